This is an optimization exercise on Yosys and OpenROAD, whose aim is small area, not a production implementation. At most, simulation tests tie the RTL to the original design; equivalence was not proved. Order is by start time. A run may have started before the one above it ended, and the first run may already hold edits. Some runs may be left out. An edit can pass the tests and still lose a function that they never use. Function not checked in runs 1 and 2: the RTL went through the layout flow alone. The clock input has no modelled driver; a real chip could not lean on it and would need a root buffer or a full tree. No activity file was given, so power comes from the tool's default toggle rates.

$ cat config.mk
export PLATFORM = sky130hd
export DESIGN_NAME = top
export DESIGN_NICKNAME = top
export VERILOG_FILES = /design/flow/design.v
export SDC_FILE = /design/flow/constraint.sdc
export NUM_CORES = 4
export LEC_CHECK = 0
export CAP_MARGIN = 20
export CORE_MARGIN = 2
export CORE_UTILIZATION = 40
export SLEW_MARGIN = 20
$ cat constraint.sdc
create_clock -name core_clock -period 10.0 [get_ports {clk}]
set_input_delay 2.0000 -clock core_clock [delete_from_list [all_inputs] [get_ports {clk}]]
set_output_delay 2.0000 -clock core_clock [all_outputs]
set_load 0.01 [all_outputs]
$ cat design.v
module clk_divider #(
	parameter   input_clk_freq  = 100_000_000,       
    parameter   output_clk_freq = 10                 
)(
    input       clk,
    input       rst_n,                               
    output      clk_100Hz,                           
    output      tick_100Hz                           
);
    reg         clk_100Hz_temp;
    integer     count;
    localparam integer half_cycle = input_clk_freq / output_clk_freq / 2 - 1;
    always @(posedge clk) begin
        if (~rst_n) begin
            clk_100Hz_temp <= 0;
            count <= 0;
        end else if (count == half_cycle) begin
            clk_100Hz_temp <= ~clk_100Hz_temp;
            count <= 0;
        end else
            count <= count + 1;
    end
    assign clk_100Hz = clk_100Hz_temp;
    assign tick_100Hz = rst_n && (count == half_cycle) && ~clk_100Hz_temp;
endmodule
module gen_eninput_pulse #(
	parameter   input_clk_freq  = 100_000_000,       
    parameter   output_clk_freq = 100                
)(
    input       clk,
    input       rst_n,                               
    input       clk_100Hz,                           
    output      en_input                             
);
    reg         en_input_r;
    integer     count;
    always @(posedge clk)
        if (~rst_n) begin
            count <= 0;
            en_input_r <= 0;
        end else if (clk_100Hz) begin
            count <= count + 1;
            if (count == 1000)           
                en_input_r <= 1;
            else if (count == 500)       
                en_input_r <= 0;
        end else begin
            count <= 0;
            en_input_r <= 0;
        end
    assign en_input = en_input_r;
endmodule
module gen_pulse #(
    parameter   setup_time      = 100,       
    parameter   pulse_duration  = 100        
)(
    input wire  clk,                         
    input wire  rst_n,                       
    input wire  toggle,
    output wire pulse
);
    localparam  [1:0]   IDLE    = 2'b00,
                        LOW     = 2'b01,
                        HIGH    = 2'b10,
                        WAIT    = 2'b11;
    reg [1:0]   state;    
    integer     count;
    reg         pulse_r;
    assign pulse = pulse_r;
    always @(posedge clk) begin
        if (~rst_n) begin
            state       <= IDLE;
            pulse_r     <= 0;
            count       <= 0;
        end else
        case (state)
            IDLE: begin                              
                if (toggle) begin
                    state       <= LOW;
                    pulse_r     <= 0;
                    count       <= 0;
                end
            end
            LOW: begin                               
                if (count == setup_time - 3) begin   
                    state       <= HIGH;
                    pulse_r     <= 1;
                    count       <= 0;
                end else begin
                    count       <= count + 1;
                end
            end
            HIGH: begin                              
                if (count == pulse_duration - 1) begin
                    state       <= WAIT;
                    pulse_r     <= 0;
                    count       <= 0;
                end else begin
                    count       <= count + 1;
                end
            end
            WAIT: begin                              
                if (~toggle) begin
                    state   <= IDLE;
                end
            end    
        endcase
    end
endmodule
module ledmatrix_convert(
    input   [31:0] data_in,
    output  [63:0] line1, line2, line3, line4, line5, line6, line7, line8
);
    reg [63:0] matrix1, matrix2, matrix3, matrix4;
    always @(*) begin
        case (data_in[31:24])
            8'h30: matrix1 = 64'h3c66666e76663c00;            
            8'h31: matrix1 = 64'h7e1818181c181800;            
            8'h32: matrix1 = 64'h7e060c3060663c00;            
            8'h33: matrix1 = 64'h3c66603860663c00;            
            8'h34: matrix1 = 64'h30307e3234383000;            
            8'h35: matrix1 = 64'h3c6660603e067e00;            
            8'h36: matrix1 = 64'h3c66663e06663c00;            
            8'h37: matrix1 = 64'h1818183030667e00;            
            8'h38: matrix1 = 64'h3c66663c66663c00;            
            8'h39: matrix1 = 64'h3c66607c66663c00;            
            8'h41: matrix1 = 64'h6666667e66663c00;            
            8'h42: matrix1 = 64'h3e66663e66663e00;            
            8'h43: matrix1 = 64'h3c66060606663c00;            
            8'h44: matrix1 = 64'h3e66666666663e00;            
            8'h45: matrix1 = 64'h7e06063e06067e00;            
            8'h46: matrix1 = 64'h0606063e06067e00;            
            8'h47: matrix1 = 64'h3c66760606663c00;            
            8'h48: matrix1 = 64'h6666667e66666600;            
            8'h49: matrix1 = 64'h3c18181818183c00;            
            8'h4a: matrix1 = 64'h1c36363030307800;            
            8'h4b: matrix1 = 64'h66361e0e1e366600;            
            8'h4c: matrix1 = 64'h7e06060606060600;            
            8'h4d: matrix1 = 64'hc6c6c6d6feeec600;            
            8'h4e: matrix1 = 64'hc6e6f6decec6c600;            
            8'h4f: matrix1 = 64'h3c66666666663c00;            
            8'h50: matrix1 = 64'h06063e6666663e00;            
            8'h51: matrix1 = 64'h603c766666663c00;            
            8'h52: matrix1 = 64'h66361e3e66663e00;            
            8'h53: matrix1 = 64'h3c66603c06663c00;            
            8'h54: matrix1 = 64'h18181818185a7e00;            
            8'h55: matrix1 = 64'h7c66666666666600;            
            8'h56: matrix1 = 64'h183c666666666600;            
            8'h57: matrix1 = 64'hc6eefed6c6c6c600;            
            8'h58: matrix1 = 64'hc6c66c386cc6c600;            
            8'h59: matrix1 = 64'h1818183c66666600;            
            8'h5a: matrix1 = 64'h7e060c1830607e00;            
            8'h80: matrix1 = 64'h183c66c3dbff6600;            
            default: matrix1 = 64'h0000000000000000;
        endcase
    end
    always @(*) begin
        case (data_in[23:16])
            8'h30: matrix2 = 64'h3c66666e76663c00;            
            8'h31: matrix2 = 64'h7e1818181c181800;            
            8'h32: matrix2 = 64'h7e060c3060663c00;            
            8'h33: matrix2 = 64'h3c66603860663c00;            
            8'h34: matrix2 = 64'h30307e3234383000;            
            8'h35: matrix2 = 64'h3c6660603e067e00;            
            8'h36: matrix2 = 64'h3c66663e06663c00;            
            8'h37: matrix2 = 64'h1818183030667e00;            
            8'h38: matrix2 = 64'h3c66663c66663c00;            
            8'h39: matrix2 = 64'h3c66607c66663c00;            
            8'h41: matrix2 = 64'h6666667e66663c00;            
            8'h42: matrix2 = 64'h3e66663e66663e00;            
            8'h43: matrix2 = 64'h3c66060606663c00;            
            8'h44: matrix2 = 64'h3e66666666663e00;            
            8'h45: matrix2 = 64'h7e06063e06067e00;            
            8'h46: matrix2 = 64'h0606063e06067e00;            
            8'h47: matrix2 = 64'h3c66760606663c00;            
            8'h48: matrix2 = 64'h6666667e66666600;            
            8'h49: matrix2 = 64'h3c18181818183c00;            
            8'h4a: matrix2 = 64'h1c36363030307800;            
            8'h4b: matrix2 = 64'h66361e0e1e366600;            
            8'h4c: matrix2 = 64'h7e06060606060600;            
            8'h4d: matrix2 = 64'hc6c6c6d6feeec600;            
            8'h4e: matrix2 = 64'hc6e6f6decec6c600;            
            8'h4f: matrix2 = 64'h3c66666666663c00;            
            8'h50: matrix2 = 64'h06063e6666663e00;            
            8'h51: matrix2 = 64'h603c766666663c00;            
            8'h52: matrix2 = 64'h66361e3e66663e00;            
            8'h53: matrix2 = 64'h3c66603c06663c00;            
            8'h54: matrix2 = 64'h18181818185a7e00;            
            8'h55: matrix2 = 64'h7c66666666666600;            
            8'h56: matrix2 = 64'h183c666666666600;            
            8'h57: matrix2 = 64'hc6eefed6c6c6c600;            
            8'h58: matrix2 = 64'hc6c66c386cc6c600;            
            8'h59: matrix2 = 64'h1818183c66666600;            
            8'h5a: matrix2 = 64'h7e060c1830607e00;            
            8'h80: matrix2 = 64'h183c66c3dbff6600;            
            default: matrix2 = 64'h0000000000000000;
        endcase
    end
    always @(*) begin
        case (data_in[15:8])
            8'h30: matrix3 = 64'h3c66666e76663c00;            
            8'h31: matrix3 = 64'h7e1818181c181800;            
            8'h32: matrix3 = 64'h7e060c3060663c00;            
            8'h33: matrix3 = 64'h3c66603860663c00;            
            8'h34: matrix3 = 64'h30307e3234383000;            
            8'h35: matrix3 = 64'h3c6660603e067e00;            
            8'h36: matrix3 = 64'h3c66663e06663c00;            
            8'h37: matrix3 = 64'h1818183030667e00;            
            8'h38: matrix3 = 64'h3c66663c66663c00;            
            8'h39: matrix3 = 64'h3c66607c66663c00;            
            8'h41: matrix3 = 64'h6666667e66663c00;            
            8'h42: matrix3 = 64'h3e66663e66663e00;            
            8'h43: matrix3 = 64'h3c66060606663c00;            
            8'h44: matrix3 = 64'h3e66666666663e00;            
            8'h45: matrix3 = 64'h7e06063e06067e00;            
            8'h46: matrix3 = 64'h0606063e06067e00;            
            8'h47: matrix3 = 64'h3c66760606663c00;            
            8'h48: matrix3 = 64'h6666667e66666600;            
            8'h49: matrix3 = 64'h3c18181818183c00;            
            8'h4a: matrix3 = 64'h1c36363030307800;            
            8'h4b: matrix3 = 64'h66361e0e1e366600;            
            8'h4c: matrix3 = 64'h7e06060606060600;            
            8'h4d: matrix3 = 64'hc6c6c6d6feeec600;            
            8'h4e: matrix3 = 64'hc6e6f6decec6c600;            
            8'h4f: matrix3 = 64'h3c66666666663c00;            
            8'h50: matrix3 = 64'h06063e6666663e00;            
            8'h51: matrix3 = 64'h603c766666663c00;            
            8'h52: matrix3 = 64'h66361e3e66663e00;            
            8'h53: matrix3 = 64'h3c66603c06663c00;            
            8'h54: matrix3 = 64'h18181818185a7e00;            
            8'h55: matrix3 = 64'h7c66666666666600;            
            8'h56: matrix3 = 64'h183c666666666600;            
            8'h57: matrix3 = 64'hc6eefed6c6c6c600;            
            8'h58: matrix3 = 64'hc6c66c386cc6c600;            
            8'h59: matrix3 = 64'h1818183c66666600;            
            8'h5a: matrix3 = 64'h7e060c1830607e00;            
            8'h80: matrix3 = 64'h183c66c3dbff6600;            
            default: matrix3 = 64'h0000000000000000;
        endcase
    end
    always @(*) begin
        case (data_in[7:0])
            8'h30: matrix4 = 64'h3c66666e76663c00;            
            8'h31: matrix4 = 64'h7e1818181c181800;            
            8'h32: matrix4 = 64'h7e060c3060663c00;            
            8'h33: matrix4 = 64'h3c66603860663c00;            
            8'h34: matrix4 = 64'h30307e3234383000;            
            8'h35: matrix4 = 64'h3c6660603e067e00;            
            8'h36: matrix4 = 64'h3c66663e06663c00;            
            8'h37: matrix4 = 64'h1818183030667e00;            
            8'h38: matrix4 = 64'h3c66663c66663c00;            
            8'h39: matrix4 = 64'h3c66607c66663c00;            
            8'h41: matrix4 = 64'h6666667e66663c00;            
            8'h42: matrix4 = 64'h3e66663e66663e00;            
            8'h43: matrix4 = 64'h3c66060606663c00;            
            8'h44: matrix4 = 64'h3e66666666663e00;            
            8'h45: matrix4 = 64'h7e06063e06067e00;            
            8'h46: matrix4 = 64'h0606063e06067e00;            
            8'h47: matrix4 = 64'h3c66760606663c00;            
            8'h48: matrix4 = 64'h6666667e66666600;            
            8'h49: matrix4 = 64'h3c18181818183c00;            
            8'h4a: matrix4 = 64'h1c36363030307800;            
            8'h4b: matrix4 = 64'h66361e0e1e366600;            
            8'h4c: matrix4 = 64'h7e06060606060600;            
            8'h4d: matrix4 = 64'hc6c6c6d6feeec600;            
            8'h4e: matrix4 = 64'hc6e6f6decec6c600;            
            8'h4f: matrix4 = 64'h3c66666666663c00;            
            8'h50: matrix4 = 64'h06063e6666663e00;            
            8'h51: matrix4 = 64'h603c766666663c00;            
            8'h52: matrix4 = 64'h66361e3e66663e00;            
            8'h53: matrix4 = 64'h3c66603c06663c00;            
            8'h54: matrix4 = 64'h18181818185a7e00;            
            8'h55: matrix4 = 64'h7c66666666666600;            
            8'h56: matrix4 = 64'h183c666666666600;            
            8'h57: matrix4 = 64'hc6eefed6c6c6c600;            
            8'h58: matrix4 = 64'hc6c66c386cc6c600;            
            8'h59: matrix4 = 64'h1818183c66666600;            
            8'h5a: matrix4 = 64'h7e060c1830607e00;            
            8'h80: matrix4 = 64'h183c66c3dbff6600;            
            default: matrix4 = 64'h0000000000000000;
        endcase
    end
    assign line1 = {8'h08, matrix4[7:0],   8'h08, matrix3[7:0],   8'h08, matrix2[7:0],   8'h08, matrix1[7:0]};
    assign line2 = {8'h07, matrix4[15:8],  8'h07, matrix3[15:8],  8'h07, matrix2[15:8],  8'h07, matrix1[15:8]};
    assign line3 = {8'h06, matrix4[23:16], 8'h06, matrix3[23:16], 8'h06, matrix2[23:16], 8'h06, matrix1[23:16]};
    assign line4 = {8'h05, matrix4[31:24], 8'h05, matrix3[31:24], 8'h05, matrix2[31:24], 8'h05, matrix1[31:24]};
    assign line5 = {8'h04, matrix4[39:32], 8'h04, matrix3[39:32], 8'h04, matrix2[39:32], 8'h04, matrix1[39:32]};
    assign line6 = {8'h03, matrix4[47:40], 8'h03, matrix3[47:40], 8'h03, matrix2[47:40], 8'h03, matrix1[47:40]};
    assign line7 = {8'h02, matrix4[55:48], 8'h02, matrix3[55:48], 8'h02, matrix2[55:48], 8'h02, matrix1[55:48]};
    assign line8 = {8'h01, matrix4[63:56], 8'h01, matrix3[63:56], 8'h01, matrix2[63:56], 8'h01, matrix1[63:56]};   
endmodule
module ledmatrix_gendata(
    input               clk,
    input               tick_100Hz,                  
    input               rst_n,                       
    output reg [63:0]   data
);
    reg     [31:0]      data_in;
    wire    [63:0]      line1, line2, line3, line4, line5, line6, line7, line8;
    ledmatrix_convert matrix_convert(
        .data_in    (data_in),
        .line1      (line1),
        .line2      (line2),
        .line3      (line3),
        .line4      (line4),
        .line5      (line5),
        .line6      (line6),
        .line7      (line7),
        .line8      (line8)
    );
    integer count;
    always @(posedge clk) begin
        if (~rst_n) begin
            count <= 0;
            data_in <= 0;
            data <= 0;
        end else if (tick_100Hz) begin
            case (count)
                10:     data <= 64'h0900090009000900;         
                11:     data <= 64'h0A0F0A0F0A0F0A0F;
                12:     data <= 64'h0B070B070B070B07;
                13:     data <= 64'h0C010C010C010C01;
                14:     data <= 64'h0F000F000F000F00;
                100:    begin
                            data_in <= 32'h00313000;         
                            data <= line1;
                        end
                101:    data <= line2;
                102:    data <= line3;
                103:    data <= line4;
                104:    data <= line5;
                105:    data <= line6;
                106:    data <= line7;
                107:    data <= line8;
                200:    begin
                            data_in <= 32'h00003900;         
                            data <= line1;
                        end
                201:    data <= line2;
                202:    data <= line3;
                203:    data <= line4;
                204:    data <= line5;
                205:    data <= line6;
                206:    data <= line7;
                207:    data <= line8;
                300:    begin
                            data_in <= 32'h00003800;         
                            data <= line1;
                        end
                301:    data <= line2;
                302:    data <= line3;
                303:    data <= line4;
                304:    data <= line5;
                305:    data <= line6;
                306:    data <= line7;
                307:    data <= line8;
                400:    begin
                            data_in <= 32'h00003700;         
                            data <= line1;
                        end
                401:    data <= line2;
                402:    data <= line3;
                403:    data <= line4;
                404:    data <= line5;
                405:    data <= line6;
                406:    data <= line7;
                407:    data <= line8;
                500:    begin
                            data_in <= 32'h00003600;         
                            data <= line1;
                        end
                501:    data <= line2;
                502:    data <= line3;
                503:    data <= line4;
                504:    data <= line5;
                505:    data <= line6;
                506:    data <= line7;
                507:    data <= line8;
                600:    begin
                            data_in <= 32'h00003500;         
                            data <= line1;
                        end
                601:    data <= line2;
                602:    data <= line3;
                603:    data <= line4;
                604:    data <= line5;
                605:    data <= line6;
                606:    data <= line7;
                607:    data <= line8;
                700:    begin
                            data_in <= 32'h00003400;         
                            data <= line1;
                        end
                701:    data <= line2;
                702:    data <= line3;
                703:    data <= line4;
                704:    data <= line5;
                705:    data <= line6;
                706:    data <= line7;
                707:    data <= line8;
                800:    begin
                            data_in <= 32'h00003300;         
                            data <= line1;
                        end
                801:    data <= line2;
                802:    data <= line3;
                803:    data <= line4;
                804:    data <= line5;
                805:    data <= line6;
                806:    data <= line7;
                807:    data <= line8;
                900:    begin
                            data_in <= 32'h00003200;         
                            data <= line1;
                        end
                901:    data <= line2;
                902:    data <= line3;
                903:    data <= line4;
                904:    data <= line5;
                905:    data <= line6;
                906:    data <= line7;
                907:    data <= line8;
                1000:   begin
                            data_in <= 32'h00003100;         
                            data <= line1;
                        end
                1001:   data <= line2;
                1002:   data <= line3;
                1003:   data <= line4;
                1004:   data <= line5;
                1005:   data <= line6;
                1006:   data <= line7;
                1007:   data <= line8;
                1100:   begin
                            data_in <= 32'h00000000;         
                            data <= line1;
                        end
                1101:   data <= line2;
                1102:   data <= line3;
                1103:   data <= line4;
                1104:   data <= line5;
                1105:   data <= line6;
                1106:   data <= line7;
                1107:   data <= line8;
                1200:   begin
                            data_in <= 32'h00000049;         
                            data <= line1;
                        end
                1201:   data <= line2;
                1202:   data <= line3;
                1203:   data <= line4;
                1204:   data <= line5;
                1205:   data <= line6;
                1206:   data <= line7;
                1207:   data <= line8;
                1250:   begin
                            data_in <= 32'h00004980;         
                            data <= line1;
                        end
                1251:   data <= line2;
                1252:   data <= line3;
                1253:   data <= line4;
                1254:   data <= line5;
                1255:   data <= line6;
                1256:   data <= line7;
                1257:   data <= line8;
                1300:   begin
                            data_in <= 32'h00498055;         
                            data <= line1;
                        end
                1301:   data <= line2;
                1302:   data <= line3;
                1303:   data <= line4;
                1304:   data <= line5;
                1305:   data <= line6;
                1306:   data <= line7;
                1307:   data <= line8;
                1350:   begin
                            data_in <= 32'h49805500;         
                            data <= line1;
                        end
                1351:   data <= line2;
                1352:   data <= line3;
                1353:   data <= line4;
                1354:   data <= line5;
                1355:   data <= line6;
                1356:   data <= line7;
                1357:   data <= line8;
                1400:   begin
                            data_in <= 32'h80550000;         
                            data <= line1;
                        end
                1401:   data <= line2;
                1402:   data <= line3;
                1403:   data <= line4;
                1404:   data <= line5;
                1405:   data <= line6;
                1406:   data <= line7;
                1407:   data <= line8;
                1450:   begin
                            data_in <= 32'h55000000;         
                            data <= line1;
                        end
                1451:   data <= line2;
                1452:   data <= line3;
                1453:   data <= line4;
                1454:   data <= line5;
                1455:   data <= line6;
                1456:   data <= line7;
                1457:   data <= line8;
                1500:   begin
                            data_in <= 32'h00000000;         
                            data <= line1;
                        end
                1501:   data <= line2;
                1502:   data <= line3;
                1503:   data <= line4;
                1504:   data <= line5;
                1505:   data <= line6;
                1506:   data <= line7;
                1507:   data <= line8;
                default:;
            endcase
            if (count == 1700)
                count <= 0;
            else
                count <= count + 1;
        end
    end
endmodule
module max7219_driver #(
    parameter   N = 8,                       
    parameter   setup_time      = 100,       
    parameter   pulse_duration  = 100        
)(
    input wire  clk,                         
    input wire  rst_n,                       
    input wire  en_input,                    
    input wire  [N-1:0] data_in,             
    output wire RDY,                         
    output wire SRCLK,                       
    output wire RCLK,                        
    output wire SER                          
);
    localparam  [1:0]   IDLE    = 2'b00,     
                        SHIFT   = 2'b01,
                        LATCH   = 2'b10;
    localparam  [1:0]   PUSH    = 2'b00,     
                        TGL_ON  = 2'b01,
                        TGL_OFF = 2'b10,
                        CHECK   = 2'b11;
    reg [1:0]   state;
    reg [1:0]   sub_state;
    reg [5:0]   count;
    reg [N:0]   shift;
    reg         SRCLK_toggle_r;
    reg         RCLK_toggle_r;
    reg         RDY_r;
    wire        SRCLK_toggle;
    wire        RCLK_toggle;
    assign SRCLK_toggle = SRCLK_toggle_r;
    assign RCLK_toggle  = RCLK_toggle_r;
    assign RDY          = RDY_r;
    assign SER          = shift[N];
    gen_pulse #(.setup_time(setup_time), .pulse_duration(pulse_duration)) SRCLK_gen (
        .clk            (clk),
        .rst_n          (rst_n),
        .toggle         (SRCLK_toggle),
        .pulse          (SRCLK)
    );
    gen_pulse #(.setup_time(setup_time), .pulse_duration(pulse_duration)) RCLK_gen (
        .clk            (clk),
        .rst_n          (rst_n),
        .toggle         (RCLK_toggle),
        .pulse          (RCLK)
    );
    always @(posedge clk) begin
        if (~rst_n) begin
            state           <= IDLE;
            sub_state       <= PUSH;
            count           <= 0;
            shift           <= 0;
            RDY_r           <= 1;
            SRCLK_toggle_r  <= 0;
            RCLK_toggle_r   <= 0;
        end else
        case (state)
            IDLE: begin                                  
                if (en_input) begin
                    state           <= SHIFT;
                    sub_state       <= PUSH;
                    shift[N-1:0]    <= data_in;
                    count           <= 0;
                    RDY_r           <= 0;
                    SRCLK_toggle_r  <= 0;
                    RCLK_toggle_r   <= 0;
                end else begin
                    state           <= IDLE;
                    sub_state       <= PUSH;
                    count           <= 0;
                    RDY_r           <= 1;
                    SRCLK_toggle_r  <= 0;
                    RCLK_toggle_r   <= 0;
                end
            end
            SHIFT: begin                                 
                case (sub_state)
                    PUSH: begin                          
                        sub_state           <= TGL_ON;
                        shift               <= {shift[N-1:0], 1'b0};
                    end
                    TGL_ON: begin                        
                        sub_state           <= TGL_OFF;
                        SRCLK_toggle_r      <= 1;
                    end
                    TGL_OFF: begin                       
                        if (SRCLK == 1) begin
                            sub_state       <= CHECK;
                            SRCLK_toggle_r  <= 0;
                        end
                    end
                    CHECK: begin                         
                        if (SRCLK == 0) begin
                            if (count == N-1) begin
                                state       <= LATCH;
                                sub_state   <= TGL_ON;
                                count       <= 0;
                            end else begin
                                sub_state   <= PUSH;
                                count       <= count + 1;
                            end
                        end
                    end
                endcase
            end
            LATCH: begin                                 
                case (sub_state)
                    TGL_ON: begin                        
                        sub_state           <= TGL_OFF;
                        RCLK_toggle_r       <= 1;
                    end
                    TGL_OFF: begin                       
                        if (RCLK == 1) begin
                            sub_state       <= CHECK;
                            RCLK_toggle_r   <= 0;
                        end
                    end
                    CHECK: begin                         
                        if (RCLK == 0) begin
                            state           <= IDLE;
                            sub_state       <= PUSH;
                            RDY_r           <= 1;
                        end
                    end
                endcase
            end
            default: begin
                state           <= IDLE;
                sub_state       <= PUSH;
                RDY_r           <= 1;
            end
        endcase
    end
endmodule
module top #(
    parameter   input_clk_freq  = 100_000_000,       
    parameter   output_clk_freq = 40_000,            
    parameter   setup_time      = 10,                
    parameter   pulse_duration  = 10                 
)(
    input   clk,
    input   rst_n,                                   
    output  SRCLK,
    output  RCLK,
    output  SER
);
    wire        clk_100Hz;
    wire        tick_100Hz;
    wire        en_input;
    wire [63:0] data;
    clk_divider #(
        .input_clk_freq (input_clk_freq),
        .output_clk_freq(output_clk_freq)
    ) clk_100Hz_gen(
        .clk        (clk),
        .rst_n      (rst_n),
        .clk_100Hz  (clk_100Hz),
        .tick_100Hz (tick_100Hz)
    );
    gen_eninput_pulse #(
        .input_clk_freq (input_clk_freq),
        .output_clk_freq(output_clk_freq)
    ) eninput_pulse_gen(
        .clk        (clk),
        .rst_n      (rst_n),
        .clk_100Hz  (clk_100Hz),
        .en_input   (en_input)
    );
    ledmatrix_gendata ledmatrix(
        .clk        (clk),
        .tick_100Hz (tick_100Hz),
        .rst_n      (rst_n),
        .data       (data)
    );
    max7219_driver #(
        .N              (64),
        .setup_time     (setup_time),
        .pulse_duration (pulse_duration)
    ) max7219_controller(
        .clk        (clk),
        .rst_n      (rst_n),
        .en_input   (en_input),
        .data_in    (data),
        .RDY        (),
        .SRCLK      (SRCLK),
        .RCLK       (RCLK),
        .SER        (SER)      
    );
endmodule
$ cat run.sh
#!/bin/bash
# synth_recipe.tcl (not shown) runs the flow's synth.tcl, then flattens the netlist and writes it again
# the make line also repeats each setting of config.mk as NAME=value (left out here)
make -C /OpenROAD-flow-scripts/flow DESIGN_CONFIG=/design/flow/config.mk WORK_HOME=/design/flow/orfs CLKGATE_MAP_FILE= SYNTH_SCRIPT=/design/flow/synth_recipe.tcl finish
==> results.json, run 1 <==
{
  "slew_violations": 0,
  "use_met2": 0.373,
  "die_w_um": 225,
  "hold_viol": 0,
  "fmax_mhz": 218,
  "post-dp-hpwl_mm": 41.5,
  "io_buffers": 4,
  "hp-class": "reg2reg",
  "wl_mm": 61.3,
  "core_area_sq_mm": 0.0479,
  "comb_power_share": 0.038,
  "p_seq_frac": 0.458,
  "grt_max_degree": 88,
  "cp-start-kind": "flop",
  "fin_crit_ps": 4580,
  "via_count": 19900,
  "synth_edf_count": 0,
  "cts_resized": 0,
  "critical_path.endpoint_type": "flop",
  "met3_usage": 0.0430,
  "root_buffer": "clkbuf_16",
  "yosysMostFrequentCell": "nor2_1",
  "worst_slew_pin_slew_ps": 1130,
  "ant_nets": 0,
  "slew-limit-headroom": 0.243,
  "avgSynthCellArea_sq_um": 7.41,
  "synth-seq-cells": 300,
  "tritoncts": "built",
  "initial_core_util": 0.408,
  "ctsHoldBuffers": 0,
  "yosysWarnings": 6,
  "finalSetupViolations": 0,
  "drcViolationCount": 0,
  "async_reset_ff_frac": 0,
  "die_h_um": 225,
  "gp_congestion": 0.961,
  "num_io_pins": 5,
  "cts_made_buffers": 35,
  "antenna_cells": 0,
  "worstSetupPathType": "reg2reg",
  "fin_crit_sh": 0.458,
  "clockPowerShare": 0.505,
  "synthTopCellsByArea": "dfxtp_1 31%, nor2_1 7.4%, nand2_1 4.6%",
  "grt_pass1_wl_mm": 99.0,
  "power_density_mw_per_mm2": 125,
  "busiest_layer": "met2",
  "grt_overflow": 0,
  "p_sw_uw": 576,
  "vdd_drop_max_uv": 107,
  "drive_gt1_frac": 0.0642,
  "clock_latency_ps": 520,
  "swShare": 0.219,
  "ys.flop_type": "dfxtp_1",
  "grt_pass1_vias": 18400,
  "drt_iter0_markers": 2566,
  "htree_levels": 2,
  "use_met1": 0.319,
  "power_leakage_uw": 0.00701,
  "rsz0062_at_grt": "false",
  "ys_seq_area_frac": 0.307,
  "postCtsSetupBuffers": 0,
  "cp.required_ps": 10390,
  "syn_inst": 2638,
  "synth_common_cells": "386 x nor2_1, 300 x dfxtp_1, 241 x nand2_1",
  "clock-sinks": 300,
  "area_delta_synth_final_pct": 8.19,
  "antenna_found_initial": 1,
  "vias_per_cell": 6.27,
  "cts-root-to-sink-buffers": 3,
  "maxCapViolations": 0,
  "crit_fanout": 34,
  "placed_area_sq_mm": 0.0199,
  "p_int_uw": 2060,
  "clock_skew_ps": 11.2,
  "netlist_area_sq_mm": 0.0195,
  "yosysTopAreaCellShare": 0.307,
  "placementRows": 80,
  "final_cell_area_sq_mm": 0.0211,
  "clk_pin_slew_worst_paths_ps": 60,
  "final_net_count": 2562,
  "track_usage": 0.236,
  "wl_per_cell_um": 19.4,
  "yosysUniqueCellTypes": 93,
  "dr.pass1.iters": 7,
  "yosysTopAreaCell": "dfxtp_1",
  "synth_nets": 2669,
  "worstPathArrival_ps": 4960,
  "die-area_sq_mm": 0.0506,
  "outcome": "timing/DRC/antenna clean",
  "fin_setup_tns_ps": 0
}
==> worst paths after layout <==
| kind | startpoint | to | slack (ps) | cells after the start |
|---|---|---|---|---|
| worst max register to register | ledmatrix.count[6]$_SDFFE_PN0P_ | ledmatrix.data[18]$_SDFFE_PN0P_ | 5420 | 10 |
| worst min register to register | ledmatrix.data[20]$_SDFFE_PN0P_ | ledmatrix.data[20]$_SDFFE_PN0P_ | 460 | 2 |
| worst max-delay path | ledmatrix.count[6]$_SDFFE_PN0P_ | ledmatrix.data[18]$_SDFFE_PN0P_ | 5420 | 10 |
| worst min-delay path | ledmatrix.data[20]$_SDFFE_PN0P_ | ledmatrix.data[20]$_SDFFE_PN0P_ | 460 | 2 |
==> power by group through the flow <==
stage / clock, uW / combinational, uW / sequential (uW)
2_1_floorplan: 0 / 76.0 / 1230
3_5_place_dp: 0 / 97.2 / 1230
5_1_grt: 1410 / 111 / 1210
3_3_place_gp: 0 / 95.5 / 1230
4_1_cts: 1370 / 97.8 / 1210
6_report: 1330 / 99.3 / 1210
==> flip-flops by register name, summed over array words and instances (netlist names), 6 cells and up <==
signal,cells
max7219_controller.shift,65
ledmatrix.data,36
max7219_controller.count,6
eninput_pulse_gen.count,32
ledmatrix.count,32
max7219_controller.SRCLK_gen.count,32
ledmatrix.data_in,19
max7219_controller.RCLK_gen.count,32
clk_100Hz_gen.count,32
==> metrics by stage <==
stage / total power (uW) / worst slack [ps] / utilization / cells / hold slack, ps
finish: 2630 / 5420 / 0.441 / 3168 / 457
global route: 2730 / 5350 / 0.441 / 3168 / 476
CTS: 2670 / 5610 / 0.441 / 3167 / 458
detailed placement: 1330 / 5270 / 0.416 / 3108 / 445
global placement: 1330 / 5340 / 0.416 / 3108 / 444
floorplan: 1310 / 5850 / - / 2638 / 428
==> layout make-up <==
type / instances / area [sq um]
multi-input cells: 2089 / 12600
clock buffers: 46 / 988
fillers: 4838 / 26800
clock inverters: 13 / 209
repair buffers: 47 / 362
well taps: 615 / 769
flip-flops and latches: 300 / 6010
inverters: 58 / 220
==> cells by family after synthesis <==
family / Yosys count / share of synthesized area
multiplexers: 56 / 0.0291
flip-flops: 300 / 0.307
XOR/XNOR: 121 / 0.0542
buffers and inverters: 249 / 0.0516
AND/OR/NAND/NOR: 1178 / 0.304
AO/OA/AOI/OAI: 705 / 0.235
adder cells (fa/ha/maj): 29 / 0.0186
==> critical path: stages (launching register included) <==
cell and delay [ps]:
dfxtp_1 1070, and4b_1 430, a22oi_1 230, a21oi_1 110, a2111oi_0 950, a21o_1 660, a2bb2oi_1 260, nand4_1 100
a2111oi_0 360, buf_4 190, o21ai_0 60
==> cells in the final DEF, fill, tap and decap left out, types with 32 or more instances in the layout <==
cell type / synthesis / final
a211oi_1: 69 / 69
o22ai_1: 35 / 35
nor2_1: 386 / 385
dfxtp_1: 300 / 299
and3_1: 52 / 52
buf_4: 7 / 42
o211ai_1: 37 / 37
inv_1: 58 / 57
clkbuf_16: 0 / 36
or3_1: 33 / 33
a21oi_1: 173 / 170
nor4_1: 54 / 54
o21ai_0: 150 / 149
nor3_1: 74 / 74
nand2_1: 241 / 241
xor2_1: 71 / 71
mux2i_1: 50 / 50
nand4_1: 37 / 37
nor2b_1: 32 / 32
a22oi_1: 60 / 60
xnor2_1: 50 / 50
nand3_1: 85 / 85
==> layer usage <==
| layer | wire length [um] | up-vias | share of wire |
|---|---|---|---|
| li1 | - | 9402 | - |
| met1 | 26900 | 9338 | 0.44 |
| met2 | 27300 | 936 | 0.44 |
| met3 | 5010 | 193 | 0.082 |
| met4 | 2160 | 0 | 0.035 |
| met5 | 0 | - | 0 |
==> run 2: changes to the inputs <==
==> design.v (replaced) <==
module top #(
    parameter   input_clk_freq  = 100_000_000,
    parameter   output_clk_freq = 40_000,
    parameter   setup_time      = 10,
    parameter   pulse_duration  = 10
)(
    input   clk,
    input   rst_n,
    output  SRCLK,
    output  RCLK,
    output  SER
);
    reg [4:0] P;
    reg [5:0] Q;
    reg [5:0] R;
    reg [6:0] U;
    wire n8;
    wire n10;
    wire n11;
    wire n14;
    wire n16;
    wire n18;
    wire n19;
    wire n21;
    wire n22;
    wire n23;
    wire n24;
    wire n25;
    wire n27;
    wire n28;
    wire n31;
    wire n32;
    wire n33;
    wire n35;
    wire n37;
    wire n38;
    wire n39;
    wire n40;
    wire n41;
    wire n42;
    wire n43;
    wire n45;
    wire n47;
    wire n48;
    wire n49;
    wire n50;
    wire n51;
    wire n52;
    wire n53;
    wire n54;
    wire n55;
    wire n56;
    wire n57;
    wire n58;
    wire n59;
    wire n60;
    wire n61;
    wire n62;
    wire n63;
    wire n64;
    wire n65;
    wire n66;
    wire n67;
    wire n68;
    wire n69;
    wire n70;
    wire n71;
    wire n72;
    wire n73;
    wire n74;
    wire n75;
    wire n76;
    wire n77;
    wire n78;
    wire n79;
    wire n80;
    wire n81;
    wire n82;
    wire n83;
    wire n84;
    wire n85;
    wire n86;
    wire n87;
    wire n88;
    wire n89;
    wire n90;
    wire n91;
    wire n92;
    wire n93;
    wire n94;
    wire n95;
    wire n96;
    wire n97;
    wire n98;
    wire n99;
    wire n100;
    wire n101;
    wire n102;
    wire n103;
    wire n104;
    wire n105;
    wire n107;
    wire n108;
    wire n109;
    wire n110;
    wire n111;
    wire n112;
    wire n113;
    wire n114;
    wire n115;
    wire n116;
    wire n117;
    wire n118;
    wire n119;
    wire n120;
    wire n121;
    wire n122;
    wire n123;
    wire n124;
    wire n125;
    wire n126;
    wire n127;
    wire n128;
    wire n129;
    wire n130;
    wire n131;
    wire n132;
    wire n133;
    wire n134;
    wire n135;
    wire n136;
    wire n137;
    wire n138;
    wire n139;
    wire n141;
    wire n143;
    wire n144;
    wire n145;
    wire n146;
    wire n147;
    wire n148;
    wire n149;
    wire n150;
    wire n151;
    wire n152;
    wire n153;
    wire n154;
    wire n155;
    wire n156;
    wire n157;
    wire n158;
    wire n159;
    wire n160;
    wire n161;
    wire n162;
    wire n163;
    wire n164;
    wire n165;
    wire n166;
    wire n167;
    wire n168;
    wire n169;
    wire n170;
    wire n171;
    wire n172;
    wire n173;
    wire n174;
    wire n175;
    wire n176;
    wire n177;
    wire n178;
    wire n179;
    wire n180;
    wire n181;
    wire n182;
    wire n183;
    wire n184;
    wire n185;
    wire n186;
    wire n187;
    wire n188;
    wire n189;
    wire n190;
    wire n191;
    wire n192;
    wire n193;
    wire n194;
    wire n195;
    wire n196;
    wire n197;
    wire n198;
    wire n199;
    wire n201;
    wire n202;
    wire n203;
    wire n204;
    wire n205;
    wire n206;
    wire n207;
    wire n208;
    wire n209;
    wire n210;
    wire n211;
    wire n212;
    wire n213;
    wire n214;
    wire n215;
    wire n216;
    wire n217;
    wire n218;
    wire n219;
    wire n220;
    wire n221;
    wire n222;
    wire n223;
    wire n224;
    wire n225;
    wire n227;
    wire n228;
    wire n229;
    wire n233;
    wire n235;
    wire n237;
    wire n238;
    wire n239;
    wire n240;
    wire n241;
    wire n242;
    wire n243;
    wire n244;
    wire n245;
    wire n246;
    wire n247;
    wire n248;
    wire n249;
    wire n250;
    wire n251;
    wire n252;
    wire n253;
    wire n254;
    wire n255;
    wire n256;
    wire n257;
    wire n258;
    wire n259;
    wire n260;
    wire n261;
    wire n262;
    wire n263;
    wire n264;
    wire n265;
    wire n266;
    wire n267;
    wire n268;
    wire n269;
    wire n270;
    wire n271;
    wire n272;
    wire n273;
    wire n274;
    wire n275;
    wire n276;
    wire n277;
    wire n278;
    wire n279;
    wire n280;
    wire n281;
    wire n282;
    wire n283;
    wire n284;
    wire n285;
    wire n286;
    wire n287;
    wire n288;
    wire n289;
    wire n290;
    wire n291;
    wire n292;
    wire n293;
    wire n294;
    wire n295;
    wire n296;
    wire n297;
    wire n298;
    wire n299;
    wire n300;
    wire n301;
    wire n302;
    wire n303;
    wire n304;
    wire n305;
    wire n306;
    wire n307;
    wire n308;
    wire n309;
    wire n310;
    wire n311;
    wire n312;
    wire n313;
    wire n314;
    wire n315;
    wire n316;
    wire n317;
    wire n318;
    wire n319;
    wire n320;
    wire n321;
    wire n322;
    wire n323;
    wire n324;
    wire n325;
    wire n326;
    wire n327;
    wire n328;
    wire n329;
    wire n330;
    wire n331;
    wire n332;
    wire n333;
    wire n334;
    wire n335;
    wire n336;
    wire n337;
    wire n338;
    wire n339;
    wire n340;
    wire n341;
    wire n342;
    wire n343;
    always @(posedge clk) begin
        P[0] <= n340;
        P[1] <= n338;
        P[2] <= n339;
        P[3] <= n343;
        P[4] <= n333;
        Q[0] <= n325;
        Q[1] <= n323;
        Q[2] <= n321;
        Q[3] <= n319;
        Q[4] <= n328;
        Q[5] <= n336;
        R[0] <= n310;
        R[1] <= n307;
        R[2] <= n305;
        R[3] <= n303;
        R[4] <= n300;
        R[5] <= n287;
        U[0] <= n298;
        U[1] <= n296;
        U[2] <= n293;
        U[3] <= n271;
        U[4] <= n269;
        U[5] <= n266;
        U[6] <= n290;
    end
    lm_clkinv g0 (.A(R[0]), .Y(n8));
    lm_nor2 g1 (.A(R[1]), .B(n8), .Y(n10));
    lm_clkinv g2 (.A(n10), .Y(n11));
    lm_nor2 g3 (.A(Q[2]), .B(Q[3]), .Y(n14));
    lm_clkinv g4 (.A(Q[4]), .Y(n16));
    lm_clkinv g5 (.A(Q[1]), .Y(n18));
    lm_nand3 g6 (.A(n14), .B(n16), .C(n18), .Y(n19));
    lm_clkinv g7 (.A(Q[0]), .Y(n21));
    lm_clkinv g8 (.A(Q[2]), .Y(n22));
    lm_nor3 g9 (.A(n21), .B(n18), .C(n22), .Y(n23));
    lm_clkinv g10 (.A(Q[3]), .Y(n24));
    lm_nor2 g11 (.A(n16), .B(n24), .Y(n25));
    lm_nand3 g12 (.A(n23), .B(Q[5]), .C(n25), .Y(n27));
    lm_o21ai g13 (.A1(Q[5]), .A2(n19), .B1(n27), .Y(n28));
    lm_nor2 g14 (.A(R[4]), .B(R[5]), .Y(n31));
    lm_o21ai g15 (.A1(Q[1]), .A2(n21), .B1(n31), .Y(n32));
    lm_clkinv g16 (.A(n32), .Y(n33));
    lm_clkinv g17 (.A(R[3]), .Y(n35));
    lm_nor2 g18 (.A(R[1]), .B(R[2]), .Y(n37));
    lm_o21ai g19 (.A1(n35), .A2(n37), .B1(n33), .Y(n38));
    lm_nand3 g20 (.A(n28), .B(n33), .C(n38), .Y(n39));
    lm_nor2 g21 (.A(n11), .B(n39), .Y(n40));
    lm_clkinv g22 (.A(Q[5]), .Y(n41));
    lm_nand2 g23 (.A(n19), .B(n41), .Y(n42));
    lm_clkinv g24 (.A(n25), .Y(n43));
    lm_clkinv g25 (.A(U[5]), .Y(n45));
    lm_nand3 g26 (.A(n43), .B(U[4]), .C(n45), .Y(n47));
    lm_nor2 g27 (.A(Q[2]), .B(n47), .Y(n48));
    lm_clkinv g28 (.A(n48), .Y(n49));
    lm_nor2 g29 (.A(n42), .B(n49), .Y(n50));
    lm_nor2 g30 (.A(U[4]), .B(n21), .Y(n51));
    lm_clkinv g31 (.A(U[4]), .Y(n52));
    lm_nor2 g32 (.A(Q[0]), .B(n52), .Y(n53));
    lm_nor2 g33 (.A(n51), .B(n53), .Y(n54));
    lm_clkinv g34 (.A(n54), .Y(n55));
    lm_nor3 g35 (.A(Q[1]), .B(Q[2]), .C(n45), .Y(n56));
    lm_nor2 g36 (.A(Q[1]), .B(n45), .Y(n57));
    lm_nor2 g37 (.A(n22), .B(n57), .Y(n58));
    lm_nor4 g38 (.A(Q[5]), .B(n56), .C(n58), .D(n43), .Y(n59));
    lm_clkinv g39 (.A(n59), .Y(n60));
    lm_nand2 g40 (.A(n14), .B(n16), .Y(n61));
    lm_o32ai g41 (.A1(U[4]), .A2(n45), .A3(n61), .B1(Q[1]), .B2(n47), .Y(n62));
    lm_nand3 g42 (.A(n62), .B(n41), .C(n19), .Y(n63));
    lm_o21ai g43 (.A1(n55), .A2(n60), .B1(n63), .Y(n64));
    lm_clkinv g44 (.A(n64), .Y(n65));
    lm_nor2 g45 (.A(n50), .B(n65), .Y(n66));
    lm_clkinv g46 (.A(n66), .Y(n67));
    lm_nor2 g47 (.A(U[5]), .B(n18), .Y(n68));
    lm_nor2 g48 (.A(n57), .B(n68), .Y(n69));
    lm_clkinv g49 (.A(n69), .Y(n70));
    lm_nand2 g50 (.A(n70), .B(n51), .Y(n71));
    lm_nand2 g51 (.A(n69), .B(n53), .Y(n72));
    lm_nor3 g52 (.A(Q[4]), .B(U[5]), .C(n52), .Y(n73));
    lm_clkinv g53 (.A(n73), .Y(n74));
    lm_nor2 g54 (.A(n42), .B(n74), .Y(n75));
    lm_a31oi g55 (.A1(n59), .A2(n71), .A3(n72), .B1(n75), .Y(n76));
    lm_nor2 g56 (.A(n76), .B(n64), .Y(n77));
    lm_clkinv g57 (.A(n77), .Y(n78));
    lm_nand2 g58 (.A(n67), .B(n78), .Y(n79));
    lm_clkinv g59 (.A(R[1]), .Y(n80));
    lm_nor4 g60 (.A(R[3]), .B(R[4]), .C(R[5]), .D(n23), .Y(n81));
    lm_o21ai g61 (.A1(n21), .A2(n25), .B1(n81), .Y(n82));
    lm_nor2 g62 (.A(n42), .B(n82), .Y(n83));
    lm_clkinv g63 (.A(n83), .Y(n84));
    lm_nor2 g64 (.A(R[2]), .B(n84), .Y(n85));
    lm_clkinv g65 (.A(n85), .Y(n86));
    lm_nor2 g66 (.A(n80), .B(n86), .Y(n87));
    lm_clkinv g67 (.A(n75), .Y(n88));
    lm_nor2 g68 (.A(n24), .B(n88), .Y(n89));
    lm_nor2 g69 (.A(n89), .B(n76), .Y(n90));
    lm_nor2 g70 (.A(n64), .B(n90), .Y(n91));
    lm_o21ai g71 (.A1(n76), .A2(n91), .B1(n49), .Y(n92));
    lm_nor2 g72 (.A(n70), .B(n55), .Y(n93));
    lm_clkinv g73 (.A(n93), .Y(n94));
    lm_nand2 g74 (.A(n92), .B(n94), .Y(n95));
    lm_clkinv g75 (.A(n95), .Y(n96));
    lm_o211ai g76 (.A1(n8), .A2(n79), .B1(n87), .C1(n96), .Y(n97));
    lm_nand2 g77 (.A(n90), .B(n94), .Y(n98));
    lm_nor2 g78 (.A(n24), .B(n98), .Y(n99));
    lm_clkinv g79 (.A(n99), .Y(n100));
    lm_clkinv g80 (.A(n89), .Y(n101));
    lm_a21oi g81 (.A1(n100), .A2(n101), .B1(n91), .Y(n102));
    lm_nand3 g82 (.A(n102), .B(n10), .C(n85), .Y(n103));
    lm_nor2 g83 (.A(R[0]), .B(R[1]), .Y(n104));
    lm_clkinv g84 (.A(n104), .Y(n105));
    lm_clkinv g85 (.A(U[3]), .Y(n107));
    lm_nor3 g86 (.A(n8), .B(R[2]), .C(n39), .Y(n108));
    lm_nor2 g87 (.A(n107), .B(n108), .Y(n109));
    lm_o21ai g88 (.A1(n105), .A2(n39), .B1(n109), .Y(n110));
    lm_nor2 g89 (.A(n40), .B(n110), .Y(n111));
    lm_nand3 g90 (.A(n97), .B(n103), .C(n111), .Y(n112));
    lm_nor2 g91 (.A(R[1]), .B(n84), .Y(n113));
    lm_clkinv g92 (.A(n113), .Y(n114));
    lm_clkinv g93 (.A(n50), .Y(n115));
    lm_a31oi g94 (.A1(n8), .A2(n115), .A3(n101), .B1(n78), .Y(n116));
    lm_nor3 g95 (.A(n114), .B(n99), .C(n116), .Y(n117));
    lm_nor2 g96 (.A(R[0]), .B(n84), .Y(n118));
    lm_a21oi g97 (.A1(n90), .A2(n94), .B1(n50), .Y(n119));
    lm_a21oi g98 (.A1(n102), .A2(n55), .B1(n119), .Y(n120));
    lm_clkinv g99 (.A(n120), .Y(n121));
    lm_nand3 g100 (.A(n121), .B(n88), .C(n65), .Y(n122));
    lm_nor2 g101 (.A(n115), .B(n65), .Y(n123));
    lm_nand2 g102 (.A(n123), .B(n73), .Y(n124));
    lm_nand2 g103 (.A(n122), .B(n124), .Y(n125));
    lm_nor2 g104 (.A(n118), .B(n125), .Y(n126));
    lm_clkinv g105 (.A(n123), .Y(n127));
    lm_nand4 g106 (.A(n122), .B(n118), .C(n124), .D(n96), .Y(n128));
    lm_nand2 g107 (.A(n128), .B(n114), .Y(n129));
    lm_a31oi g108 (.A1(n126), .A2(n76), .A3(n127), .B1(n129), .Y(n130));
    lm_nor3 g109 (.A(n85), .B(n117), .C(n130), .Y(n131));
    lm_nand2 g110 (.A(n8), .B(R[1]), .Y(n132));
    lm_nand2 g111 (.A(n11), .B(n132), .Y(n133));
    lm_nand2 g112 (.A(n83), .B(n133), .Y(n134));
    lm_nand3 g113 (.A(n105), .B(R[2]), .C(R[3]), .Y(n135));
    lm_nand2 g114 (.A(n33), .B(n135), .Y(n136));
    lm_a21oi g115 (.A1(n28), .A2(n136), .B1(U[3]), .Y(n137));
    lm_nand4 g116 (.A(n28), .B(n132), .C(n33), .D(n38), .Y(n138));
    lm_nand3 g117 (.A(n134), .B(n137), .C(n138), .Y(n139));
    lm_clkinv g118 (.A(U[1]), .Y(n141));
    lm_nor2 g119 (.A(U[0]), .B(n141), .Y(n143));
    lm_o211ai g120 (.A1(n112), .A2(n131), .B1(n139), .C1(n143), .Y(n144));
    lm_clkinv g121 (.A(n91), .Y(n145));
    lm_nor2 g122 (.A(n50), .B(n145), .Y(n146));
    lm_nor2 g123 (.A(n87), .B(n146), .Y(n147));
    lm_nor2 g124 (.A(n66), .B(n100), .Y(n148));
    lm_nand2 g125 (.A(n127), .B(n74), .Y(n149));
    lm_a21oi g126 (.A1(n149), .A2(n124), .B1(n99), .Y(n150));
    lm_nor2 g127 (.A(R[0]), .B(n150), .Y(n151));
    lm_a211oi g128 (.A1(n98), .A2(n66), .B1(n148), .C1(n151), .Y(n152));
    lm_nor2 g129 (.A(n86), .B(n152), .Y(n153));
    lm_nor3 g130 (.A(n8), .B(R[2]), .C(n99), .Y(n154));
    lm_clkinv g131 (.A(n129), .Y(n155));
    lm_o22ai g132 (.A1(n147), .A2(n153), .B1(n154), .B2(n155), .Y(n156));
    lm_clkinv g133 (.A(n146), .Y(n157));
    lm_nand2 g134 (.A(n67), .B(n8), .Y(n158));
    lm_nor3 g135 (.A(R[0]), .B(n102), .C(n150), .Y(n159));
    lm_a21oi g136 (.A1(n150), .A2(n158), .B1(n159), .Y(n160));
    lm_clkinv g137 (.A(R[2]), .Y(n161));
    lm_nor2 g138 (.A(n161), .B(n114), .Y(n162));
    lm_o21ai g139 (.A1(n74), .A2(n157), .B1(n160), .Y(n163));
    lm_o211ai g140 (.A1(n157), .A2(n160), .B1(n162), .C1(n163), .Y(n164));
    lm_nand3 g141 (.A(n156), .B(n109), .C(n164), .Y(n165));
    lm_nor2 g142 (.A(U[0]), .B(U[1]), .Y(n166));
    lm_a21oi g143 (.A1(n28), .A2(n38), .B1(U[3]), .Y(n167));
    lm_o21ai g144 (.A1(n105), .A2(n86), .B1(n167), .Y(n168));
    lm_nand3 g145 (.A(n165), .B(n166), .C(n168), .Y(n169));
    lm_nor2 g146 (.A(n27), .B(n38), .Y(n170));
    lm_nor4 g147 (.A(n40), .B(n170), .C(n108), .D(n118), .Y(n171));
    lm_clkinv g148 (.A(n111), .Y(n172));
    lm_a21oi g149 (.A1(n162), .A2(n8), .B1(n87), .Y(n173));
    lm_nor3 g150 (.A(n100), .B(n66), .C(n173), .Y(n174));
    lm_clkinv g151 (.A(U[0]), .Y(n175));
    lm_nor2 g152 (.A(n175), .B(n141), .Y(n176));
    lm_o221ai g153 (.A1(U[3]), .A2(n171), .B1(n172), .B2(n174), .C1(n176), .Y(n177));
    lm_o211ai g154 (.A1(n40), .A2(n144), .B1(n169), .C1(n177), .Y(n178));
    lm_o21ai g155 (.A1(n11), .A2(n86), .B1(n173), .Y(n179));
    lm_clkinv g156 (.A(n179), .Y(n180));
    lm_nand3 g157 (.A(n126), .B(n114), .C(n86), .Y(n181));
    lm_clkinv g158 (.A(n150), .Y(n182));
    lm_o211ai g159 (.A1(n113), .A2(n118), .B1(R[2]), .C1(n182), .Y(n183));
    lm_nand2 g160 (.A(n181), .B(n183), .Y(n184));
    lm_clkinv g161 (.A(n184), .Y(n185));
    lm_a21oi g162 (.A1(n185), .A2(n145), .B1(n146), .Y(n186));
    lm_nand2 g163 (.A(n79), .B(R[1]), .Y(n187));
    lm_o21ai g164 (.A1(n59), .A2(n187), .B1(n100), .Y(n188));
    lm_nand2 g165 (.A(n126), .B(n188), .Y(n189));
    lm_o211ai g166 (.A1(n80), .A2(n94), .B1(n133), .C1(n92), .Y(n190));
    lm_nand2 g167 (.A(n24), .B(Q[4]), .Y(n191));
    lm_a21oi g168 (.A1(n65), .A2(n50), .B1(n161), .Y(n192));
    lm_a22oi g169 (.A1(n8), .A2(n162), .B1(n117), .B2(n192), .Y(n193));
    lm_a31oi g170 (.A1(n120), .A2(n118), .A3(n191), .B1(n193), .Y(n194));
    lm_a31oi g171 (.A1(n189), .A2(n85), .A3(n190), .B1(n194), .Y(n195));
    lm_o31ai g172 (.A1(n113), .A2(n85), .A3(n186), .B1(n195), .Y(n196));
    lm_clkinv g173 (.A(n110), .Y(n197));
    lm_nand2 g174 (.A(n141), .B(U[0]), .Y(n198));
    lm_a221oi g175 (.A1(n137), .A2(n180), .B1(n196), .B2(n197), .C1(n198), .Y(n199));
    lm_o21ai g176 (.A1(n178), .A2(n199), .B1(U[2]), .Y(n201));
    lm_o21ai g177 (.A1(n8), .A2(n101), .B1(n87), .Y(n202));
    lm_nand2 g178 (.A(n75), .B(n14), .Y(n203));
    lm_o2111ai g179 (.A1(R[0]), .A2(n162), .B1(n100), .C1(n203), .D1(n122), .Y(n204));
    lm_o21ai g180 (.A1(n65), .A2(n100), .B1(n130), .Y(n205));
    lm_o211ai g181 (.A1(n158), .A2(n204), .B1(n184), .C1(n205), .Y(n206));
    lm_o2111ai g182 (.A1(n119), .A2(n202), .B1(n141), .C1(n103), .D1(n206), .Y(n207));
    lm_clkinv g183 (.A(n190), .Y(n208));
    lm_nor3 g184 (.A(n101), .B(n208), .C(n121), .Y(n209));
    lm_nor2 g185 (.A(n101), .B(n208), .Y(n210));
    lm_o21ai g186 (.A1(n101), .A2(n187), .B1(n208), .Y(n211));
    lm_nand2 g187 (.A(n121), .B(n211), .Y(n212));
    lm_o21ai g188 (.A1(n210), .A2(n212), .B1(n179), .Y(n213));
    lm_o221ai g189 (.A1(n209), .A2(n213), .B1(n174), .B2(n185), .C1(n143), .Y(n214));
    lm_o21ai g190 (.A1(n22), .A2(n101), .B1(n203), .Y(n215));
    lm_o22ai g191 (.A1(n101), .A2(n67), .B1(n8), .B2(n121), .Y(n216));
    lm_o21ai g192 (.A1(n216), .A2(n204), .B1(n176), .Y(n217));
    lm_a21oi g193 (.A1(n155), .A2(n215), .B1(n217), .Y(n218));
    lm_clkinv g194 (.A(U[2]), .Y(n219));
    lm_o311ai g195 (.A1(U[0]), .A2(U[1]), .A3(n174), .B1(n219), .C1(U[3]), .Y(n220));
    lm_a21oi g196 (.A1(n218), .A2(n156), .B1(n220), .Y(n221));
    lm_nand3 g197 (.A(n207), .B(n214), .C(n221), .Y(n222));
    lm_clkinv g198 (.A(R[4]), .Y(n223));
    lm_clkinv g199 (.A(R[5]), .Y(n224));
    lm_nor4 g200 (.A(n223), .B(n224), .C(n135), .D(n133), .Y(n225));
    lm_a21oi g201 (.A1(n201), .A2(n222), .B1(n225), .Y(SER));
    lm_clkinv g202 (.A(U[6]), .Y(n227));
    lm_nor3 g203 (.A(U[2]), .B(U[3]), .C(n227), .Y(n228));
    lm_nand4 g204 (.A(n228), .B(n52), .C(n45), .D(n166), .Y(n229));
    lm_o21ai g205 (.A1(P[1]), .A2(P[0]), .B1(P[2]), .Y(n233));
    lm_clkinv g206 (.A(P[4]), .Y(n235));
    lm_nor2 g207 (.A(P[3]), .B(n235), .Y(n237));
    lm_clkinv g208 (.A(P[3]), .Y(n238));
    lm_nor2 g209 (.A(P[4]), .B(n238), .Y(n239));
    lm_clkinv g210 (.A(n239), .Y(n240));
    lm_clkinv g211 (.A(P[1]), .Y(n241));
    lm_clkinv g212 (.A(P[0]), .Y(n242));
    lm_nor2 g213 (.A(n241), .B(n242), .Y(n243));
    lm_nor2 g214 (.A(P[2]), .B(n243), .Y(n244));
    lm_nor2 g215 (.A(n240), .B(n244), .Y(n245));
    lm_a21oi g216 (.A1(n233), .A2(n237), .B1(n245), .Y(n246));
    lm_nor3 g217 (.A(n229), .B(n246), .C(n225), .Y(RCLK));
    lm_a21oi g218 (.A1(P[2]), .A2(P[3]), .B1(P[4]), .Y(n247));
    lm_nor3 g219 (.A(U[6]), .B(n247), .C(n225), .Y(SRCLK));
    lm_nor3 g220 (.A(n52), .B(n45), .C(n198), .Y(n248));
    lm_nand2 g221 (.A(n248), .B(n228), .Y(n249));
    lm_clkinv g222 (.A(n249), .Y(n250));
    lm_clkinv g223 (.A(P[2]), .Y(n251));
    lm_nor3 g224 (.A(P[1]), .B(n242), .C(n251), .Y(n252));
    lm_clkinv g225 (.A(n252), .Y(n253));
    lm_nor2 g226 (.A(n240), .B(n253), .Y(n254));
    lm_nand2 g227 (.A(n250), .B(n254), .Y(n255));
    lm_nand2 g228 (.A(n255), .B(rst_n), .Y(n256));
    lm_clkinv g229 (.A(n255), .Y(n257));
    lm_a31oi g230 (.A1(n237), .A2(n249), .A3(n252), .B1(n257), .Y(n258));
    lm_clkinv g231 (.A(n258), .Y(n259));
    lm_nand2 g232 (.A(n259), .B(n176), .Y(n260));
    lm_nor2 g233 (.A(n219), .B(n260), .Y(n261));
    lm_nand2 g234 (.A(n261), .B(U[3]), .Y(n262));
    lm_nor3 g235 (.A(n52), .B(n45), .C(n262), .Y(n263));
    lm_nor2 g236 (.A(n52), .B(n262), .Y(n264));
    lm_nor2 g237 (.A(U[5]), .B(n264), .Y(n265));
    lm_nor3 g238 (.A(n256), .B(n263), .C(n265), .Y(n266));
    lm_clkinv g239 (.A(n262), .Y(n267));
    lm_nor2 g240 (.A(U[4]), .B(n267), .Y(n268));
    lm_nor3 g241 (.A(n264), .B(n256), .C(n268), .Y(n269));
    lm_nor2 g242 (.A(U[3]), .B(n261), .Y(n270));
    lm_o21ai g243 (.A1(n270), .A2(n267), .B1(rst_n), .Y(n271));
    lm_nor2 g244 (.A(n8), .B(n255), .Y(n272));
    lm_clkinv g245 (.A(n272), .Y(n273));
    lm_nor2 g246 (.A(n80), .B(n273), .Y(n274));
    lm_clkinv g247 (.A(n274), .Y(n275));
    lm_nor2 g248 (.A(n161), .B(n275), .Y(n276));
    lm_clkinv g249 (.A(n276), .Y(n277));
    lm_nor2 g250 (.A(n35), .B(n277), .Y(n278));
    lm_clkinv g251 (.A(n278), .Y(n279));
    lm_nor3 g252 (.A(n223), .B(n224), .C(n279), .Y(n280));
    lm_nand4 g253 (.A(n37), .B(n35), .C(R[4]), .D(R[5]), .Y(n281));
    lm_nor4 g254 (.A(n41), .B(Q[0]), .C(n18), .D(n61), .Y(n282));
    lm_nand2 g255 (.A(n257), .B(n282), .Y(n283));
    lm_o21ai g256 (.A1(n281), .A2(n273), .B1(n283), .Y(n284));
    lm_nor2 g257 (.A(n223), .B(n279), .Y(n285));
    lm_nor2 g258 (.A(R[5]), .B(n285), .Y(n286));
    lm_o31ai g259 (.A1(n280), .A2(n284), .A3(n286), .B1(rst_n), .Y(n287));
    lm_nor4 g260 (.A(n227), .B(n52), .C(n45), .D(n262), .Y(n288));
    lm_nor2 g261 (.A(U[6]), .B(n263), .Y(n289));
    lm_nor3 g262 (.A(n256), .B(n288), .C(n289), .Y(n290));
    lm_clkinv g263 (.A(n260), .Y(n291));
    lm_o21ai g264 (.A1(U[2]), .A2(n291), .B1(rst_n), .Y(n292));
    lm_nor2 g265 (.A(n261), .B(n292), .Y(n293));
    lm_nor2 g266 (.A(n175), .B(n258), .Y(n294));
    lm_o21ai g267 (.A1(U[1]), .A2(n294), .B1(n249), .Y(n295));
    lm_o21ai g268 (.A1(n295), .A2(n291), .B1(rst_n), .Y(n296));
    lm_nor2 g269 (.A(U[0]), .B(n259), .Y(n297));
    lm_o21ai g270 (.A1(n294), .A2(n297), .B1(rst_n), .Y(n298));
    lm_nor2 g271 (.A(R[4]), .B(n278), .Y(n299));
    lm_o31ai g272 (.A1(n284), .A2(n299), .A3(n285), .B1(rst_n), .Y(n300));
    lm_clkinv g273 (.A(n283), .Y(n301));
    lm_nor2 g274 (.A(R[3]), .B(n276), .Y(n302));
    lm_o31ai g275 (.A1(n301), .A2(n302), .A3(n278), .B1(rst_n), .Y(n303));
    lm_nor2 g276 (.A(R[2]), .B(n274), .Y(n304));
    lm_o31ai g277 (.A1(n304), .A2(n284), .A3(n276), .B1(rst_n), .Y(n305));
    lm_nor2 g278 (.A(R[1]), .B(n272), .Y(n306));
    lm_o31ai g279 (.A1(n306), .A2(n274), .A3(n284), .B1(rst_n), .Y(n307));
    lm_nor3 g280 (.A(n240), .B(n253), .C(n249), .Y(n308));
    lm_o211ai g281 (.A1(R[0]), .A2(n308), .B1(n283), .C1(n273), .Y(n309));
    lm_nand2 g282 (.A(n309), .B(rst_n), .Y(n310));
    lm_nand2 g283 (.A(n308), .B(R[0]), .Y(n311));
    lm_nor2 g284 (.A(n281), .B(n311), .Y(n312));
    lm_nand2 g285 (.A(n312), .B(n23), .Y(n313));
    lm_clkinv g286 (.A(n313), .Y(n314));
    lm_nor2 g287 (.A(Q[3]), .B(n314), .Y(n315));
    lm_nor2 g288 (.A(n281), .B(n273), .Y(n316));
    lm_nand2 g289 (.A(n316), .B(Q[0]), .Y(n317));
    lm_nor4 g290 (.A(n18), .B(n22), .C(n24), .D(n317), .Y(n318));
    lm_o21ai g291 (.A1(n315), .A2(n318), .B1(rst_n), .Y(n319));
    lm_a31oi g292 (.A1(n312), .A2(Q[0]), .A3(Q[1]), .B1(Q[2]), .Y(n320));
    lm_o21ai g293 (.A1(n320), .A2(n314), .B1(rst_n), .Y(n321));
    lm_nand3 g294 (.A(n317), .B(Q[1]), .C(n283), .Y(n322));
    lm_o211ai g295 (.A1(Q[1]), .A2(n317), .B1(rst_n), .C1(n322), .Y(n323));
    lm_o211ai g296 (.A1(Q[0]), .A2(n312), .B1(n283), .C1(n317), .Y(n324));
    lm_nand3 g297 (.A(n324), .B(rst_n), .C(n27), .Y(n325));
    lm_nor2 g298 (.A(n43), .B(n313), .Y(n326));
    lm_nor2 g299 (.A(Q[4]), .B(n318), .Y(n327));
    lm_o21ai g300 (.A1(n326), .A2(n327), .B1(rst_n), .Y(n328));
    lm_nand2 g301 (.A(n243), .B(P[2]), .Y(n329));
    lm_nand3 g302 (.A(n258), .B(P[4]), .C(n329), .Y(n330));
    lm_clkinv g303 (.A(n329), .Y(n331));
    lm_o21ai g304 (.A1(n239), .A2(n237), .B1(n331), .Y(n332));
    lm_a21boi g305 (.A1(n330), .A2(n332), .B1_N(rst_n), .Y(n333));
    lm_o21ai g306 (.A1(n41), .A2(n301), .B1(n326), .Y(n334));
    lm_o211ai g307 (.A1(n43), .A2(n313), .B1(Q[5]), .C1(n283), .Y(n335));
    lm_nand3 g308 (.A(n334), .B(rst_n), .C(n335), .Y(n336));
    lm_nor2 g309 (.A(P[1]), .B(P[0]), .Y(n337));
    lm_o31ai g310 (.A1(n243), .A2(n337), .A3(n259), .B1(rst_n), .Y(n338));
    lm_o31ai g311 (.A1(n244), .A2(n331), .A3(n259), .B1(rst_n), .Y(n339));
    lm_nand2 g312 (.A(P[0]), .B(rst_n), .Y(n340));
    lm_nor2 g313 (.A(P[3]), .B(n331), .Y(n341));
    lm_nor2 g314 (.A(n238), .B(n329), .Y(n342));
    lm_nor3 g315 (.A(n341), .B(n342), .C(n256), .Y(n343));
endmodule
module lm_a211oi(input A1, A2, B1, C1, output Y);
    assign Y = (~A1&~B1&~C1) | (~A2&~B1&~C1);
endmodule
module lm_a21boi(input A1, A2, B1_N, output Y);
    assign Y = (~A1&B1_N) | (~A2&B1_N);
endmodule
module lm_a21oi(input A1, A2, B1, output Y);
    assign Y = (~A1&~B1) | (~A2&~B1);
endmodule
module lm_a221oi(input A1, A2, B1, B2, C1, output Y);
    assign Y = (~A1&~B1&~C1) | (~A1&~B2&~C1) | (~A2&~B1&~C1) | (~A2&~B2&~C1);
endmodule
module lm_a22oi(input A1, A2, B1, B2, output Y);
    assign Y = (~A1&~B1) | (~A1&~B2) | (~A2&~B1) | (~A2&~B2);
endmodule
module lm_a31oi(input A1, A2, A3, B1, output Y);
    assign Y = (~A1&~B1) | (~A2&~B1) | (~A3&~B1);
endmodule
module lm_clkinv(input A, output Y);
    assign Y = (~A);
endmodule
module lm_nand2(input A, B, output Y);
    assign Y = (~A) | (~B);
endmodule
module lm_nand3(input A, B, C, output Y);
    assign Y = (~A) | (~B) | (~C);
endmodule
module lm_nand4(input A, B, C, D, output Y);
    assign Y = (~A) | (~B) | (~C) | (~D);
endmodule
module lm_nor2(input A, B, output Y);
    assign Y = (~A&~B);
endmodule
module lm_nor3(input A, B, C, output Y);
    assign Y = (~A&~B&~C);
endmodule
module lm_nor4(input A, B, C, D, output Y);
    assign Y = (~A&~B&~C&~D);
endmodule
module lm_o2111ai(input A1, A2, B1, C1, D1, output Y);
    assign Y = (~A1&~A2) | (~B1) | (~C1) | (~D1);
endmodule
module lm_o211ai(input A1, A2, B1, C1, output Y);
    assign Y = (~A1&~A2) | (~B1) | (~C1);
endmodule
module lm_o21ai(input A1, A2, B1, output Y);
    assign Y = (~A1&~A2) | (~B1);
endmodule
module lm_o221ai(input A1, A2, B1, B2, C1, output Y);
    assign Y = (~B1&~B2) | (~A1&~A2) | (~C1);
endmodule
module lm_o22ai(input A1, A2, B1, B2, output Y);
    assign Y = (~B1&~B2) | (~A1&~A2);
endmodule
module lm_o311ai(input A1, A2, A3, B1, C1, output Y);
    assign Y = (~A1&~A2&~A3) | (~B1) | (~C1);
endmodule
module lm_o31ai(input A1, A2, A3, B1, output Y);
    assign Y = (~A1&~A2&~A3) | (~B1);
endmodule
module lm_o32ai(input A1, A2, A3, B1, B2, output Y);
    assign Y = (~A1&~A2&~A3) | (~B1&~B2);
endmodule
==> flow/run.sh (new file) <==
#!/bin/bash
# Standard synthesis, then every combinational cell at its smallest drive
# strength, then the standard layout from floorplan to finish.
set -euo pipefail
R=orfs/results/$FLOW_PLATFORM/top/base
LIB=$FLOW_HOME/platforms/$FLOW_PLATFORM/lib/sky130_fd_sc_hd__tt_025C_1v80.lib
bash standard.sh synth > synth.log 2>&1
python3 flow/downsize.py $R/1_2_yosys.v $LIB > downsize.log 2>&1
rm -f $R/1_synth.odb $R/1_synth.sdc
bash standard.sh > layout.log 2>&1
==> flow/downsize.py (new file) <==
#!/usr/bin/env python3
"""Give every combinational cell in the synthesized netlist the smallest drive
strength of its function (the flow's repair steps upsize again where needed).
Registers, tie cells and buffers keep the cell the standard synthesis chose."""
import re, sys

net, lib = sys.argv[1], sys.argv[2]
dont = set(sys.argv[3].split()) if len(sys.argv) > 3 else set()
text = open(lib).read()
area = {}
for m in re.finditer(r'cell \("(sky130_fd_sc_hd__\w+)"\)\s*\{(.*?)\barea\s*:\s*([\d.]+)', text, re.S):
    area[m.group(1)] = float(m.group(3))
best = {}
for c, a in area.items():
    if c in dont:
        continue
    base = c.rsplit('_', 1)[0]
    if base not in best or a < area[best[base]] or (a == area[best[base]] and c < best[base]):
        best[base] = c
keep = ('dfxtp', 'dfrtp', 'dfstp', 'conb', 'buf', 'clkbuf', 'dlygate', 'dlymetal')
src = open(net).read()
count = {}
def sub(m):
    c = m.group(1)
    base = c.rsplit('_', 1)[0]
    short = base[len('sky130_fd_sc_hd__'):]
    if short.startswith(keep) or base not in best or best[base] == c:
        return m.group(0)
    count[c + ' -> ' + best[base]] = count.get(c + ' -> ' + best[base], 0) + 1
    return best[base] + m.group(2)
src = re.sub(r'\b(sky130_fd_sc_hd__\w+?)(\s+[\\\w])', sub, src)
open(net, 'w').write(src)
for k, v in sorted(count.items()):
    print(v, k)
==> standard.sh (new file) <==
#!/bin/bash
# synth_recipe.tcl (not shown) runs the flow's synth.tcl, then flattens the netlist and writes it again
# the make line also repeats each setting of config.mk as NAME=value (left out here)
make -C /OpenROAD-flow-scripts/flow DESIGN_CONFIG=/design/flow/config.mk WORK_HOME=/design/flow/orfs CLKGATE_MAP_FILE= SYNTH_SCRIPT=/design/flow/synth_recipe.tcl "${@:-finish}"
removed: run.sh
==> run 2 against run 1 <==
  * Still clean
  * Clock skew shrank 3.2 ps
  * Via count shrank 88%
  * First-iteration DRC count shrank 88%
  * Final cell count down 87%
==> results.json, run 2 <==
{
  "outcome": "timing/DRC/antenna clean",
  "worstSetupPathType": "reg2out",
  "cts_made_buffers": 3,
  "rsz0062_at_grt": "false",
  "yosysWarnings": 1,
  "vias_per_cell": 6.17,
  "finalSetupViolations": 0,
  "worstPathArrival_ps": 4210,
  "initial_core_util": 0.408,
  "drcViolationCount": 0,
  "reg.largest.list": "U x7, Q x6, R x6",
  "vdd_drop_max_uv": 73.5,
  "fin_crit_ps": 6210,
  "core_area_sq_mm": 0.00582,
  "p_int_uw": 161,
  "via_count": 2476,
  "clockPowerShare": 0.415,
  "fmax_mhz": 161,
  "final_cell_area_sq_mm": 0.00252,
  "tritoncts": "built",
  "netlist_area_sq_mm": 0.00237,
  "p_sw_uw": 45.7,
  "antenna_cells": 0,
  "worst_slew_pin_slew_ps": 917,
  "power_leakage_uw": 0.000957,
  "post-dp-hpwl_mm": 5.12,
  "hold_viol": 0,
  "io_buffers": 4,
  "hp-class": "reg2reg",
  "crit_fanout": 11,
  "avgSynthCellArea_sq_um": 7.20,
  "clk_pin_slew_worst_paths_ps": 90,
  "drt_iter0_markers": 301,
  "drive_gt1_frac": 0.0153,
  "root_buffer": "clkbuf_8",
  "ctsHoldBuffers": 0,
  "gp_congestion": 0.962,
  "maxCapViolations": 0,
  "final_net_count": 346,
  "placementRows": 28,
  "placed_area_sq_mm": 0.00245,
  "critical_path.endpoint_type": "primary output",
  "clock_latency_ps": 270,
  "htree_levels": 1,
  "antenna_found_initial": 0,
  "area_delta_synth_final_pct": 6.06,
  "swShare": 0.222,
  "grt_max_degree": 22,
  "p_seq_frac": 0.496,
  "final_common_cell": "nand2_1",
  "layout_common_cells": "38 x nand2_1, 26 x o21ai_0, 25 x nor2_1",
  "largest_reg_flops": 7,
  "comb_power_share": 0.089,
  "cp-start-kind": "flop",
  "wl_mm": 6.56,
  "grt_pass1_wl_mm": 10.9,
  "clock_skew_ps": 8.01,
  "die-area_sq_mm": 0.00657,
  "die_w_um": 81.1,
  "ant_nets": 0,
  "grt_pass1_vias": 2242,
  "fin_crit_sh": 0.621,
  "cts_resized": 0,
  "fin_setup_tns_ps": 0,
  "grt_overflow": 0,
  "synth_nets": 349,
  "dr.pass1.iters": 5,
  "postCtsSetupBuffers": 0,
  "cp.required_ps": 8000,
  "power_density_mw_per_mm2": 81.9,
  "die_h_um": 81.1,
  "track_usage": 0.209,
  "wl_per_cell_um": 16.4,
  "num_io_pins": 5,
  "clock-sinks": 24,
  "slew-limit-headroom": 0.384,
  "slew_violations": 0,
  "regMostFlops": "U",
  "cts-root-to-sink-buffers": 2,
  "syn_inst": 330
}
run 2: cell count changes in the layout (fill, tap and decap cells not counted), moves of 47 or more:
cell,before,now
a21oi_1,170,16
nand2_1,241,38
a211oi_1,69,5
a22oi_1,60,0
xor2_1,71,8
and3_1,52,5
nand3_1,85,14
nor3_1,74,12
mux2i_1,50,3
dfxtp_1,299,24
nor4_1,54,6
o21ai_0,149,26
nor2_1,385,25
run 2: layout make-up:
| class | count | area [sq um] |
|---|---|---|
| inverter | 19 | 71.3 |
| tap | 75 | 93.8 |
| clock inverter | 1 | 30.0 |
| timing repair buffer | 5 | 47.5 |
| fill | 619 | 3300 |
| clock buffer | 3 | 41.3 |
| sequential | 24 | 480 |
| multi-input combinational | 274 | 1750 |
run 2: stage by stage:
| stage | util | worst slack, ps | std cells | total power [uW] | hold slack, ps |
|---|---|---|---|---|---|
| 3_3_place_gp | 0.421 | 4130 | 397 | 123 | 413 |
| 5_1_grt | 0.433 | 3360 | 401 | 216 | 465 |
| 6_report | 0.433 | 3790 | 401 | 206 | 446 |
| 2_1_floorplan | - | 5080 | 330 | 119 | 400 |
| 3_5_place_dp | 0.421 | 4140 | 397 | 123 | 423 |
| 4_1_cts | 0.433 | 3830 | 401 | 208 | 446 |
run 2: power groups by stage:
stage	sequential [uW]	combinational (uW)	clock (uW)
global route	103	22.0	90.9
detailed placement	104	18.8	0
finish	102	18.4	85.5
global placement	104	18.3	0
CTS	102	18.8	87.3
floorplan	104	15.1	0
run 2: per-layer routing:
| layer | part of all wire | routed length (um) | vias to the layer above | GRT usage |
|---|---|---|---|---|
| met2 | 0.42 | 2780 | 114 | 0.312 |
| met1 | 0.48 | 3120 | 1123 | 0.297 |
| met3 | 0.060 | 392 | 28 | 0.0244 |
| met5 | 0 | 0 | - | 0 |
| met4 | 0.040 | 261 | 0 | 0.102 |
| li1 | - | - | 1211 | - |
run 2: path summary, 6_finish.rpt:
path | startpoint | endpoint | slack [ps] | depth (start not counted)
setup / recovery | Q[1]$_DFF_P_ | SER | 3790 | 12
hold / removal | P[0]$_DFF_P_ | P[0]$_DFF_P_ | 450 | 1
hold reg to reg | P[0]$_DFF_P_ | P[0]$_DFF_P_ | 450 | 1
setup reg to reg | U[4]$_DFF_P_ | R[4]$_DFF_P_ | 7030 | 6
run 2: worst max-delay path: stages (launching register included):
cell and delay (ps):
dfxtp_1 530, inv_1 170, ha_1 360, mux2i_1 230, nand4_1 270, and3_1 300, nor4b_1 490, nand3_1 180
o211ai_1 170, o21ai_0 140, a2111oi_0 440, o211ai_1 140, clkdlybuf4s50_1 500
==> run 3: changes to the inputs <==
==> design.v (replaced) <==
module top #(
    parameter   input_clk_freq  = 100_000_000,
    parameter   output_clk_freq = 40_000,
    parameter   setup_time      = 10,
    parameter   pulse_duration  = 10
)(
    input   clk,
    input   rst_n,
    output  SRCLK,
    output  RCLK,
    output  SER
);
    reg [4:0] P;
    reg [5:0] Q;
    reg [5:0] R;
    reg [6:0] U;
    wire n8;
    wire n11;
    wire n13;
    wire n14;
    wire n15;
    wire n17;
    wire n18;
    wire n20;
    wire n21;
    wire n22;
    wire n23;
    wire n24;
    wire n25;
    wire n26;
    wire n28;
    wire n31;
    wire n32;
    wire n34;
    wire n35;
    wire n37;
    wire n38;
    wire n39;
    wire n40;
    wire n42;
    wire n43;
    wire n44;
    wire n45;
    wire n46;
    wire n47;
    wire n49;
    wire n50;
    wire n51;
    wire n52;
    wire n53;
    wire n54;
    wire n55;
    wire n56;
    wire n57;
    wire n58;
    wire n59;
    wire n60;
    wire n61;
    wire n62;
    wire n63;
    wire n64;
    wire n65;
    wire n66;
    wire n67;
    wire n68;
    wire n69;
    wire n70;
    wire n71;
    wire n72;
    wire n73;
    wire n74;
    wire n75;
    wire n77;
    wire n78;
    wire n79;
    wire n80;
    wire n81;
    wire n82;
    wire n83;
    wire n84;
    wire n85;
    wire n86;
    wire n87;
    wire n88;
    wire n89;
    wire n90;
    wire n91;
    wire n92;
    wire n93;
    wire n94;
    wire n95;
    wire n96;
    wire n97;
    wire n98;
    wire n99;
    wire n100;
    wire n101;
    wire n102;
    wire n103;
    wire n104;
    wire n105;
    wire n106;
    wire n107;
    wire n108;
    wire n109;
    wire n110;
    wire n111;
    wire n112;
    wire n113;
    wire n114;
    wire n115;
    wire n116;
    wire n117;
    wire n118;
    wire n119;
    wire n120;
    wire n121;
    wire n123;
    wire n125;
    wire n126;
    wire n127;
    wire n128;
    wire n129;
    wire n130;
    wire n131;
    wire n132;
    wire n133;
    wire n134;
    wire n135;
    wire n136;
    wire n137;
    wire n138;
    wire n139;
    wire n140;
    wire n141;
    wire n142;
    wire n143;
    wire n144;
    wire n145;
    wire n146;
    wire n147;
    wire n148;
    wire n149;
    wire n150;
    wire n151;
    wire n152;
    wire n153;
    wire n154;
    wire n155;
    wire n156;
    wire n157;
    wire n158;
    wire n159;
    wire n160;
    wire n161;
    wire n162;
    wire n163;
    wire n164;
    wire n165;
    wire n166;
    wire n167;
    wire n168;
    wire n169;
    wire n170;
    wire n172;
    wire n174;
    wire n175;
    wire n176;
    wire n177;
    wire n178;
    wire n179;
    wire n180;
    wire n181;
    wire n182;
    wire n183;
    wire n184;
    wire n185;
    wire n186;
    wire n187;
    wire n188;
    wire n189;
    wire n190;
    wire n191;
    wire n192;
    wire n193;
    wire n194;
    wire n195;
    wire n196;
    wire n197;
    wire n198;
    wire n199;
    wire n200;
    wire n201;
    wire n202;
    wire n203;
    wire n204;
    wire n205;
    wire n206;
    wire n207;
    wire n208;
    wire n209;
    wire n210;
    wire n211;
    wire n212;
    wire n213;
    wire n214;
    wire n215;
    wire n216;
    wire n217;
    wire n218;
    wire n219;
    wire n220;
    wire n221;
    wire n222;
    wire n223;
    wire n224;
    wire n225;
    wire n226;
    wire n227;
    wire n228;
    wire n231;
    wire n234;
    wire n236;
    wire n237;
    wire n238;
    wire n239;
    wire n240;
    wire n241;
    wire n243;
    wire n244;
    wire n245;
    wire n246;
    wire n247;
    wire n248;
    wire n249;
    wire n250;
    wire n251;
    wire n252;
    wire n253;
    wire n254;
    wire n255;
    wire n256;
    wire n257;
    wire n258;
    wire n259;
    wire n260;
    wire n261;
    wire n262;
    wire n263;
    wire n264;
    wire n265;
    wire n266;
    wire n267;
    wire n268;
    wire n269;
    wire n270;
    wire n271;
    wire n272;
    wire n273;
    wire n274;
    wire n275;
    wire n276;
    wire n277;
    wire n278;
    wire n279;
    wire n280;
    wire n281;
    wire n282;
    wire n283;
    wire n284;
    wire n285;
    wire n286;
    wire n287;
    wire n288;
    wire n289;
    wire n290;
    wire n291;
    wire n292;
    wire n293;
    wire n294;
    wire n295;
    wire n296;
    wire n297;
    wire n298;
    wire n299;
    wire n300;
    wire n301;
    wire n302;
    wire n303;
    wire n304;
    wire n305;
    wire n306;
    wire n307;
    wire n308;
    wire n309;
    wire n310;
    wire n311;
    wire n312;
    wire n313;
    wire n314;
    wire n315;
    wire n316;
    wire n317;
    wire n318;
    wire n319;
    wire n320;
    wire n321;
    wire n322;
    wire n323;
    wire n324;
    wire n325;
    wire n326;
    wire n327;
    wire n328;
    wire n329;
    wire n330;
    wire n331;
    wire n332;
    wire n333;
    wire n334;
    wire n335;
    always @(posedge clk) begin
        P[0] <= n310;
        P[1] <= n309;
        P[2] <= n285;
        P[3] <= n306;
        P[4] <= n327;
        Q[0] <= n303;
        Q[1] <= n300;
        Q[2] <= n289;
        Q[3] <= n287;
        Q[4] <= n279;
        Q[5] <= n292;
        R[0] <= n269;
        R[1] <= n265;
        R[2] <= n335;
        R[3] <= n333;
        R[4] <= n330;
        R[5] <= n298;
        U[0] <= n326;
        U[1] <= n324;
        U[2] <= n321;
        U[3] <= n318;
        U[4] <= n315;
        U[5] <= n313;
        U[6] <= n282;
    end
    lm_clkinv g0 (.A(R[0]), .Y(n8));
    lm_nor2 g1 (.A(Q[3]), .B(Q[4]), .Y(n11));
    lm_clkinv g2 (.A(Q[2]), .Y(n13));
    lm_nand2 g3 (.A(n11), .B(n13), .Y(n14));
    lm_clkinv g4 (.A(n14), .Y(n15));
    lm_clkinv g5 (.A(Q[1]), .Y(n17));
    lm_nand2 g6 (.A(n15), .B(n17), .Y(n18));
    lm_clkinv g7 (.A(Q[5]), .Y(n20));
    lm_nand2 g8 (.A(n18), .B(n20), .Y(n21));
    lm_clkinv g9 (.A(n21), .Y(n22));
    lm_clkinv g10 (.A(Q[3]), .Y(n23));
    lm_clkinv g11 (.A(Q[4]), .Y(n24));
    lm_nor2 g12 (.A(n23), .B(n24), .Y(n25));
    lm_o21ai g13 (.A1(n17), .A2(n13), .B1(n25), .Y(n26));
    lm_nand2 g14 (.A(n26), .B(Q[0]), .Y(n28));
    lm_nor2 g15 (.A(R[4]), .B(R[5]), .Y(n31));
    lm_clkinv g16 (.A(n31), .Y(n32));
    lm_nor2 g17 (.A(R[3]), .B(n32), .Y(n34));
    lm_nand3 g18 (.A(n22), .B(n28), .C(n34), .Y(n35));
    lm_nor2 g19 (.A(R[1]), .B(n35), .Y(n37));
    lm_clkinv g20 (.A(n37), .Y(n38));
    lm_nor2 g21 (.A(n8), .B(n38), .Y(n39));
    lm_clkinv g22 (.A(n39), .Y(n40));
    lm_clkinv g23 (.A(U[5]), .Y(n42));
    lm_a21oi g24 (.A1(n42), .A2(Q[1]), .B1(Q[2]), .Y(n43));
    lm_o21ai g25 (.A1(n42), .A2(Q[1]), .B1(n43), .Y(n44));
    lm_clkinv g26 (.A(n25), .Y(n45));
    lm_nor2 g27 (.A(Q[5]), .B(n45), .Y(n46));
    lm_clkinv g28 (.A(Q[0]), .Y(n47));
    lm_nor2 g29 (.A(U[4]), .B(n47), .Y(n49));
    lm_clkinv g30 (.A(n49), .Y(n50));
    lm_nand2 g31 (.A(n47), .B(U[4]), .Y(n51));
    lm_nand3 g32 (.A(n46), .B(n50), .C(n51), .Y(n52));
    lm_nor2 g33 (.A(n44), .B(n52), .Y(n53));
    lm_clkinv g34 (.A(n53), .Y(n54));
    lm_clkinv g35 (.A(U[4]), .Y(n55));
    lm_nor2 g36 (.A(U[5]), .B(n55), .Y(n56));
    lm_clkinv g37 (.A(n56), .Y(n57));
    lm_nor3 g38 (.A(Q[1]), .B(n25), .C(n57), .Y(n58));
    lm_nor3 g39 (.A(U[4]), .B(n42), .C(n14), .Y(n59));
    lm_o21ai g40 (.A1(n58), .A2(n59), .B1(n22), .Y(n60));
    lm_nand2 g41 (.A(n54), .B(n60), .Y(n61));
    lm_clkinv g42 (.A(n61), .Y(n62));
    lm_a21oi g43 (.A1(n17), .A2(U[5]), .B1(n13), .Y(n63));
    lm_nor2 g44 (.A(n43), .B(n63), .Y(n64));
    lm_nand4 g45 (.A(n46), .B(n64), .C(n50), .D(n51), .Y(n65));
    lm_nand2 g46 (.A(n62), .B(n65), .Y(n66));
    lm_nor3 g47 (.A(Q[4]), .B(n57), .C(n21), .Y(n67));
    lm_clkinv g48 (.A(n67), .Y(n68));
    lm_nor2 g49 (.A(n23), .B(n68), .Y(n69));
    lm_clkinv g50 (.A(n64), .Y(n70));
    lm_nand2 g51 (.A(n70), .B(n50), .Y(n71));
    lm_nand2 g52 (.A(n44), .B(n49), .Y(n72));
    lm_nand3 g53 (.A(n71), .B(n72), .C(n46), .Y(n73));
    lm_clkinv g54 (.A(n73), .Y(n74));
    lm_a21oi g55 (.A1(n66), .A2(n69), .B1(n74), .Y(n75));
    lm_nor3 g56 (.A(R[2]), .B(n40), .C(n75), .Y(n77));
    lm_nor2 g57 (.A(R[0]), .B(n35), .Y(n78));
    lm_clkinv g58 (.A(n78), .Y(n79));
    lm_nor2 g59 (.A(Q[5]), .B(Q[2]), .Y(n80));
    lm_nand2 g60 (.A(n56), .B(n80), .Y(n81));
    lm_nor3 g61 (.A(n25), .B(n11), .C(n81), .Y(n82));
    lm_a21oi g62 (.A1(n67), .A2(n23), .B1(n82), .Y(n83));
    lm_clkinv g63 (.A(n83), .Y(n84));
    lm_nor2 g64 (.A(n74), .B(n84), .Y(n85));
    lm_clkinv g65 (.A(R[1]), .Y(n86));
    lm_nor2 g66 (.A(R[2]), .B(n35), .Y(n87));
    lm_clkinv g67 (.A(n87), .Y(n88));
    lm_nor2 g68 (.A(n86), .B(n88), .Y(n89));
    lm_clkinv g69 (.A(n89), .Y(n90));
    lm_a211oi g70 (.A1(n69), .A2(n79), .B1(n85), .C1(n90), .Y(n91));
    lm_clkinv g71 (.A(n85), .Y(n92));
    lm_nor2 g72 (.A(n67), .B(n92), .Y(n93));
    lm_clkinv g73 (.A(n93), .Y(n94));
    lm_nor2 g74 (.A(n67), .B(n66), .Y(n95));
    lm_clkinv g75 (.A(n95), .Y(n96));
    lm_a21oi g76 (.A1(n66), .A2(n54), .B1(n82), .Y(n97));
    lm_nor2 g77 (.A(n87), .B(n37), .Y(n98));
    lm_clkinv g78 (.A(n98), .Y(n99));
    lm_a2111oi g79 (.A1(n94), .A2(n96), .B1(n97), .C1(n78), .D1(n99), .Y(n100));
    lm_nor3 g80 (.A(n77), .B(n91), .C(n100), .Y(n101));
    lm_nor2 g81 (.A(n84), .B(n66), .Y(n102));
    lm_a211oi g82 (.A1(n73), .A2(n79), .B1(n99), .C1(n102), .Y(n103));
    lm_clkinv g83 (.A(R[2]), .Y(n104));
    lm_nor2 g84 (.A(n104), .B(n38), .Y(n105));
    lm_clkinv g85 (.A(n105), .Y(n106));
    lm_a21oi g86 (.A1(n75), .A2(n70), .B1(n82), .Y(n107));
    lm_a211oi g87 (.A1(n24), .A2(n66), .B1(R[0]), .C1(n107), .Y(n108));
    lm_nor2 g88 (.A(n106), .B(n108), .Y(n109));
    lm_nand2 g89 (.A(n66), .B(n69), .Y(n110));
    lm_nor2 g90 (.A(n85), .B(n110), .Y(n111));
    lm_nor2 g91 (.A(n93), .B(n111), .Y(n112));
    lm_clkinv g92 (.A(n112), .Y(n113));
    lm_a21oi g93 (.A1(n23), .A2(n95), .B1(n113), .Y(n114));
    lm_o21ai g94 (.A1(n103), .A2(n109), .B1(n114), .Y(n115));
    lm_clkinv g95 (.A(n66), .Y(n116));
    lm_o21ai g96 (.A1(n23), .A2(n116), .B1(n92), .Y(n117));
    lm_nor2 g97 (.A(R[0]), .B(n106), .Y(n118));
    lm_a21oi g98 (.A1(n117), .A2(R[0]), .B1(n118), .Y(n119));
    lm_nand2 g99 (.A(n95), .B(n74), .Y(n120));
    lm_a21oi g100 (.A1(n119), .A2(n90), .B1(n120), .Y(n121));
    lm_clkinv g101 (.A(U[1]), .Y(n123));
    lm_o21ai g102 (.A1(U[0]), .A2(n121), .B1(n123), .Y(n125));
    lm_a21oi g103 (.A1(n101), .A2(n115), .B1(n125), .Y(n126));
    lm_clkinv g104 (.A(U[0]), .Y(n127));
    lm_nor2 g105 (.A(n82), .B(n96), .Y(n128));
    lm_nor3 g106 (.A(n107), .B(n128), .C(n119), .Y(n129));
    lm_clkinv g107 (.A(n102), .Y(n130));
    lm_clkinv g108 (.A(R[3]), .Y(n131));
    lm_nor2 g109 (.A(n17), .B(n20), .Y(n132));
    lm_nor2 g110 (.A(Q[5]), .B(n18), .Y(n133));
    lm_a31oi g111 (.A1(Q[0]), .A2(n15), .A3(n132), .B1(n133), .Y(n134));
    lm_nor2 g112 (.A(n131), .B(n134), .Y(n135));
    lm_clkinv g113 (.A(n135), .Y(n136));
    lm_nor2 g114 (.A(n104), .B(n136), .Y(n137));
    lm_nor2 g115 (.A(R[0]), .B(R[1]), .Y(n138));
    lm_clkinv g116 (.A(n138), .Y(n139));
    lm_o21ai g117 (.A1(n87), .A2(n137), .B1(n139), .Y(n140));
    lm_a21oi g118 (.A1(n73), .A2(n37), .B1(n140), .Y(n141));
    lm_a21oi g119 (.A1(n37), .A2(n140), .B1(n141), .Y(n142));
    lm_o21ai g120 (.A1(n74), .A2(n130), .B1(n142), .Y(n143));
    lm_o21ai g121 (.A1(n15), .A2(n85), .B1(n96), .Y(n144));
    lm_nand2 g122 (.A(n144), .B(n120), .Y(n145));
    lm_nand2 g123 (.A(n145), .B(n38), .Y(n146));
    lm_nor3 g124 (.A(n79), .B(n102), .C(n113), .Y(n147));
    lm_a21oi g125 (.A1(n143), .A2(n146), .B1(n147), .Y(n148));
    lm_nor3 g126 (.A(n127), .B(n129), .C(n148), .Y(n149));
    lm_clkinv g127 (.A(n114), .Y(n150));
    lm_nor2 g128 (.A(n111), .B(n128), .Y(n151));
    lm_clkinv g129 (.A(n35), .Y(n152));
    lm_nor2 g130 (.A(n8), .B(n86), .Y(n153));
    lm_clkinv g131 (.A(n153), .Y(n154));
    lm_nand2 g132 (.A(n152), .B(n154), .Y(n155));
    lm_nand2 g133 (.A(n151), .B(n155), .Y(n156));
    lm_o21ai g134 (.A1(n79), .A2(n150), .B1(n156), .Y(n157));
    lm_o22ai g135 (.A1(n8), .A2(n87), .B1(n53), .B2(n92), .Y(n158));
    lm_a31oi g136 (.A1(n120), .A2(n54), .A3(n105), .B1(n39), .Y(n159));
    lm_a21oi g137 (.A1(n150), .A2(n158), .B1(n159), .Y(n160));
    lm_a21oi g138 (.A1(n24), .A2(Q[2]), .B1(n23), .Y(n161));
    lm_nor3 g139 (.A(n8), .B(n68), .C(n66), .Y(n162));
    lm_nor2 g140 (.A(n8), .B(n102), .Y(n163));
    lm_nor2 g141 (.A(R[0]), .B(n130), .Y(n164));
    lm_nor2 g142 (.A(n163), .B(n164), .Y(n165));
    lm_nor2 g143 (.A(n165), .B(n150), .Y(n166));
    lm_nor3 g144 (.A(n92), .B(n162), .C(n166), .Y(n167));
    lm_a311oi g145 (.A1(R[0]), .A2(n116), .A3(n161), .B1(n90), .C1(n167), .Y(n168));
    lm_a2111oi g146 (.A1(n98), .A2(n157), .B1(U[0]), .C1(n160), .D1(n168), .Y(n169));
    lm_nor3 g147 (.A(n123), .B(n149), .C(n169), .Y(n170));
    lm_clkinv g148 (.A(U[2]), .Y(n172));
    lm_o211ai g149 (.A1(n126), .A2(n170), .B1(n172), .C1(U[3]), .Y(n174));
    lm_a21oi g150 (.A1(Q[0]), .A2(n20), .B1(n32), .Y(n175));
    lm_nor2 g151 (.A(n175), .B(n134), .Y(n176));
    lm_clkinv g152 (.A(n176), .Y(n177));
    lm_o21ai g153 (.A1(R[2]), .A2(R[1]), .B1(n135), .Y(n178));
    lm_nand2 g154 (.A(n177), .B(n178), .Y(n179));
    lm_clkinv g155 (.A(U[3]), .Y(n180));
    lm_o21ai g156 (.A1(n139), .A2(n88), .B1(n180), .Y(n181));
    lm_nor2 g157 (.A(n154), .B(n136), .Y(n182));
    lm_a21oi g158 (.A1(n137), .A2(n8), .B1(n182), .Y(n183));
    lm_a31oi g159 (.A1(n152), .A2(n139), .A3(n154), .B1(n176), .Y(n184));
    lm_nand2 g160 (.A(n137), .B(n86), .Y(n185));
    lm_nand2 g161 (.A(n182), .B(n104), .Y(n186));
    lm_a21boi g162 (.A1(n185), .A2(n186), .B1_N(n175), .Y(n187));
    lm_nor2 g163 (.A(n180), .B(n187), .Y(n188));
    lm_a21oi g164 (.A1(n183), .A2(n184), .B1(n188), .Y(n189));
    lm_a211oi g165 (.A1(n144), .A2(n120), .B1(n90), .C1(n162), .Y(n190));
    lm_o21ai g166 (.A1(n189), .A2(n190), .B1(n104), .Y(n191));
    lm_a21oi g167 (.A1(n191), .A2(n143), .B1(n147), .Y(n192));
    lm_a21oi g168 (.A1(n96), .A2(n75), .B1(n163), .Y(n193));
    lm_o31ai g169 (.A1(n106), .A2(n193), .A3(n166), .B1(U[3]), .Y(n194));
    lm_o221ai g170 (.A1(n179), .A2(n181), .B1(n192), .B2(n194), .C1(n127), .Y(n195));
    lm_nor2 g171 (.A(n23), .B(n116), .Y(n196));
    lm_o21ai g172 (.A1(n67), .A2(n196), .B1(n110), .Y(n197));
    lm_nand2 g173 (.A(n154), .B(n139), .Y(n198));
    lm_a22oi g174 (.A1(R[1]), .A2(n53), .B1(n197), .B2(n198), .Y(n199));
    lm_nor2 g175 (.A(n92), .B(n196), .Y(n200));
    lm_o22ai g176 (.A1(n61), .A2(n40), .B1(n79), .B2(n200), .Y(n201));
    lm_nand3 g177 (.A(n199), .B(n94), .C(n201), .Y(n202));
    lm_nand2 g178 (.A(n140), .B(n177), .Y(n203));
    lm_nor2 g179 (.A(n203), .B(n118), .Y(n204));
    lm_nand2 g180 (.A(n102), .B(n183), .Y(n205));
    lm_nand3 g181 (.A(n204), .B(n155), .C(n205), .Y(n206));
    lm_a211oi g182 (.A1(n202), .A2(n206), .B1(n87), .C1(n111), .Y(n207));
    lm_a21oi g183 (.A1(n54), .A2(n85), .B1(n199), .Y(n208));
    lm_o21ai g184 (.A1(n138), .A2(n200), .B1(n156), .Y(n209));
    lm_nand2 g185 (.A(n209), .B(n87), .Y(n210));
    lm_o21ai g186 (.A1(n208), .A2(n210), .B1(U[3]), .Y(n211));
    lm_a21oi g187 (.A1(n204), .A2(n180), .B1(n127), .Y(n212));
    lm_o21ai g188 (.A1(n207), .A2(n211), .B1(n212), .Y(n213));
    lm_nand3 g189 (.A(n195), .B(n123), .C(n213), .Y(n214));
    lm_nor3 g190 (.A(n180), .B(n187), .C(n121), .Y(n215));
    lm_nor3 g191 (.A(Q[5]), .B(n18), .C(n179), .Y(n216));
    lm_nor2 g192 (.A(n20), .B(n24), .Y(n217));
    lm_a2111oi g193 (.A1(n187), .A2(R[0]), .B1(n78), .C1(n216), .D1(n217), .Y(n218));
    lm_o21ai g194 (.A1(U[3]), .A2(n218), .B1(U[0]), .Y(n219));
    lm_nor2 g195 (.A(n89), .B(n77), .Y(n220));
    lm_nor2 g196 (.A(n107), .B(n199), .Y(n221));
    lm_a21oi g197 (.A1(n17), .A2(n45), .B1(n106), .Y(n222));
    lm_o311ai g198 (.A1(Q[3]), .A2(R[0]), .A3(n107), .B1(n222), .C1(n114), .Y(n223));
    lm_a21oi g199 (.A1(n147), .A2(R[1]), .B1(n100), .Y(n224));
    lm_o311ai g200 (.A1(n200), .A2(n220), .A3(n221), .B1(n223), .C1(n224), .Y(n225));
    lm_a21oi g201 (.A1(n225), .A2(U[3]), .B1(n189), .Y(n226));
    lm_o221ai g202 (.A1(n215), .A2(n219), .B1(U[0]), .B2(n226), .C1(U[1]), .Y(n227));
    lm_nand3 g203 (.A(n214), .B(U[2]), .C(n227), .Y(n228));
    lm_nand2 g204 (.A(n174), .B(n228), .Y(SER));
    lm_or2 g205 (.A(P[0]), .B(P[1]), .X(n231));
    lm_a21oi g206 (.A1(n231), .A2(P[2]), .B1(P[3]), .Y(n234));
    lm_clkinv g207 (.A(P[4]), .Y(n236));
    lm_nor2 g208 (.A(n236), .B(n217), .Y(n237));
    lm_clkinv g209 (.A(P[3]), .Y(n238));
    lm_nand3 g210 (.A(P[2]), .B(P[0]), .C(P[1]), .Y(n239));
    lm_nor2 g211 (.A(n238), .B(n239), .Y(n240));
    lm_clkinv g212 (.A(n240), .Y(n241));
    lm_nor4 g213 (.A(U[0]), .B(U[4]), .C(U[5]), .D(U[6]), .Y(n243));
    lm_nand3 g214 (.A(n237), .B(n241), .C(n243), .Y(n244));
    lm_nor2 g215 (.A(n234), .B(n244), .Y(RCLK));
    lm_a21oi g216 (.A1(P[2]), .A2(P[1]), .B1(P[3]), .Y(n245));
    lm_nand2 g217 (.A(n237), .B(U[6]), .Y(n246));
    lm_nor2 g218 (.A(n245), .B(n246), .Y(SRCLK));
    lm_nor2 g219 (.A(n236), .B(n241), .Y(n247));
    lm_clkinv g220 (.A(n247), .Y(n248));
    lm_nor2 g221 (.A(n127), .B(n248), .Y(n249));
    lm_nand2 g222 (.A(n249), .B(U[1]), .Y(n250));
    lm_nor2 g223 (.A(n172), .B(n250), .Y(n251));
    lm_clkinv g224 (.A(n251), .Y(n252));
    lm_nor2 g225 (.A(n180), .B(n252), .Y(n253));
    lm_nand2 g226 (.A(n253), .B(U[4]), .Y(n254));
    lm_nor2 g227 (.A(n42), .B(n254), .Y(n255));
    lm_clkinv g228 (.A(n255), .Y(n256));
    lm_nor2 g229 (.A(U[6]), .B(n256), .Y(n257));
    lm_clkinv g230 (.A(n257), .Y(n258));
    lm_nor2 g231 (.A(n8), .B(n258), .Y(n259));
    lm_nor2 g232 (.A(R[1]), .B(n259), .Y(n260));
    lm_nor2 g233 (.A(n154), .B(n258), .Y(n261));
    lm_nand3 g234 (.A(n259), .B(R[4]), .C(R[5]), .Y(n262));
    lm_nand3 g235 (.A(n257), .B(n47), .C(n132), .Y(n263));
    lm_nand3 g236 (.A(n262), .B(rst_n), .C(n263), .Y(n264));
    lm_nor3 g237 (.A(n260), .B(n261), .C(n264), .Y(n265));
    lm_nor2 g238 (.A(R[0]), .B(n257), .Y(n266));
    lm_nor2 g239 (.A(n266), .B(n259), .Y(n267));
    lm_nand2 g240 (.A(n267), .B(n263), .Y(n268));
    lm_nand2 g241 (.A(n268), .B(rst_n), .Y(n269));
    lm_nor2 g242 (.A(n47), .B(n262), .Y(n270));
    lm_clkinv g243 (.A(n270), .Y(n271));
    lm_nor2 g244 (.A(n17), .B(n271), .Y(n272));
    lm_clkinv g245 (.A(n272), .Y(n273));
    lm_nor2 g246 (.A(n80), .B(n273), .Y(n274));
    lm_clkinv g247 (.A(n274), .Y(n275));
    lm_a21oi g248 (.A1(Q[2]), .A2(n45), .B1(n275), .Y(n276));
    lm_nor2 g249 (.A(n23), .B(n275), .Y(n277));
    lm_nor2 g250 (.A(Q[4]), .B(n277), .Y(n278));
    lm_o21ai g251 (.A1(n276), .A2(n278), .B1(rst_n), .Y(n279));
    lm_clkinv g252 (.A(rst_n), .Y(n280));
    lm_a21oi g253 (.A1(n256), .A2(U[6]), .B1(n280), .Y(n281));
    lm_nand2 g254 (.A(n258), .B(n281), .Y(n282));
    lm_a21oi g255 (.A1(P[0]), .A2(P[1]), .B1(P[2]), .Y(n283));
    lm_nand2 g256 (.A(n239), .B(rst_n), .Y(n284));
    lm_nor2 g257 (.A(n283), .B(n284), .Y(n285));
    lm_a21oi g258 (.A1(n272), .A2(Q[2]), .B1(Q[3]), .Y(n286));
    lm_o21ai g259 (.A1(n286), .A2(n277), .B1(rst_n), .Y(n287));
    lm_nor2 g260 (.A(Q[2]), .B(n272), .Y(n288));
    lm_o21ai g261 (.A1(n288), .A2(n274), .B1(rst_n), .Y(n289));
    lm_nor2 g262 (.A(n20), .B(n25), .Y(n290));
    lm_o211ai g263 (.A1(n46), .A2(n290), .B1(Q[2]), .C1(n272), .Y(n291));
    lm_o211ai g264 (.A1(n20), .A2(n272), .B1(rst_n), .C1(n291), .Y(n292));
    lm_nand3 g265 (.A(n259), .B(R[4]), .C(R[5]), .Y(n293));
    lm_nand2 g266 (.A(n293), .B(n263), .Y(n294));
    lm_nand2 g267 (.A(n261), .B(R[2]), .Y(n295));
    lm_nor3b g268 (.A(n131), .B(n295), .C_N(R[4]), .Y(n296));
    lm_nor2 g269 (.A(R[5]), .B(n296), .Y(n297));
    lm_o21ai g270 (.A1(n294), .A2(n297), .B1(rst_n), .Y(n298));
    lm_nor2 g271 (.A(Q[1]), .B(n270), .Y(n299));
    lm_o21ai g272 (.A1(n299), .A2(n272), .B1(rst_n), .Y(n300));
    lm_o21ai g273 (.A1(Q[0]), .A2(n294), .B1(n271), .Y(n301));
    lm_nand3 g274 (.A(n257), .B(n13), .C(n132), .Y(n302));
    lm_nand3 g275 (.A(n301), .B(rst_n), .C(n302), .Y(n303));
    lm_o21ai g276 (.A1(n236), .A2(n243), .B1(n240), .Y(n304));
    lm_nand2 g277 (.A(n304), .B(rst_n), .Y(n305));
    lm_a21oi g278 (.A1(n238), .A2(n239), .B1(n305), .Y(n306));
    lm_nand2 g279 (.A(P[0]), .B(P[1]), .Y(n307));
    lm_a21oi g280 (.A1(n231), .A2(n307), .B1(n247), .Y(n308));
    lm_nor2 g281 (.A(n280), .B(n308), .Y(n309));
    lm_nand2 g282 (.A(P[0]), .B(rst_n), .Y(n310));
    lm_clkinv g283 (.A(n254), .Y(n311));
    lm_o21ai g284 (.A1(U[5]), .A2(n311), .B1(rst_n), .Y(n312));
    lm_nor2 g285 (.A(n255), .B(n312), .Y(n313));
    lm_o21ai g286 (.A1(U[4]), .A2(n253), .B1(rst_n), .Y(n314));
    lm_nor2 g287 (.A(n314), .B(n311), .Y(n315));
    lm_nor2 g288 (.A(U[3]), .B(n251), .Y(n316));
    lm_nand2 g289 (.A(n255), .B(U[6]), .Y(n317));
    lm_o211ai g290 (.A1(n253), .A2(n316), .B1(rst_n), .C1(n317), .Y(n318));
    lm_nand2 g291 (.A(n250), .B(n172), .Y(n319));
    lm_nand2 g292 (.A(n252), .B(n319), .Y(n320));
    lm_a21oi g293 (.A1(n317), .A2(n320), .B1(n280), .Y(n321));
    lm_o21ai g294 (.A1(n127), .A2(n248), .B1(n123), .Y(n322));
    lm_nand2 g295 (.A(n250), .B(n322), .Y(n323));
    lm_nand3 g296 (.A(n317), .B(rst_n), .C(n323), .Y(n324));
    lm_nor2 g297 (.A(U[0]), .B(n247), .Y(n325));
    lm_o21ai g298 (.A1(n325), .A2(n249), .B1(rst_n), .Y(n326));
    lm_o211ai g299 (.A1(n236), .A2(n240), .B1(rst_n), .C1(n304), .Y(n327));
    lm_nor2 g300 (.A(n131), .B(n295), .Y(n328));
    lm_nor2 g301 (.A(R[4]), .B(n328), .Y(n329));
    lm_o31ai g302 (.A1(n294), .A2(n296), .A3(n329), .B1(rst_n), .Y(n330));
    lm_clkinv g303 (.A(n295), .Y(n331));
    lm_nor2 g304 (.A(R[3]), .B(n331), .Y(n332));
    lm_nor3 g305 (.A(n264), .B(n328), .C(n332), .Y(n333));
    lm_nor2 g306 (.A(R[2]), .B(n261), .Y(n334));
    lm_nor3 g307 (.A(n334), .B(n331), .C(n264), .Y(n335));
endmodule
module lm_a2111oi(input A1, A2, B1, C1, D1, output Y);
    assign Y = (~A1&~B1&~C1&~D1) | (~A2&~B1&~C1&~D1);
endmodule
module lm_a211oi(input A1, A2, B1, C1, output Y);
    assign Y = (~A1&~B1&~C1) | (~A2&~B1&~C1);
endmodule
module lm_a21boi(input A1, A2, B1_N, output Y);
    assign Y = (~A1&B1_N) | (~A2&B1_N);
endmodule
module lm_a21oi(input A1, A2, B1, output Y);
    assign Y = (~A1&~B1) | (~A2&~B1);
endmodule
module lm_a22oi(input A1, A2, B1, B2, output Y);
    assign Y = (~A1&~B1) | (~A1&~B2) | (~A2&~B1) | (~A2&~B2);
endmodule
module lm_a311oi(input A1, A2, A3, B1, C1, output Y);
    assign Y = (~A1&~B1&~C1) | (~A2&~B1&~C1) | (~A3&~B1&~C1);
endmodule
module lm_a31oi(input A1, A2, A3, B1, output Y);
    assign Y = (~A1&~B1) | (~A2&~B1) | (~A3&~B1);
endmodule
module lm_clkinv(input A, output Y);
    assign Y = (~A);
endmodule
module lm_nand2(input A, B, output Y);
    assign Y = (~A) | (~B);
endmodule
module lm_nand3(input A, B, C, output Y);
    assign Y = (~A) | (~B) | (~C);
endmodule
module lm_nand4(input A, B, C, D, output Y);
    assign Y = (~A) | (~B) | (~C) | (~D);
endmodule
module lm_nor2(input A, B, output Y);
    assign Y = (~A&~B);
endmodule
module lm_nor3(input A, B, C, output Y);
    assign Y = (~A&~B&~C);
endmodule
module lm_nor3b(input A, B, C_N, output Y);
    assign Y = (~A&~B&C_N);
endmodule
module lm_nor4(input A, B, C, D, output Y);
    assign Y = (~A&~B&~C&~D);
endmodule
module lm_o211ai(input A1, A2, B1, C1, output Y);
    assign Y = (~A1&~A2) | (~B1) | (~C1);
endmodule
module lm_o21ai(input A1, A2, B1, output Y);
    assign Y = (~A1&~A2) | (~B1);
endmodule
module lm_o221ai(input A1, A2, B1, B2, C1, output Y);
    assign Y = (~B1&~B2) | (~A1&~A2) | (~C1);
endmodule
module lm_o22ai(input A1, A2, B1, B2, output Y);
    assign Y = (~B1&~B2) | (~A1&~A2);
endmodule
module lm_o311ai(input A1, A2, A3, B1, C1, output Y);
    assign Y = (~A1&~A2&~A3) | (~B1) | (~C1);
endmodule
module lm_o31ai(input A1, A2, A3, B1, output Y);
    assign Y = (~A1&~A2&~A3) | (~B1);
endmodule
module lm_or2(input A, B, output X);
    assign X = (A) | (B);
endmodule
--- a/config.mk
+++ b/config.mk
@@ -11 +11,2 @@
 export SLEW_MARGIN = 20
+export SYNTH_HIERARCHICAL = 1
==> run 3 against run 2 <==
  * Critical endpoint unchanged
  * Via count shrank 8.4%
  * Wire length down 5.8%
  * Register-to-register slack worse by 1500 ps
  * Sequential share of layout area grew 4.4 points
  * Highest routed layer unchanged
  * Hold slack improved by 10 ps
  * Global-route usage grew 4.3 points
  * Final cell count decreased by 2.2%
==> results.json, run 3 <==
{
  "grt_pass1_wl_mm": 10.2,
  "final_net_count": 343,
  "slowest_delay_ps": 480,
  "finalSetupViolations": 0,
  "ant_nets": 0,
  "placed_area_sq_mm": 0.00198,
  "slew_violations": 0,
  "hold_viol": 0,
  "fmax_mhz": 154,
  "clock-sinks": 24,
  "io_buffers": 4,
  "syn_inst": 332,
  "antenna_cells": 0,
  "grt_pass1_vias": 2089,
  "die-area_sq_mm": 0.00525,
  "crit_chain": "inv_1 -> nor2_1 -> inv_1 -> nor2_1 -> nand3_1 -> nor2_1 -> inv_1 -> nand2_1 -> inv_1 -> nand2_1 -> nand2_1 -> nor2_1 -> nor2_1 -> inv_1 -> a21oi_1 -> inv_1 -> nor2_1 -> nor3_1 -> a311oi_1 -> a2111oi_0 -> nor3_1 -> o211ai_1 -> nand2_1 -> clkdlybuf4s50_1",
  "track_usage": 0.252,
  "num_io_pins": 5,
  "fin_crit_ps": 6490,
  "dr.pass1.iters": 6,
  "placementRows": 24,
  "vias_per_cell": 5.79,
  "grt_max_degree": 21,
  "die_w_um": 72.4,
  "final_common_cell": "nor2_1",
  "worstPathArrival_ps": 4490,
  "clk_pin_slew_worst_paths_ps": 90,
  "grt_overflow": 0,
  "critical_path.endpoint_type": "primary output",
  "crit_path_start": "Q[3]$_DFF_P_",
  "clock_latency_ps": 270,
  "postCtsSetupBuffers": 0,
  "avgSynthCellArea_sq_um": 5.64,
  "worstHoldEndpoint": "P[0]$_DFF_P_",
  "crit_fanout": 8,
  "reg2reg_depth": 26,
  "netlist_area_sq_mm": 0.00187,
  "clock_skew_ps": 2.45,
  "fin_setup_tns_ps": 0,
  "whs_path_depth": 1,
  "initial_core_util": 0.421,
  "tritoncts": "built",
  "drive_gt1_frac": 0.0118,
  "rsz0062_at_grt": "false",
  "slew-limit-headroom": 0.519,
  "worst_slew_pin_slew_ps": 715,
  "final_cell_area_sq_mm": 0.00205,
  "wl_mm": 6.18,
  "reg.largest.list": "U x7, Q x6, R x6",
  "maxCapViolations": 0,
  "root_buffer": "clkbuf_8",
  "cts-root-to-sink-buffers": 2,
  "gp_congestion": 1.01,
  "critPathSlowestCell": "a2111oi_0",
  "fin_crit_sh": 0.649,
  "cp-start-kind": "flop",
  "layout_common_cells": "81 x nor2_1, 60 x inv_1, 40 x nand2_1",
  "worstSetupPathType": "reg2out",
  "cts_made_buffers": 3,
  "regMostFlops": "U",
  "outcome": "timing/DRC/antenna clean",
  "setup_ws_ps": 3510,
  "reg2reg_from": "P[1]$_DFF_P_",
  "rr_endpoint": "Q[4]$_DFF_P_",
  "r2r_slack_ps": 5510,
  "core_area_sq_mm": 0.00444,
  "largest_reg_flops": 7,
  "hp-class": "reg2reg",
  "via_count": 2269,
  "drt_iter0_markers": 353,
  "antenna_found_initial": 0,
  "ctsHoldBuffers": 0,
  "cts_resized": 0,
  "drcViolationCount": 0,
  "die_h_um": 72.4,
  "dp_slack_ps": 3930,
  "synth_nets": 334,
  "hp-start": "P[0]$_DFF_P_",
  "cp.required_ps": 8000,
  "area_delta_synth_final_pct": 9.42,
  "wl_per_cell_um": 15.8,
  "utilization": 0.461,
  "yosysWarnings": 7,
  "htree_levels": 1,
  "post-dp-hpwl_mm": 4.88
}
## run 3: changes by cell type in the layout (fill, tap and decap cells not counted), moves of 6 or more
cell and change:
xor2_1 -8, and2_0 -7, nand4_1 -7, inv_1 +42
nor2_1 +56, nand2b_1 -7, xnor2_1 -7, ha_1 -17
a21oi_1 +18, or3_1 -6
## run 3: cell type report
class                           count  area (sq um)
Tap cell                           52          65.1
Clock inverter                      1          30.0
Clock buffer                        3          41.3
Fill cell                         513          2390
Multi-Input combinational cell    248          1170
Inverter                           60           225
Timing Repair Buffer                4          40.0
Sequential cell                    24           480
## run 3: metrics by stage
step,instances,hold slack [ps]
2_1_floorplan,332,399
3_3_place_gp,388,430
3_5_place_dp,388,431
4_1_cts,392,454
5_1_grt,392,490
6_report,392,456
## run 3: worst max path at each step
stage | end | slack (ps)
2_1_floorplan | SER | 5040
3_3_place_gp | SER | 3850
3_5_place_dp | SER | 3930
4_1_cts | SER | 3610
5_1_grt | SER | 3140
6_report | SER | 3510
## run 3: per-layer routing
metal,up-vias,part of all wire,global-route usage
met5,-,0,0
met4,0,0.051,0.119
met3,28,0.056,0.0361
met2,96,0.42,0.380
met1,1024,0.47,0.353
li1,1121,-,-
## run 3: worst max-delay path: cells and delay by family, from the launching register on
kind                   cells  cell delay (ps)
DFF                        1              380
buffers and inverters      7             1110
and+or+nand+nor           13             1930
AOI/OAI and AO/OA          4              810
Power of run 3 is not shown: the default activity estimate is doubtful for this run.
==> run 4: changes to the inputs <==
--- a/flow/run.sh
+++ b/flow/run.sh
@@ -2,3 +2,4 @@
 # Standard synthesis, then every combinational cell at its smallest drive
-# strength, then the standard layout from floorplan to finish.
+# strength, then the standard layout from floorplan to finish, with the ports
+# buffered by buf_1 and a clock tree without dummy loads.
 set -euo pipefail
@@ -9,2 +10,4 @@
 rm -f $R/1_synth.odb $R/1_synth.sdc
+export BUFFER_PORTS_ARGS="-buffer_cell sky130_fd_sc_hd__buf_1"
+export CTS_ARGS="-sink_clustering_enable -repair_clock_nets -dont_use_dummy_load"
 bash standard.sh > layout.log 2>&1
==> run 4 against run 3 <==
  * Hold slack worse by 5.6 ps
  * First-iteration DRC count fell by 7.6%
  * Design area is 2.7% lower
  * Register-to-register slack better by 90 ps
  * Sequential cell count did not move
  * Count of clock-buffer cells in the layout is the same
  * Sequential share of layout area increased by 0.65 points
  * Maximum frequency grew 4.3%
==> results.json, run 4 <==
{
  "tritoncts": "built",
  "core_area_sq_mm": 0.00444,
  "die_w_um": 72.4,
  "busiest_layer": "met2",
  "track_usage": 0.251,
  "antenna_found_initial": 0,
  "fill_cells": 502,
  "ant_nets": 0,
  "yosysWarnings": 7,
  "cp-start-kind": "flop",
  "reg2reg_from": "P[1]$_DFF_P_",
  "outcome": "timing/DRC/antenna clean",
  "synth_nets": 334,
  "crit_fanout": 8,
  "dp_slack_ps": 4210,
  "setup_ws_ps": 3780,
  "placementRows": 24,
  "slew-limit-headroom": 0.482,
  "vias_per_cell": 5.81,
  "avgSynthCellArea_sq_um": 5.64,
  "cts_resized": 0,
  "dr.pass1.iters": 5,
  "hp-class": "reg2reg",
  "dp.cells": 388,
  "via_count": 2271,
  "hp-start": "P[0]$_DFF_P_",
  "worstSetupPathType": "reg2out",
  "worst_slew_pin_slew_ps": 777,
  "slew_violations": 0,
  "grt_overflow": 0,
  "postCtsSetupBuffers": 0,
  "htree_levels": 1,
  "utilization": 0.449,
  "clk_pin_slew_worst_paths_ps": 90,
  "clock_skew_ps": 9.37,
  "drcViolationCount": 0,
  "ctsHoldBuffers": 0,
  "io_buffers": 4,
  "gp_congestion": 0.975,
  "largest_reg_flops": 7,
  "wl_per_cell_um": 15.8,
  "cts_made_buffers": 3,
  "initial_core_util": 0.421,
  "clock-sinks": 24,
  "netlist_area_sq_mm": 0.00187,
  "drt_iter0_markers": 326,
  "worstPathArrival_ps": 4220,
  "met3_usage": 0.0444,
  "wl_mm": 6.17,
  "grt_max_degree": 21,
  "regMostFlops": "U",
  "stdcell_count": 391,
  "finalSetupViolations": 0,
  "antenna_cells": 0,
  "clock_latency_ps": 270,
  "use_met1": 0.340,
  "critical_path.endpoint_type": "primary output",
  "area_delta_synth_final_pct": 6.48,
  "final_common_cell": "nor2_1",
  "rsz0062_at_grt": "false",
  "layout_common_cells": "81 x nor2_1, 60 x inv_1, 40 x nand2_1",
  "fin_crit_sh": 0.622,
  "final_net_count": 343,
  "drive_gt1_frac": 0.00885,
  "grt_pass1_vias": 2124,
  "syn_inst": 332,
  "die-area_sq_mm": 0.00525,
  "grt_pass1_wl_mm": 10.3,
  "cts-root-to-sink-buffers": 2,
  "die_h_um": 72.4,
  "hold_viol": 0,
  "cp.required_ps": 8000,
  "crit_path_start": "Q[3]$_DFF_P_",
  "fin_setup_tns_ps": 0,
  "post-dp-hpwl_mm": 4.91,
  "r2r_slack_ps": 5600,
  "reg.largest.list": "U x7, Q x6, R x6",
  "num_io_pins": 5,
  "maxCapViolations": 0,
  "fmax_mhz": 161,
  "root_buffer": "clkbuf_8",
  "use_met2": 0.379,
  "fin_crit_ps": 6220
}
run 4: area by class of cell:
class                   instances  area (sq um)  area share
multi-input cells             248          1170       0.585
flip-flops and latches         24           480       0.241
inverters                      60           225       0.113
well taps                      52          65.1      0.0326
clock buffers                   3          41.3      0.0207
repair buffers                  4          15.0     0.00753
run 4: path summary, 6_finish.rpt:
kind	endpoint	depth (start not counted)
max	SER	24
min	P[0]$_DFF_P_	1
max reg2reg	Q[4]$_DFF_P_	26
min reg2reg	P[0]$_DFF_P_	1
run 4: metrics by stage:
step	hold slack (ps)	area, sq um
global placement	429	1950
floorplan	399	1870
finish	451	1990
global route	502	1990
detailed placement	429	1950
CTS	451	1990
run 4: routing by layer:
| layer | up-vias | share of wire | wire, um |
|---|---|---|---|
| li1 | 1124 | - | - |
| met4 | 0 | 0.042 | 257 |
| met2 | 99 | 0.43 | 2670 |
| met5 | - | 0 | 0 |
| met3 | 24 | 0.060 | 368 |
| met1 | 1024 | 0.47 | 2870 |
run 4: worst max-delay path, cell delays in order, from the launching register on:
cell       delay (ps)
dfxtp_1           390
inv_1             160
nor2_1            260
inv_1             130
nor2_1            220
nand3_1           120
nor2_1            220
inv_1             140
nand2_1           110
inv_1              40
nand2_1           210
nand2_1           140
nor2_1            220
nor2_1             70
inv_1             100
a21oi_1            80
inv_1             120
nor2_1             70
nor3_1            200
a311oi_1           70
a2111oi_0         430
nor3_1             90
o211ai_1          180
nand2_1            70
buf_1             120
Power of run 4 is not shown: the default activity estimate is doubtful for this run.
==> run 5: changes to the inputs <==
--- a/flow/run.sh
+++ b/flow/run.sh
@@ -3,3 +3,4 @@
 # strength, then the standard layout from floorplan to finish, with the ports
-# buffered by buf_1 and a clock tree without dummy loads.
+# buffered by buf_1, a clock tree without dummy loads and its root buffer
+# (which drives only the buffers below it) at clkbuf_2.
 set -euo pipefail
@@ -12,2 +13,4 @@
 export CTS_ARGS="-sink_clustering_enable -repair_clock_nets -dont_use_dummy_load"
+bash standard.sh cts > layout_cts.log 2>&1
+CTS_ODB=$R/4_cts.odb openroad -no_init -exit flow/rootbuf.tcl > rootbuf.log 2>&1
 bash standard.sh > layout.log 2>&1
==> flow/rootbuf.tcl (new file) <==
# The clock tree's root buffer only drives the few buffers below it: give it
# the smallest clock buffer that does, and legalize the placement again.
read_db $::env(CTS_ODB)
set block [ord::get_db_block]
set small [[ord::get_db] findMaster sky130_fd_sc_hd__clkbuf_2]
set clk [$block findNet clk]
foreach it [$clk getITerms] {
  set inst [$it getInst]
  set m [[$inst getMaster] getName]
  if {[regexp {clkbuf} $m] && [$it isInputSignal]} {
    set out [[$inst findITerm X] getNet]
    set fanout [llength [$out getITerms]]
    set leafs 1
    foreach o [$out getITerms] {
      if {[$o isInputSignal] && ![regexp {clkbuf} [[[$o getInst] getMaster] getName]]} { set leafs 0 }
    }
    puts "root [$inst getName] $m fanout [expr $fanout - 1] only_buffers $leafs"
    if {$leafs && $fanout <= 5} {
      $inst swapMaster $small
      puts "swapped to sky130_fd_sc_hd__clkbuf_2"
    }
  }
}
detailed_placement
check_placement -verbose
write_db $::env(CTS_ODB)
==> run 5 against run 4 <==
  * Still clean on timing, DRC and antenna
  * Via count about the same
  * Synthesized area unchanged
  * Maximum frequency decreased by 0.35%
  * Die area unchanged
  * Register-to-register slack got worse by 70 ps
  * Critical path type unchanged
  * Critical endpoint unchanged
  * Largest cell class unchanged
==> results.json, run 5 <==
{
  "clock_skew_ps": 11.6,
  "rsz0062_at_grt": "false",
  "grt_overflow": 0,
  "postCtsSetupBuffers": 0,
  "via_count": 2270,
  "drt_iter0_markers": 288,
  "die_w_um": 72.4,
  "fin_crit_ps": 6240,
  "wl_per_cell_um": 15.8,
  "clock_latency_ps": 280,
  "avgSynthCellArea_sq_um": 5.64,
  "ant_nets": 0,
  "antenna_found_initial": 0,
  "track_usage": 0.250,
  "final_common_cell": "nor2_1",
  "critPathTopFamily": "simple AND/OR/NAND/NOR gates",
  "gp_congestion": 0.975,
  "drive_gt1_frac": 0.00885,
  "hold_viol": 0,
  "slew-limit-headroom": 0.495,
  "worstSetupPathType": "reg2out",
  "crit_chain": "inv_1 -> nor2_1 -> inv_1 -> nor2_1 -> nand3_1 -> nor2_1 -> inv_1 -> nand2_1 -> inv_1 -> nand2_1 -> nand2_1 -> nor2_1 -> nor2_1 -> inv_1 -> a21oi_1 -> inv_1 -> nor2_1 -> nor3_1 -> a311oi_1 -> a2111oi_0 -> nor3_1 -> o211ai_1 -> nand2_1 -> buf_1",
  "slowest_delay_ps": 430,
  "largest_reg_flops": 7,
  "drcViolationCount": 0,
  "grt_pass1_wl_mm": 10.2,
  "maxCapViolations": 0,
  "reg2reg_from": "P[1]$_DFF_P_",
  "clock-sinks": 24,
  "rr_endpoint": "Q[4]$_DFF_P_",
  "critical_path_buf_inv_count": 7,
  "die_h_um": 72.4,
  "crit_fanout": 8,
  "synth_nets": 334,
  "area_delta_synth_final_pct": 6.01,
  "hp-class": "reg2reg",
  "whs_path_depth": 1,
  "outcome": "timing/DRC/antenna clean",
  "root_buffer": "clkbuf_8",
  "vias_per_cell": 5.81,
  "netlist_area_sq_mm": 0.00187,
  "wl_mm": 6.17,
  "htree_levels": 1,
  "reg2reg_depth": 26,
  "critPathSlowestCell": "a2111oi_0",
  "initial_core_util": 0.421,
  "yosysWarnings": 7,
  "grt_max_degree": 21,
  "r2r_slack_ps": 5530,
  "regMostFlops": "U",
  "critical_path.endpoint_type": "primary output",
  "antenna_cells": 0,
  "grt_pass1_vias": 2121,
  "worstPathArrival_ps": 4240,
  "fmax_mhz": 160,
  "cp-start-kind": "flop",
  "tritoncts": "built",
  "num_io_pins": 5,
  "reg.largest.list": "U x7, Q x6, R x6",
  "cts_resized": 0,
  "layout_common_cells": "81 x nor2_1, 60 x inv_1, 40 x nand2_1",
  "clk_pin_slew_worst_paths_ps": 90,
  "final_net_count": 343,
  "ctsHoldBuffers": 0,
  "fin_setup_tns_ps": 0,
  "placementRows": 24,
  "finalSetupViolations": 0,
  "die-area_sq_mm": 0.00525,
  "hp-start": "P[0]$_DFF_P_",
  "syn_inst": 332,
  "core_area_sq_mm": 0.00444,
  "dr.pass1.iters": 7,
  "fill_cells": 502,
  "io_buffers": 4,
  "worst_slew_pin_slew_ps": 757,
  "cp.required_ps": 8000,
  "cts_made_buffers": 3,
  "post-dp-hpwl_mm": 4.91,
  "fin_crit_sh": 0.624,
  "slew_violations": 0,
  "worstHoldEndpoint": "P[0]$_DFF_P_",
  "cts-root-to-sink-buffers": 2
}
run 5: cell type report:
type                    count  area [sq um]  share of cell area
well taps                  52          65.1              0.0328
multi-input cells         248          1170               0.588
flip-flops and latches     24           480               0.242
inverters                  60           225               0.113
clock buffers               3          32.5              0.0164
repair buffers              4          15.0             0.00756
run 5: worst register-to-register path: cells and delay by family (launching register included):
family	cells	cell delay [ps]
AND/OR/NAND/NOR	17	3130
buffers and inverters	8	730
flip-flops	1	410
AO/OA/AOI/OAI	1	150
run 5: stage by stage:
step                setup WS [ps]  instances  utilization  cell area, sq um  hold WS, ps
floorplan                    5040        332            -              1870          399
global placement             4150        388        0.439              1950          429
detailed placement           4210        388        0.439              1950          429
CTS                          3920        391        0.449              1990          451
global route                 3340        391        0.447              1990          502
finish                       3760        391        0.447              1990          451
run 5: layer usage:
layer / track usage / vias up / routed length [um]
met4: 0.136 / 0 / 235
met2: 0.379 / 104 / 2680
met5: 0 / - / 0
met3: 0.0403 / 18 / 387
li1: - / 1125 / -
met1: 0.340 / 1023 / 2870
run 5: how the worst max path moves through the flow:
| stage | start | end | slack (ps) | cells after the start |
|---|---|---|---|---|
| 2_1_floorplan | Q[3]$_DFF_P_ | SER | 5040 | 23 |
| 3_3_place_gp | Q[2]$_DFF_P_ | SER | 4150 | 22 |
| 3_5_place_dp | Q[3]$_DFF_P_ | SER | 4210 | 24 |
| 4_1_cts | Q[3]$_DFF_P_ | SER | 3920 | 24 |
| 5_1_grt | Q[3]$_DFF_P_ | SER | 3340 | 24 |
| 6_report | Q[3]$_DFF_P_ | SER | 3760 | 24 |
Power of run 5 is not shown: the default activity estimate is doubtful for this run.
==> run 6: changes to the inputs <==
==> design.v (replaced) <==
module top #(
    parameter   input_clk_freq  = 100_000_000,
    parameter   output_clk_freq = 40_000,
    parameter   setup_time      = 10,
    parameter   pulse_duration  = 10
)(
    input   clk,
    input   rst_n,
    output  SRCLK,
    output  RCLK,
    output  SER
);
    reg [4:0] P;
    reg [5:0] Q;
    reg [5:0] R;
    reg [6:0] U;
    wire n8;
    wire n11;
    wire n13;
    wire n15;
    wire n16;
    wire n17;
    wire n19;
    wire n22;
    wire n23;
    wire n24;
    wire n25;
    wire n26;
    wire n28;
    wire n29;
    wire n31;
    wire n32;
    wire n34;
    wire n36;
    wire n37;
    wire n38;
    wire n39;
    wire n40;
    wire n41;
    wire n42;
    wire n43;
    wire n44;
    wire n45;
    wire n47;
    wire n49;
    wire n50;
    wire n51;
    wire n52;
    wire n53;
    wire n54;
    wire n55;
    wire n56;
    wire n57;
    wire n58;
    wire n59;
    wire n60;
    wire n61;
    wire n62;
    wire n63;
    wire n64;
    wire n65;
    wire n66;
    wire n67;
    wire n68;
    wire n69;
    wire n70;
    wire n71;
    wire n72;
    wire n73;
    wire n74;
    wire n75;
    wire n76;
    wire n77;
    wire n78;
    wire n79;
    wire n80;
    wire n81;
    wire n82;
    wire n83;
    wire n84;
    wire n85;
    wire n86;
    wire n87;
    wire n88;
    wire n89;
    wire n90;
    wire n91;
    wire n92;
    wire n93;
    wire n94;
    wire n95;
    wire n96;
    wire n97;
    wire n98;
    wire n99;
    wire n100;
    wire n101;
    wire n102;
    wire n103;
    wire n104;
    wire n105;
    wire n106;
    wire n108;
    wire n109;
    wire n111;
    wire n112;
    wire n113;
    wire n114;
    wire n115;
    wire n116;
    wire n117;
    wire n118;
    wire n119;
    wire n120;
    wire n121;
    wire n122;
    wire n123;
    wire n124;
    wire n125;
    wire n126;
    wire n127;
    wire n128;
    wire n129;
    wire n130;
    wire n131;
    wire n132;
    wire n133;
    wire n134;
    wire n135;
    wire n136;
    wire n137;
    wire n138;
    wire n139;
    wire n140;
    wire n141;
    wire n142;
    wire n143;
    wire n144;
    wire n145;
    wire n146;
    wire n147;
    wire n148;
    wire n149;
    wire n150;
    wire n151;
    wire n152;
    wire n153;
    wire n154;
    wire n156;
    wire n157;
    wire n158;
    wire n159;
    wire n160;
    wire n161;
    wire n162;
    wire n163;
    wire n164;
    wire n165;
    wire n166;
    wire n167;
    wire n168;
    wire n170;
    wire n171;
    wire n172;
    wire n173;
    wire n174;
    wire n175;
    wire n176;
    wire n177;
    wire n178;
    wire n179;
    wire n181;
    wire n184;
    wire n185;
    wire n187;
    wire n188;
    wire n189;
    wire n191;
    wire n193;
    wire n194;
    wire n195;
    wire n196;
    wire n197;
    wire n198;
    wire n199;
    wire n200;
    wire n201;
    wire n202;
    wire n203;
    wire n204;
    wire n205;
    wire n206;
    wire n207;
    wire n208;
    wire n209;
    wire n210;
    wire n211;
    wire n212;
    wire n213;
    wire n214;
    wire n215;
    wire n216;
    wire n217;
    wire n218;
    wire n219;
    wire n220;
    wire n221;
    wire n222;
    wire n223;
    wire n224;
    wire n225;
    wire n226;
    wire n227;
    wire n228;
    wire n229;
    wire n230;
    wire n231;
    wire n232;
    wire n233;
    wire n234;
    wire n235;
    wire n236;
    wire n237;
    wire n238;
    wire n239;
    wire n240;
    wire n241;
    wire n242;
    wire n243;
    wire n244;
    wire n245;
    wire n246;
    wire n247;
    wire n248;
    wire n249;
    wire n250;
    wire n251;
    wire n252;
    wire n253;
    wire n254;
    wire n255;
    wire n256;
    wire n257;
    wire n258;
    wire n259;
    wire n260;
    wire n261;
    wire n262;
    wire n263;
    wire n264;
    wire n265;
    wire n266;
    wire n267;
    wire n268;
    wire n269;
    wire n270;
    wire n271;
    wire n272;
    wire n273;
    wire n274;
    wire n275;
    always @(posedge clk) begin
        P[0] <= n255;
        P[1] <= n254;
        P[2] <= n233;
        P[3] <= n252;
        P[4] <= n269;
        Q[0] <= n248;
        Q[1] <= n246;
        Q[2] <= n238;
        Q[3] <= n235;
        Q[4] <= n231;
        Q[5] <= n239;
        R[0] <= n223;
        R[1] <= n220;
        R[2] <= n275;
        R[3] <= n273;
        R[4] <= n272;
        R[5] <= n243;
        U[0] <= n268;
        U[1] <= n266;
        U[2] <= n264;
        U[3] <= n261;
        U[4] <= n258;
        U[5] <= n257;
        U[6] <= n232;
    end
    lm_clkinv g0 (.A(Q[0]), .Y(n8));
    lm_nand2 g1 (.A(Q[3]), .B(Q[4]), .Y(n11));
    lm_clkinv g2 (.A(Q[1]), .Y(n13));
    lm_clkinv g3 (.A(Q[2]), .Y(n15));
    lm_nor2 g4 (.A(n13), .B(n15), .Y(n16));
    lm_nor2 g5 (.A(n11), .B(n16), .Y(n17));
    lm_clkinv g6 (.A(R[3]), .Y(n19));
    lm_nor2 g7 (.A(R[4]), .B(R[5]), .Y(n22));
    lm_clkinv g8 (.A(Q[4]), .Y(n23));
    lm_nor2 g9 (.A(Q[2]), .B(Q[3]), .Y(n24));
    lm_nand2 g10 (.A(n23), .B(n24), .Y(n25));
    lm_nor2 g11 (.A(Q[1]), .B(n25), .Y(n26));
    lm_nor2 g12 (.A(Q[5]), .B(n26), .Y(n28));
    lm_o2111ai g13 (.A1(n8), .A2(n17), .B1(n19), .C1(n22), .D1(n28), .Y(n29));
    lm_nor2 g14 (.A(R[2]), .B(n29), .Y(n31));
    lm_clkinv g15 (.A(n31), .Y(n32));
    lm_nor2 g16 (.A(U[4]), .B(n8), .Y(n34));
    lm_clkinv g17 (.A(U[5]), .Y(n36));
    lm_a21oi g18 (.A1(n36), .A2(Q[1]), .B1(Q[2]), .Y(n37));
    lm_o21a g19 (.A1(n36), .A2(Q[1]), .B1(n37), .X(n38));
    lm_a21oi g20 (.A1(U[5]), .A2(n13), .B1(n15), .Y(n39));
    lm_nor3 g21 (.A(n34), .B(n37), .C(n39), .Y(n40));
    lm_a21oi g22 (.A1(n34), .A2(n38), .B1(n40), .Y(n41));
    lm_nor2 g23 (.A(n11), .B(n41), .Y(n42));
    lm_nor2 g24 (.A(n13), .B(Q[4]), .Y(n43));
    lm_nor3 g25 (.A(Q[2]), .B(n42), .C(n43), .Y(n44));
    lm_clkinv g26 (.A(n44), .Y(n45));
    lm_clkinv g27 (.A(R[0]), .Y(n47));
    lm_nor2 g28 (.A(n47), .B(R[1]), .Y(n49));
    lm_clkinv g29 (.A(R[1]), .Y(n50));
    lm_nor2 g30 (.A(R[0]), .B(n50), .Y(n51));
    lm_nor2 g31 (.A(n49), .B(n51), .Y(n52));
    lm_clkinv g32 (.A(n52), .Y(n53));
    lm_clkinv g33 (.A(U[4]), .Y(n54));
    lm_nor2 g34 (.A(n54), .B(U[5]), .Y(n55));
    lm_o21ai g35 (.A1(n23), .A2(n24), .B1(n55), .Y(n56));
    lm_o21ai g36 (.A1(n11), .A2(n41), .B1(n56), .Y(n57));
    lm_nand2 g37 (.A(Q[3]), .B(n16), .Y(n58));
    lm_nand2 g38 (.A(n57), .B(n58), .Y(n59));
    lm_a32oi g39 (.A1(n45), .A2(n53), .A3(n59), .B1(n44), .B2(n52), .Y(n60));
    lm_clkinv g40 (.A(Q[3]), .Y(n61));
    lm_o41ai g41 (.A1(n15), .A2(n61), .A3(R[0]), .A4(n42), .B1(n57), .Y(n62));
    lm_nor2 g42 (.A(R[0]), .B(n29), .Y(n63));
    lm_a21oi g43 (.A1(U[4]), .A2(n8), .B1(n34), .Y(n64));
    lm_or3 g44 (.A(n61), .B(n23), .C(n64), .X(n65));
    lm_nand2 g45 (.A(n63), .B(n65), .Y(n66));
    lm_clkinv g46 (.A(n66), .Y(n67));
    lm_nor2 g47 (.A(R[1]), .B(n29), .Y(n68));
    lm_clkinv g48 (.A(n68), .Y(n69));
    lm_or3 g49 (.A(Q[5]), .B(n56), .C(n23), .X(n70));
    lm_nor4 g50 (.A(Q[2]), .B(Q[4]), .C(U[4]), .D(n36), .Y(n71));
    lm_a21oi g51 (.A1(n13), .A2(n55), .B1(n71), .Y(n72));
    lm_nor2 g52 (.A(Q[3]), .B(n72), .Y(n73));
    lm_and3 g53 (.A(Q[3]), .B(Q[4]), .C(n64), .X(n74));
    lm_a21oi g54 (.A1(n38), .A2(n74), .B1(n57), .Y(n75));
    lm_clkinv g55 (.A(n75), .Y(n76));
    lm_o21ai g56 (.A1(n73), .A2(n76), .B1(n28), .Y(n77));
    lm_nand2b g57 (.A_N(n77), .B(n59), .Y(n78));
    lm_o32ai g58 (.A1(n67), .A2(n72), .A3(n78), .B1(n66), .B2(n59), .Y(n79));
    lm_clkinv g59 (.A(n79), .Y(n80));
    lm_nor2 g60 (.A(n73), .B(n45), .Y(n81));
    lm_nor2 g61 (.A(n80), .B(n81), .Y(n82));
    lm_a21oi g62 (.A1(n69), .A2(n82), .B1(n72), .Y(n83));
    lm_a31o g63 (.A1(n69), .A2(n70), .A3(n80), .B1(n83), .X(n84));
    lm_nor2 g64 (.A(n47), .B(n84), .Y(n85));
    lm_a21oi g65 (.A1(n67), .A2(n45), .B1(n85), .Y(n86));
    lm_nand4 g66 (.A(n15), .B(n23), .C(n13), .D(n32), .Y(n87));
    lm_clkinv g67 (.A(n57), .Y(n88));
    lm_a21oi g68 (.A1(n63), .A2(n88), .B1(n77), .Y(n89));
    lm_o211ai g69 (.A1(n63), .A2(n65), .B1(n87), .C1(n89), .Y(n90));
    lm_a21oi g70 (.A1(n69), .A2(n58), .B1(n31), .Y(n91));
    lm_o22ai g71 (.A1(n62), .A2(n86), .B1(n90), .B2(n91), .Y(n92));
    lm_o21a g72 (.A1(n32), .A2(n60), .B1(n92), .X(n93));
    lm_clkinv g73 (.A(Q[5]), .Y(n94));
    lm_a211oi g74 (.A1(Q[0]), .A2(n94), .B1(R[4]), .C1(R[5]), .Y(n95));
    lm_nand2 g75 (.A(R[2]), .B(R[1]), .Y(n96));
    lm_nand2 g76 (.A(n94), .B(n26), .Y(n97));
    lm_clkinv g77 (.A(n97), .Y(n98));
    lm_nand3 g78 (.A(Q[1]), .B(Q[5]), .C(Q[0]), .Y(n99));
    lm_nor2 g79 (.A(n25), .B(n99), .Y(n100));
    lm_nor2 g80 (.A(R[2]), .B(R[1]), .Y(n101));
    lm_o21ai g81 (.A1(n19), .A2(n101), .B1(n95), .Y(n102));
    lm_o21ai g82 (.A1(n98), .A2(n100), .B1(n102), .Y(n103));
    lm_clkinv g83 (.A(n103), .Y(n104));
    lm_nand3 g84 (.A(n95), .B(n96), .C(n104), .Y(n105));
    lm_nand2 g85 (.A(n95), .B(n96), .Y(n106));
    lm_o21ai g86 (.A1(n29), .A2(n52), .B1(U[1]), .Y(n108));
    lm_a21oi g87 (.A1(n104), .A2(n106), .B1(n108), .Y(n109));
    lm_o22ai g88 (.A1(n105), .A2(n53), .B1(U[3]), .B2(n109), .Y(n111));
    lm_nor2 g89 (.A(n93), .B(n111), .Y(n112));
    lm_clkinv g90 (.A(U[1]), .Y(n113));
    lm_o21ai g91 (.A1(n49), .A2(n106), .B1(n104), .Y(n114));
    lm_o21ai g92 (.A1(R[0]), .A2(n69), .B1(n114), .Y(n115));
    lm_nand2 g93 (.A(n31), .B(n115), .Y(n116));
    lm_nand2 g94 (.A(n113), .B(n116), .Y(n117));
    lm_nor3 g95 (.A(U[3]), .B(n115), .C(n31), .Y(n118));
    lm_nor2 g96 (.A(n50), .B(n32), .Y(n119));
    lm_a211oi g97 (.A1(n23), .A2(R[1]), .B1(n61), .C1(n43), .Y(n120));
    lm_a21oi g98 (.A1(R[0]), .A2(n120), .B1(n51), .Y(n121));
    lm_nor2 g99 (.A(n32), .B(n121), .Y(n122));
    lm_a21oi g100 (.A1(n61), .A2(n119), .B1(n122), .Y(n123));
    lm_clkinv g101 (.A(n116), .Y(n124));
    lm_o21a g102 (.A1(n61), .A2(n43), .B1(n25), .X(n125));
    lm_nor2 g103 (.A(n64), .B(n125), .Y(n126));
    lm_o21ai g104 (.A1(R[2]), .A2(n42), .B1(n68), .Y(n127));
    lm_nand2 g105 (.A(n67), .B(n125), .Y(n128));
    lm_nand2 g106 (.A(n66), .B(n127), .Y(n129));
    lm_o211ai g107 (.A1(n127), .A2(n128), .B1(n129), .C1(n87), .Y(n130));
    lm_o31ai g108 (.A1(n50), .A2(n32), .A3(n126), .B1(n130), .Y(n131));
    lm_or2 g109 (.A(n77), .B(n131), .X(n132));
    lm_o21ai g110 (.A1(n78), .A2(n124), .B1(n132), .Y(n133));
    lm_clkinv g111 (.A(n133), .Y(n134));
    lm_nor2 g112 (.A(n72), .B(n44), .Y(n135));
    lm_a21oi g113 (.A1(n72), .A2(n44), .B1(n80), .Y(n136));
    lm_o21ai g114 (.A1(n134), .A2(n135), .B1(n136), .Y(n137));
    lm_nor2 g115 (.A(n74), .B(n44), .Y(n138));
    lm_or3 g116 (.A(n132), .B(n138), .C(n38), .X(n139));
    lm_a21oi g117 (.A1(n80), .A2(n81), .B1(n82), .Y(n140));
    lm_nand4b g118 (.A_N(n62), .B(n68), .C(R[2]), .D(n140), .Y(n141));
    lm_a211oi g119 (.A1(n16), .A2(n79), .B1(n75), .C1(n81), .Y(n142));
    lm_o21ai g120 (.A1(n69), .A2(n142), .B1(n32), .Y(n143));
    lm_a31o g121 (.A1(n137), .A2(n139), .A3(n141), .B1(n143), .X(n144));
    lm_o21a g122 (.A1(n62), .A2(n123), .B1(n144), .X(n145));
    lm_nor3 g123 (.A(n65), .B(n49), .C(n145), .Y(n146));
    lm_nor2 g124 (.A(n51), .B(n105), .Y(n147));
    lm_nor2 g125 (.A(n146), .B(n147), .Y(n148));
    lm_clkinv g126 (.A(n148), .Y(n149));
    lm_a31oi g127 (.A1(R[0]), .A2(n29), .A3(n149), .B1(n63), .Y(n150));
    lm_clkinv g128 (.A(U[3]), .Y(n151));
    lm_o221ai g129 (.A1(n102), .A2(n97), .B1(n94), .B2(n23), .C1(n151), .Y(n152));
    lm_a21oi g130 (.A1(n148), .A2(n152), .B1(n113), .Y(n153));
    lm_o21ai g131 (.A1(n150), .A2(n152), .B1(n153), .Y(n154));
    lm_o311a g132 (.A1(n112), .A2(n117), .A3(n118), .B1(U[0]), .C1(n154), .X(n156));
    lm_nand3 g133 (.A(n15), .B(n119), .C(n76), .Y(n157));
    lm_a31oi g134 (.A1(n58), .A2(n116), .A3(n157), .B1(n122), .Y(n158));
    lm_nor2 g135 (.A(Q[3]), .B(n69), .Y(n159));
    lm_nand2 g136 (.A(n57), .B(n159), .Y(n160));
    lm_nor2 g137 (.A(n141), .B(n158), .Y(n161));
    lm_a221oi g138 (.A1(n141), .A2(n158), .B1(n134), .B2(n160), .C1(n161), .Y(n162));
    lm_a21oi g139 (.A1(n45), .A2(n119), .B1(n122), .Y(n163));
    lm_o221ai g140 (.A1(n59), .A2(n163), .B1(n143), .B2(n84), .C1(U[1]), .Y(n164));
    lm_o211ai g141 (.A1(U[1]), .A2(n162), .B1(U[3]), .C1(n164), .Y(n165));
    lm_a21oi g142 (.A1(U[3]), .A2(n50), .B1(n103), .Y(n166));
    lm_o21ai g143 (.A1(n117), .A2(n166), .B1(n111), .Y(n167));
    lm_nand2 g144 (.A(n165), .B(n167), .Y(n168));
    lm_o21ai g145 (.A1(U[0]), .A2(n168), .B1(U[2]), .Y(n170));
    lm_nor2 g146 (.A(n156), .B(n170), .Y(n171));
    lm_o22a g147 (.A1(n131), .A2(n159), .B1(n88), .B2(n146), .X(n172));
    lm_a211oi g148 (.A1(n90), .A2(n162), .B1(n113), .C1(n172), .Y(n173));
    lm_clkinv g149 (.A(U[0]), .Y(n174));
    lm_o21ai g150 (.A1(U[1]), .A2(n148), .B1(n174), .Y(n175));
    lm_a21oi g151 (.A1(U[0]), .A2(U[1]), .B1(n145), .Y(n176));
    lm_a21oi g152 (.A1(U[1]), .A2(n133), .B1(n176), .Y(n177));
    lm_nor3 g153 (.A(U[2]), .B(n151), .C(n177), .Y(n178));
    lm_o21ai g154 (.A1(n173), .A2(n175), .B1(n178), .Y(n179));
    lm_nand2b g155 (.A_N(n171), .B(n179), .Y(SER));
    lm_clkinv g156 (.A(P[2]), .Y(n181));
    lm_nand2 g157 (.A(P[0]), .B(P[1]), .Y(n184));
    lm_nor2 g158 (.A(n181), .B(n184), .Y(n185));
    lm_o21ai g159 (.A1(n94), .A2(n23), .B1(P[4]), .Y(n187));
    lm_nor2 g160 (.A(P[0]), .B(P[1]), .Y(n188));
    lm_nor2 g161 (.A(n181), .B(n188), .Y(n189));
    lm_nor4 g162 (.A(U[4]), .B(U[5]), .C(U[0]), .D(U[6]), .Y(n191));
    lm_o21ai g163 (.A1(P[3]), .A2(n189), .B1(n191), .Y(n193));
    lm_a211oi g164 (.A1(P[3]), .A2(n185), .B1(n187), .C1(n193), .Y(RCLK));
    lm_clkinv g165 (.A(U[6]), .Y(n194));
    lm_a21oi g166 (.A1(P[2]), .A2(P[1]), .B1(P[3]), .Y(n195));
    lm_nor3 g167 (.A(n194), .B(n195), .C(n187), .Y(SRCLK));
    lm_clkinv g168 (.A(P[4]), .Y(n196));
    lm_nand2 g169 (.A(P[3]), .B(n185), .Y(n197));
    lm_nor2 g170 (.A(n196), .B(n197), .Y(n198));
    lm_clkinv g171 (.A(n198), .Y(n199));
    lm_nor2 g172 (.A(n174), .B(n199), .Y(n200));
    lm_clkinv g173 (.A(n200), .Y(n201));
    lm_nor2 g174 (.A(n113), .B(n201), .Y(n202));
    lm_nand2 g175 (.A(U[2]), .B(n202), .Y(n203));
    lm_nor2 g176 (.A(n151), .B(n203), .Y(n204));
    lm_clkinv g177 (.A(n204), .Y(n205));
    lm_nor2 g178 (.A(n54), .B(n205), .Y(n206));
    lm_nand2 g179 (.A(U[5]), .B(n206), .Y(n207));
    lm_clkinv g180 (.A(n207), .Y(n208));
    lm_nand3 g181 (.A(n194), .B(n208), .C(R[0]), .Y(n209));
    lm_clkinv g182 (.A(rst_n), .Y(n210));
    lm_nand2 g183 (.A(n194), .B(n208), .Y(n211));
    lm_nor4 g184 (.A(n13), .B(n94), .C(Q[0]), .D(n211), .Y(n212));
    lm_nand2 g185 (.A(R[4]), .B(R[5]), .Y(n213));
    lm_nor2 g186 (.A(n209), .B(n213), .Y(n214));
    lm_nor2 g187 (.A(n212), .B(n214), .Y(n215));
    lm_clkinv g188 (.A(n215), .Y(n216));
    lm_nor2 g189 (.A(n210), .B(n216), .Y(n217));
    lm_clkinv g190 (.A(n217), .Y(n218));
    lm_nor2 g191 (.A(n50), .B(n209), .Y(n219));
    lm_a211oi g192 (.A1(n50), .A2(n209), .B1(n218), .C1(n219), .Y(n220));
    lm_nand2 g193 (.A(n47), .B(n211), .Y(n221));
    lm_nand2 g194 (.A(n209), .B(n221), .Y(n222));
    lm_o21ai g195 (.A1(n212), .A2(n222), .B1(rst_n), .Y(n223));
    lm_nand2 g196 (.A(Q[0]), .B(n214), .Y(n224));
    lm_nor2 g197 (.A(n58), .B(n224), .Y(n225));
    lm_nor2 g198 (.A(Q[4]), .B(n225), .Y(n226));
    lm_nor3 g199 (.A(n13), .B(n224), .C(n15), .Y(n227));
    lm_nor3 g200 (.A(n99), .B(n217), .C(Q[2]), .Y(n228));
    lm_a31oi g201 (.A1(Q[3]), .A2(Q[4]), .A3(n227), .B1(n228), .Y(n229));
    lm_clkinv g202 (.A(n229), .Y(n230));
    lm_o21ai g203 (.A1(n226), .A2(n230), .B1(rst_n), .Y(n231));
    lm_o211ai g204 (.A1(n194), .A2(n208), .B1(rst_n), .C1(n211), .Y(n232));
    lm_a211oi g205 (.A1(n181), .A2(n184), .B1(n210), .C1(n185), .Y(n233));
    lm_nor2 g206 (.A(Q[3]), .B(n227), .Y(n234));
    lm_o31ai g207 (.A1(n225), .A2(n228), .A3(n234), .B1(rst_n), .Y(n235));
    lm_nor2 g208 (.A(n13), .B(n224), .Y(n236));
    lm_a21oi g209 (.A1(n94), .A2(n236), .B1(Q[2]), .Y(n237));
    lm_o21ai g210 (.A1(n227), .A2(n237), .B1(rst_n), .Y(n238));
    lm_o221ai g211 (.A1(n94), .A2(n230), .B1(Q[5]), .B2(n229), .C1(rst_n), .Y(n239));
    lm_nand2 g212 (.A(R[2]), .B(n219), .Y(n240));
    lm_nor2 g213 (.A(n19), .B(n240), .Y(n241));
    lm_a21oi g214 (.A1(R[4]), .A2(n241), .B1(R[5]), .Y(n242));
    lm_o21ai g215 (.A1(n216), .A2(n242), .B1(rst_n), .Y(n243));
    lm_clkinv g216 (.A(n224), .Y(n244));
    lm_nor2 g217 (.A(Q[1]), .B(n244), .Y(n245));
    lm_o21ai g218 (.A1(n236), .A2(n245), .B1(rst_n), .Y(n246));
    lm_a21oi g219 (.A1(n8), .A2(n215), .B1(n244), .Y(n247));
    lm_or3 g220 (.A(n210), .B(n247), .C(n228), .X(n248));
    lm_nor2 g221 (.A(n191), .B(n199), .Y(n249));
    lm_nor2 g222 (.A(n197), .B(n249), .Y(n250));
    lm_nor2 g223 (.A(n210), .B(n250), .Y(n251));
    lm_o21a g224 (.A1(P[3]), .A2(n185), .B1(n251), .X(n252));
    lm_nor2 g225 (.A(n184), .B(n198), .Y(n253));
    lm_nor3 g226 (.A(n210), .B(n253), .C(n188), .Y(n254));
    lm_nand2 g227 (.A(P[0]), .B(rst_n), .Y(n255));
    lm_nor2 g228 (.A(U[5]), .B(n206), .Y(n256));
    lm_nor3 g229 (.A(n210), .B(n256), .C(n208), .Y(n257));
    lm_a211oi g230 (.A1(n54), .A2(n205), .B1(n210), .C1(n206), .Y(n258));
    lm_nor2 g231 (.A(n194), .B(n207), .Y(n259));
    lm_a21oi g232 (.A1(n151), .A2(n203), .B1(n204), .Y(n260));
    lm_or3 g233 (.A(n210), .B(n259), .C(n260), .X(n261));
    lm_o21a g234 (.A1(U[2]), .A2(n202), .B1(n203), .X(n262));
    lm_nor2 g235 (.A(n259), .B(n262), .Y(n263));
    lm_nor2 g236 (.A(n210), .B(n263), .Y(n264));
    lm_a21oi g237 (.A1(n113), .A2(n201), .B1(n202), .Y(n265));
    lm_or3 g238 (.A(n210), .B(n259), .C(n265), .X(n266));
    lm_nor2 g239 (.A(U[0]), .B(n198), .Y(n267));
    lm_o21ai g240 (.A1(n200), .A2(n267), .B1(rst_n), .Y(n268));
    lm_o21ai g241 (.A1(n196), .A2(n249), .B1(n251), .Y(n269));
    lm_nand2 g242 (.A(R[4]), .B(n241), .Y(n270));
    lm_o211ai g243 (.A1(R[4]), .A2(n241), .B1(n215), .C1(n270), .Y(n271));
    lm_nand2 g244 (.A(rst_n), .B(n271), .Y(n272));
    lm_a211oi g245 (.A1(n19), .A2(n240), .B1(n218), .C1(n241), .Y(n273));
    lm_o21ai g246 (.A1(R[2]), .A2(n219), .B1(n240), .Y(n274));
    lm_nor2 g247 (.A(n218), .B(n274), .Y(n275));
endmodule
module lm_a211oi(input A1, A2, B1, C1, output Y);
    assign Y = (~A1&~B1&~C1) | (~A2&~B1&~C1);
endmodule
module lm_a21oi(input A1, A2, B1, output Y);
    assign Y = (~A1&~B1) | (~A2&~B1);
endmodule
module lm_a221oi(input A1, A2, B1, B2, C1, output Y);
    assign Y = (~A1&~B1&~C1) | (~A1&~B2&~C1) | (~A2&~B1&~C1) | (~A2&~B2&~C1);
endmodule
module lm_a31o(input A1, A2, A3, B1, output X);
    assign X = (A1&A2&A3) | (B1);
endmodule
module lm_a31oi(input A1, A2, A3, B1, output Y);
    assign Y = (~A1&~B1) | (~A2&~B1) | (~A3&~B1);
endmodule
module lm_a32oi(input A1, A2, A3, B1, B2, output Y);
    assign Y = (~A1&~B1) | (~A1&~B2) | (~A2&~B1) | (~A3&~B1) | (~A2&~B2) | (~A3&~B2);
endmodule
module lm_and3(input A, B, C, output X);
    assign X = (A&B&C);
endmodule
module lm_clkinv(input A, output Y);
    assign Y = (~A);
endmodule
module lm_nand2(input A, B, output Y);
    assign Y = (~A) | (~B);
endmodule
module lm_nand2b(input A_N, B, output Y);
    assign Y = (A_N) | (~B);
endmodule
module lm_nand3(input A, B, C, output Y);
    assign Y = (~A) | (~B) | (~C);
endmodule
module lm_nand4(input A, B, C, D, output Y);
    assign Y = (~A) | (~B) | (~C) | (~D);
endmodule
module lm_nand4b(input A_N, B, C, D, output Y);
    assign Y = (A_N) | (~B) | (~C) | (~D);
endmodule
module lm_nor2(input A, B, output Y);
    assign Y = (~A&~B);
endmodule
module lm_nor3(input A, B, C, output Y);
    assign Y = (~A&~B&~C);
endmodule
module lm_nor4(input A, B, C, D, output Y);
    assign Y = (~A&~B&~C&~D);
endmodule
module lm_o2111ai(input A1, A2, B1, C1, D1, output Y);
    assign Y = (~A1&~A2) | (~B1) | (~C1) | (~D1);
endmodule
module lm_o211ai(input A1, A2, B1, C1, output Y);
    assign Y = (~A1&~A2) | (~B1) | (~C1);
endmodule
module lm_o21a(input A1, A2, B1, output X);
    assign X = (A1&B1) | (A2&B1);
endmodule
module lm_o21ai(input A1, A2, B1, output Y);
    assign Y = (~A1&~A2) | (~B1);
endmodule
module lm_o221ai(input A1, A2, B1, B2, C1, output Y);
    assign Y = (~B1&~B2) | (~A1&~A2) | (~C1);
endmodule
module lm_o22a(input A1, A2, B1, B2, output X);
    assign X = (A1&B1) | (A2&B1) | (A1&B2) | (A2&B2);
endmodule
module lm_o22ai(input A1, A2, B1, B2, output Y);
    assign Y = (~B1&~B2) | (~A1&~A2);
endmodule
module lm_o311a(input A1, A2, A3, B1, C1, output X);
    assign X = (A1&B1&C1) | (A2&B1&C1) | (A3&B1&C1);
endmodule
module lm_o31ai(input A1, A2, A3, B1, output Y);
    assign Y = (~A1&~A2&~A3) | (~B1);
endmodule
module lm_o32ai(input A1, A2, A3, B1, B2, output Y);
    assign Y = (~A1&~A2&~A3) | (~B1&~B2);
endmodule
module lm_o41ai(input A1, A2, A3, A4, B1, output Y);
    assign Y = (~A1&~A2&~A3&~A4) | (~B1);
endmodule
module lm_or2(input A, B, output X);
    assign X = (A) | (B);
endmodule
module lm_or3(input A, B, C, output X);
    assign X = (A) | (B) | (C);
endmodule
==> run 6 against run 5 <==
  * Sequential share of layout area rose by 2.5 points
  * Still clean on timing, DRC and antenna
  * Die area fell by 9.2%
  * First-iteration DRC count rose by 3.1%
  * Highest routed layer unchanged
  * Hold slack lost 39 ps
  * Non-clock buffer count stayed put
  * Synthesized cell count is 18% lower
  * Critical path type unchanged
  * Final cell count fell by 16%
  * Wire length decreased by 19%
  * Register-to-register slack better by 700 ps
  * Critical endpoint unchanged
==> results.json, run 6 <==
{
  "outcome": "timing/DRC/antenna clean",
  "gp_congestion": 0.948,
  "grt_pass1_vias": 1817,
  "die_w_um": 69.0,
  "grt_pass1_wl_mm": 8.54,
  "fin_crit_sh": 0.666,
  "cts_made_buffers": 3,
  "core_area_sq_mm": 0.00403,
  "fmax_mhz": 150,
  "drive_gt1_frac": 0.0108,
  "netlist_area_sq_mm": 0.00169,
  "final_cell_area_sq_mm": 0.00180,
  "placementRows": 23,
  "worstSetupPathType": "reg2out",
  "cts-root-to-sink-buffers": 2,
  "seqCellArea_sq_um": 480,
  "antenna_cells": 0,
  "drcViolationCount": 0,
  "ant_nets": 0,
  "yosysWarnings": 7,
  "die-area_sq_mm": 0.00477,
  "io_buffers": 4,
  "regMostFlops": "U",
  "num_io_pins": 5,
  "syn_inst": 272,
  "crit_fanout": 6,
  "initial_core_util": 0.420,
  "cp-start-kind": "flop",
  "dr.pass1.iters": 5,
  "wl_mm": 4.99,
  "avgSynthCellArea_sq_um": 6.22,
  "via_count": 1975,
  "drt_iter0_markers": 297,
  "area_delta_synth_final_pct": 6.51,
  "worst_slew_pin_slew_ps": 640,
  "grt_overflow": 0,
  "worstPathArrival_ps": 4660,
  "root_buffer": "clkbuf_8",
  "vias_per_cell": 6.00,
  "ctsHoldBuffers": 0,
  "tritoncts": "built",
  "clock_skew_ps": 9.05,
  "synth_nets": 274,
  "hp-class": "reg2reg",
  "cts_resized": 0,
  "slew_violations": 0,
  "fin_setup_tns_ps": 0,
  "layout_common_cells": "61 x nor2_1, 39 x inv_1, 27 x nand2_1, 27 x o21ai_0, 26 x a21oi_1",
  "final_net_count": 283,
  "fill_cells": 452,
  "top_layer": "met4",
  "fin_crit_ps": 6660,
  "hold_viol": 0,
  "clock-sinks": 24,
  "clk_pin_slew_worst_paths_ps": 80,
  "largest_reg_flops": 7,
  "met2WireLength_mm": 2.30,
  "wl_met3_um": 354,
  "htree_levels": 1,
  "m1WireLength_mm": 2.27,
  "final_common_cell": "nor2_1",
  "rsz0062_at_grt": "false",
  "cp.required_ps": 8000,
  "slew-limit-headroom": 0.570,
  "placed_area_sq_mm": 0.00177,
  "die_h_um": 69.0,
  "track_usage": 0.215,
  "grt_max_degree": 14,
  "critical_path.endpoint_type": "primary output",
  "maxCapViolations": 0,
  "wl_per_cell_um": 15.2,
  "post-dp-hpwl_mm": 3.86,
  "finalSetupViolations": 0,
  "antenna_found_initial": 0,
  "reg.largest.list": "U x7, Q x6, R x6",
  "multi_input_area_sq_mm": 0.00106,
  "postCtsSetupBuffers": 0,
  "clock_latency_ps": 280
}
==> run 6: critical path, cell delays in order, from the launching register on <==
cell and delay [ps]:
dfxtp_1 430, inv_1 100, a21oi_1 190, o21a_1 220, a21oi_1 100, o21ai_0 440, a21oi_1 120, inv_1 120
o21ai_0 170, nand2b_1 200, o32ai_1 350, inv_1 140, a21oi_1 150, nand4b_1 150, a31o_1 250, o21a_1 120
nor3_1 230, nor2_1 110, inv_1 60, a31oi_1 70, o21ai_0 170, o311a_1 190, nor2_1 40, nand2b_1 130
buf_1 120
==> run 6: final cells by class <==
cell class / count / area share
Clock buffer: 3 / 0.0181
Sequential cell: 24 / 0.267
Multi-Input combinational cell: 209 / 0.591
Tap cell: 50 / 0.0347
Timing Repair Buffer: 4 / 0.00833
Inverter: 39 / 0.0812
==> run 6: final timing paths <==
path             endpoint  slack [ps]  cells after the start          from
min reg2reg  P[0]$_DFF_P_         410                      1  P[0]$_DFF_P_
min          P[0]$_DFF_P_         410                      1  P[0]$_DFF_P_
max                   SER        3340                     24  U[5]$_DFF_P_
max reg2reg  Q[5]$_DFF_P_        6230                     23  P[0]$_DFF_P_
==> run 6: through the flow <==
stage                     hold WS (ps)  worst slack (ps)  instances  utilization
after floorplan                    378              4520        272            -
after global placement             392              3590        326        0.439
after detailed placement           397              3800        326        0.439
after CTS                          418              3460        329        0.449
after global routing               433              2790        329        0.447
final                              412              3340        329        0.447
==> run 6: routing by layer <==
layer,vias up,GRT usage
met2,93,0.344
met4,0,0.0741
met1,905,0.297
met3,8,0.0263
met5,-,0
li1,969,-
Power of run 6 is not shown: the default activity estimate is doubtful for this run.
==> run 7: changes to the inputs <==
--- a/flow/run.sh
+++ b/flow/run.sh
@@ -3,4 +3,4 @@
 # strength, then the standard layout from floorplan to finish, with the ports
-# buffered by buf_1, a clock tree without dummy loads and its root buffer
-# (which drives only the buffers below it) at clkbuf_2.
+# buffered by buf_1, a clock tree without dummy loads and a single clock
+# buffer (clkbuf_16) driving all the flip-flops.
 set -euo pipefail
@@ -14,3 +14,3 @@
 bash standard.sh cts > layout_cts.log 2>&1
-CTS_ODB=$R/4_cts.odb openroad -no_init -exit flow/rootbuf.tcl > rootbuf.log 2>&1
+CTS_ODB=$R/4_cts.odb openroad -no_init -exit flow/clocktree.tcl > clocktree.log 2>&1
 bash standard.sh > layout.log 2>&1
==> flow/clocktree.tcl (new file) <==
# The clock tree of this small design: CTS builds a root buffer driving a few
# leaf buffers.  Drive all the flip-flops from the root buffer alone, made a
# clkbuf_16, and legalize the placement again.  The clock port still feeds
# only that one buffer.
read_db $::env(CTS_ODB)
set block [ord::get_db_block]
set clk [$block findNet clk]
set root ""
foreach it [$clk getITerms] {
  set inst [$it getInst]
  if {[regexp {clkbuf} [[$inst getMaster] getName]]} { set root $inst }
}
set rootnet [[$root findITerm X] getNet]
foreach it [$rootnet getITerms] {
  set inst [$it getInst]
  if {$inst == $root} continue
  if {[regexp {clkbuf} [[$inst getMaster] getName]]} {
    set leafnet [[$inst findITerm X] getNet]
    foreach s [$leafnet getITerms] {
      if {[$s getInst] == $inst} continue
      $s disconnect
      $s connect $rootnet
    }
    [$inst findITerm A] disconnect
    [$inst findITerm X] disconnect
    puts "removed leaf buffer [$inst getName]"
    odb::dbInst_destroy $inst
    odb::dbNet_destroy $leafnet
  }
}
$root swapMaster [[ord::get_db] findMaster sky130_fd_sc_hd__clkbuf_16]
puts "root [$root getName] drives [expr [llength [$rootnet getITerms]] - 1] pins"
detailed_placement
check_placement -verbose
write_db $::env(CTS_ODB)
removed: flow/rootbuf.tcl
==> run 7 against run 6 <==
  * Still clean on timing, DRC and antenna
  * Sequential share of layout area rose by 0.11 points
  * Global-route usage rose by 1.5 points
  * Setup slack improved by 130 ps
  * Critical path depth did not move
  * Count of clock-buffer cells in the layout fell by 2
  * Die area did not move
  * Final cell count fell by 0.61%
  * First-iteration DRC count rose by 4.4%
  * Hold slack improved by 2.6 ps
  * Synthesized cell count did not move
  * Synthesized area did not move
  * Core utilization fell by 0.19 points
  * Largest cell class unchanged
  * Highest routed layer unchanged
==> results.json, run 7 <==
{
  "postCtsSetupBuffers": 0,
  "io_buffers": 4,
  "yosysWarnings": 7,
  "initial_core_util": 0.420,
  "syn_inst": 272,
  "reg.largest.list": "U x7, Q x6, R x6",
  "grt_overflow": 0,
  "cp.required_ps": 8000,
  "fin_crit_ps": 6520,
  "cts_resized": 0,
  "ant_nets": 0,
  "hold_viol": 0,
  "hp-class": "reg2reg",
  "drcViolationCount": 0,
  "outcome": "timing/DRC/antenna clean",
  "die-area_sq_mm": 0.00477,
  "grt_pass1_vias": 1791,
  "cp-start-kind": "flop",
  "wl_mm": 5.01,
  "worstSetupPathType": "reg2out",
  "area_delta_synth_final_pct": 6.07,
  "fin_setup_tns_ps": 0,
  "crit_fanout": 6,
  "worst_slew_pin_slew_ps": 629,
  "die_w_um": 69.0,
  "wl_per_cell_um": 15.3,
  "ctsHoldBuffers": 0,
  "vias_per_cell": 6.12,
  "rsz0062_at_grt": "false",
  "worstPathArrival_ps": 4520,
  "track_usage": 0.230,
  "largest_reg_flops": 7,
  "grt_pass1_wl_mm": 8.56,
  "gp_congestion": 0.948,
  "num_io_pins": 5,
  "post-dp-hpwl_mm": 3.86,
  "via_count": 2000,
  "dr.pass1.iters": 7,
  "layout_common_cells": "61 x nor2_1, 39 x inv_1, 27 x nand2_1, 27 x o21ai_0, 26 x a21oi_1",
  "slew-limit-headroom": 0.577,
  "drive_gt1_frac": 0.00361,
  "clock_skew_ps": 5.62,
  "regMostFlops": "U",
  "final_common_cell": "nor2_1",
  "finalSetupViolations": 0,
  "antenna_cells": 0,
  "critical_path.endpoint_type": "primary output",
  "clock-sinks": 24,
  "drt_iter0_markers": 310,
  "placementRows": 23,
  "maxCapViolations": 0,
  "clk_pin_slew_worst_paths_ps": 100,
  "synth_nets": 274,
  "clock_latency_ps": 160,
  "netlist_area_sq_mm": 0.00169,
  "core_area_sq_mm": 0.00403,
  "fmax_mhz": 153,
  "antenna_found_initial": 0,
  "fin_crit_sh": 0.652,
  "grt_max_degree": 25,
  "avgSynthCellArea_sq_um": 6.22,
  "slew_violations": 0,
  "final_net_count": 281,
  "die_h_um": 69.0
}
==> run 7: metal layers <==
metal | track usage | vias to the layer above | share of wire
met5 | 0 | - | 0
met4 | 0.0545 | 0 | 0.023
li1 | - | 959 | -
met3 | 0.0175 | 19 | 0.096
met2 | 0.369 | 132 | 0.45
met1 | 0.334 | 890 | 0.43
==> run 7: final cells by class <==
class / count / area [sq um]
tap: 50 / 62.6
fill: 452 / 2230
multi-input combinational: 209 / 1060
clock buffer: 1 / 25.0
timing repair buffer: 4 / 15.0
inverter: 39 / 146
sequential: 24 / 480
==> run 7: path summary, 6_finish.rpt <==
path / endpoint / cells past startpoint / slack, ps / start
max: SER / 24 / 3480 / U[5]$_DFF_P_
min: P[0]$_DFF_P_ / 1 / 410 / P[0]$_DFF_P_
max reg2reg: Q[5]$_DFF_P_ / 23 / 6200 / P[0]$_DFF_P_
min reg2reg: P[0]$_DFF_P_ / 1 / 410 / P[0]$_DFF_P_
==> run 7: per-stage QoR <==
step / setup slack [ps] / hold WS (ps) / utilization / cells / instance area (sq um)
CTS: 3460 / 418 / 0.449 / 329 / 1810
global route: 2900 / 437 / 0.445 / 327 / 1790
floorplan: 4520 / 378 / - / 272 / 1690
detailed placement: 3800 / 397 / 0.439 / 326 / 1770
finish: 3480 / 414 / 0.445 / 327 / 1790
global placement: 3590 / 392 / 0.439 / 326 / 1770
==> run 7: worst max-delay path, cell delays in order (launching register included) <==
cell and delay [ps]:
dfxtp_1 430, inv_1 100, a21oi_1 190, o21a_1 220
a21oi_1 110, o21ai_0 440, a21oi_1 130, inv_1 110
o21ai_0 170, nand2b_1 200, o32ai_1 360, inv_1 140
a21oi_1 150, nand4b_1 150, a31o_1 250, o21a_1 120
nor3_1 230, nor2_1 110, inv_1 60, a31oi_1 70
o21ai_0 160, o311a_1 190, nor2_1 40, nand2b_1 130
buf_1 120
Power of run 7 is not shown: the default activity estimate is doubtful for this run.
==> run 8: changes to the inputs <==
--- a/config.mk
+++ b/config.mk
@@ -9,3 +9,3 @@
 export CORE_MARGIN = 2
-export CORE_UTILIZATION = 40
+export CORE_UTILIZATION = 70
 export SLEW_MARGIN = 20
==> run 8 against run 7 <==
  * Still clean
  * Wire length shrank 3.6%
  * Sequential share of layout area increased by 0.42 points
  * Final cell count shrank 6.7%
  * First-iteration DRC count down 31%
  * Core utilization increased by 34 points
  * Critical path depth unchanged
  * Clock skew decreased by 1.3 ps
  * Via count is 2.6% higher
  * Sequential cell count stayed put
==> results.json, run 8 <==
{
  "hp-class": "reg2reg",
  "critical_path.endpoint_type": "primary output",
  "use_met2": 0.646,
  "antenna_found_initial": 0,
  "gp_congestion": 1.01,
  "clock_latency_ps": 160,
  "wl_mm": 4.83,
  "post-dp-hpwl_mm": 3.59,
  "reg.largest.list": "U x7, Q x6, R x6",
  "postCtsSetupBuffers": 0,
  "num_io_pins": 5,
  "worstSetupPathType": "reg2out",
  "grt_pass1_wl_mm": 7.65,
  "die-area_sq_mm": 0.00283,
  "die_w_um": 53.2,
  "reg2reg_depth": 23,
  "cp.required_ps": 8000,
  "crit_fanout": 6,
  "yosysWarnings": 7,
  "syn_inst": 272,
  "cp-start-kind": "flop",
  "clock-sinks": 24,
  "critical_path_depth": 24,
  "critPathCapture": "SER",
  "wl_per_cell_um": 15.8,
  "grt_overflow": 0,
  "via_count": 2051,
  "fin_crit_sh": 0.652,
  "die_h_um": 53.2,
  "worstPathArrival_ps": 4520,
  "clock_skew_ps": 4.29,
  "finalSetupViolations": 0,
  "met3_usage": 0.0452,
  "rsz0062_at_grt": "false",
  "clk_pin_slew_worst_paths_ps": 100,
  "critPathTopFamily": "compound AO/OA/AOI/OAI gates",
  "grt_max_degree": 25,
  "use_met1": 0.553,
  "io_buffers": 4,
  "fmax_mhz": 153,
  "ant_nets": 0,
  "drive_gt1_frac": 0.00361,
  "netlist_area_sq_mm": 0.00169,
  "outcome": "timing/DRC/antenna clean",
  "layout_common_cells": "61 x nor2_1, 39 x inv_1, 27 x nand2_1, 27 x o21ai_0, 26 x a21oi_1",
  "hold_viol": 0,
  "maxCapViolations": 0,
  "slew_violations": 0,
  "critical_path_buf_inv_count": 5,
  "fin_crit_ps": 6520,
  "initial_core_util": 0.750,
  "drcViolationCount": 0,
  "vias_per_cell": 6.72,
  "crit_chain": "inv_1 -> a21oi_1 -> o21a_1 -> a21oi_1 -> o21ai_0 -> a21oi_1 -> inv_1 -> o21ai_0 -> nand2b_1 -> o32ai_1 -> inv_1 -> a21oi_1 -> nand4b_1 -> a31o_1 -> o21a_1 -> nor3_1 -> nor2_1 -> inv_1 -> a31oi_1 -> o21ai_0 -> o311a_1 -> nor2_1 -> nand2b_1 -> buf_1",
  "track_usage": 0.395,
  "crit_path_start": "U[5]$_DFF_P_",
  "worst_slew_pin_slew_ps": 675,
  "grt_pass1_vias": 1737,
  "antenna_cells": 0,
  "area_delta_synth_final_pct": 4.44,
  "reg2reg_from": "P[0]$_DFF_P_",
  "final_common_cell": "nor2_1",
  "cts_resized": 0,
  "placementRows": 17,
  "largest_reg_flops": 7,
  "r2r_slack_ps": 6150,
  "synth_nets": 274,
  "rr_endpoint": "Q[5]$_DFF_P_",
  "core_area_sq_mm": 0.00225,
  "ctsHoldBuffers": 0,
  "final_net_count": 281,
  "slowest_delay_ps": 450,
  "slew-limit-headroom": 0.544,
  "regMostFlops": "U",
  "final_cell_area_sq_mm": 0.00177,
  "placed_area_sq_mm": 0.00174,
  "avgSynthCellArea_sq_um": 6.22,
  "drt_iter0_markers": 214,
  "fin_setup_tns_ps": 0,
  "fill_cells": 195,
  "dr.pass1.iters": 7,
  "busiest_layer": "met2",
  "critPathSlowestCell": "dfxtp_1"
}
## run 8: per-layer routing
metal	wire, um	vias to the layer above
li1	-	973
met1	1940	893
met2	2180	163
met3	580	22
met4	123	0
met5	0	-
## run 8: through the flow
stage / hold slack (ps) / setup slack (ps) / utilization / cells
final: 430 / 3480 / 0.784 / 305
after global routing: 446 / 3000 / 0.784 / 305
after CTS: 440 / 3430 / 0.782 / 307
after detailed placement: 407 / 3830 / 0.772 / 304
after global placement: 392 / 3730 / 0.772 / 304
after floorplan: 378 / 4520 / - / 272
## run 8: final cells by class
cell class / count / area (sq um) / area share
Multi-Input combinational cell: 209 / 1060 / 0.603
Sequential cell: 24 / 480 / 0.272
Inverter: 39 / 146 / 0.0829
Tap cell: 28 / 35.0 / 0.0198
Clock buffer: 1 / 25.0 / 0.0142
Timing Repair Buffer: 4 / 15.0 / 0.00850
## run 8: worst min-delay path by stage
stage	from	endpoint	slack, ps	cells past startpoint
4_1_cts	P[0]$_DFF_P_	P[0]$_DFF_P_	440	1
3_3_place_gp	P[0]$_DFF_P_	P[0]$_DFF_P_	390	1
5_1_grt	P[0]$_DFF_P_	P[0]$_DFF_P_	450	1
2_1_floorplan	P[0]$_DFF_P_	P[0]$_DFF_P_	380	1
6_report	P[0]$_DFF_P_	P[0]$_DFF_P_	430	1
3_5_place_dp	P[0]$_DFF_P_	P[0]$_DFF_P_	410	1
## run 8: worst register-to-register path, delay by kind of cell (launching register included)
kind,cells,cell delay (ps)
buffers and inverters,6,560
AND/OR/NAND/NOR,15,2550
AO/OA/AOI/OAI,2,220
flip-flops,1,380
Power of run 8 is not shown: the default activity estimate is doubtful for this run.
==> run 9: changes to the inputs <==
==> design.v (replaced) <==
module top #(
    parameter   input_clk_freq  = 100_000_000,
    parameter   output_clk_freq = 40_000,
    parameter   setup_time      = 10,
    parameter   pulse_duration  = 10
)(
    input   clk,
    input   rst_n,
    output  SRCLK,
    output  RCLK,
    output  SER
);
    reg [4:0] P;
    reg [5:0] Q;
    reg [5:0] R;
    reg [6:0] U;
    wire n8;
    wire n10;
    wire n12;
    wire n14;
    wire n15;
    wire n17;
    wire n18;
    wire n20;
    wire n22;
    wire n23;
    wire n25;
    wire n27;
    wire n30;
    wire n31;
    wire n32;
    wire n33;
    wire n34;
    wire n35;
    wire n36;
    wire n37;
    wire n39;
    wire n40;
    wire n43;
    wire n44;
    wire n45;
    wire n46;
    wire n47;
    wire n48;
    wire n49;
    wire n51;
    wire n53;
    wire n54;
    wire n55;
    wire n56;
    wire n57;
    wire n58;
    wire n60;
    wire n61;
    wire n62;
    wire n63;
    wire n64;
    wire n65;
    wire n66;
    wire n67;
    wire n68;
    wire n69;
    wire n70;
    wire n71;
    wire n73;
    wire n74;
    wire n75;
    wire n76;
    wire n77;
    wire n78;
    wire n79;
    wire n80;
    wire n81;
    wire n82;
    wire n83;
    wire n84;
    wire n85;
    wire n86;
    wire n87;
    wire n88;
    wire n89;
    wire n90;
    wire n91;
    wire n92;
    wire n93;
    wire n94;
    wire n95;
    wire n96;
    wire n97;
    wire n98;
    wire n99;
    wire n100;
    wire n101;
    wire n102;
    wire n103;
    wire n104;
    wire n105;
    wire n106;
    wire n107;
    wire n108;
    wire n109;
    wire n110;
    wire n111;
    wire n112;
    wire n113;
    wire n114;
    wire n115;
    wire n116;
    wire n117;
    wire n118;
    wire n119;
    wire n120;
    wire n121;
    wire n122;
    wire n123;
    wire n124;
    wire n125;
    wire n126;
    wire n127;
    wire n128;
    wire n129;
    wire n130;
    wire n131;
    wire n132;
    wire n133;
    wire n134;
    wire n135;
    wire n136;
    wire n137;
    wire n138;
    wire n139;
    wire n140;
    wire n141;
    wire n142;
    wire n143;
    wire n144;
    wire n145;
    wire n146;
    wire n147;
    wire n148;
    wire n149;
    wire n150;
    wire n151;
    wire n152;
    wire n153;
    wire n154;
    wire n155;
    wire n156;
    wire n157;
    wire n158;
    wire n159;
    wire n160;
    wire n161;
    wire n162;
    wire n163;
    wire n164;
    wire n165;
    wire n166;
    wire n167;
    wire n168;
    wire n169;
    wire n170;
    wire n171;
    wire n172;
    wire n174;
    wire n177;
    wire n178;
    wire n180;
    wire n182;
    wire n183;
    wire n184;
    wire n185;
    wire n187;
    wire n188;
    wire n189;
    wire n190;
    wire n191;
    wire n192;
    wire n193;
    wire n194;
    wire n195;
    wire n196;
    wire n197;
    wire n198;
    wire n199;
    wire n200;
    wire n201;
    wire n202;
    wire n203;
    wire n204;
    wire n205;
    wire n206;
    wire n207;
    wire n208;
    wire n209;
    wire n210;
    wire n211;
    wire n212;
    wire n213;
    wire n214;
    wire n215;
    wire n216;
    wire n217;
    wire n218;
    wire n219;
    wire n220;
    wire n221;
    wire n222;
    wire n223;
    wire n224;
    wire n225;
    wire n226;
    wire n227;
    wire n228;
    wire n229;
    wire n230;
    wire n231;
    wire n232;
    wire n233;
    wire n234;
    wire n235;
    wire n236;
    wire n237;
    wire n238;
    wire n239;
    wire n240;
    wire n241;
    wire n242;
    wire n243;
    wire n244;
    wire n245;
    wire n246;
    wire n247;
    wire n248;
    wire n249;
    wire n250;
    wire n251;
    wire n252;
    wire n253;
    wire n254;
    wire n255;
    wire n256;
    wire n257;
    wire n258;
    wire n259;
    wire n260;
    wire n261;
    wire n262;
    wire n263;
    wire n264;
    wire n265;
    wire n266;
    wire n267;
    wire n268;
    wire n269;
    always @(posedge clk) begin
        P[0] <= n252;
        P[1] <= n251;
        P[2] <= n222;
        P[3] <= n249;
        P[4] <= n269;
        Q[0] <= n245;
        Q[1] <= n243;
        Q[2] <= n241;
        Q[3] <= n239;
        Q[4] <= n231;
        Q[5] <= n236;
        R[0] <= n225;
        R[1] <= n219;
        R[2] <= n218;
        R[3] <= n216;
        R[4] <= n268;
        R[5] <= n238;
        U[0] <= n265;
        U[1] <= n263;
        U[2] <= n261;
        U[3] <= n258;
        U[4] <= n255;
        U[5] <= n254;
        U[6] <= n220;
    end
    lm_clkinv g0 (.A(U[2]), .Y(n8));
    lm_clkinv g1 (.A(U[1]), .Y(n10));
    lm_clkinv g2 (.A(Q[1]), .Y(n12));
    lm_clkinv g3 (.A(Q[2]), .Y(n14));
    lm_nor2 g4 (.A(n12), .B(n14), .Y(n15));
    lm_nand2 g5 (.A(Q[0]), .B(n15), .Y(n17));
    lm_clkinv g6 (.A(Q[0]), .Y(n18));
    lm_clkinv g7 (.A(Q[3]), .Y(n20));
    lm_clkinv g8 (.A(Q[4]), .Y(n22));
    lm_nor2 g9 (.A(n20), .B(n22), .Y(n23));
    lm_clkinv g10 (.A(Q[5]), .Y(n25));
    lm_clkinv g11 (.A(R[3]), .Y(n27));
    lm_nor2 g12 (.A(R[4]), .B(R[5]), .Y(n30));
    lm_o2111ai g13 (.A1(n18), .A2(n23), .B1(n25), .C1(n27), .D1(n30), .Y(n31));
    lm_nor2 g14 (.A(Q[2]), .B(Q[4]), .Y(n32));
    lm_clkinv g15 (.A(n32), .Y(n33));
    lm_nor2 g16 (.A(Q[3]), .B(n33), .Y(n34));
    lm_clkinv g17 (.A(n34), .Y(n35));
    lm_nor3 g18 (.A(Q[1]), .B(Q[5]), .C(n35), .Y(n36));
    lm_nor2 g19 (.A(n31), .B(n36), .Y(n37));
    lm_clkinv g20 (.A(R[2]), .Y(n39));
    lm_nand3 g21 (.A(n17), .B(n37), .C(n39), .Y(n40));
    lm_nor2 g22 (.A(R[0]), .B(R[1]), .Y(n43));
    lm_clkinv g23 (.A(n43), .Y(n44));
    lm_o21a g24 (.A1(n18), .A2(Q[5]), .B1(n30), .X(n45));
    lm_nand3 g25 (.A(Q[1]), .B(Q[5]), .C(Q[0]), .Y(n46));
    lm_nor2 g26 (.A(n35), .B(n46), .Y(n47));
    lm_nor2 g27 (.A(n36), .B(n47), .Y(n48));
    lm_nor2 g28 (.A(n45), .B(n48), .Y(n49));
    lm_clkinv g29 (.A(U[0]), .Y(n51));
    lm_clkinv g30 (.A(U[3]), .Y(n53));
    lm_a21oi g31 (.A1(n51), .A2(n53), .B1(n36), .Y(n54));
    lm_nor2 g32 (.A(R[1]), .B(R[2]), .Y(n55));
    lm_nor3 g33 (.A(n27), .B(n48), .C(n55), .Y(n56));
    lm_nor3 g34 (.A(n49), .B(n54), .C(n56), .Y(n57));
    lm_o21ai g35 (.A1(n40), .A2(n44), .B1(n57), .Y(n58));
    lm_clkinv g36 (.A(U[5]), .Y(n60));
    lm_nor2 g37 (.A(Q[1]), .B(n33), .Y(n61));
    lm_a31oi g38 (.A1(n60), .A2(Q[1]), .A3(n20), .B1(n61), .Y(n62));
    lm_nand2 g39 (.A(n17), .B(n37), .Y(n63));
    lm_nor2 g40 (.A(n39), .B(n43), .Y(n64));
    lm_nor2 g41 (.A(n63), .B(n64), .Y(n65));
    lm_o21ai g42 (.A1(R[1]), .A2(R[2]), .B1(n65), .Y(n66));
    lm_nor2 g43 (.A(R[0]), .B(n63), .Y(n67));
    lm_nand2 g44 (.A(n39), .B(n67), .Y(n68));
    lm_a31oi g45 (.A1(Q[3]), .A2(n15), .A3(n68), .B1(U[0]), .Y(n69));
    lm_o21ai g46 (.A1(n62), .A2(n66), .B1(n69), .Y(n70));
    lm_clkinv g47 (.A(n23), .Y(n71));
    lm_clkinv g48 (.A(U[4]), .Y(n73));
    lm_nor2 g49 (.A(n73), .B(U[5]), .Y(n74));
    lm_nand2 g50 (.A(n71), .B(n74), .Y(n75));
    lm_a211oi g51 (.A1(Q[2]), .A2(Q[4]), .B1(n34), .C1(n75), .Y(n76));
    lm_nor2 g52 (.A(U[4]), .B(n18), .Y(n77));
    lm_o21ai g53 (.A1(U[5]), .A2(n12), .B1(n14), .Y(n78));
    lm_nor2 g54 (.A(n60), .B(Q[1]), .Y(n79));
    lm_o22ai g55 (.A1(U[4]), .A2(n18), .B1(n14), .B2(n79), .Y(n80));
    lm_o21ai g56 (.A1(n79), .A2(n78), .B1(n80), .Y(n81));
    lm_o211ai g57 (.A1(n77), .A2(n78), .B1(n23), .C1(n81), .Y(n82));
    lm_nor2 g58 (.A(n12), .B(Q[4]), .Y(n83));
    lm_nand2 g59 (.A(n74), .B(n83), .Y(n84));
    lm_nand2 g60 (.A(n82), .B(n84), .Y(n85));
    lm_o21ai g61 (.A1(n76), .A2(n85), .B1(n25), .Y(n86));
    lm_clkinv g62 (.A(n86), .Y(n87));
    lm_a221o g63 (.A1(U[4]), .A2(n18), .B1(n14), .B2(n79), .C1(n71), .X(n88));
    lm_o32ai g64 (.A1(Q[1]), .A2(n14), .A3(n75), .B1(n80), .B2(n88), .Y(n89));
    lm_clkinv g65 (.A(n89), .Y(n90));
    lm_nand3 g66 (.A(n73), .B(n62), .C(n34), .Y(n91));
    lm_a21oi g67 (.A1(n90), .A2(n91), .B1(Q[5]), .Y(n92));
    lm_o22ai g68 (.A1(n87), .A2(n92), .B1(n40), .B2(n44), .Y(n93));
    lm_nor2 g69 (.A(R[1]), .B(n63), .Y(n94));
    lm_clkinv g70 (.A(n94), .Y(n95));
    lm_clkinv g71 (.A(R[0]), .Y(n96));
    lm_nand2 g72 (.A(n14), .B(n96), .Y(n97));
    lm_a31oi g73 (.A1(Q[3]), .A2(n22), .A3(n97), .B1(n86), .Y(n98));
    lm_nor2 g74 (.A(n20), .B(n32), .Y(n99));
    lm_a211oi g75 (.A1(n90), .A2(n99), .B1(n61), .C1(n86), .Y(n100));
    lm_clkinv g76 (.A(R[1]), .Y(n101));
    lm_nor2 g77 (.A(n101), .B(n40), .Y(n102));
    lm_o21ai g78 (.A1(n98), .A2(n100), .B1(n102), .Y(n103));
    lm_o22ai g79 (.A1(n76), .A2(n89), .B1(n98), .B2(n90), .Y(n104));
    lm_nor2 g80 (.A(n96), .B(n101), .Y(n105));
    lm_nor3 g81 (.A(n63), .B(n105), .C(n55), .Y(n106));
    lm_o311ai g82 (.A1(n34), .A2(n44), .A3(n99), .B1(n106), .C1(n100), .Y(n107));
    lm_o221ai g83 (.A1(n82), .A2(n95), .B1(n103), .B2(n104), .C1(n107), .Y(n108));
    lm_nor2 g84 (.A(n93), .B(n108), .Y(n109));
    lm_nor2 g85 (.A(n53), .B(n109), .Y(n110));
    lm_o21a g86 (.A1(U[3]), .A2(n64), .B1(n56), .X(n111));
    lm_a21oi g87 (.A1(n55), .A2(n67), .B1(U[3]), .Y(n112));
    lm_nor2 g88 (.A(U[0]), .B(n105), .Y(n113));
    lm_nor2 g89 (.A(n96), .B(R[2]), .Y(n114));
    lm_nand2 g90 (.A(n45), .B(n56), .Y(n115));
    lm_o21bai g91 (.A1(n101), .A2(n114), .B1_N(n115), .Y(n116));
    lm_nor3 g92 (.A(n64), .B(n113), .C(n116), .Y(n117));
    lm_o32ai g93 (.A1(n65), .A2(n49), .A3(n111), .B1(n112), .B2(n117), .Y(n118));
    lm_nor2 g94 (.A(n22), .B(n78), .Y(n119));
    lm_clkinv g95 (.A(n119), .Y(n120));
    lm_nor2b g96 (.A(Q[4]), .B_N(n78), .Y(n121));
    lm_a211oi g97 (.A1(n92), .A2(n120), .B1(n96), .C1(n121), .Y(n122));
    lm_nor4 g98 (.A(n98), .B(n100), .C(n122), .D(n105), .Y(n123));
    lm_a2111oi g99 (.A1(R[1]), .A2(n122), .B1(n40), .C1(n93), .D1(n123), .Y(n124));
    lm_nand2 g100 (.A(U[0]), .B(n124), .Y(n125));
    lm_nand2 g101 (.A(n20), .B(n109), .Y(n126));
    lm_a211oi g102 (.A1(n85), .A2(n126), .B1(n39), .C1(n95), .Y(n127));
    lm_nand2 g103 (.A(n82), .B(n67), .Y(n128));
    lm_a21oi g104 (.A1(Q[4]), .A2(n101), .B1(n128), .Y(n129));
    lm_nor3 g105 (.A(n67), .B(n94), .C(n92), .Y(n130));
    lm_nor3 g106 (.A(n108), .B(n129), .C(n130), .Y(n131));
    lm_a21o g107 (.A1(n12), .A2(n108), .B1(n131), .X(n132));
    lm_or3 g108 (.A(n20), .B(n96), .C(n83), .X(n133));
    lm_nor3 g109 (.A(n95), .B(n133), .C(n86), .Y(n134));
    lm_nor3 g110 (.A(n100), .B(n134), .C(n131), .Y(n135));
    lm_a21oi g111 (.A1(n127), .A2(n132), .B1(n135), .Y(n136));
    lm_o2111ai g112 (.A1(n127), .A2(n70), .B1(U[3]), .C1(n40), .D1(n136), .Y(n137));
    lm_o2111ai g113 (.A1(n70), .A2(n110), .B1(n118), .C1(n125), .D1(n137), .Y(n138));
    lm_nor2 g114 (.A(n96), .B(n116), .Y(n139));
    lm_nor2 g115 (.A(n67), .B(n139), .Y(n140));
    lm_o21ai g116 (.A1(n67), .A2(n94), .B1(n44), .Y(n141));
    lm_o21ai g117 (.A1(R[0]), .A2(n39), .B1(n113), .Y(n142));
    lm_o21ai g118 (.A1(n115), .A2(n142), .B1(U[1]), .Y(n143));
    lm_a21oi g119 (.A1(n141), .A2(n57), .B1(n143), .Y(n144));
    lm_clkinv g120 (.A(n107), .Y(n145));
    lm_a21oi g121 (.A1(n12), .A2(Q[2]), .B1(R[0]), .Y(n146));
    lm_o32ai g122 (.A1(n119), .A2(n121), .A3(n67), .B1(n95), .B2(n146), .Y(n147));
    lm_o211ai g123 (.A1(n62), .A2(n65), .B1(n25), .C1(n76), .Y(n148));
    lm_clkinv g124 (.A(n148), .Y(n149));
    lm_nor2 g125 (.A(Q[3]), .B(n22), .Y(n150));
    lm_nor2 g126 (.A(n12), .B(n105), .Y(n151));
    lm_a21oi g127 (.A1(n150), .A2(n151), .B1(n39), .Y(n152));
    lm_o22a g128 (.A1(n136), .A2(n149), .B1(n31), .B2(n152), .X(n153));
    lm_o21ai g129 (.A1(n145), .A2(n147), .B1(n153), .Y(n154));
    lm_nor2 g130 (.A(Q[3]), .B(n154), .Y(n155));
    lm_a2111oi g131 (.A1(R[2]), .A2(n94), .B1(n134), .C1(n145), .D1(n155), .Y(n156));
    lm_o22a g132 (.A1(n103), .A2(n122), .B1(n127), .B2(n156), .X(n157));
    lm_or3 g133 (.A(n82), .B(n92), .C(n66), .X(n158));
    lm_o2111ai g134 (.A1(U[0]), .A2(n157), .B1(U[3]), .C1(n116), .D1(n158), .Y(n159));
    lm_o311a g135 (.A1(n51), .A2(U[3]), .A3(n140), .B1(n144), .C1(n159), .X(n160));
    lm_a31oi g136 (.A1(n10), .A2(n58), .A3(n138), .B1(n160), .Y(n161));
    lm_nor2 g137 (.A(n8), .B(n161), .Y(n162));
    lm_a21oi g138 (.A1(R[1]), .A2(n98), .B1(n134), .Y(n163));
    lm_o21a g139 (.A1(n40), .A2(n163), .B1(n154), .X(n164));
    lm_o211a g140 (.A1(n51), .A2(n164), .B1(n10), .C1(n158), .X(n165));
    lm_o21a g141 (.A1(U[0]), .A2(n149), .B1(n109), .X(n166));
    lm_nor2 g142 (.A(n101), .B(n148), .Y(n167));
    lm_o22a g143 (.A1(n101), .A2(n98), .B1(n124), .B2(n167), .X(n168));
    lm_nor2 g144 (.A(n153), .B(n168), .Y(n169));
    lm_nor2 g145 (.A(U[0]), .B(n169), .Y(n170));
    lm_nor3 g146 (.A(n10), .B(n166), .C(n170), .Y(n171));
    lm_nor4 g147 (.A(U[2]), .B(n53), .C(n165), .D(n171), .Y(n172));
    lm_or2 g148 (.A(n162), .B(n172), .X(SER));
    lm_clkinv g149 (.A(P[2]), .Y(n174));
    lm_nor2 g150 (.A(P[1]), .B(P[0]), .Y(n177));
    lm_nor2 g151 (.A(n174), .B(n177), .Y(n178));
    lm_nor2 g152 (.A(P[3]), .B(n178), .Y(n180));
    lm_o21ai g153 (.A1(n25), .A2(n22), .B1(P[4]), .Y(n182));
    lm_nand2 g154 (.A(P[1]), .B(P[0]), .Y(n183));
    lm_nor2 g155 (.A(n174), .B(n183), .Y(n184));
    lm_nand2 g156 (.A(P[3]), .B(n184), .Y(n185));
    lm_nor4 g157 (.A(U[4]), .B(U[5]), .C(U[0]), .D(U[6]), .Y(n187));
    lm_nand2 g158 (.A(n185), .B(n187), .Y(n188));
    lm_nor3 g159 (.A(n180), .B(n182), .C(n188), .Y(RCLK));
    lm_clkinv g160 (.A(U[6]), .Y(n189));
    lm_a21oi g161 (.A1(P[1]), .A2(P[2]), .B1(P[3]), .Y(n190));
    lm_nor3 g162 (.A(n189), .B(n190), .C(n182), .Y(SRCLK));
    lm_clkinv g163 (.A(P[4]), .Y(n191));
    lm_nor2 g164 (.A(n191), .B(n185), .Y(n192));
    lm_clkinv g165 (.A(n192), .Y(n193));
    lm_nor2 g166 (.A(n51), .B(n193), .Y(n194));
    lm_clkinv g167 (.A(n194), .Y(n195));
    lm_nor2 g168 (.A(n10), .B(n195), .Y(n196));
    lm_clkinv g169 (.A(n196), .Y(n197));
    lm_nor2 g170 (.A(n8), .B(n197), .Y(n198));
    lm_clkinv g171 (.A(n198), .Y(n199));
    lm_nor2 g172 (.A(n53), .B(n199), .Y(n200));
    lm_clkinv g173 (.A(n200), .Y(n201));
    lm_nor2 g174 (.A(n73), .B(n201), .Y(n202));
    lm_nand2 g175 (.A(U[5]), .B(n202), .Y(n203));
    lm_clkinv g176 (.A(n203), .Y(n204));
    lm_nand2 g177 (.A(n189), .B(n204), .Y(n205));
    lm_nor2 g178 (.A(n96), .B(n205), .Y(n206));
    lm_clkinv g179 (.A(n206), .Y(n207));
    lm_nor2 g180 (.A(n101), .B(n207), .Y(n208));
    lm_nand2 g181 (.A(R[2]), .B(n208), .Y(n209));
    lm_or4 g182 (.A(n12), .B(n25), .C(Q[0]), .D(n205), .X(n210));
    lm_nand3 g183 (.A(R[4]), .B(R[5]), .C(n206), .Y(n211));
    lm_nand2 g184 (.A(n210), .B(n211), .Y(n212));
    lm_clkinv g185 (.A(n212), .Y(n213));
    lm_nand2 g186 (.A(rst_n), .B(n213), .Y(n214));
    lm_nor2 g187 (.A(n27), .B(n209), .Y(n215));
    lm_a211oi g188 (.A1(n27), .A2(n209), .B1(n214), .C1(n215), .Y(n216));
    lm_o21ai g189 (.A1(R[2]), .A2(n208), .B1(n209), .Y(n217));
    lm_nor2 g190 (.A(n214), .B(n217), .Y(n218));
    lm_a211oi g191 (.A1(n101), .A2(n207), .B1(n208), .C1(n214), .Y(n219));
    lm_o211ai g192 (.A1(n189), .A2(n204), .B1(rst_n), .C1(n205), .Y(n220));
    lm_clkinv g193 (.A(rst_n), .Y(n221));
    lm_a211oi g194 (.A1(n174), .A2(n183), .B1(n221), .C1(n184), .Y(n222));
    lm_nand2 g195 (.A(n96), .B(n205), .Y(n223));
    lm_nand3 g196 (.A(n207), .B(n210), .C(n223), .Y(n224));
    lm_nand2 g197 (.A(rst_n), .B(n224), .Y(n225));
    lm_a21oi g198 (.A1(Q[3]), .A2(n22), .B1(n150), .Y(n226));
    lm_or2 g199 (.A(n17), .B(n211), .X(n227));
    lm_nor2 g200 (.A(n18), .B(n213), .Y(n228));
    lm_nand2 g201 (.A(Q[1]), .B(n228), .Y(n229));
    lm_a21oi g202 (.A1(n14), .A2(n25), .B1(n229), .Y(n230));
    lm_o221ai g203 (.A1(n226), .A2(n227), .B1(n22), .B2(n230), .C1(rst_n), .Y(n231));
    lm_clkinv g204 (.A(n229), .Y(n232));
    lm_a21oi g205 (.A1(n23), .A2(n232), .B1(Q[5]), .Y(n233));
    lm_a31oi g206 (.A1(Q[5]), .A2(Q[4]), .A3(Q[3]), .B1(n14), .Y(n234));
    lm_nor2 g207 (.A(n229), .B(n234), .Y(n235));
    lm_o21ai g208 (.A1(n233), .A2(n235), .B1(rst_n), .Y(n236));
    lm_a21oi g209 (.A1(R[4]), .A2(n215), .B1(R[5]), .Y(n237));
    lm_o21ai g210 (.A1(n212), .A2(n237), .B1(rst_n), .Y(n238));
    lm_o221ai g211 (.A1(Q[3]), .A2(n227), .B1(n20), .B2(n230), .C1(rst_n), .Y(n239));
    lm_nor2 g212 (.A(Q[2]), .B(n232), .Y(n240));
    lm_o21ai g213 (.A1(n230), .A2(n240), .B1(rst_n), .Y(n241));
    lm_nor2 g214 (.A(Q[1]), .B(n228), .Y(n242));
    lm_o21ai g215 (.A1(n232), .A2(n242), .B1(rst_n), .Y(n243));
    lm_nor2 g216 (.A(Q[0]), .B(n212), .Y(n244));
    lm_o221ai g217 (.A1(n228), .A2(n244), .B1(Q[2]), .B2(n46), .C1(rst_n), .Y(n245));
    lm_nor2 g218 (.A(n187), .B(n193), .Y(n246));
    lm_nor2 g219 (.A(n185), .B(n246), .Y(n247));
    lm_nor2 g220 (.A(n221), .B(n247), .Y(n248));
    lm_o21a g221 (.A1(P[3]), .A2(n184), .B1(n248), .X(n249));
    lm_nor2 g222 (.A(n183), .B(n192), .Y(n250));
    lm_nor3 g223 (.A(n221), .B(n250), .C(n177), .Y(n251));
    lm_nand2 g224 (.A(P[0]), .B(rst_n), .Y(n252));
    lm_nor2 g225 (.A(U[5]), .B(n202), .Y(n253));
    lm_nor3 g226 (.A(n221), .B(n253), .C(n204), .Y(n254));
    lm_a211oi g227 (.A1(n73), .A2(n201), .B1(n221), .C1(n202), .Y(n255));
    lm_nor2 g228 (.A(n189), .B(n203), .Y(n256));
    lm_a21oi g229 (.A1(n53), .A2(n199), .B1(n200), .Y(n257));
    lm_or3 g230 (.A(n221), .B(n256), .C(n257), .X(n258));
    lm_a21oi g231 (.A1(n8), .A2(n197), .B1(n198), .Y(n259));
    lm_nor2 g232 (.A(n256), .B(n259), .Y(n260));
    lm_nor2 g233 (.A(n221), .B(n260), .Y(n261));
    lm_a21oi g234 (.A1(n10), .A2(n195), .B1(n196), .Y(n262));
    lm_or3 g235 (.A(n221), .B(n256), .C(n262), .X(n263));
    lm_nor2 g236 (.A(U[0]), .B(n192), .Y(n264));
    lm_o21ai g237 (.A1(n194), .A2(n264), .B1(rst_n), .Y(n265));
    lm_nand2 g238 (.A(R[4]), .B(n215), .Y(n266));
    lm_o211ai g239 (.A1(R[4]), .A2(n215), .B1(n213), .C1(n266), .Y(n267));
    lm_nand2 g240 (.A(rst_n), .B(n267), .Y(n268));
    lm_o21ai g241 (.A1(n191), .A2(n246), .B1(n248), .Y(n269));
endmodule
module lm_a2111oi(input A1, A2, B1, C1, D1, output Y);
    assign Y = (~A1&~B1&~C1&~D1) | (~A2&~B1&~C1&~D1);
endmodule
module lm_a211oi(input A1, A2, B1, C1, output Y);
    assign Y = (~A1&~B1&~C1) | (~A2&~B1&~C1);
endmodule
module lm_a21o(input A1, A2, B1, output X);
    assign X = (A1&A2) | (B1);
endmodule
module lm_a21oi(input A1, A2, B1, output Y);
    assign Y = (~A1&~B1) | (~A2&~B1);
endmodule
module lm_a221o(input A1, A2, B1, B2, C1, output X);
    assign X = (B1&B2) | (A1&A2) | (C1);
endmodule
module lm_a31oi(input A1, A2, A3, B1, output Y);
    assign Y = (~A1&~B1) | (~A2&~B1) | (~A3&~B1);
endmodule
module lm_clkinv(input A, output Y);
    assign Y = (~A);
endmodule
module lm_nand2(input A, B, output Y);
    assign Y = (~A) | (~B);
endmodule
module lm_nand3(input A, B, C, output Y);
    assign Y = (~A) | (~B) | (~C);
endmodule
module lm_nor2(input A, B, output Y);
    assign Y = (~A&~B);
endmodule
module lm_nor2b(input A, B_N, output Y);
    assign Y = (~A&B_N);
endmodule
module lm_nor3(input A, B, C, output Y);
    assign Y = (~A&~B&~C);
endmodule
module lm_nor4(input A, B, C, D, output Y);
    assign Y = (~A&~B&~C&~D);
endmodule
module lm_o2111ai(input A1, A2, B1, C1, D1, output Y);
    assign Y = (~A1&~A2) | (~B1) | (~C1) | (~D1);
endmodule
module lm_o211a(input A1, A2, B1, C1, output X);
    assign X = (A1&B1&C1) | (A2&B1&C1);
endmodule
module lm_o211ai(input A1, A2, B1, C1, output Y);
    assign Y = (~A1&~A2) | (~B1) | (~C1);
endmodule
module lm_o21a(input A1, A2, B1, output X);
    assign X = (A1&B1) | (A2&B1);
endmodule
module lm_o21ai(input A1, A2, B1, output Y);
    assign Y = (~A1&~A2) | (~B1);
endmodule
module lm_o21bai(input A1, A2, B1_N, output Y);
    assign Y = (~A1&~A2) | (B1_N);
endmodule
module lm_o221ai(input A1, A2, B1, B2, C1, output Y);
    assign Y = (~B1&~B2) | (~A1&~A2) | (~C1);
endmodule
module lm_o22a(input A1, A2, B1, B2, output X);
    assign X = (A1&B1) | (A2&B1) | (A1&B2) | (A2&B2);
endmodule
module lm_o22ai(input A1, A2, B1, B2, output Y);
    assign Y = (~B1&~B2) | (~A1&~A2);
endmodule
module lm_o311a(input A1, A2, A3, B1, C1, output X);
    assign X = (A1&B1&C1) | (A2&B1&C1) | (A3&B1&C1);
endmodule
module lm_o311ai(input A1, A2, A3, B1, C1, output Y);
    assign Y = (~A1&~A2&~A3) | (~B1) | (~C1);
endmodule
module lm_o32ai(input A1, A2, A3, B1, B2, output Y);
    assign Y = (~A1&~A2&~A3) | (~B1&~B2);
endmodule
module lm_or2(input A, B, output X);
    assign X = (A) | (B);
endmodule
module lm_or3(input A, B, C, output X);
    assign X = (A) | (B) | (C);
endmodule
module lm_or4(input A, B, C, D, output X);
    assign X = (A) | (B) | (C) | (D);
endmodule
--- a/config.mk
+++ b/config.mk
@@ -9,3 +9,3 @@
 export CORE_MARGIN = 2
-export CORE_UTILIZATION = 70
+export CORE_UTILIZATION = 40
 export SLEW_MARGIN = 20
==> run 9 against run 8 <==
  * Critical endpoint unchanged
  * Via count fell by 6.7%
  * Hold slack got worse by 16 ps
  * Die area rose by 68%
  * Setup slack got worse by 810 ps
==> results.json, run 9 <==
{
  "outcome": "timing/DRC/antenna clean",
  "rsz0062_at_grt": "false",
  "clk_pin_slew_worst_paths_ps": 90,
  "netlist_area_sq_mm": 0.00168,
  "worst_slew_pin_slew_ps": 547,
  "yosysWarnings": 7,
  "regMostFlops": "U",
  "slew_violations": 0,
  "num_io_pins": 5,
  "ant_nets": 0,
  "worstPathArrival_ps": 5330,
  "wl_mm": 4.91,
  "drcViolationCount": 0,
  "die_h_um": 68.8,
  "grt_pass1_vias": 1739,
  "cp-start-kind": "flop",
  "vias_per_cell": 5.96,
  "fin_hold_ws_ps": 414,
  "worstSetupPathType": "reg2out",
  "gp_congestion": 1.03,
  "setup_ws_ps": 2670,
  "drive_gt1_frac": 0.00369,
  "hold_viol": 0,
  "dr.pass1.iters": 5,
  "grt_pass1_wl_mm": 8.29,
  "antenna_cells": 0,
  "final_common_cell": "nor2_1",
  "clock-sinks": 24,
  "track_usage": 0.249,
  "hp-start": "P[0]$_DFF_P_",
  "finalSetupViolations": 0,
  "rr_endpoint": "Q[4]$_DFF_P_",
  "fmax_mhz": 136,
  "area_delta_synth_final_pct": 6.10,
  "r2r_slack_ps": 5980,
  "cp.required_ps": 8000,
  "reg.largest.list": "U x7, Q x6, R x6",
  "antenna_found_initial": 0,
  "fin_crit_sh": 0.733,
  "final_cell_area_sq_mm": 0.00178,
  "whs_path_depth": 1,
  "io_buffers": 4,
  "placed_area_sq_mm": 0.00176,
  "reg2reg_from": "P[1]$_DFF_P_",
  "synth_nets": 268,
  "worstHoldEndpoint": "P[0]$_DFF_P_",
  "clock_skew_ps": 8.21,
  "hp-class": "reg2reg",
  "wl_per_cell_um": 15.3,
  "die-area_sq_mm": 0.00474,
  "fin_setup_tns_ps": 0,
  "crit_fanout": 9,
  "avgSynthCellArea_sq_um": 6.32,
  "postCtsSetupBuffers": 0,
  "grt_overflow": 0,
  "ctsHoldBuffers": 0,
  "cts_resized": 0,
  "dp_slack_ps": 3020,
  "placementRows": 23,
  "reg2reg_depth": 24,
  "die_w_um": 68.8,
  "final_net_count": 275,
  "via_count": 1914,
  "core_area_sq_mm": 0.00403,
  "post-dp-hpwl_mm": 3.73,
  "clock_latency_ps": 160,
  "layout_common_cells": "65 x nor2_1, 39 x inv_1, 25 x nand2_1",
  "syn_inst": 266,
  "initial_core_util": 0.417,
  "fin_crit_ps": 7330,
  "maxCapViolations": 0,
  "largest_reg_flops": 7,
  "critical_path.endpoint_type": "primary output",
  "drt_iter0_markers": 335,
  "slew-limit-headroom": 0.626,
  "grt_max_degree": 25
}
-- run 9: worst max-delay path, stage by stage, from the launching register on --
cell       delay, ps
dfxtp_1          490
inv_1            200
o21ai_0          350
o21ai_0          150
o211ai_1         170
nand2_1          130
o21ai_0          390
a31oi_1          180
o21ai_0          320
o221ai_1         210
nor2_1           250
nand2_1           70
a211oi_1         400
a21oi_1          150
o22a_1           200
o21ai_0          110
nor2_1            70
a2111oi_0        340
o22a_1           200
o2111ai_1        130
o311a_1          150
a31oi_1          140
nor2_1            60
or2_0            180
buf_1            120
-- run 9: through the flow --
stage,util,cells
6_report,0.443,321
5_1_grt,0.443,321
4_1_cts,0.447,323
3_5_place_dp,0.437,320
3_3_place_gp,0.437,320
2_1_floorplan,-,266
-- run 9: cell type report --
class	instances	area (sq um)
fill	446	2240
multi-input combinational	203	1050
sequential	24	480
inverter	39	146
tap	50	62.6
clock buffer	1	25.0
timing repair buffer	4	15.0
-- run 9: worst max-delay path by stage --
stage            startpoint  slack (ps)  endpoint  cells past startpoint
6_report       Q[1]$_DFF_P_        2670       SER                     24
5_1_grt        Q[1]$_DFF_P_        2030       SER                     24
4_1_cts        Q[1]$_DFF_P_        2700       SER                     24
3_5_place_dp   Q[1]$_DFF_P_        3020       SER                     24
3_3_place_gp   Q[1]$_DFF_P_        3130       SER                     24
2_1_floorplan  Q[1]$_DFF_P_        3750       SER                     23
-- run 9: per-layer routing --
layer | wire, um | vias up | GRT usage
met2 | 2100 | 114 | 0.383
met5 | 0 | - | 0
li1 | - | 950 | -
met1 | 2180 | 834 | 0.362
met3 | 458 | 16 | 0.0292
met4 | 171 | 0 | 0.0735
Power of run 9 is not shown: the default activity estimate is doubtful for this run.

## port drivers added, routing unchanged
The flow's constraints put no driver on any port. The routed layouts listed below were extracted and timed again, unchanged, in two steps. Step 1: set_driving_cell puts a clkbuf_16 on clk and a buf_2 on each other input, an assumption about the parent block. Step 2, shift: input delay + t, output delay - t, t = (earliest + latest rising clock arrival at the registers) / 2. This alone moves slack from input paths to output paths. Three values: ideal, step 1, step 2; two values: the first two.
run | shift t [ns] | slack for setup (ns) | hold slack, ns | pins driven straight from the clock port
run 1 | 0.575 | 5.422 / 5.422 / 5.238 | 0.457 / 0.457 / 0.457 | 1
run 2 | 0.290 | 3.788 / 3.760 / 4.050 | 0.446 / 0.446 / 0.446 | 1
run 3 | 0.292 | 3.513 / 3.486 / 3.778 | 0.456 / 0.456 / 0.456 | 1
run 4 | 0.290 | 3.780 / 3.754 / 4.044 | 0.451 / 0.451 / 0.451 | 1
run 5 | 0.301 | 3.759 / 3.734 / 4.036 | 0.451 / 0.451 / 0.451 | 1
run 6 | 0.296 | 3.345 / 3.324 / 3.620 | 0.412 / 0.412 / 0.412 | 1
run 7 | 0.188 | 3.475 / 3.444 / 3.632 | 0.414 / 0.414 / 0.414 | 1
run 8 | 0.185 | 3.476 / 3.447 / 3.632 | 0.430 / 0.430 / 0.430 | 1
run 9 | 0.181 | 2.668 / 2.641 / 2.822 | 0.414 / 0.414 / 0.414 | 1
After both steps every run listed still meets setup and hold. For run 1, which loses most, drivers alone change the setup slack by 0.000 ns; drivers and shift together by -0.184 ns.
